Source: an optimization exercise on an open RTL-to-GDS flow (aim: small area and a short achievable clock period). Production flows keep margins and buffers that such runs may drop. At most, simulation tests tie the RTL to the original design; equivalence was not proved. The runs stand in the order in which they began. Some may have run side by side, so a run need not build on the results above it, and the first need not be the original design. Not every run is shown, and edits may drop behaviour that the tests do not exercise. Function not checked in run 15: the RTL went through the layout flow alone.

File: flow/run.sh
#!/bin/bash
# synth_recipe.tcl (not shown) runs the flow's synth.tcl, then flattens the netlist and writes it again
# the make line also repeats each setting of config.mk as NAME=value (left out here)
make -C /OpenROAD-flow-scripts/flow DESIGN_CONFIG=/design/flow/config.mk WORK_HOME=/design/flow/orfs CLKGATE_MAP_FILE= SYNTH_SCRIPT=/design/flow/synth_recipe.tcl finish
File: flow/config.mk
export PLATFORM = sky130hd
export DESIGN_NAME = TopModule
export DESIGN_NICKNAME = TopModule
export VERILOG_FILES = /design/flow/design.v
export SDC_FILE = /design/flow/constraint.sdc
export NUM_CORES = 4
export LEC_CHECK = 0
export CAP_MARGIN = 20
export CORE_MARGIN = 2
export CORE_UTILIZATION = 40
export SLEW_MARGIN = 20
File: flow/constraint.sdc
create_clock -name core_clock -period 5.0 [get_ports {clk}]
set_input_delay 1.0000 -clock core_clock [delete_from_list [all_inputs] [get_ports {clk}]]
set_output_delay 1.0000 -clock core_clock [all_outputs]
set_load 0.01 [all_outputs]
File: flow/design.v
`timescale 1ns / 1ps
module alu( input logic aluOP, input logic [7:0] number1, number2, output logic [7:0] sum, output logic equals);
    always_comb
        case ( aluOP)
            1'b1: begin equals = ( number1 == number2); sum = 8'b0; end
            1'b0: begin equals = 0; sum = number1 + number2; end
            default: begin equals = 0; sum = 8'b0; end
        endcase
endmodule
`timescale 1ns / 1ps
module registerFile( input logic clk, reset, writeEnable, input logic [3:0] writeAddress, input logic [7:0] writeData,
                     input logic [3:0] readAddress1, readAddress2,
                     output logic [7:0] readData1, readData2);
    logic [7:0] registers [15:0];
    always_ff @(posedge clk, posedge reset)
        if ( reset) begin
            for ( int i = 0; i < 16; i++) begin
                registers[i] <= 8'b0;
            end
        end
        else if ( writeEnable) begin
            registers[writeAddress] <= writeData;
        end 
    assign readData1 = registers[readAddress1];
    assign readData2 = registers[readAddress2];                           
endmodule
`timescale 1ns / 1ps
module dataMem( input logic clk, reset, writeEnable, input logic [7:0] writeData, input logic [3:0] writeAddress,
                input logic [3:0] readAddress1, readAddress2,
                output logic [7:0] readData1, readData2);
    logic [7:0] memory [15:0];  
    always_ff @( posedge clk, posedge reset)
        if ( reset) begin
            for ( int i = 0; i < 16; i++) begin
                memory[i] <= 8'b0;
            end
        end
        else if ( writeEnable) begin
            memory[writeAddress] <= writeData;
        end
    assign readData1 = memory[readAddress1];
    assign readData2 = memory[readAddress2];              
endmodule
`timescale 1ns / 1ps
module datapath( input logic clk, reset, 
                 input logic [15:0] instruction,
                 input logic [7:0] memReadData,
                 input logic writeEnableReg, writeEnableMem, aluopcode, jumpEnable, stopEnable, loadPC, writeFromMem,
                 input logic addrDst, dataDst,
                 output logic equals,
                 output logic [3:0] memAddress,
                 output logic [7:0] memWriteData,
                 output logic [4:0] insAddress,
                 output logic [3:0] memWriteAddress);
    logic [4:0] nextAddress;
    logic [3:0] regAddr;
    logic [7:0] regWriteData, regRead1, regRead2;  
    logic [7:0] sum; 
    always_ff @( posedge clk, posedge reset)
        if (reset)
            insAddress <= 5'b0;                   
        else if ( ( loadPC && ~stopEnable) || jumpEnable) insAddress <= nextAddress;                   
    assign nextAddress = jumpEnable ? instruction[12:8] : (insAddress + 1);
    registerFile register( clk, reset, writeEnableReg, regAddr, regWriteData, instruction[7:4], instruction[3:0], regRead1, regRead2);
    assign regAddr = addrDst ? instruction[11:8] : instruction[7:4];    
    assign regWriteData = dataDst ? instruction[7:0] : ( writeFromMem ? memReadData : sum);
    alu ALU( aluopcode, regRead1, regRead2, sum, equals);                     
    assign memAddress = instruction[3:0];
    assign memWriteData = dataDst ? instruction[7:0] : regRead2;
    assign memWriteAddress = addrDst ?  instruction[11:8] : instruction[7:4];
endmodule
`timescale 1ns / 1ps
module controller( input logic [2:0] opcode, input logic immBit, equals, nextInstruction,
                   output logic writeEnableReg, writeEnableMem, loadPC, writeFromMem,
                   output logic aluopcode, jumpEnable, 
                   output logic addrDst, dataDst,
                   output logic stopEnable);
    always_comb
        case ( opcode)
            3'b000: begin
                writeEnableMem = 1;
                writeEnableReg = 0;
                aluopcode = 0;
                jumpEnable = 0;
                stopEnable = 0;
                writeFromMem = 0;
                if ( immBit) begin 
                    addrDst = 1;
                    dataDst = 1;
                end 
                else begin
                    addrDst = 0;
                    dataDst = 0;
                end
            end
            3'b001: begin
                writeEnableMem = 0;
                writeEnableReg = 1;
                aluopcode = 0;
                jumpEnable = 0;
                stopEnable = 0;
                if ( immBit) begin
                    addrDst = 1;
                    dataDst = 1;
                    writeFromMem = 0;
                end
                else begin
                    addrDst = 0;
                    dataDst = 0;
                    writeFromMem = 1;
                end
            end
            3'b010: begin
                writeEnableReg = 1;
                aluopcode = 0;
                writeEnableMem = 0;
                jumpEnable = 0;
                addrDst = 1;
                dataDst = 0; 
                stopEnable = 0;
                writeFromMem = 0;               
            end
            3'b101: begin
                writeEnableReg = 0;
                aluopcode = 1;
                writeEnableMem = 0;
                writeFromMem = 0;
                if ( equals)
                    jumpEnable = 1;
                else
                    jumpEnable = 0;
                addrDst = 0;
                dataDst = 0;
                stopEnable = 0;
            end
            3'b111: begin
                writeEnableReg = 0;
                aluopcode = 0;
                writeEnableMem = 0;
                jumpEnable = 0;
                addrDst = 0;
                dataDst = 0; 
                stopEnable = 1;  
                writeFromMem = 0;             
            end
            default: begin
                writeEnableReg = 0;
                aluopcode = 0;
                writeEnableMem = 0;
                jumpEnable = 0;
                addrDst = 0;
                dataDst = 0; 
                stopEnable = 0;  
                writeFromMem = 0;      
            end
        endcase
    assign loadPC = nextInstruction;        
endmodule
`timescale 1ns / 1ps
module processor( input logic clk, reset, nextInstruction,
                  input logic [2:0] opcode,
                  input logic immBit, 
                  input logic [15:0] instruction,
                  input logic [7:0] memReadData,
                  output logic [7:0] memWriteData,
                  output logic [3:0] memAddress,
                  output logic [4:0] insAddress,
                  output logic [3:0] memWriteAddress,
                  output logic stopEnable,
                  output logic writeEnableMem);
    logic equals, writeEnableReg, loadPC, writeFromMem, jumpEnable, addrDst, dataDst, aluopcode;
    controller controls( opcode, immBit, equals, nextInstruction,
                         writeEnableReg, writeEnableMem, loadPC, writeFromMem,
                         aluopcode, jumpEnable,
                         addrDst, dataDst, 
                         stopEnable);
    datapath path( clk, reset, 
                   instruction,
                   memReadData,
                   writeEnableReg, writeEnableMem, aluopcode, jumpEnable, stopEnable, loadPC, writeFromMem,
                   addrDst, dataDst,
                   equals,
                   memAddress,
                   memWriteData,
                   insAddress,
                   memWriteAddress);
endmodule
`timescale 1ns / 1ps
module instructionMem( input [4:0] address, output logic [15:0] instruction);
    always_comb
        case ( address)
            5'b00000: instruction = 16'b001_0_0000_0000_0000;  
            5'b00001: instruction = 16'b001_0_0000_0001_0001;  
            5'b00010: instruction = 16'b001_1_0010_00000000;  
            5'b00011: instruction = 16'b001_1_1111_00000000;  
            5'b00100: instruction = 16'b001_1_0100_00000001;  
            5'b00101: instruction = 16'b101_01001_0010_0001;  
            5'b00110: instruction = 16'b010_0_1111_1111_0000;  
            5'b00111: instruction = 16'b010_0_0010_0010_0100;  
            5'b01000: instruction = 16'b101_00101_0000_0000;  
            5'b01001: instruction = 16'b000_0_1111_1111_1111;  
            default: instruction = 16'b111_0_0000_0000_0000;            
        endcase
endmodule
`timescale 1ns / 1ps
module TopModule( input logic clk, input logic reset,
                  input logic prevMem, nextMem, executeSwitch, executeMem,
                  input logic [15:0] switchInstruction, output logic [15:0] memInst,
                  output logic [7:0] dispData, output logic [3:0] dispAddr,
                  output logic [4:0] pc, output logic halted);
    logic [4:0] insAddress;
    logic [3:0] addressCounter, memAddress;
    logic [15:0] instruction;
    logic writeEnable;
    logic [7:0] memReadData, memWriteData, sevSegData;
    logic [3:0] memWriteAddress;
    logic stopEnable;
    always_ff @( posedge clk, posedge reset)
    begin
        if (reset) begin
            instruction <= 16'b110_0000000000000;
            addressCounter <= 0;
        end
        else if ( nextMem) begin
            addressCounter <= addressCounter + 1;
        end
        else if ( prevMem) begin
            addressCounter <= addressCounter - 1;
        end
        else if ( !stopEnable) begin
            if ( executeSwitch) begin
                instruction <= switchInstruction;
            end
            else if ( executeMem) begin
                instruction <= memInst;
            end
            else begin
                instruction <= 16'b110_0000000000000;
            end
        end
    end
    instructionMem instMem( insAddress, memInst);
    processor process( clk, reset, executeMem, instruction[15:13], instruction[12], instruction, memReadData, memWriteData, memAddress,
                         insAddress, memWriteAddress, stopEnable, writeEnable);
    dataMem datamemory( clk, reset, writeEnable, memWriteData, memWriteAddress, memAddress, 
                        addressCounter, memReadData, sevSegData);
    assign dispData = sevSegData;
    assign dispAddr = addressCounter;
    assign pc = insAddress;
    assign halted = stopEnable;
endmodule
==> results.sh, run 1 <==
export IMPL_outcome="finished clean"
export IMPL_dieHeight_um=204
export IMPL_slowest_stage="nor3b_1"
export IMPL_num_vias=14400
export IMPL_detail_route_antenna_nets=0
export IMPL_grt_max_degree=78
export IMPL_area_growth_pct=15.4
export IMPL_dp_hpwl_mm=46.4
export IMPL_drive_above_1_share_pct=18.8
export IMPL_globalRouteMet3Util_pct=5.10
export IMPL_syn_num_nets=1706
export IMPL_endpoint_kind="flop"
export IMPL_clock_sinks=281
export IMPL_slowest_delay_ns=0.70
export IMPL_seq_area_frac_synth_pct=44.0
export IMPL_pin_count=56
export IMPL_synth_edff_count=0
export IMPL_cts_hold_buffers=0
export IMPL_clock_latency_ns=0.60
export IMPL_final_hold_violation_count=0
export IMPL_critPathLaunchType="flop"
export IMPL_cts_tree="yes"
export IMPL_fin_crit_sh_pct=93.8
export IMPL_critical_path_top_delay_family="compound AO/OA/AOI/OAI gates"
export IMPL_met2_usage_pct=48.9
export IMPL_viasPerCell=6.39
export IMPL_clk_pin_slew_worst_paths_ns=0.06
export IMPL_worst_slew_pin_slew_ns=1.15
export IMPL_start_util_pct=40.4
export IMPL_clock_path_buffers=3
export IMPL_syn_instance_count=1665
export IMPL_slew_headroom_pct=22.8
export IMPL_dominantRegCellSynth="dfrtp_1"
export IMPL_yosysMostFrequentCell="dfrtp_1"
export IMPL_min_delay_start="datamemory.memory[11][4]"
export IMPL_async_reset_ff_share_pct=100
export IMPL_cts_max_level=1
export IMPL_cp_max_fo=27
export IMPL_syn_area_per_cell_um2=9.61
export IMPL_yosys_top_cells_count="279 x dfrtp_1, 180 x nor2_1, 155 x mux2_2"
export IMPL_yosysUniqueCellTypes=68
export IMPL_arrival_ns=5.15
export IMPL_slew_viol_final=0
export IMPL_hp_class="reg2reg"
export IMPL_clock_skew_ns=0.0290
export IMPL_fin_crit_ns=4.69
export IMPL_max_freq_ghz=0.213
export IMPL_yosys_warnings=9
export IMPL_cts_buffers=30
export IMPL_cap_violations=0
export IMPL_final_nets=1751
export IMPL_routedWlPerCell_um=28.9
export IMPL_antenna_cells=0
export IMPL_rr_startpoint="instruction[1]"
export IMPL_cp_required_ns=5.46
export IMPL_dr_pass1_iters=6
export IMPL_antenna_found_initial=0
export IMPL_die_w_um=204
export IMPL_cp_startpoint="instruction[1]"
export IMPL_gp_congestion=1.00
export IMPL_nFillCells=3816
export IMPL_gr_total_overflow=0
export IMPL_grt_pass1_vias=13900
export IMPL_post_cts_buffers=0
export IMPL_syn_area_um2=16000
export IMPL_port_buffers=55
export IMPL_synth_top_cell_area_share_pct=43.6
export IMPL_grt_use_met1_pct=44.4
export IMPL_path_cells="buf_4 > nor3b_1 > a32oi_1 > o22ai_1 > a21oi_1 > o21ai_0 > o21a_1 > ha_1 > nand3_1 > o211ai_1 > o21ai_0 > nand2b_1 > a21oi_1 > nor4_1 > o32a_1 > mux2_2"
export IMPL_grt_usage_pct=31.5
export IMPL_die_area_um2=41600
export IMPL_routed_wl_mm=65.2
export IMPL_coreArea_um2=39600
export IMPL_top_usage_layer="met2"
export IMPL_cts_root_buf="clkbuf_16"
export IMPL_yosys_area_top_type="dfrtp_1"
export IMPL_worstSetupPathType="reg2reg"
export IMPL_yosys_register_bits=281
export IMPL_postCtsResizedCells=0
export IMPL_grt_setup_unrepaired="no"
export IMPL_placement_rows=73
export IMPL_drc=0
export IMPL_setup_tns_ns=0
export IMPL_drt_iter0_drc=1989
export IMPL_cp_num_buf_inv=1
export IMPL_grt_first_pass_wirelength_mm=97.1
export IMPL_synthTopCellsByArea="dfrtp_1 44%, mux2_2 11%, a21oi_1 4.7%, nor2_1 4.2%, o21ai_0 3.4%"
export IMPL_setup_viol=0
-- tightest hold or removal path: stages, from the launching register on --
cell     delay (ns)
dfrtp_1        0.37
nand2_1        0.05
o21ai_0        0.06
-- cells by family (layout without fill, tap and decap cells) --
group,Yosys count,in the layout,share of synthesized area (%)
buffers and inverters,149,217,3.75
multiplexers,212,212,15.6
AND/OR/NAND/NOR,469,469,13.0
flip-flops,281,281,44.0
adder cells (fa/ha/maj),19,19,1.53
XOR/XNOR,10,10,0.547
AO/OA/AOI/OAI,525,525,21.6
-- per-stage QoR --
step | instance area (um^2) | cells | setup slack [ns] | hold WS [ns] | util, %
floorplan | 16000 | 1665 | 0.280 | 0.463 | -
global placement | 17400 | 2201 | 0.390 | 0.485 | 43.9
detailed placement | 17400 | 2202 | 0.407 | 0.498 | 44.0
CTS | 18400 | 2257 | 0.367 | 0.511 | 46.5
global route | 18500 | 2258 | 0.110 | 0.527 | 46.6
finish | 18500 | 2258 | 0.311 | 0.510 | 46.6
-- cell type report --
cell class | instances | area (um^2) | share of cell area, %
multi-input combinational | 1235 | 8390 | 45.4
inverter | 20 | 78.8 | 0.427
tap | 525 | 657 | 3.56
clock buffer | 44 | 893 | 4.84
clock inverter | 11 | 130 | 0.704
sequential | 281 | 7040 | 38.1
timing repair buffer | 142 | 1280 | 6.92
-- layout by cell type (no fill, tap or decap), types with 19 or more instances in the layout --
cell type        instances
clkdlybuf4s50_1         55
a221oi_1                22
mux2i_1                 40
nor2b_1                 28
nand2_1                145
nand2b_1                24
a22o_1                  24
inv_1                   19
o21ai_0                110
mux2_2                 155
nor2_1                 177
buf_4                   81
dfrtp_1                275
clkbuf_16               30
a21oi_1                151
a22oi_1                 56
nand3_1                 32
-- routing by layer --
layer	vias up	share of wire [%]	wire (um)
li1	6270	-	-
met1	7172	42	27500
met2	815	45	29100
met3	181	8.9	5770
met4	0	4.3	2800
met5	-	0	0
-- sequential cells by signal, indices dropped and copies added (netlist names) --
register,flops
datamemory.memory,128
process.path.register.registers,128
instruction,16
process.path.insAddress,5
addressCounter,4
-- final timing paths --
path | endpoint | depth (start not counted) | slack, ns
worst max-delay path | process.path.register.registers[13][7] | 16 | 0.31
max in group asynchronous | process.path.register.registers[6][3] | 4 | 3.28
worst min register to register | datamemory.memory[11][4] | 2 | 0.51
worst min-delay path | datamemory.memory[11][4] | 2 | 0.51
worst max register to register | process.path.register.registers[13][7] | 16 | 0.31
min in group asynchronous | addressCounter[0] | 2 | 0.72
Power of run 1 is not shown: the default activity estimate is doubtful for this run.
==> run 2: changes to the inputs <==
==> flow/design.v (replaced) <==
`timescale 1ns / 1ps
module TopModule( input logic clk, input logic reset,
                  input logic prevMem, nextMem, executeSwitch, executeMem,
                  input logic [15:0] switchInstruction, output logic [15:0] memInst,
                  output logic [7:0] dispData, output logic [3:0] dispAddr,
                  output logic [4:0] pc, output logic halted);
    logic [15:0] ir;
    logic [4:0]  pcr;
    logic [3:0]  ac;
    logic [7:0]  rf [15:0];
    logic [7:0]  dm [15:0];
    logic [15:0] mi;
    logic [7:0]  dd;
    logic        hlt;
    logic [7:0]  opb, opc;
    wire [2:0] op  = ir[15:13];
    wire       imm = ir[12];
    wire [3:0] fa  = ir[11:8];
    wire [3:0] fb  = ir[7:4];
    function automatic logic [15:0] romf(input logic [4:0] a);
        case (a)
            5'd0: romf = 16'b001_0_0000_0000_0000;
            5'd1: romf = 16'b001_0_0000_0001_0001;
            5'd2: romf = 16'b001_1_0010_00000000;
            5'd3: romf = 16'b001_1_1111_00000000;
            5'd4: romf = 16'b001_1_0100_00000001;
            5'd5: romf = 16'b101_01001_0010_0001;
            5'd6: romf = 16'b010_0_1111_1111_0000;
            5'd7: romf = 16'b010_0_0010_0010_0100;
            5'd8: romf = 16'b101_00101_0000_0000;
            5'd9: romf = 16'b000_0_1111_1111_1111;
            default: romf = 16'b111_0_0000_0000_0000;
        endcase
    endfunction
    logic [15:0] da, db;
    always_comb
        for (int i = 0; i < 16; i++) begin
            da[i] = (fa == i);
            db[i] = (fb == i);
        end
    wire [7:0] p = opb ^ opc;
    wire g0 = p[0] ? 1'b0 : opb[0];
    logic [7:0] g1, p1, g2, p2, g3;
    always_comb begin
        for (int i = 0; i < 8; i++) begin
            if (i >= 2)       begin g1[i] = p[i] ? opb[i-1] : opb[i]; p1[i] = p[i] & p[i-1]; end
            else if (i == 1)  begin g1[i] = p[i] ? g0       : opb[i]; p1[i] = 1'b0; end
            else              begin g1[i] = g0;                       p1[i] = 1'b0; end
        end
        for (int i = 0; i < 8; i++) begin
            if (i >= 2) begin g2[i] = p1[i] ? g1[i-2] : g1[i]; p2[i] = p1[i] & p1[i-2]; end
            else        begin g2[i] = g1[i];                   p2[i] = 1'b0; end
        end
        for (int i = 0; i < 8; i++) begin
            if (i >= 4) g3[i] = p2[i] ? g2[i-4] : g2[i];
            else        g3[i] = g2[i];
        end
    end
    wire [7:0] sum = p ^ {g3[6:0], 1'b0};
    wire taken = (op == 3'b101) && (p == 8'b0);
    wire inc   = executeMem && !hlt;
    wire       rf_imm   = (op == 3'b001) &&  imm;
    wire       rf_ld    = (op == 3'b001) && !imm;
    wire       rf_add   = (op == 3'b010);
    wire [7:0] rf_wdata = rf_imm ? ir[7:0] : rf_ld ? opc : sum;
    wire       dm_we    = (op == 3'b000);
    wire [7:0] dm_wdata = imm ? ir[7:0] : opc;
    logic [15:0] rf_en, dm_en;
    always_comb
        for (int i = 0; i < 16; i++) begin
            rf_en[i] = ((rf_imm || rf_add) && da[i]) || (rf_ld && db[i]);
            dm_en[i] = dm_we && (imm ? da[i] : db[i]);
        end
    always_ff @(posedge clk, posedge reset)
        if (reset) begin
            for (int i = 0; i < 16; i++) rf[i] <= 8'b0;
        end else begin
            for (int i = 0; i < 16; i++) if (rf_en[i]) rf[i] <= rf_wdata;
        end
    always_ff @(posedge clk, posedge reset)
        if (reset) begin
            for (int i = 0; i < 16; i++) dm[i] <= 8'b0;
        end else begin
            for (int i = 0; i < 16; i++) if (dm_en[i]) dm[i] <= dm_wdata;
        end
    wire ir_load = !nextMem && !prevMem && !hlt;
    wire [15:0] ir_new  = executeSwitch ? switchInstruction : executeMem ? mi : 16'hC000;
    wire [15:0] ir_next = ir_load ? ir_new : ir;
    wire ld_sw  = ir_load &&  executeSwitch;
    wire ld_mi  = ir_load && !executeSwitch &&  executeMem;
    wire ld_nop = ir_load && !executeSwitch && !executeMem;
    logic [15:0] nb, nc;
    always_comb
        for (int i = 0; i < 16; i++) begin
            nb[i] = (!ir_load && ir[7:4] == i) || (ld_sw && switchInstruction[7:4] == i) ||
                    (ld_mi && mi[7:4] == i) || (ld_nop && i == 0);
            nc[i] = (!ir_load && ir[3:0] == i) || (ld_sw && switchInstruction[3:0] == i) ||
                    (ld_mi && mi[3:0] == i) || (ld_nop && i == 0);
        end
    wire next_ld = (ir_next[15:12] == 4'b0010);
    logic [7:0] rbn, rcn, mcn;
    always_comb begin
        rbn = 8'b0; rcn = 8'b0; mcn = 8'b0;
        for (int i = 0; i < 16; i++) begin
            rbn = rbn | (rf[i] & {8{nb[i]}});
            rcn = rcn | (rf[i] & {8{nc[i]}});
            mcn = mcn | (dm[i] & {8{nc[i]}});
        end
    end
    wire       rf_we    = rf_imm || rf_ld || rf_add;
    wire [3:0] rf_waddr = rf_ld ? fb : fa;
    wire [3:0] dm_waddr = imm ? fa : fb;
    wire fwd_b = rf_we && (rf_waddr == ir_next[7:4]);
    wire fwd_c = next_ld ? (dm_we && (dm_waddr == ir_next[3:0]))
                         : (rf_we && (rf_waddr == ir_next[3:0]));
    wire [7:0] opb_next = fwd_b ? rf_wdata : rbn;
    wire [7:0] opc_next = fwd_c ? (next_ld ? dm_wdata : rf_wdata) : (next_ld ? mcn : rcn);
    always_ff @(posedge clk, posedge reset)
        if (reset) begin
            ir  <= 16'hC000;
            hlt <= 1'b0;
            opb <= 8'b0;
            opc <= 8'b0;
        end else begin
            ir  <= ir_next;
            hlt <= (ir_next[15:13] == 3'b111);
            opb <= opb_next;
            opc <= opc_next;
        end
    logic [15:0] dac, dnx;
    always_comb
        for (int i = 0; i < 16; i++) dac[i] = (ac == i);
    always_comb
        for (int i = 0; i < 16; i++)
            dnx[i] = nextMem ? dac[(i + 15) % 16] : prevMem ? dac[(i + 1) % 16] : dac[i];
    wire [3:0] ac_next = nextMem ? ac + 4'd1 : prevMem ? ac - 4'd1 : ac;
    logic [7:0] dmx;
    always_comb begin
        dmx = 8'b0;
        for (int i = 0; i < 16; i++)
            dmx = dmx | (dm[i] & {8{dnx[i]}});
    end
    wire fwd_d = dm_we && (dm_waddr == ac_next);
    wire [7:0] dnext = fwd_d ? dm_wdata : dmx;
    always_ff @(posedge clk, posedge reset)
        if (reset)         ac <= 4'b0;
        else               ac <= ac_next;
    always_ff @(posedge clk, posedge reset)
        if (reset) dd <= 8'b0;
        else       dd <= dnext;
    wire [4:0]  pc_inc  = pcr + 5'd1;
    wire [15:0] rom_t   = romf(ir[12:8]);
    wire [15:0] rom_inc = romf(pc_inc);
    always_ff @(posedge clk, posedge reset)
        if (reset) begin
            pcr <= 5'b0;
            mi  <= romf(5'd0);
        end else if (taken) begin
            pcr <= ir[12:8];
            mi  <= rom_t;
        end else if (inc) begin
            pcr <= pc_inc;
            mi  <= rom_inc;
        end
    assign memInst  = mi;
    assign dispData = dd;
    assign dispAddr = ac;
    assign pc       = pcr;
    assign halted   = hlt;
endmodule
--- a/flow/config.mk
+++ b/flow/config.mk
@@ -5,7 +5,9 @@
 export SDC_FILE = /design/flow/constraint.sdc
 export NUM_CORES = 4
 export LEC_CHECK = 0
+export ABC_AREA = 1
 export CAP_MARGIN = 20
 export CORE_MARGIN = 2
 export CORE_UTILIZATION = 40
+export SETUP_SLACK_MARGIN = 2.5
 export SLEW_MARGIN = 20
==> results.sh, run 2 <==
export IMPL_synth_top_cell_area_share_pct=40.6
export IMPL_antenna_cells=0
export IMPL_cts_buffers=41
export IMPL_slew_viol_final=0
export IMPL_cts_root_buf="clkbuf_16"
export IMPL_endpoint_kind="flop"
export IMPL_drc=0
export IMPL_synth_edff_count=0
export IMPL_fin_crit_sh_pct=49.8
export IMPL_viasPerCell=5.66
export IMPL_grt_setup_unrepaired="no"
export IMPL_m1WireLength_mm=36.6
export IMPL_seq_area_frac_synth_pct=41.0
export IMPL_antenna_found_initial=0
export IMPL_clk_pin_slew_worst_paths_ns=0.06
export IMPL_die_area_um2=50700
export IMPL_cp_max_fo=10
export IMPL_fin_crit_ns=2.49
export IMPL_drive_above_1_share_pct=13.0
export IMPL_layout_commonest_cell="nand2_1"
export IMPL_yosys_top_cells_count="1378 x nand2_1, 317 x dfrtp_1, 267 x nor2_1"
export IMPL_worst_slew_pin_slew_ns=0.998
export IMPL_dominantRegCellSynth="dfrtp_1"
export IMPL_pin_count=56
export IMPL_dr_max_layer_used="met4"
export IMPL_yosys_register_bits=320
export IMPL_cp_required_ns=5.45
export IMPL_final_util_pct=49.2
export IMPL_dieHeight_um=225
export IMPL_routedWlPerCell_um=24.1
export IMPL_yosys_area_top_type="dfrtp_1"
export IMPL_grt_max_degree=91
export IMPL_port_buffers=55
export IMPL_final_nets=3113
export IMPL_slew_headroom_pct=33.5
export IMPL_cap_violations=0
export IMPL_setup_viol=0
export IMPL_final_hold_violation_count=0
export IMPL_async_reset_ff_share_pct=100
export IMPL_placement_rows=81
export IMPL_worstSetupPathType="in2reg"
export IMPL_yosys_warnings=3
export IMPL_dp_hpwl_mm=64.4
export IMPL_dr_pass1_iters=6
export IMPL_coreArea_um2=48600
export IMPL_layout_setup_ws_ns=2.51
export IMPL_syn_instance_count=2935
export IMPL_yosysUniqueCellTypes=49
export IMPL_start_util_pct=40.2
export IMPL_critPathLaunchType="input port"
export IMPL_grt_usage_pct=35.2
export IMPL_place_area_um2=20800
export IMPL_gr_total_overflow=0
export IMPL_clock_sinks=320
export IMPL_hp_class="reg2reg"
export IMPL_num_vias=21100
export IMPL_clock_skew_ns=0.0315
export IMPL_yosysMostFrequentCell="nand2_1"
export IMPL_grt_pass1_vias=19700
export IMPL_postLayoutCellArea_um2=23900
export IMPL_mostFrequentLayoutCells="1355 x nand2_1, 303 x dfrtp_1, 232 x nor2_1"
export IMPL_routed_wl_mm=89.7
export IMPL_die_w_um=225
export IMPL_detail_route_antenna_nets=0
export IMPL_cts_tree="yes"
export IMPL_syn_area_per_cell_um2=6.66
export IMPL_syn_num_nets=2974
export IMPL_arrival_ns=2.94
export IMPL_dpl_cell_count=3565
export IMPL_route_met2_wl_mm=39.3
export IMPL_grt_first_pass_wirelength_mm=131
export IMPL_outcome="finished clean"
export IMPL_nFillCells=4967
export IMPL_max_freq_ghz=0.402
export IMPL_met3WireLength_mm=8.08
export IMPL_clock_path_buffers=3
export IMPL_reg_largest_list="dm x128, rf x128, ir x16"
export IMPL_clock_latency_ns=0.59
export IMPL_gp_congestion=1.08
export IMPL_syn_area_um2=19600
export IMPL_cts_max_level=2
export IMPL_drt_iter0_drc=2800
export IMPL_area_growth_pct=22.3
export IMPL_dp_slack_ns=0.502
export IMPL_layout_cells_non_filler=3729
export IMPL_synthTopCellsByArea="dfrtp_1 41%, nand2_1 26%, o21ai_0 5.7%, nor2_1 5.1%, inv_1 3.9%"
==> run 2: what timing repair did <==
| action | in CTS | in global routing |
|---|---|---|
| hold buffers | 0 | 0 |
| pin swaps | 19 | 25 |
| setup endpoints to repair | 189 | 146 |
| buffers inserted | 58 | 18 |
| gates cloned | 7 | 5 |
| gates resized for setup | 151 | 94 |
==> run 2: routing by layer <==
metal  GRT usage (%)  vias up
li1                -     9666
met1            47.5    10100
met5               0        -
met2            54.6     1110
met3            5.40      279
met4            18.6        0
==> run 2: final cells by class <==
cell class	count	area, um^2	share of cell area, %
multi-input cells	2311	10900	45.6
flip-flops and latches	320	8030	33.6
repair buffers	178	1770	7.40
clock buffers	55	1190	4.98
inverters	220	887	3.71
well taps	622	778	3.25
clock inverters	21	329	1.38
repair inverters	2	16.3	0.0680
==> run 2: per-stage QoR <==
stage / TNS [ns] / hold slack, ns
floorplan: -83.80 / 0.453
global placement: 0 / 0.467
detailed placement: 0 / 0.473
CTS: 0 / 0.488
global route: 0 / 0.501
finish: 0 / 0.485
==> run 2: cell families (layout without fill, tap and decap cells) <==
kind of cell / after synthesis / after routing / share of synthesized area [%]
AO/OA/AOI/OAI: 384 / 385 / 11.3
AND/OR/NAND/NOR: 1895 / 1903 / 39.4
XOR/XNOR: 6 / 6 / 0.345
buffers and inverters: 313 / 476 / 6.86
adder cells (fa/ha/maj): 17 / 17 / 1.09
flip-flops: 320 / 320 / 41.0
==> run 2: worst paths after layout <==
path,from,slack (ns),cells after the start,endpoint
setup / recovery,prevMem,2.51,14,opb[6]
hold / removal,mi[13],0.48,2,mi[13]
setup reg to reg,ir[7],2.58,12,opb[1]
hold reg to reg,mi[13],0.48,2,mi[13]
max in group asynchronous,reset,3.07,3,rf[7][4]
min in group asynchronous,reset,0.92,2,dm[1][0]
==> run 2: critical path, cell delays in order <==
cell,delay [ns]
clkbuf_4,0.16
nor2_8,0.21
buf_6,0.13
buf_4,0.16
nand2_4,0.17
nand2_1,0.16
o21ai_4,0.12
buf_4,0.16
nand2_1,0.06
nand4_1,0.12
nor2_2,0.21
nand3_1,0.14
nand2_1,0.08
nand2_1,0.05
Power of run 2 is not shown: the default activity estimate is doubtful for this run.
==> run 3: changes to the inputs <==
==> flow/design.v (replaced) <==
`timescale 1ns / 1ps
module TopModule( input logic clk, input logic reset,
                  input logic prevMem, nextMem, executeSwitch, executeMem,
                  input logic [15:0] switchInstruction, output logic [15:0] memInst,
                  output logic [7:0] dispData, output logic [3:0] dispAddr,
                  output logic [4:0] pc, output logic halted);
    logic [4:0]  pcr;
    logic [3:0]  ac;
    logic [7:0]  rf [15:0];
    logic [7:0]  dm [15:0];
    logic [15:0] mi;
    logic [7:0]  dd;
    logic        hlt, rf_we, dm_we, is_add, is_br, sfb, sfc, t4;
    logic [3:0]  wa;
    logic [7:0]  opb, opc;
    function automatic logic [15:0] romf(input logic [4:0] a);
        case (a)
            5'd0: romf = 16'b001_0_0000_0000_0000;
            5'd1: romf = 16'b001_0_0000_0001_0001;
            5'd2: romf = 16'b001_1_0010_00000000;
            5'd3: romf = 16'b001_1_1111_00000000;
            5'd4: romf = 16'b001_1_0100_00000001;
            5'd5: romf = 16'b101_01001_0010_0001;
            5'd6: romf = 16'b010_0_1111_1111_0000;
            5'd7: romf = 16'b010_0_0010_0010_0100;
            5'd8: romf = 16'b101_00101_0000_0000;
            5'd9: romf = 16'b000_0_1111_1111_1111;
            default: romf = 16'b111_0_0000_0000_0000;
        endcase
    endfunction
    wire [7:0] p = opb ^ opc;
    wire g0 = p[0] ? 1'b0 : opb[0];
    logic [7:0] g1, p1, g2, p2, g3;
    always_comb begin
        for (int i = 0; i < 8; i++) begin
            if (i >= 2)       begin g1[i] = p[i] ? opb[i-1] : opb[i]; p1[i] = p[i] & p[i-1]; end
            else if (i == 1)  begin g1[i] = p[i] ? g0       : opb[i]; p1[i] = 1'b0; end
            else              begin g1[i] = g0;                       p1[i] = 1'b0; end
        end
        for (int i = 0; i < 8; i++) begin
            if (i >= 2) begin g2[i] = p1[i] ? g1[i-2] : g1[i]; p2[i] = p1[i] & p1[i-2]; end
            else        begin g2[i] = g1[i];                   p2[i] = 1'b0; end
        end
        for (int i = 0; i < 8; i++) begin
            if (i >= 4) g3[i] = p2[i] ? g2[i-4] : g2[i];
            else        g3[i] = g2[i];
        end
    end
    wire [7:0] sum = p ^ {g3[6:0], 1'b0};
    wire taken = is_br && (p == 8'b0);
    wire [7:0] rf_wdata = is_add ? sum : opc;
    wire [7:0] dm_wdata = opc;
    logic [15:0] dwa, rf_en, dm_en;
    always_comb
        for (int i = 0; i < 16; i++) begin
            dwa[i]   = (wa == i);
            rf_en[i] = rf_we && dwa[i];
            dm_en[i] = dm_we && dwa[i];
        end
    always_ff @(posedge clk, posedge reset)
        if (reset) begin
            for (int i = 0; i < 16; i++) rf[i] <= 8'b0;
        end else begin
            for (int i = 0; i < 16; i++) if (rf_en[i]) rf[i] <= rf_wdata;
        end
    always_ff @(posedge clk, posedge reset)
        if (reset) begin
            for (int i = 0; i < 16; i++) dm[i] <= 8'b0;
        end else begin
            for (int i = 0; i < 16; i++) if (dm_en[i]) dm[i] <= dm_wdata;
        end
    wire ir_load = !nextMem && !prevMem && !hlt;
    function automatic logic [13:0] decode(input logic [15:0] w);
        logic [2:0] op;
        op = w[15:13];
        decode = {(op == 3'b001) || (op == 3'b010),
                  (op == 3'b000),
                  (op == 3'b010),
                  (op == 3'b101),
                  (op == 3'b111),
                  (op == 3'b010) && (w[11:8] == w[7:4]),
                  (op == 3'b010) && (w[11:8] == w[3:0]),
                  w[12],
                  (op == 3'b000 || op == 3'b001) &&  w[12],
                  (op == 3'b001) && !w[12],
                  ((op == 3'b000 || op == 3'b001) && !w[12]) ? w[7:4] : w[11:8]};
    endfunction
    wire [15:0] sw = switchInstruction;
    wire [13:0] dsw  = decode(sw);
    wire [13:0] dmi  = decode(mi);
    wire [13:0] dnew = executeSwitch ? dsw : executeMem ? dmi : decode(16'hC000);
    wire dsw_imm = dsw[5], dsw_ld = dsw[4];
    wire dmi_imm = dmi[5], dmi_ld = dmi[4];
    logic [15:0] sb, sc;
    always_comb
        for (int i = 0; i < 16; i++) begin
            sb[i] = (sw[7:4] == i);
            sc[i] = (sw[3:0] == i);
        end
    logic [7:0] rb_sw, rc_sw, mc_sw;
    always_comb begin
        rb_sw = 8'b0; rc_sw = 8'b0; mc_sw = 8'b0;
        for (int i = 0; i < 16; i++) begin
            rb_sw = rb_sw | (rf[i] & {8{sb[i]}});
            rc_sw = rc_sw | (rf[i] & {8{sc[i]}});
            mc_sw = mc_sw | (dm[i] & {8{sc[i]}});
        end
    end
    logic [7:0] rb_mi, rc_mi;
    always_comb begin
        case (mi[7:4])
            4'd1:    rb_mi = rf[1];
            4'd2:    rb_mi = rf[2];
            4'd15:   rb_mi = rf[15];
            default: rb_mi = rf[0];
        endcase
        if (dmi_ld)
            rc_mi = (mi[3:0] == 4'd1) ? dm[1] : dm[0];
        else
            case (mi[3:0])
                4'd1:    rc_mi = rf[1];
                4'd4:    rc_mi = rf[4];
                4'd15:   rc_mi = rf[15];
                default: rc_mi = rf[0];
            endcase
    end
    wire sel_sw  = ir_load &&  executeSwitch;
    wire sel_mi  = ir_load && !executeSwitch &&  executeMem;
    wire sel_nop = ir_load && !executeSwitch && !executeMem;
    wire [7:0] b_base = sel_sw ? rb_sw : sel_mi ? rb_mi : sel_nop ? rf[0] : opb;
    wire       b_fr   = sel_sw  ? rf_we && (wa == sw[7:4]) :
                        sel_mi  ? rf_we && (wa == mi[7:4]) :
                        sel_nop ? rf_we && (wa == 4'd0) : sfb;
    wire [7:0] c_base = sel_sw ? (dsw_imm ? sw[7:0] : dsw_ld ? mc_sw : rc_sw) :
                        sel_mi ? (dmi_imm ? mi[7:0] : rc_mi) :
                        sel_nop ? rf[0] : opc;
    wire       c_fr   = sel_sw  ? !dsw_imm && !dsw_ld && rf_we && (wa == sw[3:0]) :
                        sel_mi  ? !dmi_imm && !dmi_ld && rf_we && (wa == mi[3:0]) :
                        sel_nop ? rf_we && (wa == 4'd0) : sfc;
    wire       c_fd   = sel_sw  ? dsw_ld && dm_we && (wa == sw[3:0]) :
                        sel_mi  ? dmi_ld && dm_we && (wa == mi[3:0]) : 1'b0;
    wire [7:0] opb_next = b_fr ? rf_wdata : b_base;
    wire [7:0] opc_next = c_fr ? rf_wdata : c_fd ? dm_wdata : c_base;
    always_ff @(posedge clk, posedge reset)
        if (reset) begin
            {rf_we, dm_we, is_add, is_br, hlt, sfb, sfc, t4} <= 8'b0;
            wa  <= 4'b0;
        end else if (ir_load) begin
            {rf_we, dm_we, is_add, is_br, hlt, sfb, sfc, t4} <= dnew[13:6];
            wa     <= dnew[3:0];
        end
    always_ff @(posedge clk, posedge reset)
        if (reset) begin
            opb <= 8'b0;
            opc <= 8'b0;
        end else begin
            opb <= opb_next;
            opc <= opc_next;
        end
    logic [15:0] dac, dpm;
    always_comb
        for (int i = 0; i < 16; i++) dac[i] = (ac == i);
    always_comb
        for (int i = 0; i < 16; i++)
            dpm[i] = nextMem ? dac[(i + 15) % 16] : dac[(i + 1) % 16];
    logic [7:0] dm_pm;
    always_comb begin
        dm_pm = 8'b0;
        for (int i = 0; i < 16; i++)
            dm_pm = dm_pm | (dm[i] & {8{dpm[i]}});
    end
    wire [3:0] ac_pm = nextMem ? ac + 4'd1 : ac - 4'd1;
    wire fwd_pm = dm_we && (wa == ac_pm);
    wire fwd_st = dm_we && (wa == ac);
    wire [7:0] dd_next = (nextMem || prevMem) ? (fwd_pm ? dm_wdata : dm_pm)
                                             : (fwd_st ? dm_wdata : dd);
    always_ff @(posedge clk, posedge reset)
        if (reset) begin
            ac <= 4'b0;
            dd <= 8'b0;
        end else begin
            if (nextMem || prevMem) ac <= ac_pm;
            dd <= dd_next;
        end
    wire [4:0]  t       = {t4, wa};
    wire [4:0]  pc_inc  = pcr + 5'd1;
    wire        inc     = executeMem && !hlt;
    always_ff @(posedge clk, posedge reset)
        if (reset) begin
            pcr <= 5'b0;
            mi  <= romf(5'd0);
        end else if (taken) begin
            pcr <= t;
            mi  <= romf(t);
        end else if (inc) begin
            pcr <= pc_inc;
            mi  <= romf(pc_inc);
        end
    assign memInst  = mi;
    assign dispData = dd;
    assign dispAddr = ac;
    assign pc       = pcr;
    assign halted   = hlt;
endmodule
--- a/flow/config.mk
+++ b/flow/config.mk
@@ -9,5 +9,5 @@
 export CAP_MARGIN = 20
 export CORE_MARGIN = 2
 export CORE_UTILIZATION = 40
-export SETUP_SLACK_MARGIN = 2.5
+export SETUP_SLACK_MARGIN = 2.8
 export SLEW_MARGIN = 20
==> results.sh, run 3 <==
export IMPL_final_nets=3043
export IMPL_drc=0
export IMPL_yosys_register_bits=315
export IMPL_path_cells="buf_2 > inv_1 > nand2_2 > inv_1 > nand2_1 > o2bb2ai_1 > nor2_2 > nand3_1 > o211ai_1 > nand2_1"
export IMPL_syn_area_um2=19500
export IMPL_antenna_cells=0
export IMPL_worstSetupPathType="in2reg"
export IMPL_antenna_found_initial=4
export IMPL_gp_congestion=1.12
export IMPL_rr_startpoint="opc[6]"
export IMPL_detail_route_antenna_nets=0
export IMPL_cp_required_ns=5.44
export IMPL_fin_crit_sh_pct=46.5
export IMPL_routed_wl_mm=102
export IMPL_arrival_ns=2.77
export IMPL_yosys_warnings=3
export IMPL_grt_first_pass_wirelength_mm=143
export IMPL_clock_path_buffers=3
export IMPL_syn_area_per_cell_um2=6.94
export IMPL_yosysUniqueCellTypes=50
export IMPL_cts_max_level=2
export IMPL_dp_hpwl_mm=73.8
export IMPL_gr_total_overflow=0
export IMPL_dr_pass1_iters=6
export IMPL_final_util_pct=51.6
export IMPL_dieHeight_um=225
export IMPL_seq_area_frac_synth_pct=40.4
export IMPL_outcome="finished clean"
export IMPL_routedWlPerCell_um=28.1
export IMPL_yosys_area_top_type="dfrtp_1"
export IMPL_critPathLaunchType="input port"
export IMPL_num_vias=21700
export IMPL_cap_violations=0
export IMPL_synth_top_cell_area_share_pct=40.2
export IMPL_reg_largest_list="dm x128, rf x128, mi x14"
export IMPL_yosysMostFrequentCell="nand2_1"
export IMPL_multiInputGateArea_um2=11300
export IMPL_reg2reg_depth=5
export IMPL_max_freq_ghz=0.430
export IMPL_die_w_um=225
export IMPL_layout_cells_non_filler=3644
export IMPL_endpoint_kind="flop"
export IMPL_area_growth_pct=26.7
export IMPL_layout_commonest_cell="nand2_1"
export IMPL_cp_max_fo=8
export IMPL_grt_max_degree=85
export IMPL_worst_slew_pin_slew_ns=0.746
export IMPL_coreArea_um2=47900
export IMPL_port_buffers=55
export IMPL_slew_headroom_pct=50.2
export IMPL_setup_viol=0
export IMPL_die_area_um2=50600
export IMPL_cts_tree="yes"
export IMPL_clock_latency_ns=0.58
export IMPL_dpl_cell_count=3415
export IMPL_dominantRegCellSynth="dfrtp_1"
export IMPL_drt_iter0_drc=2846
export IMPL_cts_root_buf="clkbuf_16"
export IMPL_cp_startpoint="switchInstruction[7]"
export IMPL_grt_setup_unrepaired="yes"
export IMPL_seqCellArea_um2=7940
export IMPL_synthTopCellsByArea="dfrtp_1 40%, nand2_1 20%, o21ai_0 8.1%, inv_1 4.3%, nand3_1 4.2%"
export IMPL_syn_num_nets=2855
export IMPL_clock_sinks=315
export IMPL_grt_pass1_vias=20300
export IMPL_dp_slack_ns=0.710
export IMPL_hp_class="reg2reg"
export IMPL_cts_buffers=39
export IMPL_drive_above_1_share_pct=22.3
export IMPL_viasPerCell=5.95
export IMPL_async_reset_ff_share_pct=100
export IMPL_critPathCapture="opb[2]"
export IMPL_ff2ff_setup_slack_ns=2.77
export IMPL_yosys_top_cells_count="1017 x nand2_1, 318 x o21ai_0, 314 x dfrtp_1"
export IMPL_slowest_delay_ns=0.47
export IMPL_synth_edff_count=0
export IMPL_syn_instance_count=2817
export IMPL_slowest_stage="o211ai_1"
export IMPL_start_util_pct=40.7
export IMPL_nFillCells=4770
export IMPL_layout_setup_ws_ns=2.68
export IMPL_fin_crit_ns=2.32
export IMPL_clock_skew_ns=0.0160
export IMPL_clk_pin_slew_worst_paths_ns=0.06
export IMPL_final_hold_violation_count=0
export IMPL_r2r_end="rf[10][6]"
export IMPL_grt_usage_pct=39.6
export IMPL_mostFrequentLayoutCells="949 x nand2_1, 299 x o21ai_0, 284 x dfrtp_1"
export IMPL_min_delay_start="dm[10][2]"
export IMPL_pin_count=56
export IMPL_slew_viol_final=0
export IMPL_placement_rows=80
==> run 3: changes by cell type in the layout (fill, tap and decap cells not counted), sizes merged, moves of 17 or more <==
cell	change
nand2	-346
o21ai	+131
nor2	-29
xnor2	+24
dlygate4sd2	-20
o2bb2ai	+17
clkdlybuf4s50	-18
buf	+114
==> run 3: repair_timing <==
action	in CTS	in global routing
gates resized for setup	419	198
hold buffers	0	0
endpoints found under the setup margin	338	154
buffers inserted	92	65
cloned	4	3
pin swaps	38	78
==> run 3: worst min path at each step <==
stage                     end  slack, ns  depth (start not counted)
floorplan            dm[0][2]       0.45                          2
global placement     dm[1][0]       0.47                          2
detailed placement   dm[5][5]       0.47                          2
CTS                  dm[5][5]       0.49                          2
global route         rf[2][0]       0.50                          2
finish              dm[10][2]       0.49                          2
==> run 3: worst max-delay path: cells and delay by family <==
kind | cells | cell delay, ns
and+or+nand+nor | 5 | 0.72
buffers and inverters | 3 | 0.48
AOI/OAI and AO/OA | 2 | 0.56
==> run 3: layer usage <==
| layer | track usage [%] | wire (um) |
|---|---|---|
| met1 | 51.1 | 40700 |
| met2 | 61.7 | 45200 |
| met3 | 7.48 | 8950 |
| met4 | 23.5 | 7440 |
| met5 | 0 | 21 |
==> run 3: cell type report <==
class	count	share of cell area [%]
clock buffers	52	4.63
clock inverters	13	0.505
multi-input cells	2149	45.8
flip-flops and latches	315	32.1
inverters	242	4.23
well taps	615	3.11
repair inverters	3	0.0859
repair buffers	255	9.55
==> run 3: kinds of logic (layout without fill, tap and decap cells) <==
| family | Yosys count | count (layout) | synth area share [%] |
|---|---|---|---|
| mux | 1 | 1 | 0.0512 |
| xor+xnor | 35 | 35 | 1.57 |
| fa+ha+maj | 16 | 16 | 1.02 |
| flops | 315 | 315 | 40.4 |
| compound gates | 545 | 545 | 15.7 |
| buf+inv | 356 | 565 | 7.88 |
| simple gates | 1549 | 1552 | 33.4 |
==> run 3: metrics by stage <==
step | TNS (ns) | hold WS, ns | area, um^2
3_3_place_gp | 0 | 0.467 | 20600
6_report | 0 | 0.489 | 24800
4_1_cts | 0 | 0.488 | 23500
3_5_place_dp | 0 | 0.474 | 20600
2_1_floorplan | -61.56 | 0.453 | 19600
5_1_grt | 0 | 0.503 | 24800
Power of run 3 is not shown: the default activity estimate is doubtful for this run.
==> run 4: changes to the inputs <==
--- a/flow/config.mk
+++ b/flow/config.mk
@@ -9,5 +9,5 @@
 export CAP_MARGIN = 20
 export CORE_MARGIN = 2
 export CORE_UTILIZATION = 40
-export SETUP_SLACK_MARGIN = 2.8
+export SETUP_SLACK_MARGIN = 2.5
 export SLEW_MARGIN = 20
==> results.sh, run 4 <==
export IMPL_outcome="finished clean"
export IMPL_yosysMostFrequentCell="nand2_1"
export IMPL_critPathMostFrequentCell="nand2_1"
export IMPL_cts_root_buf="clkbuf_16"
export IMPL_cts_hold_buffers=0
export IMPL_endpoint_kind="flop"
export IMPL_placement_rows=80
export IMPL_dieHeight_um=225
export IMPL_fin_crit_sh_pct=50.1
export IMPL_area_growth_pct=16.6
export IMPL_num_vias=21300
export IMPL_reg_largest_list="dm x128, rf x128, mi x14"
export IMPL_cts_tree="yes"
export IMPL_layout_setup_ws_ns=2.50
export IMPL_dp_hpwl_mm=73.6
export IMPL_clock_skew_ns=0.0222
export IMPL_slowest_stage="clkdlybuf4s50_1"
export IMPL_pin_count=56
export IMPL_gp_congestion=1.07
export IMPL_dp_slack_ns=0.834
export IMPL_drive_above_1_share_pct=12.7
export IMPL_syn_num_nets=2855
export IMPL_detail_route_antenna_nets=0
export IMPL_antenna_found_initial=5
export IMPL_syn_area_per_cell_um2=6.94
export IMPL_clock_path_buffers=3
export IMPL_slew_headroom_pct=40.7
export IMPL_clk_pin_slew_worst_paths_ns=0.06
export IMPL_viasPerCell=6.01
export IMPL_cts_buffers=39
export IMPL_rr_startpoint="wa[0]"
export IMPL_gr_total_overflow=0
export IMPL_drt_iter0_drc=2629
export IMPL_yosys_warnings=3
export IMPL_synth_top_cell_area_share_pct=40.2
export IMPL_yosys_top_cells_count="1017 x nand2_1, 318 x o21ai_0, 314 x dfrtp_1"
export IMPL_critical_path_top_delay_family="simple AND/OR/NAND/NOR gates"
export IMPL_mostFrequentLayoutCells="1002 x nand2_1, 313 x o21ai_0, 290 x dfrtp_1"
export IMPL_cap_violations=0
export IMPL_dr_pass1_iters=6
export IMPL_min_delay_start="rf[2][1]"
export IMPL_syn_area_um2=19500
export IMPL_arrival_ns=2.96
export IMPL_routedWlPerCell_um=28.0
export IMPL_clock_latency_ns=0.58
export IMPL_grt_first_pass_wirelength_mm=142
export IMPL_final_nets=2935
export IMPL_grt_pass1_vias=20300
export IMPL_setup_viol=0
export IMPL_cp_required_ns=5.45
export IMPL_coreArea_um2=47900
export IMPL_async_reset_ff_share_pct=100
export IMPL_yosys_area_top_type="dfrtp_1"
export IMPL_cp_max_fo=8
export IMPL_slew_viol_final=0
export IMPL_fin_crit_ns=2.50
export IMPL_worstSetupPathType="in2reg"
export IMPL_drc=0
export IMPL_layout_commonest_cell="nand2_1"
export IMPL_synthTopCellsByArea="dfrtp_1 40%, nand2_1 20%, o21ai_0 8.1%, inv_1 4.3%, nand3_1 4.2%"
export IMPL_seqCellArea_um2=7920
export IMPL_seq_area_frac_synth_pct=40.4
export IMPL_die_w_um=225
export IMPL_multiInputGateArea_um2=10400
export IMPL_max_freq_ghz=0.399
export IMPL_synth_edff_count=0
export IMPL_grt_setup_unrepaired="yes"
export IMPL_die_area_um2=50600
export IMPL_final_hold_violation_count=0
export IMPL_cp_startpoint="switchInstruction[12]"
export IMPL_grt_max_degree=92
export IMPL_nFillCells=4949
export IMPL_syn_instance_count=2817
export IMPL_dominantRegCellSynth="dfrtp_1"
export IMPL_yosysUniqueCellTypes=50
export IMPL_cp_num_buf_inv=3
export IMPL_port_buffers=55
export IMPL_worst_slew_pin_slew_ns=0.888
export IMPL_cts_max_level=2
export IMPL_routed_wl_mm=99.1
export IMPL_path_cells="clkdlybuf4s50_1 > inv_2 > nand3_4 > buf_4 > nand2_1 > nor2_1 > nand3_1 > nand3_1 > nand2_1 > nand2_1 > nand2_1"
export IMPL_start_util_pct=40.7
export IMPL_grt_usage_pct=39.0
export IMPL_yosys_register_bits=315
export IMPL_critPathLaunchType="input port"
export IMPL_hp_class="reg2reg"
export IMPL_slowest_delay_ns=0.56
export IMPL_clock_sinks=315
run 4: cell types whose count changed in the layout (fill, tap and decap cells not counted), moves of 21 or more:
| cell | change |
|---|---|
| buf_4 | -61 |
| nand2_1 | +53 |
| nor2_1 | +33 |
| buf_2 | -31 |
| nand2_2 | -29 |
| dlygate4sd2_1 | +26 |
| buf_6 | -23 |
| buf_12 | -22 |
| inv_1 | +22 |
| nand3_1 | +21 |
run 4: area by class of cell:
type                    instances  area share, %
clock inverters                21           1.26
flip-flops and latches        315           34.8
diodes                          2         0.0220
repair buffers                152           5.83
clock buffers                  48           4.66
inverters                     242           4.26
multi-input cells            2147           45.8
well taps                     615           3.38
run 4: worst paths after layout:
path / slack (ns) / depth (start not counted) / end
worst max-delay path: 2.50 / 11 / opc[4]
min in group asynchronous: 0.93 / 2 / pcr[0]
max in group asynchronous: 3.02 / 3 / rf[8][2]
worst min-delay path: 0.48 / 2 / rf[2][1]
worst min register to register: 0.48 / 2 / rf[2][1]
worst max register to register: 2.51 / 7 / dm[15][3]
run 4: logic make-up after synthesis:
| kind of cell | synth area share [%] |
|---|---|
| AO/OA/AOI/OAI | 15.7 |
| XOR/XNOR | 1.57 |
| adder cells (fa/ha/maj) | 1.02 |
| buffers and inverters | 7.88 |
| flip-flops | 40.4 |
| multiplexers | 0.0512 |
| AND/OR/NAND/NOR | 33.4 |
run 4: routing by layer:
metal  GRT usage (%)  vias to the layer above  share of wire, %
met5               0                        -             0.016
met4            22.9                        2               7.0
met3            6.68                      345               8.9
met2            60.9                     1354                44
met1            51.0                    10300                40
li1                -                     9342                 -
run 4: per-stage QoR:
| stage | util, % | setup TNS [ns] | instance area, um^2 | hold slack (ns) | cells |
|---|---|---|---|---|---|
| global route | 47.5 | 0 | 22800 | 0.514 | 3540 |
| global placement | 42.9 | 0 | 20500 | 0.467 | 3410 |
| detailed placement | 42.9 | 0 | 20500 | 0.475 | 3410 |
| finish | 47.5 | 0 | 22800 | 0.483 | 3542 |
| floorplan | - | -61.56 | 19500 | 0.453 | 2817 |
| CTS | 46.9 | 0 | 22500 | 0.489 | 3523 |
run 4: timing repair:
| action | CTS | global route |
|---|---|---|
| gates cloned | 0 | 1 |
| pin swaps | 11 | 8 |
| resized for setup | 136 | 68 |
| setup endpoints to repair | 243 | 123 |
| buffers inserted | 44 | 16 |
run 4: worst reg2reg max path: stages, from the launching register on:
cell and delay, ns:
dfrtp_2 0.36, buf_4 0.12, buf_4 0.22, ha_1 0.41, inv_1 0.17, nor2_1 0.26, nand2_1 0.49, o21ai_0 0.35
Power of run 4 is not shown: the default activity estimate is doubtful for this run.
==> run 5: changes to the inputs <==
--- a/flow/config.mk
+++ b/flow/config.mk
@@ -9,5 +9,5 @@
 export CAP_MARGIN = 20
 export CORE_MARGIN = 2
 export CORE_UTILIZATION = 40
-export SETUP_SLACK_MARGIN = 2.5
+export SETUP_SLACK_MARGIN = 2.65
 export SLEW_MARGIN = 20
==> results.sh, run 5 <==
export IMPL_yosys_top_cells_count="1017 x nand2_1, 318 x o21ai_0, 314 x dfrtp_1"
export IMPL_clock_skew_ns=0.0203
export IMPL_syn_instance_count=2817
export IMPL_ff2ff_setup_slack_ns=2.66
export IMPL_dp_slack_ns=0.834
export IMPL_dominantRegCellSynth="dfrtp_1"
export IMPL_die_w_um=225
export IMPL_pin_count=56
export IMPL_grt_usage_pct=39.0
export IMPL_drt_iter0_drc=2551
export IMPL_yosys_area_top_type="dfrtp_1"
export IMPL_critPathLaunchType="input port"
export IMPL_cts_root_buf="clkbuf_16"
export IMPL_num_vias=21500
export IMPL_placement_rows=80
export IMPL_min_delay_start="rf[2][1]"
export IMPL_yosysUniqueCellTypes=50
export IMPL_mostFrequentLayoutCells="982 x nand2_1, 309 x o21ai_0, 287 x dfrtp_1"
export IMPL_syn_area_um2=19500
export IMPL_gp_congestion=1.07
export IMPL_slew_viol_final=0
export IMPL_layout_commonest_cell="nand2_1"
export IMPL_cap_violations=0
export IMPL_final_hold_violation_count=0
export IMPL_slew_headroom_pct=40.9
export IMPL_r2r_end="opc[1]"
export IMPL_yosys_warnings=3
export IMPL_multiInputGateArea_um2=10700
export IMPL_viasPerCell=6.02
export IMPL_nFillCells=4884
export IMPL_seqCellArea_um2=7920
export IMPL_layout_setup_ws_ns=2.55
export IMPL_synth_edff_count=0
export IMPL_grt_pass1_vias=20300
export IMPL_clock_path_buffers=3
export IMPL_dieHeight_um=225
export IMPL_gr_total_overflow=0
export IMPL_reg_largest_list="dm x128, rf x128, mi x14"
export IMPL_fin_crit_ns=2.45
export IMPL_cts_hold_buffers=0
export IMPL_worstSetupPathType="in2reg"
export IMPL_coreArea_um2=47900
export IMPL_endpoint_kind="flop"
export IMPL_worst_hold_slack_ns=0.483
export IMPL_final_nets=2968
export IMPL_yosys_register_bits=315
export IMPL_drive_above_1_share_pct=15.8
export IMPL_seq_area_frac_synth_pct=40.4
export IMPL_grt_setup_unrepaired="yes"
export IMPL_synthTopCellsByArea="dfrtp_1 40%, nand2_1 20%, o21ai_0 8.1%, inv_1 4.3%, nand3_1 4.2%"
export IMPL_syn_area_per_cell_um2=6.94
export IMPL_fin_crit_sh_pct=49.1
export IMPL_antenna_found_initial=3
export IMPL_setup_viol=0
export IMPL_yosysMostFrequentCell="nand2_1"
export IMPL_cp_required_ns=5.43
export IMPL_cts_tree="yes"
export IMPL_grt_max_degree=92
export IMPL_area_growth_pct=20.0
export IMPL_async_reset_ff_share_pct=100
export IMPL_hold_depth=2
export IMPL_routed_wl_mm=99.8
export IMPL_dp_hpwl_mm=73.6
export IMPL_drc=0
export IMPL_min_to="rf[2][1]"
export IMPL_start_util_pct=40.7
export IMPL_detail_route_antenna_nets=0
export IMPL_dr_pass1_iters=6
export IMPL_clock_latency_ns=0.57
export IMPL_worst_slew_pin_slew_ns=0.884
export IMPL_clock_sinks=315
export IMPL_cts_buffers=39
export IMPL_routedWlPerCell_um=27.9
export IMPL_rr_startpoint="mi[3]"
export IMPL_clk_pin_slew_worst_paths_ns=0.06
export IMPL_hp_class="reg2reg"
export IMPL_syn_num_nets=2855
export IMPL_reg2reg_depth=15
export IMPL_max_freq_ghz=0.407
export IMPL_outcome="finished clean"
export IMPL_die_area_um2=50600
export IMPL_cts_max_level=2
export IMPL_grt_first_pass_wirelength_mm=142
export IMPL_cp_max_fo=6
export IMPL_arrival_ns=2.89
export IMPL_port_buffers=55
export IMPL_synth_top_cell_area_share_pct=40.2
run 5: cell families (layout without fill, tap and decap cells):
kind of cell / count (synthesis) / after routing / synth area share [%]
other cells: 0 / 1 / 0
flops: 315 / 315 / 40.4
mux: 1 / 1 / 0.0512
simple gates: 1549 / 1550 / 33.4
buf+inv: 356 / 496 / 7.88
xor+xnor: 35 / 35 / 1.57
fa+ha+maj: 16 / 16 / 1.02
compound gates: 545 / 545 / 15.7
run 5: metrics by stage:
step                cell area, um^2  utilization [%]  cells  TNS (ns)
finish                        23400             48.9   3574         0
global placement              20500             42.9   3410         0
detailed placement            20500             42.9   3410         0
global route                  23400             48.9   3573         0
floorplan                     19500                -   2817    -61.56
CTS                           22600             47.1   3529         0
run 5: layout make-up:
class,instances,area share [%]
Timing Repair Buffer,185,7.06
Antenna cell,1,0.0107
Clock inverter,21,1.22
Multi-Input combinational cell,2147,45.8
Inverter,242,4.30
Sequential cell,315,33.8
Tap cell,615,3.28
Clock buffer,48,4.52
run 5: per-layer routing:
metal  vias up  track usage [%]  wire (um)
met3       378             6.74       9180
met1     10300             50.7      39700
met2      1384             61.1      43800
met5         -                0         16
met4         2             22.9       7170
li1       9412                -          -
run 5: critical path, cell delays in order:
cell,delay [ns]
clkdlybuf4s15_2,0.31
inv_1,0.14
nand2_1,0.22
nor2_1,0.10
buf_4,0.18
o2bb2ai_1,0.21
nor2_1,0.13
nand3_1,0.12
o211ai_1,0.39
nand2_1,0.09
run 5: how the worst max path moves through the flow:
| stage | startpoint | slack [ns] | depth (start not counted) | to |
|---|---|---|---|---|
| 4_1_cts | executeMem | 2.47 | 9 | mi[8] |
| 3_3_place_gp | nextMem | 0.88 | 10 | opb[7] |
| 3_5_place_dp | nextMem | 0.83 | 10 | opb[7] |
| 5_1_grt | prevMem | 2.54 | 13 | opc[0] |
| 2_1_floorplan | reset | -0.20 | 1 | ac[0] |
| 6_report | switchInstruction[6] | 2.55 | 10 | opb[2] |
run 5: repair_timing:
item	4_1_cts	5_1_grt
gates cloned	0	2
pin swaps	14	33
endpoints found under the setup margin	322	112
endpoints found under the hold margin	0	0
setup buffers	50	42
gates resized for setup	187	135
Power of run 5 is not shown: the default activity estimate is doubtful for this run.
==> run 6: changes to the inputs <==
--- a/flow/design.v
+++ b/flow/design.v
@@ -185,16 +185,14 @@
     wire [4:0]  t       = {t4, wa};
     wire [4:0]  pc_inc  = pcr + 5'd1;
     wire        inc     = executeMem && !hlt;
+    wire [4:0] pc_next = taken ? t : inc ? pc_inc : pcr;
     always_ff @(posedge clk, posedge reset)
         if (reset) begin
             pcr <= 5'b0;
             mi  <= romf(5'd0);
-        end else if (taken) begin
-            pcr <= t;
-            mi  <= romf(t);
-        end else if (inc) begin
-            pcr <= pc_inc;
-            mi  <= romf(pc_inc);
+        end else begin
+            pcr <= pc_next;
+            mi  <= romf(pc_next);
         end
     assign memInst  = mi;
     assign dispData = dd;
--- a/flow/config.mk
+++ b/flow/config.mk
@@ -9,5 +9,5 @@
 export CAP_MARGIN = 20
 export CORE_MARGIN = 2
 export CORE_UTILIZATION = 40
-export SETUP_SLACK_MARGIN = 2.65
+export SETUP_SLACK_MARGIN = 2.8
 export SLEW_MARGIN = 20
==> results.sh, run 6 <==
export IMPL_grt_max_degree=84
export IMPL_nFillCells=4589
export IMPL_setup_viol=0
export IMPL_synth_top_cell_area_share_pct=42.2
export IMPL_worstSetupPathType="reg2out"
export IMPL_setup_tns_ns=0
export IMPL_antenna_cells=0
export IMPL_cts_root_buf="clkbuf_16"
export IMPL_arrival_ns=1.33
export IMPL_pin_count=56
export IMPL_viasPerCell=5.88
export IMPL_drc=0
export IMPL_grt_first_pass_wirelength_mm=136
export IMPL_hold_depth=2
export IMPL_critPathLaunchType="flop"
export IMPL_cp_required_ns=4.00
export IMPL_drive_above_1_share_pct=24.9
export IMPL_final_nets=2883
export IMPL_yosys_register_bits=315
export IMPL_yosysUniqueCellTypes=55
export IMPL_outcome="finished clean"
export IMPL_drt_iter0_drc=2708
export IMPL_die_area_um2=48300
export IMPL_routedWlPerCell_um=27.6
export IMPL_hp_class="reg2reg"
export IMPL_start_util_pct=40.3
export IMPL_antenna_found_initial=2
export IMPL_r2r_end="opc[5]"
export IMPL_placement_rows=79
export IMPL_port_buffers=55
export IMPL_clock_latency_ns=0.58
export IMPL_fin_crit_ns=2.33
export IMPL_grt_setup_unrepaired="yes"
export IMPL_num_vias=20500
export IMPL_cts_tree="yes"
export IMPL_synthTopCellsByArea="dfrtp_1 42%, nand2_1 20%, o21ai_0 9.2%, inv_1 4.2%, nor2_1 3.9%"
export IMPL_grt_usage_pct=39.7
export IMPL_top_usage_layer="met2"
export IMPL_cts_max_level=2
export IMPL_min_to="dm[6][7]"
export IMPL_coreArea_um2=46300
export IMPL_clock_path_buffers=3
export IMPL_async_reset_ff_share_pct=100
export IMPL_dominantRegCellSynth="dfrtp_1"
export IMPL_yosys_area_top_type="dfrtp_1"
export IMPL_fin_crit_sh_pct=46.5
export IMPL_routed_wl_mm=96.2
export IMPL_syn_num_nets=2685
export IMPL_clock_skew_ns=0.0224
export IMPL_reg2reg_depth=12
export IMPL_seq_area_frac_synth_pct=42.3
export IMPL_rr_startpoint="mi[1]"
export IMPL_min_delay_start="dm[6][7]"
export IMPL_dieHeight_um=220
export IMPL_syn_instance_count=2652
export IMPL_layout_commonest_cell="nand2_1"
export IMPL_grt_use_met1_pct=51.7
export IMPL_mostFrequentLayoutCells="876 x nand2_1, 319 x o21ai_0, 288 x dfrtp_1"
export IMPL_dp_hpwl_mm=70.2
export IMPL_cts_buffers=39
export IMPL_gr_total_overflow=0
export IMPL_endpoint_kind="output pin"
export IMPL_clock_sinks=315
export IMPL_grt_pass1_vias=19400
export IMPL_yosysMostFrequentCell="nand2_1"
export IMPL_cp_max_fo=5
export IMPL_yosys_top_cells_count="973 x nand2_1, 341 x o21ai_0, 314 x dfrtp_1"
export IMPL_max_freq_ghz=0.430
export IMPL_syn_area_per_cell_um2=7.02
export IMPL_syn_area_um2=18600
export IMPL_yosys_warnings=3
export IMPL_met2_usage_pct=61.9
export IMPL_synth_edff_count=0
export IMPL_die_w_um=220
export IMPL_clk_pin_slew_worst_paths_ns=0.06
export IMPL_cts_hold_buffers=0
export IMPL_globalRouteMet3Util_pct=6.40
export IMPL_reg_largest_list="dm x128, rf x128, mi x14"
export IMPL_cap_violations=0
export IMPL_area_growth_pct=29.5
export IMPL_detail_route_antenna_nets=0
export IMPL_gp_congestion=1.06
export IMPL_final_hold_violation_count=0
export IMPL_ff2ff_setup_slack_ns=2.68
export IMPL_slew_viol_final=0
export IMPL_worst_slew_pin_slew_ns=0.866
export IMPL_slew_headroom_pct=42.2
export IMPL_dr_pass1_iters=5
run 6: changes by cell type in the layout (fill, tap and decap cells not counted), sizes merged, moves of 10 or more:
cell         change
buf             +88
dlygate4sd2     -25
inv             -13
nand2           -42
nand3           -51
nand4           +16
nor2            -28
o211ai          -10
o21ai           -13
xnor2           -11
run 6: routing by layer:
metal,vias up,wire length [um]
met5,-,42
met4,6,7310
met3,338,7830
met2,1152,42700
met1,9933,38300
li1,9063,-
run 6: worst max-delay path by stage:
stage,end,from,cells past startpoint,slack (ns)
global placement,opb[0],nextMem,11,0.80
detailed placement,opb[0],nextMem,11,0.84
CTS,rf[13][3],wa[0],6,2.67
floorplan,ac[0],reset,1,-0.20
global route,opc[5],nextMem,15,2.61
finish,dispAddr[0],ac[0],2,2.67
run 6: timing repair:
action,in CTS,in global routing
gates resized for setup,413,224
setup endpoints to repair,331,260
pin swaps,60,108
setup buffers,107,55
gates cloned,3,1
run 6: critical path: stages, from the launching register on:
cell	delay [ns]
dfrtp_2	0.48
buf_4	0.16
buf_2	0.13
run 6: stage by stage:
step / hold slack (ns) / setup slack [ns] / utilization, % / std cells / instance area [um^2]
2_1_floorplan: 0.453 / -0.196 / - / 2652 / 18800
3_3_place_gp: 0.469 / 0.804 / 43.0 / 3249 / 19900
3_5_place_dp: 0.474 / 0.844 / 43.0 / 3249 / 19900
4_1_cts: 0.488 / 2.67 / 49.6 / 3430 / 23000
5_1_grt: 0.508 / 2.61 / 52.1 / 3487 / 24100
6_report: 0.483 / 2.67 / 52.1 / 3487 / 24100
run 6: cell type report:
| class | count | area [um^2] | share of cell area [%] |
|---|---|---|---|
| repair buffers | 251 | 2250 | 9.32 |
| multi-input cells | 2011 | 10700 | 44.5 |
| inverters | 231 | 1050 | 4.37 |
| flip-flops and latches | 315 | 7930 | 32.9 |
| clock inverters | 23 | 290 | 1.20 |
| repair inverters | 1 | 6.26 | 0.0259 |
| well taps | 607 | 759 | 3.15 |
| clock buffers | 48 | 1100 | 4.57 |
run 6: cells by family (layout without fill, tap and decap cells):
family / count (synthesis) / count (layout) / synth area share (%)
adders and majority gates: 11 / 11 / 0.739
and+or+nand+nor: 1427 / 1428 / 31.8
muxes: 1 / 1 / 0.0537
xor gates and xnor gates: 30 / 30 / 1.41
buffers and inverters: 327 / 554 / 7.27
AOI/OAI and AO/OA: 541 / 541 / 16.3
DFF: 315 / 315 / 42.3
Power of run 6 is not shown: the default activity estimate is doubtful for this run.
==> run 7: changes to the inputs <==
--- a/flow/config.mk
+++ b/flow/config.mk
@@ -9,5 +9,5 @@
 export CAP_MARGIN = 20
 export CORE_MARGIN = 2
 export CORE_UTILIZATION = 40
-export SETUP_SLACK_MARGIN = 2.8
+export SETUP_SLACK_MARGIN = 2.6
 export SLEW_MARGIN = 20
==> results.sh, run 7 <==
export IMPL_grt_usage_pct=39.0
export IMPL_fin_crit_ns=2.43
export IMPL_placement_rows=79
export IMPL_yosys_area_top_type="dfrtp_1"
export IMPL_routedWlPerCell_um=27.5
export IMPL_met2_usage_pct=61.0
export IMPL_clk_pin_slew_worst_paths_ns=0.05
export IMPL_synthTopCellsByArea="dfrtp_1 42%, nand2_1 20%, o21ai_0 9.2%, inv_1 4.2%, nor2_1 3.9%"
export IMPL_slew_viol_final=0
export IMPL_port_buffers=55
export IMPL_clock_path_buffers=3
export IMPL_yosysMostFrequentCell="nand2_1"
export IMPL_pin_count=56
export IMPL_antenna_cells=0
export IMPL_yosysUniqueCellTypes=55
export IMPL_synth_top_cell_area_share_pct=42.2
export IMPL_worst_slew_pin_slew_ns=0.855
export IMPL_routed_wl_mm=93.3
export IMPL_setup_viol=0
export IMPL_synth_edff_count=0
export IMPL_yosys_top_cells_count="973 x nand2_1, 341 x o21ai_0, 314 x dfrtp_1"
export IMPL_grt_first_pass_wirelength_mm=134
export IMPL_yosys_warnings=3
export IMPL_drc=0
export IMPL_yosys_register_bits=315
export IMPL_drt_iter0_drc=2574
export IMPL_num_vias=19900
export IMPL_detail_route_antenna_nets=0
export IMPL_mostFrequentLayoutCells="934 x nand2_1, 331 x o21ai_0, 295 x dfrtp_1"
export IMPL_grt_pass1_vias=19200
export IMPL_cts_tree="yes"
export IMPL_top_usage_layer="met2"
export IMPL_grt_setup_unrepaired="yes"
export IMPL_clock_sinks=315
export IMPL_clock_latency_ns=0.56
export IMPL_cap_violations=0
export IMPL_critical_path_top_delay_family="simple AND/OR/NAND/NOR gates"
export IMPL_coreArea_um2=46300
export IMPL_dpl_cell_count=3252
export IMPL_grt_max_degree=91
export IMPL_arrival_ns=2.86
export IMPL_cts_hold_buffers=0
export IMPL_setup_tns_ns=0
export IMPL_slew_headroom_pct=42.9
export IMPL_path_cells="buf_2 > inv_2 > nand2_2 > nor2_4 > buf_4 > nand2_1 > nand4_1 > nor2_2 > nand2_1 > nand2_1 > nand2_1 > nand2_2 > nand2_2 > nand2_1 > nor2_1"
export IMPL_cp_max_fo=7
export IMPL_reg_largest_list="dm x128, rf x128, mi x14"
export IMPL_hp_class="reg2reg"
export IMPL_layout_commonest_cell="nand2_1"
export IMPL_syn_area_um2=18600
export IMPL_critPathMostFrequentCell="nand2_1"
export IMPL_final_nets=2787
export IMPL_syn_instance_count=2652
export IMPL_endpoint_kind="flop"
export IMPL_critPathLaunchType="input port"
export IMPL_max_freq_ghz=0.412
export IMPL_syn_num_nets=2685
export IMPL_layout_cells_non_filler=3389
export IMPL_drive_above_1_share_pct=14.8
export IMPL_place_area_um2=19800
export IMPL_viasPerCell=5.87
export IMPL_dp_hpwl_mm=70.1
export IMPL_async_reset_ff_share_pct=100
export IMPL_gp_congestion=1.08
export IMPL_grt_use_met1_pct=50.9
export IMPL_antenna_found_initial=1
export IMPL_cp_required_ns=5.44
export IMPL_postLayoutCellArea_um2=22300
export IMPL_cts_root_buf="clkbuf_16"
export IMPL_area_growth_pct=19.5
export IMPL_clock_skew_ns=0.0237
export IMPL_gr_total_overflow=0
export IMPL_dieHeight_um=220
export IMPL_die_area_um2=48300
export IMPL_final_hold_violation_count=0
export IMPL_outcome="finished clean"
export IMPL_slowest_stage="nand4_1"
export IMPL_cts_buffers=39
export IMPL_die_w_um=220
export IMPL_cts_max_level=2
export IMPL_dr_pass1_iters=6
export IMPL_cp_num_buf_inv=3
export IMPL_start_util_pct=40.3
export IMPL_syn_area_per_cell_um2=7.02
export IMPL_dominantRegCellSynth="dfrtp_1"
export IMPL_worstSetupPathType="in2reg"
export IMPL_globalRouteMet3Util_pct=6.05
export IMPL_fin_crit_sh_pct=48.6
export IMPL_seq_area_frac_synth_pct=42.3
export IMPL_slowest_delay_ns=0.25
-- run 7: changes by cell type in the layout (fill, tap and decap cells not counted), sizes merged --
cell / change
inv: +8
clkinv: -2
clkinvlp: -13
dlygate4sd2: +30
clkdlybuf4s15: -2
bufinv: -2
nand2: -1
clkbuf: -3
buf: -116
clkdlybuf4s50: +1
dlymetal6s2s: +2
-- run 7: what timing repair did --
item	4_1_cts	5_1_grt
pin swaps	21	20
buffers inserted	50	18
gates cloned	0	0
gates resized for setup	212	80
endpoints found under the setup margin	257	124
-- run 7: stage by stage --
| step | hold WS [ns] | setup WS, ns | util [%] |
|---|---|---|---|
| final | 0.484 | 2.57 | 48.1 |
| after global routing | 0.504 | 2.52 | 48.1 |
| after CTS | 0.486 | 2.50 | 47.4 |
| after detailed placement | 0.473 | 1.08 | 42.7 |
| after global placement | 0.469 | 1.12 | 42.7 |
| after floorplan | 0.453 | -0.196 | - |
-- run 7: worst paths after layout --
path	startpoint	to	slack, ns	cells after the start
min in group asynchronous	reset	rf[6][1]	0.95	2
max reg2reg	wa[2]	opb[2]	2.63	10
max in group asynchronous	reset	mi[1]	3.05	3
min reg2reg	dm[1][3]	dm[1][3]	0.48	2
min	dm[1][3]	dm[1][3]	0.48	2
max	switchInstruction[3]	opc[6]	2.57	15
-- run 7: kinds of logic after synthesis --
kind of cell               share of synthesized area [%]
buffers and inverters                               7.27
adders and majority gates                          0.739
and+or+nand+nor                                     31.8
xor gates and xnor gates                            1.41
muxes                                             0.0537
AOI/OAI and AO/OA                                   16.3
DFF                                                 42.3
-- run 7: worst reg2reg max path, delay by kind of cell, from the launching register on --
family,cells,cell delay [ns]
and+or+nand+nor,6,1.20
DFF,1,0.59
AOI/OAI and AO/OA,3,0.35
buffers and inverters,1,0.12
-- run 7: final cells by class --
cell class	instances	area [um^2]
Clock buffer	54	1160
Sequential cell	315	7910
Multi-Input combinational cell	2010	9880
Tap cell	607	759
Timing Repair Buffer	157	1410
Fill cell	4723	24000
Clock inverter	15	186
Inverter	231	945
-- run 7: routing by layer --
layer	share of wire [%]	vias up
li1	-	8873
met4	7.1	0
met5	0	-
met1	40	9574
met2	45	1166
met3	8.3	292
Power of run 7 is not shown: the default activity estimate is doubtful for this run.
==> run 8: changes to the inputs <==
--- a/flow/config.mk
+++ b/flow/config.mk
@@ -9,5 +9,5 @@
 export CAP_MARGIN = 20
 export CORE_MARGIN = 2
 export CORE_UTILIZATION = 40
-export SETUP_SLACK_MARGIN = 2.6
+export SETUP_SLACK_MARGIN = 2.4
 export SLEW_MARGIN = 20
==> results.sh, run 8 <==
export IMPL_syn_area_per_cell_um2=7.02
export IMPL_clock_path_buffers=3
export IMPL_clock_skew_ns=0.0144
export IMPL_reg_largest_list="dm x128, rf x128, mi x14"
export IMPL_die_area_um2=48300
export IMPL_grt_pass1_vias=18900
export IMPL_final_hold_violation_count=0
export IMPL_detail_route_antenna_nets=0
export IMPL_layout_commonest_cell="nand2_1"
export IMPL_grt_setup_unrepaired="yes"
export IMPL_grt_max_degree=149
export IMPL_final_util_pct=46.9
export IMPL_outcome="finished clean"
export IMPL_placement_rows=79
export IMPL_yosys_register_bits=315
export IMPL_clock_latency_ns=0.56
export IMPL_fin_crit_ns=2.59
export IMPL_yosysUniqueCellTypes=55
export IMPL_cap_violations=0
export IMPL_cp_required_ns=5.45
export IMPL_cts_max_level=2
export IMPL_routedWlPerCell_um=28.2
export IMPL_cts_tree="yes"
export IMPL_worst_hold_slack_ns=0.487
export IMPL_routed_wl_mm=94.7
export IMPL_coreArea_um2=46300
export IMPL_gp_congestion=1.08
export IMPL_setup_viol=0
export IMPL_slew_viol_final=0
export IMPL_final_nets=2753
export IMPL_num_vias=19800
export IMPL_clock_sinks=315
export IMPL_max_freq_ghz=0.386
export IMPL_drt_iter0_drc=2264
export IMPL_async_reset_ff_share_pct=100
export IMPL_start_util_pct=40.3
export IMPL_dieHeight_um=220
export IMPL_dp_hpwl_mm=71.5
export IMPL_seq_area_frac_synth_pct=42.3
export IMPL_port_buffers=55
export IMPL_synth_top_cell_area_share_pct=42.2
export IMPL_clk_pin_slew_worst_paths_ns=0.06
export IMPL_grt_first_pass_wirelength_mm=136
export IMPL_yosys_area_top_type="dfrtp_1"
export IMPL_cp_max_fo=12
export IMPL_drc=0
export IMPL_syn_instance_count=2652
export IMPL_viasPerCell=5.90
export IMPL_cts_buffers=38
export IMPL_cts_root_buf="clkbuf_16"
export IMPL_slew_headroom_pct=39.3
export IMPL_synth_edff_count=0
export IMPL_synthTopCellsByArea="dfrtp_1 42%, nand2_1 20%, o21ai_0 9.2%, inv_1 4.2%, nor2_1 3.9%"
export IMPL_hp_class="reg2reg"
export IMPL_pin_count=56
export IMPL_dr_pass1_iters=7
export IMPL_syn_area_um2=18600
export IMPL_yosys_warnings=3
export IMPL_fin_crit_sh_pct=51.9
export IMPL_arrival_ns=3.05
export IMPL_worstSetupPathType="in2reg"
export IMPL_dominantRegCellSynth="dfrtp_1"
export IMPL_syn_num_nets=2685
export IMPL_drive_above_1_share_pct=11.4
export IMPL_yosys_top_cells_count="973 x nand2_1, 341 x o21ai_0, 314 x dfrtp_1"
export IMPL_mostFrequentLayoutCells="954 x nand2_1, 329 x o21ai_0, 293 x dfrtp_1"
export IMPL_yosysMostFrequentCell="nand2_1"
export IMPL_grt_usage_pct=39.5
export IMPL_die_w_um=220
export IMPL_dpl_cell_count=3252
export IMPL_antenna_found_initial=2
export IMPL_gr_total_overflow=0
export IMPL_area_growth_pct=16.4
export IMPL_layout_cells_non_filler=3356
export IMPL_critPathLaunchType="input port"
export IMPL_setup_tns_ns=0
export IMPL_worst_slew_pin_slew_ns=0.911
export IMPL_endpoint_kind="flop"
-- run 8: changes by cell type in the layout (fill, tap and decap cells not counted), sizes merged, moves of 3 or more --
cell / delta
buf: -38
clkdlybuf4s50: +35
dlygate4sd2: -34
clkbuf: +5
clkdlybuf4s15: -3
inv: +3
-- run 8: cell families after synthesis --
group / Yosys count / share of synthesized area (%)
AO/OA/AOI/OAI: 541 / 16.3
XOR/XNOR: 30 / 1.41
adder cells (fa/ha/maj): 11 / 0.739
buffers and inverters: 327 / 7.27
flip-flops: 315 / 42.3
multiplexers: 1 / 0.0537
AND/OR/NAND/NOR: 1427 / 31.8
-- run 8: stage by stage --
stage | cell area, um^2 | setup WS (ns)
final | 21700 | 2.41
after global routing | 21700 | 2.28
after CTS | 21500 | 2.39
after detailed placement | 19800 | 1.11
after global placement | 19700 | 1.19
after floorplan | 18600 | -0.196
-- run 8: cell type report --
type	instances	area, um^2
fill	4825	24600
multi-input combinational	2010	9660
sequential	315	7910
timing repair buffer	124	1160
clock buffer	54	1130
inverter	231	921
tap	607	759
clock inverter	13	130
antenna	2	5.00
-- run 8: path summary, 6_finish.rpt --
| path | startpoint | to | slack, ns | depth (start not counted) |
|---|---|---|---|---|
| max in group asynchronous | reset | ac[3] | 3.20 | 3 |
| min | dm[5][5] | dm[5][5] | 0.49 | 2 |
| max | switchInstruction[2] | opc[6] | 2.41 | 15 |
| max reg2reg | ac[0] | dd[4] | 2.46 | 11 |
| min reg2reg | dm[5][5] | dm[5][5] | 0.49 | 2 |
| min in group asynchronous | reset | rf[13][5] | 0.96 | 3 |
-- run 8: critical path, cell delays in order --
cell,delay (ns)
clkdlybuf4s15_2,0.36
inv_2,0.10
nand2_1,0.19
nor2_1,0.09
buf_6,0.18
nand2_1,0.14
nand4_1,0.22
nor2_2,0.23
nand2_1,0.10
nand2_1,0.08
nand2_1,0.09
nand2_1,0.08
nand2_1,0.06
nand2_1,0.07
nor2_1,0.04
-- run 8: layer usage --
layer / up-vias / part of all wire [%] / track usage, %
met5: - / 0.012 / 0
met4: 2 / 7.1 / 24.3
met3: 330 / 8.6 / 7.78
met2: 1157 / 44 / 61.6
met1: 9514 / 40 / 50.5
li1: 8804 / - / -
-- run 8: repair_timing --
action,in CTS,in global routing
gates resized for setup,86,74
pin swaps,8,6
hold buffers,0,0
setup buffers,21,13
endpoints found under the setup margin,133,120
cloned,1,0
Power of run 8 is not shown: the default activity estimate is doubtful for this run.
==> run 9: changes to the inputs <==
--- a/flow/config.mk
+++ b/flow/config.mk
@@ -9,5 +9,6 @@
 export CAP_MARGIN = 20
 export CORE_MARGIN = 2
 export CORE_UTILIZATION = 40
-export SETUP_SLACK_MARGIN = 2.4
+export PLACE_DENSITY = 0.75
+export SETUP_SLACK_MARGIN = 2.6
 export SLEW_MARGIN = 20
==> results.sh, run 9 <==
export IMPL_outcome="finished clean"
export IMPL_drive_above_1_share_pct=12.7
export IMPL_port_buffers=55
export IMPL_routed_wl_mm=82.8
export IMPL_yosysUniqueCellTypes=55
export IMPL_fin_crit_ns=2.46
export IMPL_dieHeight_um=220
export IMPL_layout_commonest_cell="nand2_1"
export IMPL_clock_path_buffers=3
export IMPL_yosysMostFrequentCell="nand2_1"
export IMPL_worst_slew_pin_slew_ns=0.860
export IMPL_fin_crit_sh_pct=49.2
export IMPL_synth_top_cell_area_share_pct=42.2
export IMPL_synth_edff_count=0
export IMPL_mostFrequentLayoutCells="941 x nand2_1, 335 x o21ai_0, 294 x dfrtp_1"
export IMPL_yosys_area_share_simple_pct=31.8
export IMPL_drt_iter0_drc=2787
export IMPL_cts_hold_buffers=0
export IMPL_hp_class="reg2reg"
export IMPL_gp_congestion=1.11
export IMPL_num_vias=19800
export IMPL_critPathLaunchType="flop"
export IMPL_routedWlPerCell_um=24.7
export IMPL_yosys_register_bits=315
export IMPL_final_nets=2748
export IMPL_clock_sinks=315
export IMPL_cp_max_fo=11
export IMPL_reg_largest_list="dm x128, rf x128, mi x14"
export IMPL_clock_skew_ns=0.0156
export IMPL_synth_compound_area_share_pct=16.3
export IMPL_yosys_area_top_type="dfrtp_1"
export IMPL_syn_instance_count=2652
export IMPL_seq_area_frac_synth_pct=42.3
export IMPL_synthAdderAreaFrac_pct=0.739
export IMPL_seqCellArea_um2=7910
export IMPL_coreArea_um2=46300
export IMPL_yosys_warnings=3
export IMPL_dr_pass1_iters=6
export IMPL_max_freq_ghz=0.406
export IMPL_cap_violations=0
export IMPL_antenna_found_initial=2
export IMPL_synth_xor_area_share_pct=1.41
export IMPL_grt_first_pass_wirelength_mm=121
export IMPL_syn_area_um2=18600
export IMPL_slew_viol_final=0
export IMPL_postLayoutCellArea_um2=21700
export IMPL_multiInputGateArea_um2=9830
export IMPL_die_area_um2=48300
export IMPL_detail_route_antenna_nets=0
export IMPL_dominantRegCellSynth="dfrtp_1"
export IMPL_final_hold_violation_count=0
export IMPL_drc=0
export IMPL_start_util_pct=40.3
export IMPL_clk_pin_slew_worst_paths_ns=0.06
export IMPL_dp_hpwl_mm=61.2
export IMPL_grt_max_degree=99
export IMPL_syn_area_per_cell_um2=7.02
export IMPL_grt_usage_pct=34.1
export IMPL_grt_pass1_vias=18200
export IMPL_ff2ff_setup_slack_ns=2.54
export IMPL_setup_viol=0
export IMPL_cts_buffers=35
export IMPL_cp_required_ns=5.43
export IMPL_cts_root_buf="clkbuf_16"
export IMPL_area_growth_pct=16.6
export IMPL_pin_count=56
export IMPL_clock_latency_ns=0.54
export IMPL_slew_headroom_pct=42.7
export IMPL_syn_num_nets=2685
export IMPL_viasPerCell=5.90
export IMPL_endpoint_kind="flop"
export IMPL_nFillCells=4672
export IMPL_worstSetupPathType="reg2reg"
export IMPL_arrival_ns=2.89
export IMPL_synthTopCellsByArea="dfrtp_1 42%, nand2_1 20%, o21ai_0 9.2%, inv_1 4.2%, nor2_1 3.9%"
export IMPL_async_reset_ff_share_pct=100
export IMPL_die_w_um=220
export IMPL_cts_tree="yes"
export IMPL_grt_setup_unrepaired="yes"
export IMPL_synth_top_family_by_area="simple AND/OR/NAND/NOR gates"
export IMPL_gr_total_overflow=0
export IMPL_place_area_um2=19700
export IMPL_cts_max_level=2
export IMPL_placement_rows=79
export IMPL_yosys_top_cells_count="973 x nand2_1, 341 x o21ai_0, 314 x dfrtp_1"
export IMPL_synth_mux_area_share_pct=0.0537
run 9: kinds of logic (layout without fill, tap and decap cells):
group / count (synthesis) / count (layout)
buffers and inverters: 327 / 415
AO/OA/AOI/OAI: 541 / 541
multiplexers: 1 / 1
flip-flops: 315 / 315
other: 0 / 2
AND/OR/NAND/NOR: 1427 / 1427
XOR/XNOR: 30 / 30
adder cells (fa/ha/maj): 11 / 11
run 9: layout make-up:
class	count	share of cell area, %
Antenna cell	2	0.0230
Clock buffer	55	5.08
Clock inverter	7	0.323
Inverter	231	4.30
Multi-Input combinational cell	2010	45.3
Sequential cell	315	36.4
Tap cell	607	3.50
Timing Repair Buffer	121	5.05
Timing Repair inverter	1	0.0346
run 9: routing by layer:
metal | vias to the layer above | share of wire (%) | track usage [%]
li1 | 8800 | - | -
met1 | 9346 | 40 | 46.1
met2 | 1292 | 42 | 50.5
met3 | 315 | 11 | 7.88
met4 | 0 | 7.1 | 18.7
met5 | - | 0 | 0
run 9: timing repair:
item                                    in CTS  in global routing
endpoints found under the setup margin     223                178
buffers inserted                            34                 12
pin swaps                                   13                 15
resized for setup                          188                 81
gates cloned                                 2                  0
run 9: worst max-delay path, stage by stage (launching register included):
cell	delay [ns]
dfrtp_2	0.40
buf_4	0.16
inv_1	0.09
nand3_1	0.41
inv_1	0.26
nand2_1	0.11
nand2_1	0.06
o21ai_1	0.36
nand3_1	0.18
nand2_1	0.13
a21oi_1	0.08
nand2_1	0.07
nand2_1	0.05
run 9: worst paths after layout:
path,endpoint,from,cells past startpoint
hold reg to reg,dm[5][3],dm[5][3],2
min in group asynchronous,rf[3][1],reset,2
hold / removal,dm[5][3],dm[5][3],2
max in group asynchronous,wa[1],reset,3
setup reg to reg,opc[5],mi[1],12
setup / recovery,opc[5],mi[1],12
run 9: stage by stage:
| stage | hold slack, ns | instances | TNS [ns] | setup WS [ns] | utilization, % |
|---|---|---|---|---|---|
| 6_report | 0.486 | 3349 | 0 | 2.54 | 46.9 |
| 5_1_grt | 0.513 | 3347 | 0 | 2.52 | 46.9 |
| 2_1_floorplan | 0.453 | 2652 | -61.56 | -0.196 | - |
| 3_5_place_dp | 0.475 | 3237 | 0 | 0.770 | 42.5 |
| 3_3_place_gp | 0.467 | 3237 | 0 | 0.754 | 42.5 |
| 4_1_cts | 0.489 | 3335 | 0 | 2.60 | 46.3 |
Power of run 9 is not shown: the default activity estimate is doubtful for this run.
==> run 10: changes to the inputs <==
--- a/flow/config.mk
+++ b/flow/config.mk
@@ -8,7 +8,6 @@
 export ABC_AREA = 1
 export CAP_MARGIN = 20
 export CORE_MARGIN = 2
-export CORE_UTILIZATION = 40
-export PLACE_DENSITY = 0.75
+export CORE_UTILIZATION = 55
 export SETUP_SLACK_MARGIN = 2.6
 export SLEW_MARGIN = 20
==> results.sh, run 10 <==
export IMPL_cp_depth=5
export IMPL_setup_viol=0
export IMPL_drt_iter0_drc=3518
export IMPL_syn_instance_count=2652
export IMPL_yosysUniqueCellTypes=55
export IMPL_port_buffers=55
export IMPL_cts_root_buf="clkbuf_16"
export IMPL_coreArea_um2=33400
export IMPL_critical_path_top_delay_family="simple AND/OR/NAND/NOR gates"
export IMPL_yosys_area_top_type="dfrtp_1"
export IMPL_clock_path_buffers=3
export IMPL_synth_top_cell_area_share_pct=42.2
export IMPL_seq_area_frac_synth_pct=42.3
export IMPL_layout_commonest_cell="nand2_1"
export IMPL_clock_sinks=315
export IMPL_syn_num_nets=2685
export IMPL_arrival_ns=2.91
export IMPL_slowest_delay_ns=0.70
export IMPL_cts_hold_buffers=0
export IMPL_routedWlPerCell_um=28.0
export IMPL_worstSetupPathType="reg2reg"
export IMPL_final_hold_violation_count=0
export IMPL_fin_crit_ns=2.50
export IMPL_yosys_warnings=3
export IMPL_clock_skew_ns=0.0131
export IMPL_hold_depth=2
export IMPL_grt_usage_pct=51.2
export IMPL_yosys_top_cells_count="973 x nand2_1, 341 x o21ai_0, 314 x dfrtp_1"
export IMPL_grt_first_pass_wirelength_mm=132
export IMPL_viasPerCell=6.58
export IMPL_gp_congestion=1.14
export IMPL_endpoint_kind="flop"
export IMPL_syn_area_per_cell_um2=7.02
export IMPL_synth_edff_count=0
export IMPL_area_growth_pct=19.8
export IMPL_drive_above_1_share_pct=15.6
export IMPL_worst_slew_pin_slew_ns=0.857
export IMPL_final_util_pct=66.7
export IMPL_grt_pass1_vias=20200
export IMPL_detail_route_antenna_nets=0
export IMPL_clock_latency_ns=0.57
export IMPL_antenna_found_initial=3
export IMPL_routed_wl_mm=91.0
export IMPL_dominantRegCellSynth="dfrtp_1"
export IMPL_worst_hold_slack_ns=0.485
export IMPL_die_w_um=188
export IMPL_dieHeight_um=188
export IMPL_gr_total_overflow=0
export IMPL_final_nets=2815
export IMPL_grt_max_degree=110
export IMPL_yosysMostFrequentCell="nand2_1"
export IMPL_cp_max_fo=16
export IMPL_outcome="finished clean"
export IMPL_cp_num_buf_inv=1
export IMPL_reg2reg_depth=5
export IMPL_mostFrequentLayoutCells="932 x nand2_1, 331 x o21ai_0, 297 x dfrtp_1"
export IMPL_slew_viol_final=0
export IMPL_cap_violations=0
export IMPL_dp_hpwl_mm=64.4
export IMPL_grt_setup_unrepaired="yes"
export IMPL_yosys_register_bits=315
export IMPL_pin_count=56
export IMPL_path_cells="inv_6 > nor2_2 > nand3_1 > nand2_1 > o21ai_0"
export IMPL_nFillCells=2854
export IMPL_placement_rows=67
export IMPL_drc=0
export IMPL_cts_tree="yes"
export IMPL_cts_buffers=36
export IMPL_fin_crit_sh_pct=50.0
export IMPL_cp_required_ns=5.41
export IMPL_max_freq_ghz=0.400
export IMPL_dr_pass1_iters=7
export IMPL_cts_max_level=2
export IMPL_synthTopCellsByArea="dfrtp_1 42%, nand2_1 20%, o21ai_0 9.2%, inv_1 4.2%, nor2_1 3.9%"
export IMPL_die_area_um2=35400
export IMPL_clk_pin_slew_worst_paths_ns=0.07
export IMPL_reg_largest_list="dm x128, rf x128, mi x14"
export IMPL_async_reset_ff_share_pct=100
export IMPL_hp_class="reg2reg"
export IMPL_num_vias=21400
export IMPL_critPathLaunchType="flop"
export IMPL_slew_headroom_pct=42.8
export IMPL_slowest_stage="nand3_1"
export IMPL_start_util_pct=55.7
export IMPL_syn_area_um2=18600
run 10: cell families after synthesis:
family	count (synthesis)	share of synthesized area, %
adder cells (fa/ha/maj)	11	0.739
AND/OR/NAND/NOR	1427	31.8
multiplexers	1	0.0537
buffers and inverters	327	7.27
flip-flops	315	42.3
AO/OA/AOI/OAI	541	16.3
XOR/XNOR	30	1.41
run 10: metrics by stage:
step / area (um^2) / setup TNS, ns / std cells / worst slack, ns
floorplan: 18600 / -61.56 / 2652 / -0.196
global placement: 19600 / 0 / 3091 / 0.411
detailed placement: 19600 / 0 / 3092 / 0.385
CTS: 21800 / 0 / 3223 / 2.49
global route: 22300 / 0 / 3252 / 2.51
finish: 22300 / 0 / 3254 / 2.50
run 10: path summary, 6_finish.rpt:
path	startpoint	endpoint	slack (ns)
hold reg to reg	dm[14][7]	dm[14][7]	0.48
setup reg to reg	wa[2]	rf[4][0]	2.50
min in group asynchronous	reset	rf[14][7]	0.91
max in group asynchronous	reset	mi[13]	2.94
hold / removal	dm[14][7]	dm[14][7]	0.48
setup / recovery	wa[2]	rf[4][0]	2.50
run 10: per-layer routing:
metal	vias up	GRT usage [%]	part of all wire [%]
li1	8933	-	-
met1	9894	62.4	34
met2	1953	77.1	42
met3	624	14.9	14
met4	0	37.9	10
met5	-	0	0
run 10: repair_timing:
item	CTS	global route
gates resized for setup	196	119
cloned	2	1
hold endpoints to repair	0	0
pin swaps	26	37
buffers inserted	69	28
endpoints found under the setup margin	224	182
run 10: area by class of cell:
| type | instances | area [um^2] | area share (%) |
|---|---|---|---|
| clock inverters | 14 | 138 | 0.617 |
| repair buffers | 186 | 1740 | 7.81 |
| diodes | 2 | 5.00 | 0.0224 |
| repair inverters | 2 | 12.5 | 0.0561 |
| inverters | 231 | 956 | 4.28 |
| multi-input cells | 2010 | 9970 | 44.7 |
| well taps | 448 | 561 | 2.51 |
| clock buffers | 46 | 1020 | 4.57 |
| flip-flops and latches | 315 | 7910 | 35.4 |
run 10: worst register-to-register path, stage by stage, from the launching register on:
cell and delay, ns:
dfrtp_2 0.62, inv_6 0.12, nor2_2 0.47, nand3_1 0.70, nand2_1 0.30, o21ai_0 0.12
Power of run 10 is not shown: the default activity estimate is doubtful for this run.
==> run 11: changes to the inputs <==
--- a/flow/design.v
+++ b/flow/design.v
@@ -13,20 +13,17 @@
     logic        hlt, rf_we, dm_we, is_add, is_br, sfb, sfc, t4;
     logic [3:0]  wa;
     logic [7:0]  opb, opc;
+    localparam logic [159:0] ROMW = {16'h0FFF, 16'hA500, 16'h4224, 16'h4FF0, 16'hA921,
+                                     16'h3401, 16'h3F00, 16'h3200, 16'h2011, 16'h2000};
     function automatic logic [15:0] romf(input logic [4:0] a);
-        case (a)
-            5'd0: romf = 16'b001_0_0000_0000_0000;
-            5'd1: romf = 16'b001_0_0000_0001_0001;
-            5'd2: romf = 16'b001_1_0010_00000000;
-            5'd3: romf = 16'b001_1_1111_00000000;
-            5'd4: romf = 16'b001_1_0100_00000001;
-            5'd5: romf = 16'b101_01001_0010_0001;
-            5'd6: romf = 16'b010_0_1111_1111_0000;
-            5'd7: romf = 16'b010_0_0010_0010_0100;
-            5'd8: romf = 16'b101_00101_0000_0000;
-            5'd9: romf = 16'b000_0_1111_1111_1111;
-            default: romf = 16'b111_0_0000_0000_0000;
-        endcase
+        logic [9:0] wl;
+        logic       stp;
+        stp = a[4] || (a[3] && (a[2] || a[1]));
+        for (int k = 0; k < 10; k++) wl[k] = (a[3:0] == k) && !a[4];
+        for (int j = 0; j < 16; j++) begin
+            romf[j] = stp && ((16'hE000 >> j) & 1);
+            for (int k = 0; k < 10; k++) romf[j] = romf[j] || (wl[k] && ROMW[k*16+j]);
+        end
     endfunction
     wire [7:0] p = opb ^ opc;
     wire g0 = p[0] ? 1'b0 : opb[0];
--- a/flow/config.mk
+++ b/flow/config.mk
@@ -8,6 +8,7 @@
 export ABC_AREA = 1
 export CAP_MARGIN = 20
 export CORE_MARGIN = 2
-export CORE_UTILIZATION = 55
+export CORE_UTILIZATION = 40
+export PLACE_DENSITY = 0.75
 export SETUP_SLACK_MARGIN = 2.6
 export SLEW_MARGIN = 20
==> results.sh, run 11 <==
export IMPL_dieHeight_um=220
export IMPL_slew_headroom_pct=44.7
export IMPL_critPathLaunchType="input port"
export IMPL_dr_pass1_iters=7
export IMPL_reg2reg_depth=6
export IMPL_routedWlPerCell_um=25.3
export IMPL_yosysUniqueCellTypes=54
export IMPL_cap_violations=0
export IMPL_yosys_register_bits=315
export IMPL_clk_pin_slew_worst_paths_ns=0.06
export IMPL_rr_startpoint="wa[1]"
export IMPL_antenna_found_initial=1
export IMPL_syn_num_nets=2690
export IMPL_worst_slew_pin_slew_ns=0.827
export IMPL_cts_tree="yes"
export IMPL_yosysMostFrequentCell="nand2_1"
export IMPL_syn_area_per_cell_um2=6.98
export IMPL_cts_max_level=2
export IMPL_gp_congestion=1.10
export IMPL_syn_instance_count=2662
export IMPL_hp_class="reg2reg"
export IMPL_routed_wl_mm=85.4
export IMPL_nFillCells=4503
export IMPL_port_buffers=55
export IMPL_r2r_end="dm[6][2]"
export IMPL_min_delay_start="dm[9][1]"
export IMPL_endpoint_kind="flop"
export IMPL_clock_skew_ns=0.0249
export IMPL_drc=0
export IMPL_worstSetupPathType="in2reg"
export IMPL_cp_required_ns=5.45
export IMPL_async_reset_ff_share_pct=100
export IMPL_pin_count=56
export IMPL_synth_edff_count=0
export IMPL_dp_hpwl_mm=62.8
export IMPL_start_util_pct=40.8
export IMPL_grt_max_degree=99
export IMPL_max_freq_ghz=0.401
export IMPL_synthTopCellsByArea="dfrtp_1 42%, nand2_1 18%, o21ai_0 9.6%, inv_1 5.7%, nor2_1 4.5%"
export IMPL_hold_depth=2
export IMPL_clock_sinks=315
export IMPL_num_vias=20400
export IMPL_ff2ff_setup_slack_ns=2.55
export IMPL_yosys_top_cells_count="868 x nand2_1, 356 x o21ai_0, 314 x dfrtp_1"
export IMPL_cp_max_fo=7
export IMPL_fin_crit_ns=2.49
export IMPL_placement_rows=78
export IMPL_dominantRegCellSynth="dfrtp_1"
export IMPL_fin_crit_sh_pct=49.8
export IMPL_dpl_cell_count=3231
export IMPL_die_area_um2=48200
export IMPL_syn_area_um2=18600
export IMPL_viasPerCell=6.04
export IMPL_cts_buffers=37
export IMPL_mostFrequentLayoutCells="817 x nand2_1, 341 x o21ai_0, 288 x dfrtp_1"
export IMPL_setup_viol=0
export IMPL_reg_largest_list="dm x128, rf x128, mi x14"
export IMPL_gr_total_overflow=0
export IMPL_seq_area_frac_synth_pct=42.4
export IMPL_drive_above_1_share_pct=13.8
export IMPL_arrival_ns=2.94
export IMPL_layout_commonest_cell="nand2_1"
export IMPL_clock_path_buffers=3
export IMPL_grt_first_pass_wirelength_mm=124
export IMPL_die_w_um=220
export IMPL_synth_top_cell_area_share_pct=42.3
export IMPL_outcome="finished clean"
export IMPL_coreArea_um2=45600
export IMPL_grt_usage_pct=35.3
export IMPL_cts_root_buf="clkbuf_16"
export IMPL_grt_setup_unrepaired="yes"
export IMPL_min_to="dm[9][1]"
export IMPL_area_growth_pct=19.6
export IMPL_slew_viol_final=0
export IMPL_detail_route_antenna_nets=0
export IMPL_final_nets=2778
export IMPL_clock_latency_ns=0.58
export IMPL_drt_iter0_drc=3115
export IMPL_final_hold_violation_count=0
export IMPL_layout_cells_non_filler=3379
export IMPL_yosys_area_top_type="dfrtp_1"
export IMPL_yosys_warnings=3
export IMPL_cts_hold_buffers=0
export IMPL_grt_pass1_vias=18800
[run 11: cell count changes after synthesis, moves of 6 or more]
cell / previous run / this run
o21ai_0: 341 / 356
inv_1: 208 / 284
o22ai_1: 16 / 89
xnor2_1: 13 / 7
inv_2: 16 / 9
buf_4: 15 / 4
clkbuf_1: 50 / 63
a21oi_1: 75 / 59
nor2_1: 195 / 223
o21ai_1: 21 / 13
nand3_1: 117 / 124
nand4_1: 69 / 39
nand2_1: 973 / 868
[run 11: repair_timing]
item                       4_1_cts  5_1_grt
setup endpoints to repair      274      147
gates cloned                     2        0
buffers inserted                48       30
pin swaps                       16       30
resized for setup              220      106
[run 11: cells by family (layout without fill, tap and decap cells)]
logic type | after synthesis | after routing | share of synthesized area, %
adders and majority gates | 6 | 6 | 0.404
buffers and inverters | 395 | 510 | 8.30
DFF | 315 | 315 | 42.4
and+or+nand+nor | 1318 | 1318 | 29.3
xor gates and xnor gates | 29 | 29 | 1.37
AOI/OAI and AO/OA | 599 | 599 | 18.2
other | 0 | 2 | 0
[run 11: area by class of cell]
class                           instances  area [um^2]  area share, %
Tap cell                              600          751           3.38
Inverter                              295         1160           5.24
Sequential cell                       315         7920           35.6
Timing Repair Buffer                  148         1360           6.13
Clock inverter                         15          194          0.872
Timing Repair inverter                  1         5.00         0.0225
Clock buffer                           51         1040           4.68
Antenna cell                            2         5.00         0.0225
Multi-Input combinational cell       1952         9790           44.0
[run 11: worst max-delay path by stage]
stage	start	end	slack, ns
final	switchInstruction[6]	opb[7]	2.51
after global placement	nextMem	opb[7]	0.91
after floorplan	reset	ac[0]	-0.20
after CTS	switchInstruction[5]	opb[7]	2.60
after global routing	mi[14]	opc[1]	2.50
after detailed placement	nextMem	opb[7]	0.91
[run 11: through the flow]
stage | worst slack (ns) | hold slack, ns | TNS [ns] | instance area, um^2 | utilization (%)
2_1_floorplan | -0.196 | 0.450 | -61.56 | 18600 | -
3_3_place_gp | 0.912 | 0.466 | 0 | 19600 | 43.1
3_5_place_dp | 0.906 | 0.473 | 0 | 19600 | 43.1
4_1_cts | 2.60 | 0.488 | 0 | 21700 | 47.6
5_1_grt | 2.50 | 0.507 | 0 | 22200 | 48.8
6_report | 2.51 | 0.489 | 0 | 22200 | 48.8
[run 11: metal layers]
layer	GRT usage [%]	part of all wire [%]
met1	48.6	41
met2	48.5	40
met3	10.8	13
met4	20.8	6.8
met5	0	0.016
[run 11: worst max-delay path, stage by stage]
cell	delay (ns)
clkdlybuf4s15_2	0.28
inv_2	0.17
nor2_1	0.11
nand2_2	0.19
inv_1	0.08
nand2_1	0.14
o2111ai_1	0.13
nor2_1	0.30
nand3_1	0.21
nand3_1	0.22
nand3_1	0.10
Power of run 11 is not shown: the default activity estimate is doubtful for this run.
==> run 12: changes to the inputs <==
--- a/flow/config.mk
+++ b/flow/config.mk
@@ -9,6 +9,6 @@
 export CAP_MARGIN = 20
 export CORE_MARGIN = 2
 export CORE_UTILIZATION = 40
-export PLACE_DENSITY = 0.75
-export SETUP_SLACK_MARGIN = 2.6
+export PLACE_DENSITY = 0.85
+export SETUP_SLACK_MARGIN = 2.8
 export SLEW_MARGIN = 20
==> results.sh, run 12 <==
export IMPL_seq_area_frac_synth_pct=42.4
export IMPL_die_w_um=220
export IMPL_dp_hpwl_mm=67.1
export IMPL_antenna_found_initial=1
export IMPL_multiInputGateArea_um2=10800
export IMPL_worst_slew_pin_slew_ns=0.826
export IMPL_drt_iter0_drc=3261
export IMPL_yosys_register_bits=315
export IMPL_reg2reg_depth=4
export IMPL_drive_above_1_share_pct=24.2
export IMPL_reg_largest_list="dm x128, rf x128, mi x14"
export IMPL_final_util_pct=53.0
export IMPL_setup_viol=0
export IMPL_synthTopCellsByArea="dfrtp_1 42%, nand2_1 18%, o21ai_0 9.6%, inv_1 5.7%, nor2_1 4.5%"
export IMPL_setup_tns_ns=0
export IMPL_layout_commonest_cell="nand2_1"
export IMPL_slowest_delay_ns=0.69
export IMPL_max_freq_ghz=0.413
export IMPL_synth_top_cell_area_share_pct=42.3
export IMPL_dr_pass1_iters=8
export IMPL_detail_route_antenna_nets=0
export IMPL_num_vias=21000
export IMPL_area_growth_pct=29.9
export IMPL_hp_class="reg2reg"
export IMPL_syn_instance_count=2662
export IMPL_synth_edff_count=0
export IMPL_cap_violations=0
export IMPL_grt_usage_pct=37.9
export IMPL_fin_crit_sh_pct=48.4
export IMPL_routed_wl_mm=92.0
export IMPL_worstSetupPathType="reg2reg"
export IMPL_grt_max_degree=100
export IMPL_coreArea_um2=45600
export IMPL_viasPerCell=6.07
export IMPL_layout_setup_ws_ns=2.58
export IMPL_cts_buffers=38
export IMPL_port_buffers=55
export IMPL_cts_max_level=2
export IMPL_slew_viol_final=0
export IMPL_dieHeight_um=220
export IMPL_final_nets=2858
export IMPL_hold_depth=2
export IMPL_syn_area_per_cell_um2=6.98
export IMPL_yosysUniqueCellTypes=54
export IMPL_arrival_ns=2.89
export IMPL_cts_hold_buffers=0
export IMPL_cts_tree="yes"
export IMPL_placement_rows=78
export IMPL_clock_latency_ns=0.59
export IMPL_syn_num_nets=2690
export IMPL_yosysMostFrequentCell="nand2_1"
export IMPL_clock_skew_ns=0.0204
export IMPL_yosys_area_top_type="dfrtp_1"
export IMPL_outcome="finished clean"
export IMPL_cts_root_buf="clkbuf_16"
export IMPL_slowest_stage="dfrtp_2"
export IMPL_critPathLaunchType="flop"
export IMPL_cp_num_buf_inv=1
export IMPL_grt_first_pass_wirelength_mm=132
export IMPL_clk_pin_slew_worst_paths_ns=0.06
export IMPL_clock_path_buffers=3
export IMPL_cp_required_ns=5.47
export IMPL_yosys_warnings=3
export IMPL_mostFrequentLayoutCells="751 x nand2_1, 313 x o21ai_0, 290 x dfrtp_1"
export IMPL_slew_headroom_pct=44.8
export IMPL_cp_depth=4
export IMPL_async_reset_ff_share_pct=100
export IMPL_seqCellArea_um2=7920
export IMPL_routedWlPerCell_um=26.6
export IMPL_fin_crit_ns=2.42
export IMPL_critical_path_top_delay_family="simple AND/OR/NAND/NOR gates"
export IMPL_yosys_top_cells_count="868 x nand2_1, 356 x o21ai_0, 314 x dfrtp_1"
export IMPL_syn_area_um2=18600
export IMPL_start_util_pct=40.8
export IMPL_clock_sinks=315
export IMPL_dominantRegCellSynth="dfrtp_1"
export IMPL_nFillCells=4295
export IMPL_final_hold_violation_count=0
export IMPL_die_area_um2=48200
export IMPL_dp_slack_ns=0.891
export IMPL_gr_total_overflow=0
export IMPL_cp_max_fo=16
export IMPL_grt_setup_unrepaired="yes"
export IMPL_endpoint_kind="flop"
export IMPL_gp_congestion=1.08
export IMPL_pin_count=56
export IMPL_path_cells="nand2_1 > inv_1 > nand3_1 > o21ai_0"
export IMPL_drc=0
export IMPL_grt_pass1_vias=19500
[run 12: cell counts after synthesis]
No cell type changed its count.
[run 12: timing repair]
action / CTS / global route
hold endpoints to repair: 0 / 0
setup buffers: 78 / 62
pin swaps: 52 / 117
resized for setup: 481 / 254
gates cloned: 6 / 1
endpoints found under the setup margin: 328 / 232
[run 12: cell families (layout without fill, tap and decap cells)]
| logic type | count (synthesis) | count (layout) | synth area share, % |
|---|---|---|---|
| buf+inv | 395 | 587 | 8.30 |
| flops | 315 | 315 | 42.4 |
| xor+xnor | 29 | 29 | 1.37 |
| fa+ha+maj | 6 | 6 | 0.404 |
| simple gates | 1318 | 1322 | 29.3 |
| other cells | 0 | 2 | 0 |
| compound gates | 599 | 599 | 18.2 |
[run 12: layer usage]
layer / vias to the layer above / GRT usage [%] / share of wire, %
li1: 9057 / - / -
met1: 9995 / 52.9 / 40
met4: 0 / 19.6 / 6.4
met5: - / 0 / 0
met2: 1601 / 52.4 / 40
met3: 344 / 11.8 / 13
[run 12: worst paths after layout]
path,slack (ns),from,endpoint
worst max-delay path,2.58,wa[3],dm[12][3]
worst max register to register,2.58,wa[3],dm[12][3]
worst min-delay path,0.49,rf[5][6],rf[5][6]
worst min register to register,0.49,rf[5][6],rf[5][6]
min in group asynchronous,0.89,reset,rf[7][6]
max in group asynchronous,3.07,reset,mi[15]
[run 12: metrics by stage]
step	area, um^2	std cells	hold WS (ns)
detailed placement	19800	3243	0.473
global placement	19800	3243	0.466
global route	24100	3458	0.500
CTS	22800	3395	0.486
finish	24100	3460	0.487
floorplan	18700	2662	0.450
[run 12: area by class of cell]
class | count | area share [%]
Clock buffer | 51 | 4.65
Clock inverter | 17 | 1.15
Sequential cell | 315 | 32.8
Antenna cell | 2 | 0.0207
Inverter | 295 | 5.11
Multi-Input combinational cell | 1956 | 44.6
Timing Repair Buffer | 222 | 8.46
Timing Repair inverter | 2 | 0.0415
Tap cell | 600 | 3.11
[run 12: worst min-delay path, stage by stage (launching register included)]
cell,delay (ns)
dfrtp_1,0.34
nand2_1,0.05
o21ai_0,0.06
Power of run 12 is not shown: the default activity estimate is doubtful for this run.
==> run 13: changes to the inputs <==
--- a/flow/design.v
+++ b/flow/design.v
@@ -124,20 +124,31 @@
     wire sel_sw  = ir_load &&  executeSwitch;
     wire sel_mi  = ir_load && !executeSwitch &&  executeMem;
     wire sel_nop = ir_load && !executeSwitch && !executeMem;
-    wire [7:0] b_base = sel_sw ? rb_sw : sel_mi ? rb_mi : sel_nop ? rf[0] : opb;
-    wire       b_fr   = sel_sw  ? rf_we && (wa == sw[7:4]) :
-                        sel_mi  ? rf_we && (wa == mi[7:4]) :
-                        sel_nop ? rf_we && (wa == 4'd0) : sfb;
-    wire [7:0] c_base = sel_sw ? (dsw_imm ? sw[7:0] : dsw_ld ? mc_sw : rc_sw) :
-                        sel_mi ? (dmi_imm ? mi[7:0] : rc_mi) :
-                        sel_nop ? rf[0] : opc;
-    wire       c_fr   = sel_sw  ? !dsw_imm && !dsw_ld && rf_we && (wa == sw[3:0]) :
-                        sel_mi  ? !dmi_imm && !dmi_ld && rf_we && (wa == mi[3:0]) :
-                        sel_nop ? rf_we && (wa == 4'd0) : sfc;
-    wire       c_fd   = sel_sw  ? dsw_ld && dm_we && (wa == sw[3:0]) :
-                        sel_mi  ? dmi_ld && dm_we && (wa == mi[3:0]) : 1'b0;
-    wire [7:0] opb_next = b_fr ? rf_wdata : b_base;
-    wire [7:0] opc_next = c_fr ? rf_wdata : c_fd ? dm_wdata : c_base;
+    wire hold    = !ir_load;
+    wire fb_sw  = rf_we && (wa == sw[7:4]);
+    wire fb_mi  = rf_we && (wa == mi[7:4]);
+    wire f0     = rf_we && (wa == 4'd0);
+    wire fc_sw  = dsw_ld ? dm_we && (wa == sw[3:0]) : rf_we && (wa == sw[3:0]);
+    wire fc_mi  = dmi_ld ? dm_we && (wa == mi[3:0]) : rf_we && (wa == mi[3:0]);
+    wire b_sw = sel_sw  && !fb_sw;
+    wire b_mi = sel_mi  && !fb_mi;
+    wire b_0  = sel_nop && !f0;
+    wire b_st = hold    && !sfb;
+    wire b_fr = (sel_sw && fb_sw) || (sel_mi && fb_mi) || (sel_nop && f0) || (hold && sfb);
+    wire c_swi = sel_sw && dsw_imm;
+    wire c_swm = sel_sw && dsw_ld && !fc_sw;
+    wire c_swr = sel_sw && !dsw_imm && !dsw_ld && !fc_sw;
+    wire c_mii = sel_mi && dmi_imm;
+    wire c_mir = sel_mi && !dmi_imm && !fc_mi;
+    wire c_0   = sel_nop && !f0;
+    wire c_st  = (hold && !sfc) || (sel_sw && dsw_ld && fc_sw) || (sel_mi && dmi_ld && fc_mi);
+    wire c_fr  = (sel_sw && !dsw_imm && !dsw_ld && fc_sw) || (sel_mi && !dmi_imm && !dmi_ld && fc_mi) ||
+                 (sel_nop && f0) || (hold && sfc);
+    wire [7:0] opb_next = (rb_sw    & {8{b_sw}}) | (rb_mi & {8{b_mi}}) | (rf[0] & {8{b_0}}) |
+                          (opb      & {8{b_st}}) | (rf_wdata & {8{b_fr}});
+    wire [7:0] opc_next = (sw[7:0]  & {8{c_swi}}) | (mc_sw & {8{c_swm}}) | (rc_sw & {8{c_swr}}) |
+                          (mi[7:0]  & {8{c_mii}}) | (rc_mi & {8{c_mir}}) | (rf[0] & {8{c_0}}) |
+                          (opc      & {8{c_st}})  | (rf_wdata & {8{c_fr}});
     always_ff @(posedge clk, posedge reset)
         if (reset) begin
             {rf_we, dm_we, is_add, is_br, hlt, sfb, sfc, t4} <= 8'b0;
--- a/flow/config.mk
+++ b/flow/config.mk
@@ -9,6 +9,6 @@
 export CAP_MARGIN = 20
 export CORE_MARGIN = 2
 export CORE_UTILIZATION = 40
-export PLACE_DENSITY = 0.85
+export PLACE_DENSITY = 0.75
 export SETUP_SLACK_MARGIN = 2.8
 export SLEW_MARGIN = 20
==> results.sh, run 13 <==
export IMPL_ff2ff_setup_slack_ns=2.77
export IMPL_multiInputGateArea_um2=10400
export IMPL_nFillCells=4678
export IMPL_dieHeight_um=221
export IMPL_area_growth_pct=21.4
export IMPL_pin_count=56
export IMPL_final_hold_violation_count=0
export IMPL_synth_top_cell_area_share_pct=41.8
export IMPL_async_reset_ff_share_pct=100
export IMPL_clock_skew_ns=0.0299
export IMPL_yosysUniqueCellTypes=52
export IMPL_dr_pass1_iters=8
export IMPL_rr_startpoint="wa[2]"
export IMPL_synthTopCellsByArea="dfrtp_1 42%, nand2_1 21%, o21ai_0 8.9%, nor2_1 5.1%, inv_1 5.0%"
export IMPL_slew_headroom_pct=31.5
export IMPL_cp_startpoint="switchInstruction[3]"
export IMPL_yosys_area_top_type="dfrtp_1"
export IMPL_outcome="finished clean"
export IMPL_die_area_um2=48700
export IMPL_r2r_end="opb[3]"
export IMPL_num_vias=20500
export IMPL_start_util_pct=40.4
export IMPL_cp_required_ns=5.46
export IMPL_seq_area_frac_synth_pct=42.0
export IMPL_layout_setup_ws_ns=2.69
export IMPL_clock_path_buffers=3
export IMPL_drc=0
export IMPL_dp_slack_ns=1.28
export IMPL_mostFrequentLayoutCells="955 x nand2_1, 316 x o21ai_0, 292 x dfrtp_1"
export IMPL_max_freq_ghz=0.433
export IMPL_detail_route_antenna_nets=0
export IMPL_syn_area_um2=18800
export IMPL_placement_rows=79
export IMPL_seqCellArea_um2=7920
export IMPL_syn_num_nets=2794
export IMPL_cts_tree="yes"
export IMPL_yosys_top_cells_count="1030 x nand2_1, 334 x o21ai_0, 314 x dfrtp_1"
export IMPL_gp_congestion=1.12
export IMPL_drive_above_1_share_pct=17.8
export IMPL_port_buffers=55
export IMPL_drt_iter0_drc=2846
export IMPL_critPathCapture="opc[1]"
export IMPL_die_w_um=221
export IMPL_grt_usage_pct=36.6
export IMPL_dp_hpwl_mm=65.7
export IMPL_syn_area_per_cell_um2=6.79
export IMPL_routedWlPerCell_um=25.5
export IMPL_yosysMostFrequentCell="nand2_1"
export IMPL_slew_viol_final=0
export IMPL_grt_max_degree=92
export IMPL_critPathLaunchType="input port"
export IMPL_cp_max_fo=6
export IMPL_cap_violations=0
export IMPL_clk_pin_slew_worst_paths_ns=0.06
export IMPL_routed_wl_mm=89.7
export IMPL_grt_setup_unrepaired="yes"
export IMPL_yosys_warnings=3
export IMPL_fin_crit_sh_pct=46.2
export IMPL_gr_total_overflow=0
export IMPL_worst_slew_pin_slew_ns=1.02
export IMPL_setup_viol=0
export IMPL_cts_max_level=2
export IMPL_layout_commonest_cell="nand2_1"
export IMPL_antenna_found_initial=3
export IMPL_reg2reg_depth=9
export IMPL_viasPerCell=5.84
export IMPL_grt_pass1_vias=19500
export IMPL_syn_instance_count=2765
export IMPL_endpoint_kind="flop"
export IMPL_cts_buffers=38
export IMPL_final_nets=2907
export IMPL_arrival_ns=2.77
export IMPL_postLayoutCellArea_um2=22800
export IMPL_hp_class="reg2reg"
export IMPL_clock_sinks=315
export IMPL_fin_crit_ns=2.31
export IMPL_cts_hold_buffers=0
export IMPL_min_delay_start="rf[13][1]"
export IMPL_place_area_um2=20000
export IMPL_cts_root_buf="clkbuf_16"
export IMPL_coreArea_um2=46500
export IMPL_grt_first_pass_wirelength_mm=129
export IMPL_reg_largest_list="dm x128, rf x128, mi x14"
export IMPL_dominantRegCellSynth="dfrtp_1"
export IMPL_synth_edff_count=0
export IMPL_yosys_register_bits=315
export IMPL_clock_latency_ns=0.58
export IMPL_setup_tns_ns=0
export IMPL_worstSetupPathType="in2reg"
==> run 13: changes by cell type after synthesis, moves of 18 or more <==
cell	before	now
nand2_1	868	1030
nor2_1	223	255
inv_1	284	249
o22ai_1	89	56
a21oi_1	59	39
o21ai_0	356	334
nand3_1	124	142
==> run 13: final cells by class <==
type,count,share of cell area (%)
Timing Repair Buffer,164,5.67
Tap cell,607,3.33
Sequential cell,315,34.7
Inverter,272,4.95
Multi-Input combinational cell,2087,45.8
Antenna cell,1,0.0110
Clock inverter,17,0.823
Clock buffer,52,4.75
==> run 13: kinds of logic after synthesis <==
logic type                 Yosys count  synth area share (%)
buffers and inverters              366                  7.80
AOI/OAI and AO/OA                  496                  14.4
and+or+nand+nor                   1558                  34.3
DFF                                315                  42.0
xor gates and xnor gates            21                 0.979
adders and majority gates            7                 0.466
muxes                                2                 0.107
==> run 13: worst min path at each step <==
stage,slack [ns],to,cells past startpoint
final,0.48,rf[13][1],2
after global routing,0.51,rf[10][2],2
after CTS,0.49,dm[8][1],2
after detailed placement,0.47,dm[5][3],2
after global placement,0.46,rf[9][7],2
after floorplan,0.45,rf[9][7],2
==> run 13: what timing repair did <==
item / in CTS / in global routing
pin swaps: 29 / 40
setup buffers: 47 / 40
cloned: 1 / 2
resized for setup: 325 / 182
endpoints found under the setup margin: 265 / 181
==> run 13: metal layers <==
| metal | track usage (%) | vias to the layer above | wire length [um] |
|---|---|---|---|
| li1 | - | 9171 | - |
| met1 | 47.1 | 9648 | 34500 |
| met2 | 55.7 | 1322 | 38700 |
| met3 | 8.18 | 384 | 9650 |
| met4 | 22.9 | 4 | 6860 |
| met5 | 0 | - | 38 |
==> run 13: metrics by stage <==
step	hold WS (ns)	utilization, %	instances
5_1_grt	0.510	49.1	3514
6_report	0.484	49.1	3515
3_3_place_gp	0.463	43.0	3355
4_1_cts	0.488	47.2	3472
2_1_floorplan	0.449	-	2765
3_5_place_dp	0.473	43.0	3355
==> run 13: worst max-delay path, cell delays in order <==
cell	delay, ns
clkbuf_4	0.19
inv_2	0.09
nand2_2	0.13
inv_1	0.14
nand2_2	0.23
o21ai_0	0.11
nor2_1	0.24
nand2_1	0.14
nor2_1	0.24
nor2_1	0.06
nor2_1	0.09
nand3_1	0.08
Power of run 13 is not shown: the default activity estimate is doubtful for this run.
==> run 14: changes to the inputs <==
--- a/flow/config.mk
+++ b/flow/config.mk
@@ -9,6 +9,5 @@
 export CAP_MARGIN = 20
 export CORE_MARGIN = 2
 export CORE_UTILIZATION = 40
-export PLACE_DENSITY = 0.75
-export SETUP_SLACK_MARGIN = 2.8
+export SETUP_SLACK_MARGIN = 2.6
 export SLEW_MARGIN = 20
==> results.sh, run 14 <==
export IMPL_outcome="finished clean"
export IMPL_syn_instance_count=2765
export IMPL_max_freq_ghz=0.419
export IMPL_async_reset_ff_share_pct=100
export IMPL_fin_crit_ns=2.39
export IMPL_endpoint_kind="flop"
export IMPL_yosys_warnings=3
export IMPL_port_buffers=55
export IMPL_yosys_top_cells_count="1030 x nand2_1, 334 x o21ai_0, 314 x dfrtp_1"
export IMPL_coreArea_um2=46500
export IMPL_grt_first_pass_wirelength_mm=138
export IMPL_dieHeight_um=221
export IMPL_mostFrequentLayoutCells="986 x nand2_1, 318 x o21ai_0, 282 x dfrtp_1"
export IMPL_routed_wl_mm=97.2
export IMPL_detail_route_antenna_nets=0
export IMPL_postLayoutCellArea_um2=22200
export IMPL_seq_area_frac_synth_pct=42.0
export IMPL_layout_commonest_cell="nand2_1"
export IMPL_r2r_end="dd[4]"
export IMPL_final_nets=2861
export IMPL_cp_required_ns=5.51
export IMPL_area_growth_pct=18.1
export IMPL_drc=0
export IMPL_slew_headroom_pct=39.1
export IMPL_worst_slew_pin_slew_ns=0.914
export IMPL_gp_congestion=1.10
export IMPL_ff2ff_setup_slack_ns=2.65
export IMPL_rr_startpoint="ac[0]"
export IMPL_grt_max_degree=95
export IMPL_syn_num_nets=2794
export IMPL_dr_pass1_iters=8
export IMPL_arrival_ns=2.90
export IMPL_synth_edff_count=0
export IMPL_worstSetupPathType="in2reg"
export IMPL_grt_pass1_vias=19300
export IMPL_grt_usage_pct=39.8
export IMPL_start_util_pct=40.4
export IMPL_clock_skew_ns=0.0335
export IMPL_drive_above_1_share_pct=13.2
export IMPL_clock_sinks=315
export IMPL_viasPerCell=5.94
export IMPL_drt_iter0_drc=2517
export IMPL_dp_hpwl_mm=73.4
export IMPL_clock_latency_ns=0.60
export IMPL_fin_crit_sh_pct=47.8
export IMPL_reg_largest_list="dm x128, rf x128, mi x14"
export IMPL_cts_tree="yes"
export IMPL_gr_total_overflow=0
export IMPL_clock_path_buffers=3
export IMPL_yosys_register_bits=315
export IMPL_placement_rows=79
export IMPL_layout_cells_non_filler=3468
export IMPL_cap_violations=0
export IMPL_routedWlPerCell_um=28.0
export IMPL_nFillCells=4826
export IMPL_slew_viol_final=0
export IMPL_setup_viol=0
export IMPL_syn_area_per_cell_um2=6.79
export IMPL_layout_setup_ws_ns=2.61
export IMPL_synthTopCellsByArea="dfrtp_1 42%, nand2_1 21%, o21ai_0 8.9%, nor2_1 5.1%, inv_1 5.0%"
export IMPL_dpl_cell_count=3358
export IMPL_hold_depth=2
export IMPL_num_vias=20600
export IMPL_yosysMostFrequentCell="nand2_1"
export IMPL_place_area_um2=19900
export IMPL_die_area_um2=48700
export IMPL_clk_pin_slew_worst_paths_ns=0.06
export IMPL_reg2reg_depth=13
export IMPL_yosys_area_top_type="dfrtp_1"
export IMPL_syn_area_um2=18800
export IMPL_cp_max_fo=8
export IMPL_min_to="rf[4][4]"
export IMPL_yosysUniqueCellTypes=52
export IMPL_cts_buffers=40
export IMPL_hp_class="reg2reg"
export IMPL_final_hold_violation_count=0
export IMPL_worst_hold_slack_ns=0.484
export IMPL_antenna_found_initial=5
export IMPL_min_delay_start="rf[4][4]"
export IMPL_cts_max_level=2
export IMPL_grt_setup_unrepaired="yes"
export IMPL_dominantRegCellSynth="dfrtp_1"
export IMPL_pin_count=56
export IMPL_cts_root_buf="clkbuf_16"
export IMPL_critPathLaunchType="input port"
export IMPL_dp_slack_ns=1.21
export IMPL_die_w_um=221
export IMPL_synth_top_cell_area_share_pct=41.8
## run 14: how the worst max path moves through the flow
stage | slack, ns | cells after the start | to | start
global route | 2.56 | 6 | dm[6][2] | wa[1]
finish | 2.61 | 8 | opb[0] | switchInstruction[5]
detailed placement | 1.21 | 8 | dd[6] | nextMem
CTS | 2.55 | 12 | opc[4] | prevMem
global placement | 1.17 | 12 | opc[7] | nextMem
floorplan | -0.20 | 1 | ac[0] | reset
## run 14: cell families (layout without fill, tap and decap cells)
| group | count (synthesis) | in the layout | share of synthesized area, % |
|---|---|---|---|
| simple gates | 1558 | 1558 | 34.3 |
| fa+ha+maj | 7 | 7 | 0.466 |
| buf+inv | 366 | 460 | 7.80 |
| xor+xnor | 21 | 21 | 0.979 |
| other cells | 0 | 2 | 0 |
| compound gates | 496 | 496 | 14.4 |
| mux | 2 | 2 | 0.107 |
| flops | 315 | 315 | 42.0 |
## run 14: what timing repair did
item	in CTS	in global routing
pin swaps	17	25
setup buffers	25	13
hold buffers	0	0
setup endpoints to repair	257	128
gates cloned	1	0
gates resized for setup	209	114
## run 14: cell type report
type                       instances  area (um^2)  area share, %
tap                              607          759           3.42
clock buffer                      58         1160           5.22
timing repair inverter             1         5.00         0.0226
sequential                       315         7930           35.7
multi-input combinational       2084        10000           45.3
inverter                         272         1110           5.00
timing repair buffer             118         1020           4.62
antenna                            2         5.00         0.0226
clock inverter                    11          145          0.654
## run 14: layer usage
metal | part of all wire [%] | GRT usage [%] | up-vias | wire [um]
li1 | - | - | 9062 | -
met1 | 39 | 51.4 | 9879 | 38300
met2 | 45 | 62.6 | 1281 | 43600
met3 | 8.3 | 5.98 | 367 | 8110
met4 | 7.4 | 25.0 | 2 | 7220
met5 | 0.011 | 0 | - | 11
## run 14: per-stage QoR
step | TNS [ns] | utilization [%]
2_1_floorplan | -61.56 | -
3_3_place_gp | 0 | 42.8
3_5_place_dp | 0 | 42.9
4_1_cts | 0 | 46.9
5_1_grt | 0 | 47.7
6_report | 0 | 47.7
## run 14: worst max-delay path: stages
cell             delay [ns]
clkdlybuf4s15_2        0.29
nor2_2                 0.35
nand2_1                0.32
o21ai_0                0.47
nor2_1                 0.08
nand4_1                0.14
o21ai_0                0.14
nand3_1                0.11
Power of run 14 is not shown: the default activity estimate is doubtful for this run.
==> run 15: changes to the inputs <==
--- a/flow/design.v
+++ b/flow/design.v
@@ -180,8 +180,11 @@
     wire [3:0] ac_pm = nextMem ? ac + 4'd1 : ac - 4'd1;
     wire fwd_pm = dm_we && (wa == ac_pm);
     wire fwd_st = dm_we && (wa == ac);
-    wire [7:0] dd_next = (nextMem || prevMem) ? (fwd_pm ? dm_wdata : dm_pm)
-                                             : (fwd_st ? dm_wdata : dd);
+    wire mv   = nextMem || prevMem;
+    wire d_pm = mv && !fwd_pm;
+    wire d_f  = mv ? fwd_pm : fwd_st;
+    wire d_st = !mv && !fwd_st;
+    wire [7:0] dd_next = (dm_pm & {8{d_pm}}) | (dm_wdata & {8{d_f}}) | (dd & {8{d_st}});
     always_ff @(posedge clk, posedge reset)
         if (reset) begin
             ac <= 4'b0;
==> results.sh, run 15 <==
export IMPL_gp_congestion=1.05
export IMPL_nFillCells=4828
export IMPL_area_growth_pct=18.8
export IMPL_seqCellArea_um2=7910
export IMPL_yosys_area_top_type="dfrtp_1"
export IMPL_yosys_warnings=3
export IMPL_die_area_um2=49000
export IMPL_dieHeight_um=221
export IMPL_cts_root_buf="clkbuf_16"
export IMPL_grt_max_degree=85
export IMPL_syn_instance_count=2744
export IMPL_slew_viol_final=0
export IMPL_hp_class="reg2reg"
export IMPL_synth_edff_count=0
export IMPL_clock_path_buffers=3
export IMPL_layout_cells_non_filler=3468
export IMPL_cts_max_level=2
export IMPL_dp_hpwl_mm=71.4
export IMPL_clock_skew_ns=0.0174
export IMPL_cp_required_ns=5.45
export IMPL_cap_violations=0
export IMPL_yosys_register_bits=315
export IMPL_gr_total_overflow=0
export IMPL_viasPerCell=5.81
export IMPL_clock_latency_ns=0.56
export IMPL_place_area_um2=20100
export IMPL_grt_usage_pct=38.1
export IMPL_dominantRegCellSynth="dfrtp_1"
export IMPL_yosys_top_cells_count="1013 x nand2_1, 341 x o21ai_0, 314 x dfrtp_1"
export IMPL_pin_count=56
export IMPL_postLayoutCellArea_um2=22400
export IMPL_slew_headroom_pct=26.5
export IMPL_antenna_found_initial=1
export IMPL_cts_tree="yes"
export IMPL_multiInputGateArea_um2=10100
export IMPL_drive_above_1_share_pct=13.3
export IMPL_grt_pass1_vias=19000
export IMPL_final_hold_violation_count=0
export IMPL_clk_pin_slew_worst_paths_ns=0.07
export IMPL_layout_commonest_cell="nand2_1"
export IMPL_setup_viol=0
export IMPL_dr_pass1_iters=6
export IMPL_dpl_cell_count=3344
export IMPL_syn_area_per_cell_um2=6.88
export IMPL_drc=0
export IMPL_start_util_pct=40.6
export IMPL_port_buffers=55
export IMPL_seq_area_frac_synth_pct=41.8
export IMPL_grt_first_pass_wirelength_mm=136
export IMPL_fin_crit_sh_pct=48.8
export IMPL_reg_largest_list="dm x128, rf x128, mi x14"
export IMPL_endpoint_kind="flop"
export IMPL_syn_area_um2=18900
export IMPL_cts_buffers=39
export IMPL_coreArea_um2=46600
export IMPL_syn_num_nets=2772
export IMPL_placement_rows=79
export IMPL_worstSetupPathType="in2reg"
export IMPL_cp_max_fo=13
export IMPL_synth_top_cell_area_share_pct=41.6
export IMPL_dp_slack_ns=1.07
export IMPL_routedWlPerCell_um=27.4
export IMPL_drt_iter0_drc=2476
export IMPL_cts_hold_buffers=0
export IMPL_max_freq_ghz=0.410
export IMPL_synthTopCellsByArea="dfrtp_1 42%, nand2_1 20%, o21ai_0 9.0%, nor2_1 4.8%, inv_1 4.7%"
export IMPL_critPathLaunchType="input port"
export IMPL_mostFrequentLayoutCells="971 x nand2_1, 326 x o21ai_0, 291 x dfrtp_1"
export IMPL_layout_setup_ws_ns=2.56
export IMPL_die_w_um=221
export IMPL_async_reset_ff_share_pct=100
export IMPL_grt_setup_unrepaired="yes"
export IMPL_yosysUniqueCellTypes=50
export IMPL_fin_crit_ns=2.44
export IMPL_clock_sinks=315
export IMPL_outcome="finished clean"
export IMPL_yosysMostFrequentCell="nand2_1"
export IMPL_num_vias=20200
export IMPL_detail_route_antenna_nets=0
export IMPL_final_nets=2862
export IMPL_arrival_ns=2.89
export IMPL_worst_slew_pin_slew_ns=1.10
export IMPL_routed_wl_mm=94.9
-- run 15: cell type report --
class	instances	share of cell area, %
timing repair buffer	142	5.98
inverter	261	4.67
clock buffer	55	4.93
multi-input combinational	2075	45.1
tap	607	3.39
clock inverter	12	0.603
antenna	1	0.0112
sequential	315	35.3
-- run 15: cells by family after synthesis --
logic type,Yosys count,share of synthesized area (%)
AOI/OAI and AO/OA,495,14.4
DFF,315,41.8
adders and majority gates,6,0.398
and+or+nand+nor,1542,34.4
buffers and inverters,354,7.50
xor gates and xnor gates,24,1.11
muxes,8,0.424
-- run 15: final timing paths --
path / start / end / slack (ns) / cells after the start
hold / removal: rf[10][7] / rf[10][7] / 0.48 / 2
min in group asynchronous: reset / ac[2] / 0.99 / 2
hold reg to reg: rf[10][7] / rf[10][7] / 0.48 / 2
setup reg to reg: wa[3] / rf[11][2] / 2.61 / 8
setup / recovery: switchInstruction[2] / opc[6] / 2.56 / 15
max in group asynchronous: reset / rf[6][6] / 2.95 / 3
-- run 15: metrics by stage --
step | TNS [ns] | util, % | hold slack [ns]
floorplan | -61.56 | - | 0.449
global placement | 0 | 43.0 | 0.465
detailed placement | 0 | 43.1 | 0.466
CTS | 0 | 47.4 | 0.482
global route | 0 | 48.2 | 0.507
finish | 0 | 48.2 | 0.480
-- run 15: worst max-delay path, cell delays in order --
cell and delay [ns]:
dlygate4sd2_1 0.21, buf_6 0.16, buf_4 0.14, nor2_4 0.04
buf_12 0.15, nand2_8 0.14, inv_1 0.11, nand2_1 0.12
nand2_1 0.06, nor2_1 0.09, nand4_1 0.23, nand2_1 0.19
nand3_1 0.10, nor2_1 0.10, nand2_1 0.07
-- run 15: repair_timing --
item                       4_1_cts  5_1_grt
hold endpoints to repair         0        0
pin swaps                       21       16
resized for setup              211       93
setup buffers                   43       13
setup endpoints to repair      256      120
-- run 15: per-layer routing --
metal	wire, um	up-vias	global-route usage, %	part of all wire, %
met3	7950	262	6.49	8.4
li1	-	9081	-	-
met5	0	-	0	0
met4	5720	0	19.7	6.0
met1	37700	9705	49.4	40
met2	43500	1111	61.3	46
Power of run 15 is not shown: the default activity estimate is doubtful for this run.
==> run 16: changes to the inputs <==
--- a/flow/design.v
+++ b/flow/design.v
@@ -180,11 +180,8 @@
     wire [3:0] ac_pm = nextMem ? ac + 4'd1 : ac - 4'd1;
     wire fwd_pm = dm_we && (wa == ac_pm);
     wire fwd_st = dm_we && (wa == ac);
-    wire mv   = nextMem || prevMem;
-    wire d_pm = mv && !fwd_pm;
-    wire d_f  = mv ? fwd_pm : fwd_st;
-    wire d_st = !mv && !fwd_st;
-    wire [7:0] dd_next = (dm_pm & {8{d_pm}}) | (dm_wdata & {8{d_f}}) | (dd & {8{d_st}});
+    wire [7:0] dd_next = (nextMem || prevMem) ? (fwd_pm ? dm_wdata : dm_pm)
+                                             : (fwd_st ? dm_wdata : dd);
     always_ff @(posedge clk, posedge reset)
         if (reset) begin
             ac <= 4'b0;
--- a/flow/config.mk
+++ b/flow/config.mk
@@ -9,5 +9,6 @@
 export CAP_MARGIN = 20
 export CORE_MARGIN = 2
 export CORE_UTILIZATION = 40
-export SETUP_SLACK_MARGIN = 2.6
+export PLACE_DENSITY = 0.75
+export SETUP_SLACK_MARGIN = 3.0
 export SLEW_MARGIN = 20
==> results.sh, run 16 <==
export IMPL_outcome="finished clean"
export IMPL_arrival_ns=2.78
export IMPL_worst_slew_pin_slew_ns=0.907
export IMPL_yosys_warnings=3
export IMPL_die_w_um=221
export IMPL_met2_usage_pct=56.2
export IMPL_viasPerCell=6.13
export IMPL_syn_area_um2=18800
export IMPL_gr_total_overflow=0
export IMPL_synthTopCellsByArea="dfrtp_1 42%, nand2_1 21%, o21ai_0 8.9%, nor2_1 5.1%, inv_1 5.0%"
export IMPL_grt_setup_unrepaired="yes"
export IMPL_hp_class="reg2reg"
export IMPL_drc=0
export IMPL_cts_root_buf="clkbuf_16"
export IMPL_grt_first_pass_wirelength_mm=133
export IMPL_yosysUniqueCellTypes=52
export IMPL_max_freq_ghz=0.443
export IMPL_dp_slack_ns=1.43
export IMPL_synth_top_cell_area_share_pct=41.8
export IMPL_fin_crit_sh_pct=45.2
export IMPL_drive_above_1_share_pct=26.6
export IMPL_syn_instance_count=2765
export IMPL_grt_usage_pct=37.4
export IMPL_globalRouteMet3Util_pct=10.1
export IMPL_dr_pass1_iters=8
export IMPL_critPathLaunchType="flop"
export IMPL_synth_edff_count=0
export IMPL_dieHeight_um=221
export IMPL_start_util_pct=40.4
export IMPL_routedWlPerCell_um=26.9
export IMPL_syn_num_nets=2794
export IMPL_reg_largest_list="dm x128, rf x128, mi x14"
export IMPL_final_hold_violation_count=0
export IMPL_rr_startpoint="ac[0]"
export IMPL_placement_rows=79
export IMPL_endpoint_kind="flop"
export IMPL_layout_setup_ws_ns=2.74
export IMPL_cap_violations=0
export IMPL_async_reset_ff_share_pct=100
export IMPL_num_vias=22100
export IMPL_mostFrequentLayoutCells="893 x nand2_1, 284 x dfrtp_1, 283 x o21ai_0"
export IMPL_detail_route_antenna_nets=0
export IMPL_grt_use_met1_pct=47.4
export IMPL_cp_max_fo=8
export IMPL_clock_latency_ns=0.59
export IMPL_worstSetupPathType="reg2reg"
export IMPL_top_usage_layer="met2"
export IMPL_area_growth_pct=34.5
export IMPL_critPathCapture="dd[0]"
export IMPL_ff2ff_setup_slack_ns=2.74
export IMPL_yosys_register_bits=315
export IMPL_clock_sinks=315
export IMPL_clock_path_buffers=3
export IMPL_routed_wl_mm=97.1
export IMPL_pin_count=56
export IMPL_dominantRegCellSynth="dfrtp_1"
export IMPL_cts_buffers=36
export IMPL_port_buffers=55
export IMPL_fin_crit_ns=2.26
export IMPL_yosysMostFrequentCell="nand2_1"
export IMPL_final_nets=2999
export IMPL_yosys_area_top_type="dfrtp_1"
export IMPL_cts_max_level=2
export IMPL_coreArea_um2=46500
export IMPL_slew_headroom_pct=39.5
export IMPL_die_area_um2=48700
export IMPL_grt_max_degree=97
export IMPL_syn_area_per_cell_um2=6.79
export IMPL_yosys_top_cells_count="1030 x nand2_1, 334 x o21ai_0, 314 x dfrtp_1"
export IMPL_cp_startpoint="ac[0]"
export IMPL_cts_tree="yes"
export IMPL_layout_commonest_cell="nand2_1"
export IMPL_drt_iter0_drc=3418
export IMPL_antenna_found_initial=5
export IMPL_cts_hold_buffers=0
export IMPL_setup_viol=0
export IMPL_nFillCells=4221
export IMPL_gp_congestion=1.14
export IMPL_cp_required_ns=5.52
export IMPL_dp_hpwl_mm=65.8
export IMPL_clock_skew_ns=0.0253
export IMPL_seq_area_frac_synth_pct=42.0
export IMPL_clk_pin_slew_worst_paths_ns=0.06
export IMPL_grt_pass1_vias=20300
export IMPL_reg2reg_depth=16
export IMPL_slew_viol_final=0
export IMPL_r2r_end="dd[0]"
## run 16: cell types whose count changed in the layout (fill, tap and decap cells not counted), moves of 43 or more
| cell | previous run | this run |
|---|---|---|
| nand2_1 | 971 | 893 |
| nand2_2 | 44 | 88 |
| buf_4 | 64 | 142 |
| o21ai_0 | 326 | 283 |
| buf_6 | 9 | 58 |
| nand3_1 | 152 | 90 |
## run 16: how the worst min path moves through the flow
| stage | from | end | slack, ns | depth (start not counted) |
|---|---|---|---|---|
| floorplan | rf[9][7] | rf[9][7] | 0.45 | 2 |
| global placement | rf[6][7] | rf[6][7] | 0.46 | 2 |
| detailed placement | rf[6][7] | rf[6][7] | 0.47 | 2 |
| CTS | rf[6][7] | rf[6][7] | 0.48 | 2 |
| global route | rf[6][7] | rf[6][7] | 0.49 | 2 |
| finish | rf[9][7] | rf[9][7] | 0.48 | 2 |
## run 16: kinds of logic (layout without fill, tap and decap cells)
logic type      count (synthesis)  count (layout)  share of synthesized area [%]
simple gates                 1558            1561                           34.3
flops                         315             315                           42.0
compound gates                496             496                           14.4
other cells                     0               3                              0
fa+ha+maj                       7               7                          0.466
xor+xnor                       21              21                          0.979
mux                             2               2                          0.107
buf+inv                       366             591                           7.80
## run 16: metal layers
layer  wire, um  vias to the layer above
met4       8660                        4
met5         27                        -
li1           -                     9373
met1      34600                    10300
met2      41100                     1811
met3      12600                      581
## run 16: timing repair
| item | CTS | global route |
|---|---|---|
| pin swaps | 74 | 132 |
| gates resized for setup | 551 | 359 |
| gates cloned | 2 | 9 |
| setup endpoints to repair | 324 | 234 |
| buffers inserted | 93 | 77 |
## run 16: metrics by stage
step | utilization (%) | setup TNS [ns] | area (um^2) | cells | hold slack (ns)
floorplan | - | -61.56 | 19100 | 2765 | 0.449
global placement | 43.3 | 0 | 20100 | 3357 | 0.465
detailed placement | 43.3 | 0 | 20100 | 3358 | 0.466
CTS | 49.9 | 0 | 23200 | 3514 | 0.481
global route | 54.4 | 0 | 25300 | 3600 | 0.489
finish | 54.4 | 0 | 25300 | 3603 | 0.482
## run 16: layout make-up
| class | count | area, um^2 | area share (%) |
|---|---|---|---|
| clock inverters | 12 | 125 | 0.495 |
| flip-flops and latches | 315 | 7930 | 31.4 |
| well taps | 607 | 759 | 3.01 |
| repair buffers | 258 | 2540 | 10.1 |
| diodes | 3 | 7.51 | 0.0297 |
| inverters | 272 | 1240 | 4.92 |
| multi-input cells | 2087 | 11600 | 46.0 |
| clock buffers | 49 | 1040 | 4.12 |
## run 16: critical path: stages, from the launching register on
cell,delay (ns)
dfrtp_2,0.43
buf_6,0.13
buf_6,0.12
inv_8,0.08
buf_12,0.12
ha_4,0.15
nand2_2,0.07
o21ai_4,0.08
xor2_1,0.25
nand2_1,0.10
nand2_1,0.10
inv_2,0.05
nand2_4,0.13
nand2_8,0.10
inv_8,0.11
o21ai_1,0.08
nand2_1,0.08
Power of run 16 is not shown: the default activity estimate is doubtful for this run.
==> run 17: changes to the inputs <==
==> flow/flow/run.sh (new file) <==
#!/bin/bash
set -euo pipefail
bash standard.sh synth > synth.log 2>&1
bash standard.sh SETUP_SLACK_MARGIN=3.0 floorplan place cts > place_cts.log 2>&1
bash standard.sh SETUP_SLACK_MARGIN=2.6 finish > route_finish.log 2>&1
==> flow/standard.sh (new file) <==
#!/bin/bash
# synth_recipe.tcl (not shown) runs the flow's synth.tcl, then flattens the netlist and writes it again
# the make line also repeats each setting of config.mk as NAME=value (left out here)
make -C /OpenROAD-flow-scripts/flow DESIGN_CONFIG=/design/flow/config.mk WORK_HOME=/design/flow/orfs CLKGATE_MAP_FILE= SYNTH_SCRIPT=/design/flow/synth_recipe.tcl "${@:-finish}"
--- a/flow/config.mk
+++ b/flow/config.mk
@@ -10,5 +10,5 @@
 export CORE_MARGIN = 2
 export CORE_UTILIZATION = 40
 export PLACE_DENSITY = 0.75
-export SETUP_SLACK_MARGIN = 3.0
+export SETUP_SLACK_MARGIN = 2.6
 export SLEW_MARGIN = 20
removed: flow/run.sh
==> results.sh, run 17 <==
export IMPL_yosysUniqueCellTypes=52
export IMPL_gp_congestion=1.14
export IMPL_viasPerCell=5.97
export IMPL_layout_commonest_cell="nand2_1"
export IMPL_syn_area_um2=18800
export IMPL_min_delay_start="rf[6][7]"
export IMPL_hold_depth=2
export IMPL_final_hold_violation_count=0
export IMPL_yosys_warnings=3
export IMPL_routedWlPerCell_um=25.7
export IMPL_num_vias=21000
export IMPL_setup_viol=0
export IMPL_placement_rows=79
export IMPL_fin_crit_ns=2.27
export IMPL_hp_class="reg2reg"
export IMPL_start_util_pct=40.4
export IMPL_cp_max_fo=2
export IMPL_cts_root_buf="clkbuf_16"
export IMPL_r2r_end="dd[6]"
export IMPL_drt_iter0_drc=3127
export IMPL_cts_tree="yes"
export IMPL_min_to="rf[6][7]"
export IMPL_dr_pass1_iters=8
export IMPL_grt_usage_pct=37.4
export IMPL_drive_above_1_share_pct=18.7
export IMPL_max_freq_ghz=0.440
export IMPL_grt_max_degree=97
export IMPL_die_w_um=221
export IMPL_routed_wl_mm=90.2
export IMPL_die_area_um2=48700
export IMPL_clock_sinks=315
export IMPL_endpoint_kind="output pin"
export IMPL_grt_first_pass_wirelength_mm=133
export IMPL_cts_hold_buffers=0
export IMPL_cts_buffers=36
export IMPL_ff2ff_setup_slack_ns=2.75
export IMPL_outcome="finished clean"
export IMPL_antenna_found_initial=3
export IMPL_layout_setup_ws_ns=2.73
export IMPL_worstSetupPathType="reg2out"
export IMPL_cp_required_ns=4.00
export IMPL_yosysMostFrequentCell="nand2_1"
export IMPL_yosys_area_top_type="dfrtp_1"
export IMPL_slowest_delay_ns=0.58
export IMPL_synth_edff_count=0
export IMPL_critical_path_top_delay_family="flip-flops"
export IMPL_synthTopCellsByArea="dfrtp_1 42%, nand2_1 21%, o21ai_0 8.9%, nor2_1 5.1%, inv_1 5.0%"
export IMPL_final_nets=2913
export IMPL_grt_setup_unrepaired="no"
export IMPL_slew_viol_final=0
export IMPL_layout_cells_non_filler=3514
export IMPL_yosys_register_bits=315
export IMPL_slowest_stage="dfstp_2"
export IMPL_seqCellArea_um2=7920
export IMPL_coreArea_um2=46500
export IMPL_seq_area_frac_synth_pct=42.0
export IMPL_dieHeight_um=221
export IMPL_synth_top_cell_area_share_pct=41.8
export IMPL_slew_headroom_pct=22.4
export IMPL_worst_hold_slack_ns=0.481
export IMPL_dpl_cell_count=3358
export IMPL_async_reset_ff_share_pct=100
export IMPL_fin_crit_sh_pct=45.4
export IMPL_dp_slack_ns=1.43
export IMPL_syn_num_nets=2794
export IMPL_critPathLaunchType="flop"
export IMPL_worst_slew_pin_slew_ns=1.16
export IMPL_nFillCells=4570
export IMPL_clock_path_buffers=3
export IMPL_drc=0
export IMPL_area_growth_pct=23.3
export IMPL_antenna_cells=0
export IMPL_clk_pin_slew_worst_paths_ns=0.05
export IMPL_reg_largest_list="dm x128, rf x128, mi x14"
export IMPL_dominantRegCellSynth="dfrtp_1"
export IMPL_syn_area_per_cell_um2=6.79
export IMPL_detail_route_antenna_nets=0
export IMPL_cp_num_buf_inv=1
export IMPL_yosys_top_cells_count="1030 x nand2_1, 334 x o21ai_0, 314 x dfrtp_1"
export IMPL_path_cells="buf_6"
export IMPL_rr_startpoint="ac[0]"
export IMPL_multiInputGateArea_um2=10600
export IMPL_arrival_ns=1.27
export IMPL_cts_max_level=2
export IMPL_clock_latency_ns=0.59
export IMPL_port_buffers=55
export IMPL_clock_skew_ns=0.0248
export IMPL_grt_pass1_vias=20300
export IMPL_reg2reg_depth=13
export IMPL_syn_instance_count=2765
export IMPL_dp_hpwl_mm=65.8
export IMPL_cap_violations=0
export IMPL_pin_count=56
export IMPL_gr_total_overflow=0
export IMPL_mostFrequentLayoutCells="946 x nand2_1, 313 x o21ai_0, 287 x dfrtp_1"
==> run 17: cell counts after synthesis <==
Identical to the previous run, type by type.
==> run 17: stage by stage <==
step | setup TNS [ns] | instance area [um^2] | util [%]
2_1_floorplan | -61.56 | 19100 | -
3_3_place_gp | 0 | 20100 | 43.3
3_5_place_dp | 0 | 20100 | 43.3
4_1_cts | 0 | 23200 | 49.9
5_1_grt | 0 | 23200 | 49.9
6_report | 0 | 23200 | 49.9
==> run 17: routing by layer <==
layer | GRT usage (%) | up-vias | routed length, um
met5 | 0 | - | 60
met3 | 10.1 | 478 | 10900
li1 | - | 9190 | -
met1 | 47.4 | 9781 | 33500
met4 | 24.3 | 6 | 7380
met2 | 56.2 | 1522 | 38400
==> run 17: cells by family (layout without fill, tap and decap cells) <==
| logic type | Yosys count | count (layout) | share of synthesized area (%) |
|---|---|---|---|
| simple gates | 1558 | 1560 | 34.3 |
| xor+xnor | 21 | 21 | 0.979 |
| mux | 2 | 2 | 0.107 |
| flops | 315 | 315 | 42.0 |
| buf+inv | 366 | 506 | 7.80 |
| fa+ha+maj | 7 | 7 | 0.466 |
| compound gates | 496 | 496 | 14.4 |
==> run 17: worst register-to-register path, stage by stage, from the launching register on <==
cell,delay [ns]
dfrtp_2,0.41
buf_4,0.14
buf_4,0.15
ha_2,0.22
nand3_1,0.11
nand2_1,0.07
nand2_2,0.16
inv_2,0.13
nand2_1,0.08
nand2_1,0.21
nor2_1,0.17
nand2_1,0.08
o21ai_1,0.16
nand2_1,0.07
==> run 17: worst max path at each step <==
stage / startpoint / endpoint / slack, ns / cells past startpoint
finish: mi[13] / memInst[13] / 2.73 / 1
global route: wa[1] / opc[6] / 2.66 / 13
CTS: mi[13] / memInst[13] / 2.74 / 1
detailed placement: nextMem / dd[0] / 1.43 / 12
global placement: switchInstruction[3] / opc[6] / 1.20 / 12
floorplan: reset / ac[0] / -0.20 / 1
==> run 17: repair_timing <==
action / 4_1_cts / 5_1_grt
endpoints found under the setup margin: 324 / 0
buffers inserted: 93 / 0
gates resized for setup: 551 / 0
==> run 17: layout make-up <==
type	count	share of cell area, %
clock buffer	49	4.49
clock inverter	12	0.540
multi-input combinational	2086	45.7
tap	607	3.28
timing repair buffer	173	6.78
inverter	272	5.02
sequential	315	34.2
Power of run 17 is not shown: the default activity estimate is doubtful for this run.

==> what the ideal ports hide <==
The flow's constraints put no driver on any port. The routed layouts listed below were extracted and timed again, unchanged, in two steps. Step 1: set_driving_cell puts a clkbuf_16 on clk and a buf_2 on each other input, an assumption about the parent block. Step 2 adds t to the input delays and takes it off the output delays; t is the mean of the earliest and latest rising clock arrival at the registers after step 1. Input paths then give back, and output paths get back, about the clock's delay inside the block. Slacks: ideal ports / drivers / drivers and shift; pairs: ideal ports / drivers.
run | t, ns | slack for setup (ns) | hold WS [ns] | latest minus earliest clock arrival (ns) | worst data-port slew with drivers (ns)
run 1 | 0.641 | 0.311 / 0.311 / 0.311 | 0.510 / 0.510 / 0.510 | 0.029 / 0.029 | 0.05
run 2 | 0.633 | 2.511 / 2.473 / 1.914 | 0.485 / 0.485 / 0.485 | 0.032 / 0.031 | 0.04
run 3 | 0.629 | 2.677 / 2.697 / 2.077 | 0.489 / 0.489 / 0.489 | 0.016 / 0.016 | 0.12
run 4 | 0.626 | 2.495 / 2.472 / 1.897 | 0.483 / 0.483 / 0.483 | 0.024 / 0.024 | 0.04
run 5 | 0.625 | 2.546 / 2.539 / 1.953 | 0.483 / 0.483 / 0.483 | 0.024 / 0.025 | 0.04
run 6 | 0.629 | 2.674 / 2.613 / 2.028 | 0.483 / 0.483 / 0.483 | 0.025 / 0.025 | 0.09
run 7 | 0.615 | 2.571 / 2.577 / 1.995 | 0.484 / 0.484 / 0.484 | 0.026 / 0.027 | 0.05
run 8 | 0.621 | 2.407 / 2.354 / 1.824 | 0.487 / 0.487 / 0.487 | 0.014 / 0.015 | 0.04
run 9 | 0.587 | 2.538 / 2.538 / 2.018 | 0.486 / 0.486 / 0.486 | 0.019 / 0.019 | 0.12
run 10 | 0.621 | 2.502 / 2.502 / 1.911 | 0.485 / 0.485 / 0.485 | 0.017 / 0.017 | 0.07
run 11 | 0.632 | 2.508 / 2.549 / 1.917 | 0.489 / 0.489 / 0.489 | 0.025 / 0.026 | 0.09
run 12 | 0.633 | 2.579 / 2.579 / 2.035 | 0.487 / 0.487 / 0.487 | 0.022 / 0.021 | 0.08
run 13 | 0.625 | 2.691 / 2.662 / 2.097 | 0.484 / 0.484 / 0.484 | 0.031 / 0.030 | 0.12
run 14 | 0.641 | 2.611 / 2.596 / 2.009 | 0.484 / 0.484 / 0.484 | 0.036 / 0.037 | 0.03
run 15 | 0.617 | 2.558 / 2.580 / 1.973 | 0.480 / 0.480 / 0.480 | 0.023 / 0.024 | 0.09
run 16 | 0.639 | 2.742 / 2.681 / 2.243 | 0.482 / 0.482 / 0.482 | 0.025 / 0.026 | 0.13
run 17 | 0.635 | 2.728 / 2.668 / 2.229 | 0.481 / 0.481 / 0.481 | 0.025 / 0.025 | 0.10
After both steps every run listed still meets setup and hold. For run 6, which loses most, drivers alone change the setup slack by -0.061 ns; drivers and shift together by -0.646 ns.
